From an optimization exercise on the open Yosys and OpenROAD flow, aimed at small area and a short achievable clock period; shortcuts taken in it are not production practice.
In this exercise RTL edits were held to simulation tests only and were not proved equivalent to the original.
Order is by start time. A run may have started before the one above it ended, and the first run may already hold edits.
Some runs may be left out. An edit can pass the tests and still lose a function that they never use.
No driver is modelled on the clock port, so clocking that relies on it looks cheaper here than on a real chip.

--- flow/run.sh ---
#!/bin/bash
# synth_recipe.tcl (not shown) runs the flow's synth.tcl, then flattens the netlist and writes it again
# the make line also repeats each setting of config.mk as NAME=value (left out here)
make -C /OpenROAD-flow-scripts/flow DESIGN_CONFIG=/design/flow/config.mk WORK_HOME=/design/flow/orfs CLKGATE_MAP_FILE= SYNTH_SCRIPT=/design/flow/synth_recipe.tcl finish
--- flow/config.mk ---
export PLATFORM = sky130hd
export DESIGN_NAME = FNTT_FINTT_8point
export DESIGN_NICKNAME = FNTT_FINTT_8point
export VERILOG_FILES = /design/flow/design.v
export SDC_FILE = /design/flow/constraint.sdc
export NUM_CORES = 4
export LEC_CHECK = 0
export CAP_MARGIN = 20
export CORE_MARGIN = 2
export CORE_UTILIZATION = 40
export SLEW_MARGIN = 20
--- flow/constraint.sdc ---
create_clock -name core_clock -period 36.0 [get_ports {clock}]
set_input_delay 7.2000 -clock core_clock [delete_from_list [all_inputs] [get_ports {clock}]]
set_output_delay 7.2000 -clock core_clock [all_outputs]
set_load 0.01 [all_outputs]
--- flow/design.v ---
module ntt_add(input [7:0] a, input [7:0] b, input [7:0] mn, output [7:0] r);
  wire n0;
  wire n1;
  wire n2;
  wire n3;
  wire n4;
  wire n5;
  wire n6;
  wire n7;
  wire n8;
  wire n9;
  wire n10;
  wire n11;
  wire n12;
  wire n13;
  wire n14;
  wire n15;
  wire n16;
  wire n17;
  wire n18;
  wire n19;
  wire n20;
  wire n21;
  wire n22;
  wire n23;
  wire n24;
  wire n25;
  wire n26;
  wire n27;
  wire n28;
  wire n29;
  wire n30;
  wire n31;
  wire n32;
  wire n33;
  wire n34;
  wire n35;
  wire n36;
  wire n37;
  wire n38;
  wire n39;
  wire n40;
  wire n41;
  wire n42;
  wire n43;
  wire n44;
  assign n0 = a[0] ^ b[0];
  assign n1 = a[0] & b[0];
  assign n2 = a[1] ^ b[1] ^ n1;
  assign n3 = (a[1] & b[1]) | (a[1] & n1) | (b[1] & n1);
  assign n4 = a[2] ^ b[2] ^ n3;
  assign n5 = (a[2] & b[2]) | (a[2] & n3) | (b[2] & n3);
  assign n6 = a[3] ^ b[3] ^ n5;
  assign n7 = (a[3] & b[3]) | (a[3] & n5) | (b[3] & n5);
  assign n8 = a[4] ^ b[4] ^ n7;
  assign n9 = (a[4] & b[4]) | (a[4] & n7) | (b[4] & n7);
  assign n10 = a[5] ^ b[5] ^ n9;
  assign n11 = (a[5] & b[5]) | (a[5] & n9) | (b[5] & n9);
  assign n12 = a[6] ^ b[6] ^ n11;
  assign n13 = (a[6] & b[6]) | (a[6] & n11) | (b[6] & n11);
  assign n14 = a[7] ^ b[7] ^ n13;
  assign n15 = (a[7] & b[7]) | (a[7] & n13) | (b[7] & n13);
  assign n16 = n0 ^ mn[0];
  assign n17 = ~n16;
  assign n18 = n0 | mn[0];
  assign n19 = n2 ^ mn[1] ^ n18;
  assign n20 = (n2 & mn[1]) | (n2 & n18) | (mn[1] & n18);
  assign n21 = n4 ^ mn[2] ^ n20;
  assign n22 = (n4 & mn[2]) | (n4 & n20) | (mn[2] & n20);
  assign n23 = n6 ^ mn[3] ^ n22;
  assign n24 = (n6 & mn[3]) | (n6 & n22) | (mn[3] & n22);
  assign n25 = n8 ^ mn[4] ^ n24;
  assign n26 = (n8 & mn[4]) | (n8 & n24) | (mn[4] & n24);
  assign n27 = n10 ^ mn[5] ^ n26;
  assign n28 = (n10 & mn[5]) | (n10 & n26) | (mn[5] & n26);
  assign n29 = n12 ^ mn[6] ^ n28;
  assign n30 = (n12 & mn[6]) | (n12 & n28) | (mn[6] & n28);
  assign n31 = n14 ^ mn[7] ^ n30;
  assign n32 = (n14 & mn[7]) | (n14 & n30) | (mn[7] & n30);
  assign n33 = n15 ^ n32;
  assign n34 = ~n33;
  assign n35 = n15 | n32;
  assign n36 = n35 ? n17 : n0;
  assign n37 = n35 ? n19 : n2;
  assign n38 = n35 ? n21 : n4;
  assign n39 = n35 ? n23 : n6;
  assign n40 = n35 ? n25 : n8;
  assign n41 = n35 ? n27 : n10;
  assign n42 = n35 ? n29 : n12;
  assign n43 = n35 ? n31 : n14;
  assign n44 = n35 ? n34 : n15;
  assign r = {n43, n42, n41, n40, n39, n38, n37, n36};
endmodule
module ntt_sub(input [7:0] a, input [7:0] b, input [7:0] m, output [7:0] r);
  wire n0;
  wire n1;
  wire n2;
  wire n3;
  wire n4;
  wire n5;
  wire n6;
  wire n7;
  wire n8;
  wire n9;
  wire n10;
  wire n11;
  wire n12;
  wire n13;
  wire n14;
  wire n15;
  wire n16;
  wire n17;
  wire n18;
  wire n19;
  wire n20;
  wire n21;
  wire n22;
  wire n23;
  wire n24;
  wire n25;
  wire n26;
  wire n27;
  wire n28;
  wire n29;
  wire n30;
  wire n31;
  wire n32;
  wire n33;
  wire n34;
  wire n35;
  wire n36;
  wire n37;
  wire n38;
  wire n39;
  wire n40;
  wire n41;
  wire n42;
  wire n43;
  wire n44;
  wire n45;
  wire n46;
  wire n47;
  wire n48;
  assign n0 = ~b[0];
  assign n1 = ~b[1];
  assign n2 = ~b[2];
  assign n3 = ~b[3];
  assign n4 = ~b[4];
  assign n5 = ~b[5];
  assign n6 = ~b[6];
  assign n7 = ~b[7];
  assign n8 = a[0] ^ n0;
  assign n9 = ~n8;
  assign n10 = a[0] | n0;
  assign n11 = a[1] ^ n1 ^ n10;
  assign n12 = (a[1] & n1) | (a[1] & n10) | (n1 & n10);
  assign n13 = a[2] ^ n2 ^ n12;
  assign n14 = (a[2] & n2) | (a[2] & n12) | (n2 & n12);
  assign n15 = a[3] ^ n3 ^ n14;
  assign n16 = (a[3] & n3) | (a[3] & n14) | (n3 & n14);
  assign n17 = a[4] ^ n4 ^ n16;
  assign n18 = (a[4] & n4) | (a[4] & n16) | (n4 & n16);
  assign n19 = a[5] ^ n5 ^ n18;
  assign n20 = (a[5] & n5) | (a[5] & n18) | (n5 & n18);
  assign n21 = a[6] ^ n6 ^ n20;
  assign n22 = (a[6] & n6) | (a[6] & n20) | (n6 & n20);
  assign n23 = a[7] ^ n7 ^ n22;
  assign n24 = (a[7] & n7) | (a[7] & n22) | (n7 & n22);
  assign n25 = n9 ^ m[0];
  assign n26 = n9 & m[0];
  assign n27 = n11 ^ m[1] ^ n26;
  assign n28 = (n11 & m[1]) | (n11 & n26) | (m[1] & n26);
  assign n29 = n13 ^ m[2] ^ n28;
  assign n30 = (n13 & m[2]) | (n13 & n28) | (m[2] & n28);
  assign n31 = n15 ^ m[3] ^ n30;
  assign n32 = (n15 & m[3]) | (n15 & n30) | (m[3] & n30);
  assign n33 = n17 ^ m[4] ^ n32;
  assign n34 = (n17 & m[4]) | (n17 & n32) | (m[4] & n32);
  assign n35 = n19 ^ m[5] ^ n34;
  assign n36 = (n19 & m[5]) | (n19 & n34) | (m[5] & n34);
  assign n37 = n21 ^ m[6] ^ n36;
  assign n38 = (n21 & m[6]) | (n21 & n36) | (m[6] & n36);
  assign n39 = n23 ^ m[7] ^ n38;
  assign n40 = (n23 & m[7]) | (n23 & n38) | (m[7] & n38);
  assign n41 = n24 ? n9 : n25;
  assign n42 = n24 ? n11 : n27;
  assign n43 = n24 ? n13 : n29;
  assign n44 = n24 ? n15 : n31;
  assign n45 = n24 ? n17 : n33;
  assign n46 = n24 ? n19 : n35;
  assign n47 = n24 ? n21 : n37;
  assign n48 = n24 ? n23 : n39;
  assign r = {n48, n47, n46, n45, n44, n43, n42, n41};
endmodule
module ntt_dbl(input [7:0] x, input [7:0] mn, output [7:0] r);
  wire n0;
  wire n1;
  wire n2;
  wire n3;
  wire n4;
  wire n5;
  wire n6;
  wire n7;
  wire n8;
  wire n9;
  wire n10;
  wire n11;
  wire n12;
  wire n13;
  wire n14;
  wire n15;
  wire n16;
  wire n17;
  wire n18;
  wire n19;
  wire n20;
  wire n21;
  wire n22;
  wire n23;
  wire n24;
  wire n25;
  wire n26;
  assign n0 = ~mn[0];
  assign n1 = x[0] ^ mn[1] ^ mn[0];
  assign n2 = (x[0] & mn[1]) | (x[0] & mn[0]) | (mn[1] & mn[0]);
  assign n3 = x[1] ^ mn[2] ^ n2;
  assign n4 = (x[1] & mn[2]) | (x[1] & n2) | (mn[2] & n2);
  assign n5 = x[2] ^ mn[3] ^ n4;
  assign n6 = (x[2] & mn[3]) | (x[2] & n4) | (mn[3] & n4);
  assign n7 = x[3] ^ mn[4] ^ n6;
  assign n8 = (x[3] & mn[4]) | (x[3] & n6) | (mn[4] & n6);
  assign n9 = x[4] ^ mn[5] ^ n8;
  assign n10 = (x[4] & mn[5]) | (x[4] & n8) | (mn[5] & n8);
  assign n11 = x[5] ^ mn[6] ^ n10;
  assign n12 = (x[5] & mn[6]) | (x[5] & n10) | (mn[6] & n10);
  assign n13 = x[6] ^ mn[7] ^ n12;
  assign n14 = (x[6] & mn[7]) | (x[6] & n12) | (mn[7] & n12);
  assign n15 = x[7] ^ n14;
  assign n16 = ~n15;
  assign n17 = x[7] | n14;
  assign n18 = n17 ? n0 : 1'b0;
  assign n19 = n17 ? n1 : x[0];
  assign n20 = n17 ? n3 : x[1];
  assign n21 = n17 ? n5 : x[2];
  assign n22 = n17 ? n7 : x[3];
  assign n23 = n17 ? n9 : x[4];
  assign n24 = n17 ? n11 : x[5];
  assign n25 = n17 ? n13 : x[6];
  assign n26 = n17 ? n16 : x[7];
  assign r = {n25, n24, n23, n22, n21, n20, n19, n18};
endmodule
module ntt_tmul1(input [7:0] f, input [63:0] w, input [7:0] mn, output [9:0] r);
  wire n0;
  wire n1;
  wire n2;
  wire n3;
  wire n4;
  wire n5;
  wire n6;
  wire n7;
  wire n8;
  wire n9;
  wire n10;
  wire n11;
  wire n12;
  wire n13;
  wire n14;
  wire n15;
  wire n16;
  wire n17;
  wire n18;
  wire n19;
  wire n20;
  wire n21;
  wire n22;
  wire n23;
  wire n24;
  wire n25;
  wire n26;
  wire n27;
  wire n28;
  wire n29;
  wire n30;
  wire n31;
  wire n32;
  wire n33;
  wire n34;
  wire n35;
  wire n36;
  wire n37;
  wire n38;
  wire n39;
  wire n40;
  wire n41;
  wire n42;
  wire n43;
  wire n44;
  wire n45;
  wire n46;
  wire n47;
  wire n48;
  wire n49;
  wire n50;
  wire n51;
  wire n52;
  wire n53;
  wire n54;
  wire n55;
  wire n56;
  wire n57;
  wire n58;
  wire n59;
  wire n60;
  wire n61;
  wire n62;
  wire n63;
  wire n64;
  wire n65;
  wire n66;
  wire n67;
  wire n68;
  wire n69;
  wire n70;
  wire n71;
  wire n72;
  wire n73;
  wire n74;
  wire n75;
  wire n76;
  wire n77;
  wire n78;
  wire n79;
  wire n80;
  wire n81;
  wire n82;
  wire n83;
  wire n84;
  wire n85;
  wire n86;
  wire n87;
  wire n88;
  wire n89;
  wire n90;
  wire n91;
  wire n92;
  wire n93;
  wire n94;
  wire n95;
  wire n96;
  wire n97;
  wire n98;
  wire n99;
  wire n100;
  wire n101;
  wire n102;
  wire n103;
  wire n104;
  wire n105;
  wire n106;
  wire n107;
  wire n108;
  wire n109;
  wire n110;
  wire n111;
  wire n112;
  wire n113;
  wire n114;
  wire n115;
  wire n116;
  wire n117;
  wire n118;
  wire n119;
  wire n120;
  wire n121;
  wire n122;
  wire n123;
  wire n124;
  wire n125;
  wire n126;
  wire n127;
  wire n128;
  wire n129;
  wire n130;
  wire n131;
  wire n132;
  wire n133;
  wire n134;
  wire n135;
  wire n136;
  wire n137;
  wire n138;
  wire n139;
  wire n140;
  wire n141;
  wire n142;
  wire n143;
  wire n144;
  wire n145;
  wire n146;
  wire n147;
  wire n148;
  wire n149;
  wire n150;
  wire n151;
  wire n152;
  wire n153;
  wire n154;
  wire n155;
  wire n156;
  wire n157;
  wire n158;
  wire n159;
  wire n160;
  wire n161;
  wire n162;
  wire n163;
  wire n164;
  wire n165;
  wire n166;
  wire n167;
  wire n168;
  wire n169;
  wire n170;
  wire n171;
  wire n172;
  wire n173;
  wire n174;
  wire n175;
  wire n176;
  wire n177;
  wire n178;
  wire n179;
  wire n180;
  wire n181;
  wire n182;
  wire n183;
  wire n184;
  wire n185;
  wire n186;
  wire n187;
  wire n188;
  wire n189;
  wire n190;
  wire n191;
  wire n192;
  wire n193;
  wire n194;
  wire n195;
  wire n196;
  wire n197;
  wire n198;
  wire n199;
  wire n200;
  wire n201;
  wire n202;
  wire n203;
  wire n204;
  assign n0 = f[0] & w[0];
  assign n1 = f[1] & w[8];
  assign n2 = f[2] & w[16];
  assign n3 = f[3] & w[24];
  assign n4 = f[4] & w[32];
  assign n5 = f[5] & w[40];
  assign n6 = f[6] & w[48];
  assign n7 = f[7] & w[56];
  assign n8 = f[0] & w[1];
  assign n9 = f[1] & w[9];
  assign n10 = f[2] & w[17];
  assign n11 = f[3] & w[25];
  assign n12 = f[4] & w[33];
  assign n13 = f[5] & w[41];
  assign n14 = f[6] & w[49];
  assign n15 = f[7] & w[57];
  assign n16 = f[0] & w[2];
  assign n17 = f[1] & w[10];
  assign n18 = f[2] & w[18];
  assign n19 = f[3] & w[26];
  assign n20 = f[4] & w[34];
  assign n21 = f[5] & w[42];
  assign n22 = f[6] & w[50];
  assign n23 = f[7] & w[58];
  assign n24 = f[0] & w[3];
  assign n25 = f[1] & w[11];
  assign n26 = f[2] & w[19];
  assign n27 = f[3] & w[27];
  assign n28 = f[4] & w[35];
  assign n29 = f[5] & w[43];
  assign n30 = f[6] & w[51];
  assign n31 = f[7] & w[59];
  assign n32 = f[0] & w[4];
  assign n33 = f[1] & w[12];
  assign n34 = f[2] & w[20];
  assign n35 = f[3] & w[28];
  assign n36 = f[4] & w[36];
  assign n37 = f[5] & w[44];
  assign n38 = f[6] & w[52];
  assign n39 = f[7] & w[60];
  assign n40 = f[0] & w[5];
  assign n41 = f[1] & w[13];
  assign n42 = f[2] & w[21];
  assign n43 = f[3] & w[29];
  assign n44 = f[4] & w[37];
  assign n45 = f[5] & w[45];
  assign n46 = f[6] & w[53];
  assign n47 = f[7] & w[61];
  assign n48 = f[0] & w[6];
  assign n49 = f[1] & w[14];
  assign n50 = f[2] & w[22];
  assign n51 = f[3] & w[30];
  assign n52 = f[4] & w[38];
  assign n53 = f[5] & w[46];
  assign n54 = f[6] & w[54];
  assign n55 = f[7] & w[62];
  assign n56 = f[0] & w[7];
  assign n57 = f[1] & w[15];
  assign n58 = f[2] & w[23];
  assign n59 = f[3] & w[31];
  assign n60 = f[4] & w[39];
  assign n61 = f[5] & w[47];
  assign n62 = f[6] & w[55];
  assign n63 = f[7] & w[63];
  assign n64 = n0 ^ n1 ^ n2;
  assign n65 = (n0 & n1) | (n0 & n2) | (n1 & n2);
  assign n66 = n3 ^ n4 ^ n5;
  assign n67 = (n3 & n4) | (n3 & n5) | (n4 & n5);
  assign n68 = n8 ^ n9 ^ n10;
  assign n69 = (n8 & n9) | (n8 & n10) | (n9 & n10);
  assign n70 = n11 ^ n12 ^ n13;
  assign n71 = (n11 & n12) | (n11 & n13) | (n12 & n13);
  assign n72 = n16 ^ n17 ^ n18;
  assign n73 = (n16 & n17) | (n16 & n18) | (n17 & n18);
  assign n74 = n19 ^ n20 ^ n21;
  assign n75 = (n19 & n20) | (n19 & n21) | (n20 & n21);
  assign n76 = n24 ^ n25 ^ n26;
  assign n77 = (n24 & n25) | (n24 & n26) | (n25 & n26);
  assign n78 = n27 ^ n28 ^ n29;
  assign n79 = (n27 & n28) | (n27 & n29) | (n28 & n29);
  assign n80 = n32 ^ n33 ^ n34;
  assign n81 = (n32 & n33) | (n32 & n34) | (n33 & n34);
  assign n82 = n35 ^ n36 ^ n37;
  assign n83 = (n35 & n36) | (n35 & n37) | (n36 & n37);
  assign n84 = n40 ^ n41 ^ n42;
  assign n85 = (n40 & n41) | (n40 & n42) | (n41 & n42);
  assign n86 = n43 ^ n44 ^ n45;
  assign n87 = (n43 & n44) | (n43 & n45) | (n44 & n45);
  assign n88 = n48 ^ n49 ^ n50;
  assign n89 = (n48 & n49) | (n48 & n50) | (n49 & n50);
  assign n90 = n51 ^ n52 ^ n53;
  assign n91 = (n51 & n52) | (n51 & n53) | (n52 & n53);
  assign n92 = n56 ^ n57 ^ n58;
  assign n93 = (n56 & n57) | (n56 & n58) | (n57 & n58);
  assign n94 = n59 ^ n60 ^ n61;
  assign n95 = (n59 & n60) | (n59 & n61) | (n60 & n61);
  assign n96 = n64 ^ n66 ^ n6;
  assign n97 = (n64 & n66) | (n64 & n6) | (n66 & n6);
  assign n98 = n65 ^ n67 ^ n68;
  assign n99 = (n65 & n67) | (n65 & n68) | (n67 & n68);
  assign n100 = n70 ^ n14 ^ n15;
  assign n101 = (n70 & n14) | (n70 & n15) | (n14 & n15);
  assign n102 = n69 ^ n71 ^ n72;
  assign n103 = (n69 & n71) | (n69 & n72) | (n71 & n72);
  assign n104 = n74 ^ n22 ^ n23;
  assign n105 = (n74 & n22) | (n74 & n23) | (n22 & n23);
  assign n106 = n73 ^ n75 ^ n76;
  assign n107 = (n73 & n75) | (n73 & n76) | (n75 & n76);
  assign n108 = n78 ^ n30 ^ n31;
  assign n109 = (n78 & n30) | (n78 & n31) | (n30 & n31);
  assign n110 = n77 ^ n79 ^ n80;
  assign n111 = (n77 & n79) | (n77 & n80) | (n79 & n80);
  assign n112 = n82 ^ n38 ^ n39;
  assign n113 = (n82 & n38) | (n82 & n39) | (n38 & n39);
  assign n114 = n81 ^ n83 ^ n84;
  assign n115 = (n81 & n83) | (n81 & n84) | (n83 & n84);
  assign n116 = n86 ^ n46 ^ n47;
  assign n117 = (n86 & n46) | (n86 & n47) | (n46 & n47);
  assign n118 = n85 ^ n87 ^ n88;
  assign n119 = (n85 & n87) | (n85 & n88) | (n87 & n88);
  assign n120 = n90 ^ n54 ^ n55;
  assign n121 = (n90 & n54) | (n90 & n55) | (n54 & n55);
  assign n122 = n89 ^ n91 ^ n92;
  assign n123 = (n89 & n91) | (n89 & n92) | (n91 & n92);
  assign n124 = n94 ^ n62 ^ n63;
  assign n125 = (n94 & n62) | (n94 & n63) | (n62 & n63);
  assign n126 = n97 ^ n98 ^ n100;
  assign n127 = (n97 & n98) | (n97 & n100) | (n98 & n100);
  assign n128 = n99 ^ n101 ^ n102;
  assign n129 = (n99 & n101) | (n99 & n102) | (n101 & n102);
  assign n130 = n103 ^ n105 ^ n106;
  assign n131 = (n103 & n105) | (n103 & n106) | (n105 & n106);
  assign n132 = n107 ^ n109 ^ n110;
  assign n133 = (n107 & n109) | (n107 & n110) | (n109 & n110);
  assign n134 = n111 ^ n113 ^ n114;
  assign n135 = (n111 & n113) | (n111 & n114) | (n113 & n114);
  assign n136 = n115 ^ n117 ^ n118;
  assign n137 = (n115 & n117) | (n115 & n118) | (n117 & n118);
  assign n138 = n119 ^ n121 ^ n122;
  assign n139 = (n119 & n121) | (n119 & n122) | (n121 & n122);
  assign n140 = n123 ^ n125 ^ n93;
  assign n141 = (n123 & n125) | (n123 & n93) | (n125 & n93);
  assign n142 = n127 ^ n128 ^ n104;
  assign n143 = (n127 & n128) | (n127 & n104) | (n128 & n104);
  assign n144 = n129 ^ n130 ^ n108;
  assign n145 = (n129 & n130) | (n129 & n108) | (n130 & n108);
  assign n146 = n131 ^ n132 ^ n112;
  assign n147 = (n131 & n132) | (n131 & n112) | (n132 & n112);
  assign n148 = n133 ^ n134 ^ n116;
  assign n149 = (n133 & n134) | (n133 & n116) | (n134 & n116);
  assign n150 = n135 ^ n136 ^ n120;
  assign n151 = (n135 & n136) | (n135 & n120) | (n136 & n120);
  assign n152 = n137 ^ n138 ^ n124;
  assign n153 = (n137 & n138) | (n137 & n124) | (n138 & n124);
  assign n154 = n139 ^ n140 ^ n95;
  assign n155 = (n139 & n140) | (n139 & n95) | (n140 & n95);
  assign n156 = n96 ^ n7;
  assign n157 = n96 & n7;
  assign n158 = n126 ^ n157;
  assign n159 = n126 & n157;
  assign n160 = n142 ^ n159;
  assign n161 = n142 & n159;
  assign n162 = n143 ^ n144 ^ n161;
  assign n163 = (n143 & n144) | (n143 & n161) | (n144 & n161);
  assign n164 = n145 ^ n146 ^ n163;
  assign n165 = (n145 & n146) | (n145 & n163) | (n146 & n163);
  assign n166 = n147 ^ n148 ^ n165;
  assign n167 = (n147 & n148) | (n147 & n165) | (n148 & n165);
  assign n168 = n149 ^ n150 ^ n167;
  assign n169 = (n149 & n150) | (n149 & n167) | (n150 & n167);
  assign n170 = n151 ^ n152 ^ n169;
  assign n171 = (n151 & n152) | (n151 & n169) | (n152 & n169);
  assign n172 = n153 ^ n154 ^ n171;
  assign n173 = (n153 & n154) | (n153 & n171) | (n154 & n171);
  assign n174 = n155 ^ n141 ^ n173;
  assign n175 = (n155 & n141) | (n155 & n173) | (n141 & n173);
  assign n176 = n160 ^ mn[0];
  assign n177 = ~n176;
  assign n178 = n160 | mn[0];
  assign n179 = n162 ^ mn[1] ^ n178;
  assign n180 = (n162 & mn[1]) | (n162 & n178) | (mn[1] & n178);
  assign n181 = n164 ^ mn[2] ^ n180;
  assign n182 = (n164 & mn[2]) | (n164 & n180) | (mn[2] & n180);
  assign n183 = n166 ^ mn[3] ^ n182;
  assign n184 = (n166 & mn[3]) | (n166 & n182) | (mn[3] & n182);
  assign n185 = n168 ^ mn[4] ^ n184;
  assign n186 = (n168 & mn[4]) | (n168 & n184) | (mn[4] & n184);
  assign n187 = n170 ^ mn[5] ^ n186;
  assign n188 = (n170 & mn[5]) | (n170 & n186) | (mn[5] & n186);
  assign n189 = n172 ^ mn[6] ^ n188;
  assign n190 = (n172 & mn[6]) | (n172 & n188) | (mn[6] & n188);
  assign n191 = n174 ^ mn[7] ^ n190;
  assign n192 = (n174 & mn[7]) | (n174 & n190) | (mn[7] & n190);
  assign n193 = n175 ^ n192;
  assign n194 = ~n193;
  assign n195 = n175 | n192;
  assign n196 = n195 ? n177 : n160;
  assign n197 = n195 ? n179 : n162;
  assign n198 = n195 ? n181 : n164;
  assign n199 = n195 ? n183 : n166;
  assign n200 = n195 ? n185 : n168;
  assign n201 = n195 ? n187 : n170;
  assign n202 = n195 ? n189 : n172;
  assign n203 = n195 ? n191 : n174;
  assign n204 = n195 ? n194 : n175;
  assign r = {n203, n202, n201, n200, n199, n198, n197, n196, n158, n156};
endmodule
module ntt_red21(input [9:0] v, input [7:0] mn, output [7:0] r);
  wire n0;
  wire n1;
  wire n2;
  wire n3;
  wire n4;
  wire n5;
  wire n6;
  wire n7;
  wire n8;
  wire n9;
  wire n10;
  wire n11;
  wire n12;
  wire n13;
  wire n14;
  wire n15;
  wire n16;
  wire n17;
  wire n18;
  wire n19;
  wire n20;
  wire n21;
  wire n22;
  wire n23;
  wire n24;
  wire n25;
  wire n26;
  wire n27;
  wire n28;
  wire n29;
  wire n30;
  wire n31;
  wire n32;
  wire n33;
  wire n34;
  wire n35;
  wire n36;
  wire n37;
  wire n38;
  wire n39;
  wire n40;
  wire n41;
  wire n42;
  wire n43;
  wire n44;
  wire n45;
  wire n46;
  wire n47;
  wire n48;
  wire n49;
  wire n50;
  wire n51;
  wire n52;
  wire n53;
  wire n54;
  wire n55;
  wire n56;
  wire n57;
  assign n0 = v[1] ^ mn[0];
  assign n1 = ~n0;
  assign n2 = v[1] | mn[0];
  assign n3 = v[2] ^ mn[1] ^ n2;
  assign n4 = (v[2] & mn[1]) | (v[2] & n2) | (mn[1] & n2);
  assign n5 = v[3] ^ mn[2] ^ n4;
  assign n6 = (v[3] & mn[2]) | (v[3] & n4) | (mn[2] & n4);
  assign n7 = v[4] ^ mn[3] ^ n6;
  assign n8 = (v[4] & mn[3]) | (v[4] & n6) | (mn[3] & n6);
  assign n9 = v[5] ^ mn[4] ^ n8;
  assign n10 = (v[5] & mn[4]) | (v[5] & n8) | (mn[4] & n8);
  assign n11 = v[6] ^ mn[5] ^ n10;
  assign n12 = (v[6] & mn[5]) | (v[6] & n10) | (mn[5] & n10);
  assign n13 = v[7] ^ mn[6] ^ n12;
  assign n14 = (v[7] & mn[6]) | (v[7] & n12) | (mn[6] & n12);
  assign n15 = v[8] ^ mn[7] ^ n14;
  assign n16 = (v[8] & mn[7]) | (v[8] & n14) | (mn[7] & n14);
  assign n17 = v[9] ^ n16;
  assign n18 = ~n17;
  assign n19 = v[9] | n16;
  assign n20 = n19 ? n1 : v[1];
  assign n21 = n19 ? n3 : v[2];
  assign n22 = n19 ? n5 : v[3];
  assign n23 = n19 ? n7 : v[4];
  assign n24 = n19 ? n9 : v[5];
  assign n25 = n19 ? n11 : v[6];
  assign n26 = n19 ? n13 : v[7];
  assign n27 = n19 ? n15 : v[8];
  assign n28 = n19 ? n18 : v[9];
  assign n29 = v[0] ^ mn[0];
  assign n30 = ~n29;
  assign n31 = v[0] | mn[0];
  assign n32 = n20 ^ mn[1] ^ n31;
  assign n33 = (n20 & mn[1]) | (n20 & n31) | (mn[1] & n31);
  assign n34 = n21 ^ mn[2] ^ n33;
  assign n35 = (n21 & mn[2]) | (n21 & n33) | (mn[2] & n33);
  assign n36 = n22 ^ mn[3] ^ n35;
  assign n37 = (n22 & mn[3]) | (n22 & n35) | (mn[3] & n35);
  assign n38 = n23 ^ mn[4] ^ n37;
  assign n39 = (n23 & mn[4]) | (n23 & n37) | (mn[4] & n37);
  assign n40 = n24 ^ mn[5] ^ n39;
  assign n41 = (n24 & mn[5]) | (n24 & n39) | (mn[5] & n39);
  assign n42 = n25 ^ mn[6] ^ n41;
  assign n43 = (n25 & mn[6]) | (n25 & n41) | (mn[6] & n41);
  assign n44 = n26 ^ mn[7] ^ n43;
  assign n45 = (n26 & mn[7]) | (n26 & n43) | (mn[7] & n43);
  assign n46 = n27 ^ n45;
  assign n47 = ~n46;
  assign n48 = n27 | n45;
  assign n49 = n48 ? n30 : v[0];
  assign n50 = n48 ? n32 : n20;
  assign n51 = n48 ? n34 : n21;
  assign n52 = n48 ? n36 : n22;
  assign n53 = n48 ? n38 : n23;
  assign n54 = n48 ? n40 : n24;
  assign n55 = n48 ? n42 : n25;
  assign n56 = n48 ? n44 : n26;
  assign n57 = n48 ? n47 : n27;
  assign r = {n56, n55, n54, n53, n52, n51, n50, n49};
endmodule
module ntt_tmul4(input [7:0] f, input [63:0] w, input [31:0] w3, input [7:0] mn, output [8:0] r);
  wire n0;
  wire n1;
  wire n2;
  wire n3;
  wire n4;
  wire n5;
  wire n6;
  wire n7;
  wire n8;
  wire n9;
  wire n10;
  wire n11;
  wire n12;
  wire n13;
  wire n14;
  wire n15;
  wire n16;
  wire n17;
  wire n18;
  wire n19;
  wire n20;
  wire n21;
  wire n22;
  wire n23;
  wire n24;
  wire n25;
  wire n26;
  wire n27;
  wire n28;
  wire n29;
  wire n30;
  wire n31;
  wire n32;
  wire n33;
  wire n34;
  wire n35;
  wire n36;
  wire n37;
  wire n38;
  wire n39;
  wire n40;
  wire n41;
  wire n42;
  wire n43;
  wire n44;
  wire n45;
  wire n46;
  wire n47;
  wire n48;
  wire n49;
  wire n50;
  wire n51;
  wire n52;
  wire n53;
  wire n54;
  wire n55;
  wire n56;
  wire n57;
  wire n58;
  wire n59;
  wire n60;
  wire n61;
  wire n62;
  wire n63;
  wire n64;
  wire n65;
  wire n66;
  wire n67;
  wire n68;
  wire n69;
  wire n70;
  wire n71;
  wire n72;
  wire n73;
  wire n74;
  wire n75;
  wire n76;
  wire n77;
  wire n78;
  wire n79;
  wire n80;
  wire n81;
  wire n82;
  wire n83;
  wire n84;
  wire n85;
  wire n86;
  wire n87;
  wire n88;
  wire n89;
  wire n90;
  wire n91;
  wire n92;
  wire n93;
  wire n94;
  wire n95;
  wire n96;
  wire n97;
  wire n98;
  wire n99;
  wire n100;
  wire n101;
  wire n102;
  wire n103;
  wire n104;
  wire n105;
  wire n106;
  wire n107;
  wire n108;
  assign n0 = f[1] ? (f[0] ? w3[0] : w[8]) : (f[0] & w[0]);
  assign n1 = f[1] ? (f[0] ? w3[1] : w[9]) : (f[0] & w[1]);
  assign n2 = f[1] ? (f[0] ? w3[2] : w[10]) : (f[0] & w[2]);
  assign n3 = f[1] ? (f[0] ? w3[3] : w[11]) : (f[0] & w[3]);
  assign n4 = f[1] ? (f[0] ? w3[4] : w[12]) : (f[0] & w[4]);
  assign n5 = f[1] ? (f[0] ? w3[5] : w[13]) : (f[0] & w[5]);
  assign n6 = f[1] ? (f[0] ? w3[6] : w[14]) : (f[0] & w[6]);
  assign n7 = f[1] ? (f[0] ? w3[7] : w[15]) : (f[0] & w[7]);
  assign n8 = f[3] ? (f[2] ? w3[8] : w[24]) : (f[2] & w[16]);
  assign n9 = f[3] ? (f[2] ? w3[9] : w[25]) : (f[2] & w[17]);
  assign n10 = f[3] ? (f[2] ? w3[10] : w[26]) : (f[2] & w[18]);
  assign n11 = f[3] ? (f[2] ? w3[11] : w[27]) : (f[2] & w[19]);
  assign n12 = f[3] ? (f[2] ? w3[12] : w[28]) : (f[2] & w[20]);
  assign n13 = f[3] ? (f[2] ? w3[13] : w[29]) : (f[2] & w[21]);
  assign n14 = f[3] ? (f[2] ? w3[14] : w[30]) : (f[2] & w[22]);
  assign n15 = f[3] ? (f[2] ? w3[15] : w[31]) : (f[2] & w[23]);
  assign n16 = f[5] ? (f[4] ? w3[16] : w[40]) : (f[4] & w[32]);
  assign n17 = f[5] ? (f[4] ? w3[17] : w[41]) : (f[4] & w[33]);
  assign n18 = f[5] ? (f[4] ? w3[18] : w[42]) : (f[4] & w[34]);
  assign n19 = f[5] ? (f[4] ? w3[19] : w[43]) : (f[4] & w[35]);
  assign n20 = f[5] ? (f[4] ? w3[20] : w[44]) : (f[4] & w[36]);
  assign n21 = f[5] ? (f[4] ? w3[21] : w[45]) : (f[4] & w[37]);
  assign n22 = f[5] ? (f[4] ? w3[22] : w[46]) : (f[4] & w[38]);
  assign n23 = f[5] ? (f[4] ? w3[23] : w[47]) : (f[4] & w[39]);
  assign n24 = f[7] ? (f[6] ? w3[24] : w[56]) : (f[6] & w[48]);
  assign n25 = f[7] ? (f[6] ? w3[25] : w[57]) : (f[6] & w[49]);
  assign n26 = f[7] ? (f[6] ? w3[26] : w[58]) : (f[6] & w[50]);
  assign n27 = f[7] ? (f[6] ? w3[27] : w[59]) : (f[6] & w[51]);
  assign n28 = f[7] ? (f[6] ? w3[28] : w[60]) : (f[6] & w[52]);
  assign n29 = f[7] ? (f[6] ? w3[29] : w[61]) : (f[6] & w[53]);
  assign n30 = f[7] ? (f[6] ? w3[30] : w[62]) : (f[6] & w[54]);
  assign n31 = f[7] ? (f[6] ? w3[31] : w[63]) : (f[6] & w[55]);
  assign n32 = n0 ^ n8 ^ n16;
  assign n33 = (n0 & n8) | (n0 & n16) | (n8 & n16);
  assign n34 = n1 ^ n9 ^ n17;
  assign n35 = (n1 & n9) | (n1 & n17) | (n9 & n17);
  assign n36 = n2 ^ n10 ^ n18;
  assign n37 = (n2 & n10) | (n2 & n18) | (n10 & n18);
  assign n38 = n3 ^ n11 ^ n19;
  assign n39 = (n3 & n11) | (n3 & n19) | (n11 & n19);
  assign n40 = n4 ^ n12 ^ n20;
  assign n41 = (n4 & n12) | (n4 & n20) | (n12 & n20);
  assign n42 = n5 ^ n13 ^ n21;
  assign n43 = (n5 & n13) | (n5 & n21) | (n13 & n21);
  assign n44 = n6 ^ n14 ^ n22;
  assign n45 = (n6 & n14) | (n6 & n22) | (n14 & n22);
  assign n46 = n7 ^ n15 ^ n23;
  assign n47 = (n7 & n15) | (n7 & n23) | (n15 & n23);
  assign n48 = n33 ^ n34 ^ n25;
  assign n49 = (n33 & n34) | (n33 & n25) | (n34 & n25);
  assign n50 = n35 ^ n36 ^ n26;
  assign n51 = (n35 & n36) | (n35 & n26) | (n36 & n26);
  assign n52 = n37 ^ n38 ^ n27;
  assign n53 = (n37 & n38) | (n37 & n27) | (n38 & n27);
  assign n54 = n39 ^ n40 ^ n28;
  assign n55 = (n39 & n40) | (n39 & n28) | (n40 & n28);
  assign n56 = n41 ^ n42 ^ n29;
  assign n57 = (n41 & n42) | (n41 & n29) | (n42 & n29);
  assign n58 = n43 ^ n44 ^ n30;
  assign n59 = (n43 & n44) | (n43 & n30) | (n44 & n30);
  assign n60 = n45 ^ n46 ^ n31;
  assign n61 = (n45 & n46) | (n45 & n31) | (n46 & n31);
  assign n62 = n32 ^ n24;
  assign n63 = n32 & n24;
  assign n64 = n48 ^ n63;
  assign n65 = n48 & n63;
  assign n66 = n49 ^ n50 ^ n65;
  assign n67 = (n49 & n50) | (n49 & n65) | (n50 & n65);
  assign n68 = n51 ^ n52 ^ n67;
  assign n69 = (n51 & n52) | (n51 & n67) | (n52 & n67);
  assign n70 = n53 ^ n54 ^ n69;
  assign n71 = (n53 & n54) | (n53 & n69) | (n54 & n69);
  assign n72 = n55 ^ n56 ^ n71;
  assign n73 = (n55 & n56) | (n55 & n71) | (n56 & n71);
  assign n74 = n57 ^ n58 ^ n73;
  assign n75 = (n57 & n58) | (n57 & n73) | (n58 & n73);
  assign n76 = n59 ^ n60 ^ n75;
  assign n77 = (n59 & n60) | (n59 & n75) | (n60 & n75);
  assign n78 = n61 ^ n47 ^ n77;
  assign n79 = (n61 & n47) | (n61 & n77) | (n47 & n77);
  assign n80 = n64 ^ mn[0];
  assign n81 = ~n80;
  assign n82 = n64 | mn[0];
  assign n83 = n66 ^ mn[1] ^ n82;
  assign n84 = (n66 & mn[1]) | (n66 & n82) | (mn[1] & n82);
  assign n85 = n68 ^ mn[2] ^ n84;
  assign n86 = (n68 & mn[2]) | (n68 & n84) | (mn[2] & n84);
  assign n87 = n70 ^ mn[3] ^ n86;
  assign n88 = (n70 & mn[3]) | (n70 & n86) | (mn[3] & n86);
  assign n89 = n72 ^ mn[4] ^ n88;
  assign n90 = (n72 & mn[4]) | (n72 & n88) | (mn[4] & n88);
  assign n91 = n74 ^ mn[5] ^ n90;
  assign n92 = (n74 & mn[5]) | (n74 & n90) | (mn[5] & n90);
  assign n93 = n76 ^ mn[6] ^ n92;
  assign n94 = (n76 & mn[6]) | (n76 & n92) | (mn[6] & n92);
  assign n95 = n78 ^ mn[7] ^ n94;
  assign n96 = (n78 & mn[7]) | (n78 & n94) | (mn[7] & n94);
  assign n97 = n79 ^ n96;
  assign n98 = ~n97;
  assign n99 = n79 | n96;
  assign n100 = n99 ? n81 : n64;
  assign n101 = n99 ? n83 : n66;
  assign n102 = n99 ? n85 : n68;
  assign n103 = n99 ? n87 : n70;
  assign n104 = n99 ? n89 : n72;
  assign n105 = n99 ? n91 : n74;
  assign n106 = n99 ? n93 : n76;
  assign n107 = n99 ? n95 : n78;
  assign n108 = n99 ? n98 : n79;
  assign r = {n107, n106, n105, n104, n103, n102, n101, n100, n62};
endmodule
module ntt_red1(input [8:0] v, input [7:0] mn, output [7:0] r);
  wire n0;
  wire n1;
  wire n2;
  wire n3;
  wire n4;
  wire n5;
  wire n6;
  wire n7;
  wire n8;
  wire n9;
  wire n10;
  wire n11;
  wire n12;
  wire n13;
  wire n14;
  wire n15;
  wire n16;
  wire n17;
  wire n18;
  wire n19;
  wire n20;
  wire n21;
  wire n22;
  wire n23;
  wire n24;
  wire n25;
  wire n26;
  wire n27;
  wire n28;
  assign n0 = v[0] ^ mn[0];
  assign n1 = ~n0;
  assign n2 = v[0] | mn[0];
  assign n3 = v[1] ^ mn[1] ^ n2;
  assign n4 = (v[1] & mn[1]) | (v[1] & n2) | (mn[1] & n2);
  assign n5 = v[2] ^ mn[2] ^ n4;
  assign n6 = (v[2] & mn[2]) | (v[2] & n4) | (mn[2] & n4);
  assign n7 = v[3] ^ mn[3] ^ n6;
  assign n8 = (v[3] & mn[3]) | (v[3] & n6) | (mn[3] & n6);
  assign n9 = v[4] ^ mn[4] ^ n8;
  assign n10 = (v[4] & mn[4]) | (v[4] & n8) | (mn[4] & n8);
  assign n11 = v[5] ^ mn[5] ^ n10;
  assign n12 = (v[5] & mn[5]) | (v[5] & n10) | (mn[5] & n10);
  assign n13 = v[6] ^ mn[6] ^ n12;
  assign n14 = (v[6] & mn[6]) | (v[6] & n12) | (mn[6] & n12);
  assign n15 = v[7] ^ mn[7] ^ n14;
  assign n16 = (v[7] & mn[7]) | (v[7] & n14) | (mn[7] & n14);
  assign n17 = v[8] ^ n16;
  assign n18 = ~n17;
  assign n19 = v[8] | n16;
  assign n20 = n19 ? n1 : v[0];
  assign n21 = n19 ? n3 : v[1];
  assign n22 = n19 ? n5 : v[2];
  assign n23 = n19 ? n7 : v[3];
  assign n24 = n19 ? n9 : v[4];
  assign n25 = n19 ? n11 : v[5];
  assign n26 = n19 ? n13 : v[6];
  assign n27 = n19 ? n15 : v[7];
  assign n28 = n19 ? n18 : v[8];
  assign r = {n27, n26, n25, n24, n23, n22, n21, n20};
endmodule
module ntt_gmul0(input [7:0] a, input [7:0] b, input [7:0] mn, output [14:0] r);
  wire n0;
  wire n1;
  wire n2;
  wire n3;
  wire n4;
  wire n5;
  wire n6;
  wire n7;
  wire n8;
  wire n9;
  wire n10;
  wire n11;
  wire n12;
  wire n13;
  wire n14;
  wire n15;
  wire n16;
  wire n17;
  wire n18;
  wire n19;
  wire n20;
  wire n21;
  wire n22;
  wire n23;
  wire n24;
  wire n25;
  wire n26;
  wire n27;
  wire n28;
  wire n29;
  wire n30;
  wire n31;
  wire n32;
  wire n33;
  wire n34;
  wire n35;
  wire n36;
  wire n37;
  wire n38;
  wire n39;
  wire n40;
  wire n41;
  wire n42;
  wire n43;
  wire n44;
  wire n45;
  wire n46;
  wire n47;
  wire n48;
  wire n49;
  wire n50;
  wire n51;
  wire n52;
  wire n53;
  wire n54;
  wire n55;
  wire n56;
  wire n57;
  wire n58;
  wire n59;
  wire n60;
  wire n61;
  wire n62;
  wire n63;
  wire n64;
  wire n65;
  wire n66;
  wire n67;
  wire n68;
  wire n69;
  wire n70;
  wire n71;
  wire n72;
  wire n73;
  wire n74;
  wire n75;
  wire n76;
  wire n77;
  wire n78;
  wire n79;
  wire n80;
  wire n81;
  wire n82;
  wire n83;
  wire n84;
  wire n85;
  wire n86;
  wire n87;
  wire n88;
  wire n89;
  wire n90;
  wire n91;
  wire n92;
  wire n93;
  wire n94;
  wire n95;
  wire n96;
  wire n97;
  wire n98;
  wire n99;
  wire n100;
  wire n101;
  wire n102;
  wire n103;
  wire n104;
  wire n105;
  wire n106;
  wire n107;
  wire n108;
  wire n109;
  wire n110;
  wire n111;
  wire n112;
  wire n113;
  wire n114;
  wire n115;
  wire n116;
  wire n117;
  wire n118;
  wire n119;
  wire n120;
  wire n121;
  wire n122;
  wire n123;
  wire n124;
  wire n125;
  wire n126;
  wire n127;
  wire n128;
  wire n129;
  wire n130;
  wire n131;
  wire n132;
  wire n133;
  wire n134;
  wire n135;
  wire n136;
  wire n137;
  wire n138;
  wire n139;
  wire n140;
  wire n141;
  wire n142;
  wire n143;
  wire n144;
  wire n145;
  wire n146;
  wire n147;
  wire n148;
  wire n149;
  wire n150;
  wire n151;
  wire n152;
  wire n153;
  wire n154;
  wire n155;
  wire n156;
  wire n157;
  wire n158;
  wire n159;
  wire n160;
  wire n161;
  wire n162;
  wire n163;
  wire n164;
  wire n165;
  wire n166;
  wire n167;
  wire n168;
  wire n169;
  wire n170;
  wire n171;
  wire n172;
  wire n173;
  wire n174;
  wire n175;
  wire n176;
  wire n177;
  wire n178;
  wire n179;
  wire n180;
  wire n181;
  wire n182;
  wire n183;
  wire n184;
  wire n185;
  wire n186;
  wire n187;
  wire n188;
  wire n189;
  wire n190;
  wire n191;
  wire n192;
  wire n193;
  wire n194;
  wire n195;
  wire n196;
  wire n197;
  wire n198;
  wire n199;
  wire n200;
  wire n201;
  wire n202;
  wire n203;
  wire n204;
  assign n0 = a[0] & b[0];
  assign n1 = a[0] & b[1];
  assign n2 = a[0] & b[2];
  assign n3 = a[0] & b[3];
  assign n4 = a[0] & b[4];
  assign n5 = a[0] & b[5];
  assign n6 = a[0] & b[6];
  assign n7 = a[0] & b[7];
  assign n8 = a[1] & b[0];
  assign n9 = a[1] & b[1];
  assign n10 = a[1] & b[2];
  assign n11 = a[1] & b[3];
  assign n12 = a[1] & b[4];
  assign n13 = a[1] & b[5];
  assign n14 = a[1] & b[6];
  assign n15 = a[1] & b[7];
  assign n16 = a[2] & b[0];
  assign n17 = a[2] & b[1];
  assign n18 = a[2] & b[2];
  assign n19 = a[2] & b[3];
  assign n20 = a[2] & b[4];
  assign n21 = a[2] & b[5];
  assign n22 = a[2] & b[6];
  assign n23 = a[2] & b[7];
  assign n24 = a[3] & b[0];
  assign n25 = a[3] & b[1];
  assign n26 = a[3] & b[2];
  assign n27 = a[3] & b[3];
  assign n28 = a[3] & b[4];
  assign n29 = a[3] & b[5];
  assign n30 = a[3] & b[6];
  assign n31 = a[3] & b[7];
  assign n32 = a[4] & b[0];
  assign n33 = a[4] & b[1];
  assign n34 = a[4] & b[2];
  assign n35 = a[4] & b[3];
  assign n36 = a[4] & b[4];
  assign n37 = a[4] & b[5];
  assign n38 = a[4] & b[6];
  assign n39 = a[4] & b[7];
  assign n40 = a[5] & b[0];
  assign n41 = a[5] & b[1];
  assign n42 = a[5] & b[2];
  assign n43 = a[5] & b[3];
  assign n44 = a[5] & b[4];
  assign n45 = a[5] & b[5];
  assign n46 = a[5] & b[6];
  assign n47 = a[5] & b[7];
  assign n48 = a[6] & b[0];
  assign n49 = a[6] & b[1];
  assign n50 = a[6] & b[2];
  assign n51 = a[6] & b[3];
  assign n52 = a[6] & b[4];
  assign n53 = a[6] & b[5];
  assign n54 = a[6] & b[6];
  assign n55 = a[6] & b[7];
  assign n56 = a[7] & b[0];
  assign n57 = a[7] & b[1];
  assign n58 = a[7] & b[2];
  assign n59 = a[7] & b[3];
  assign n60 = a[7] & b[4];
  assign n61 = a[7] & b[5];
  assign n62 = a[7] & b[6];
  assign n63 = a[7] & b[7];
  assign n64 = n2 ^ n9 ^ n16;
  assign n65 = (n2 & n9) | (n2 & n16) | (n9 & n16);
  assign n66 = n3 ^ n10 ^ n17;
  assign n67 = (n3 & n10) | (n3 & n17) | (n10 & n17);
  assign n68 = n4 ^ n11 ^ n18;
  assign n69 = (n4 & n11) | (n4 & n18) | (n11 & n18);
  assign n70 = n5 ^ n12 ^ n19;
  assign n71 = (n5 & n12) | (n5 & n19) | (n12 & n19);
  assign n72 = n26 ^ n33 ^ n40;
  assign n73 = (n26 & n33) | (n26 & n40) | (n33 & n40);
  assign n74 = n6 ^ n13 ^ n20;
  assign n75 = (n6 & n13) | (n6 & n20) | (n13 & n20);
  assign n76 = n27 ^ n34 ^ n41;
  assign n77 = (n27 & n34) | (n27 & n41) | (n34 & n41);
  assign n78 = n7 ^ n14 ^ n21;
  assign n79 = (n7 & n14) | (n7 & n21) | (n14 & n21);
  assign n80 = n28 ^ n35 ^ n42;
  assign n81 = (n28 & n35) | (n28 & n42) | (n35 & n42);
  assign n82 = n15 ^ n22 ^ n29;
  assign n83 = (n15 & n22) | (n15 & n29) | (n22 & n29);
  assign n84 = n36 ^ n43 ^ n50;
  assign n85 = (n36 & n43) | (n36 & n50) | (n43 & n50);
  assign n86 = n23 ^ n30 ^ n37;
  assign n87 = (n23 & n30) | (n23 & n37) | (n30 & n37);
  assign n88 = n44 ^ n51 ^ n58;
  assign n89 = (n44 & n51) | (n44 & n58) | (n51 & n58);
  assign n90 = n31 ^ n38 ^ n45;
  assign n91 = (n31 & n38) | (n31 & n45) | (n38 & n45);
  assign n92 = n39 ^ n46 ^ n53;
  assign n93 = (n39 & n46) | (n39 & n53) | (n46 & n53);
  assign n94 = n47 ^ n54 ^ n61;
  assign n95 = (n47 & n54) | (n47 & n61) | (n54 & n61);
  assign n96 = n65 ^ n66 ^ n24;
  assign n97 = (n65 & n66) | (n65 & n24) | (n66 & n24);
  assign n98 = n67 ^ n68 ^ n25;
  assign n99 = (n67 & n68) | (n67 & n25) | (n68 & n25);
  assign n100 = n69 ^ n70 ^ n72;
  assign n101 = (n69 & n70) | (n69 & n72) | (n70 & n72);
  assign n102 = n71 ^ n73 ^ n74;
  assign n103 = (n71 & n73) | (n71 & n74) | (n73 & n74);
  assign n104 = n75 ^ n77 ^ n78;
  assign n105 = (n75 & n77) | (n75 & n78) | (n77 & n78);
  assign n106 = n80 ^ n49 ^ n56;
  assign n107 = (n80 & n49) | (n80 & n56) | (n49 & n56);
  assign n108 = n79 ^ n81 ^ n82;
  assign n109 = (n79 & n81) | (n79 & n82) | (n81 & n82);
  assign n110 = n83 ^ n85 ^ n86;
  assign n111 = (n83 & n85) | (n83 & n86) | (n85 & n86);
  assign n112 = n87 ^ n89 ^ n90;
  assign n113 = (n87 & n89) | (n87 & n90) | (n89 & n90);
  assign n114 = n91 ^ n92 ^ n60;
  assign n115 = (n91 & n92) | (n91 & n60) | (n92 & n60);
  assign n116 = n95 ^ n55 ^ n62;
  assign n117 = (n95 & n55) | (n95 & n62) | (n55 & n62);
  assign n118 = n97 ^ n98 ^ n32;
  assign n119 = (n97 & n98) | (n97 & n32) | (n98 & n32);
  assign n120 = n101 ^ n102 ^ n76;
  assign n121 = (n101 & n102) | (n101 & n76) | (n102 & n76);
  assign n122 = n103 ^ n104 ^ n106;
  assign n123 = (n103 & n104) | (n103 & n106) | (n104 & n106);
  assign n124 = n105 ^ n107 ^ n108;
  assign n125 = (n105 & n107) | (n105 & n108) | (n107 & n108);
  assign n126 = n109 ^ n110 ^ n88;
  assign n127 = (n109 & n110) | (n109 & n88) | (n110 & n88);
  assign n128 = n111 ^ n112 ^ n52;
  assign n129 = (n111 & n112) | (n111 & n52) | (n112 & n52);
  assign n130 = n115 ^ n93 ^ n94;
  assign n131 = (n115 & n93) | (n115 & n94) | (n93 & n94);
  assign n132 = n119 ^ n99 ^ n100;
  assign n133 = (n119 & n99) | (n119 & n100) | (n99 & n100);
  assign n134 = n123 ^ n124 ^ n84;
  assign n135 = (n123 & n124) | (n123 & n84) | (n124 & n84);
  assign n136 = n127 ^ n128 ^ n59;
  assign n137 = (n127 & n128) | (n127 & n59) | (n128 & n59);
  assign n138 = n129 ^ n113 ^ n114;
  assign n139 = (n129 & n113) | (n129 & n114) | (n113 & n114);
  assign n140 = n133 ^ n120 ^ n48;
  assign n141 = (n133 & n120) | (n133 & n48) | (n120 & n48);
  assign n142 = n135 ^ n125 ^ n126;
  assign n143 = (n135 & n125) | (n135 & n126) | (n125 & n126);
  assign n144 = n141 ^ n121 ^ n122;
  assign n145 = (n141 & n121) | (n141 & n122) | (n121 & n122);
  assign n146 = n145 ^ n134 ^ n57;
  assign n147 = (n145 & n134) | (n145 & n57) | (n134 & n57);
  assign n148 = n1 ^ n8;
  assign n149 = n1 & n8;
  assign n150 = n64 ^ n149;
  assign n151 = n64 & n149;
  assign n152 = n96 ^ n151;
  assign n153 = n96 & n151;
  assign n154 = n118 ^ n153;
  assign n155 = n118 & n153;
  assign n156 = n132 ^ n155;
  assign n157 = n132 & n155;
  assign n158 = n140 ^ n157;
  assign n159 = n140 & n157;
  assign n160 = n144 ^ n159;
  assign n161 = n144 & n159;
  assign n162 = n146 ^ n161;
  assign n163 = n146 & n161;
  assign n164 = n147 ^ n142 ^ n163;
  assign n165 = (n147 & n142) | (n147 & n163) | (n142 & n163);
  assign n166 = n143 ^ n136 ^ n165;
  assign n167 = (n143 & n136) | (n143 & n165) | (n136 & n165);
  assign n168 = n137 ^ n138 ^ n167;
  assign n169 = (n137 & n138) | (n137 & n167) | (n138 & n167);
  assign n170 = n139 ^ n130 ^ n169;
  assign n171 = (n139 & n130) | (n139 & n169) | (n130 & n169);
  assign n172 = n131 ^ n116 ^ n171;
  assign n173 = (n131 & n116) | (n131 & n171) | (n116 & n171);
  assign n174 = n117 ^ n63 ^ n173;
  assign n175 = (n117 & n63) | (n117 & n173) | (n63 & n173);
  assign n176 = n160 ^ mn[0];
  assign n177 = ~n176;
  assign n178 = n160 | mn[0];
  assign n179 = n162 ^ mn[1] ^ n178;
  assign n180 = (n162 & mn[1]) | (n162 & n178) | (mn[1] & n178);
  assign n181 = n164 ^ mn[2] ^ n180;
  assign n182 = (n164 & mn[2]) | (n164 & n180) | (mn[2] & n180);
  assign n183 = n166 ^ mn[3] ^ n182;
  assign n184 = (n166 & mn[3]) | (n166 & n182) | (mn[3] & n182);
  assign n185 = n168 ^ mn[4] ^ n184;
  assign n186 = (n168 & mn[4]) | (n168 & n184) | (mn[4] & n184);
  assign n187 = n170 ^ mn[5] ^ n186;
  assign n188 = (n170 & mn[5]) | (n170 & n186) | (mn[5] & n186);
  assign n189 = n172 ^ mn[6] ^ n188;
  assign n190 = (n172 & mn[6]) | (n172 & n188) | (mn[6] & n188);
  assign n191 = n174 ^ mn[7] ^ n190;
  assign n192 = (n174 & mn[7]) | (n174 & n190) | (mn[7] & n190);
  assign n193 = n175 ^ n192;
  assign n194 = ~n193;
  assign n195 = n175 | n192;
  assign n196 = n195 ? n177 : n160;
  assign n197 = n195 ? n179 : n162;
  assign n198 = n195 ? n181 : n164;
  assign n199 = n195 ? n183 : n166;
  assign n200 = n195 ? n185 : n168;
  assign n201 = n195 ? n187 : n170;
  assign n202 = n195 ? n189 : n172;
  assign n203 = n195 ? n191 : n174;
  assign n204 = n195 ? n194 : n175;
  assign r = {n203, n202, n201, n200, n199, n198, n197, n196, n158, n156, n154, n152, n150, n148, n0};
endmodule
module ntt_gmul1(input [14:0] v, input [7:0] mn, output [11:0] r);
  wire n0;
  wire n1;
  wire n2;
  wire n3;
  wire n4;
  wire n5;
  wire n6;
  wire n7;
  wire n8;
  wire n9;
  wire n10;
  wire n11;
  wire n12;
  wire n13;
  wire n14;
  wire n15;
  wire n16;
  wire n17;
  wire n18;
  wire n19;
  wire n20;
  wire n21;
  wire n22;
  wire n23;
  wire n24;
  wire n25;
  wire n26;
  wire n27;
  wire n28;
  wire n29;
  wire n30;
  wire n31;
  wire n32;
  wire n33;
  wire n34;
  wire n35;
  wire n36;
  wire n37;
  wire n38;
  wire n39;
  wire n40;
  wire n41;
  wire n42;
  wire n43;
  wire n44;
  wire n45;
  wire n46;
  wire n47;
  wire n48;
  wire n49;
  wire n50;
  wire n51;
  wire n52;
  wire n53;
  wire n54;
  wire n55;
  wire n56;
  wire n57;
  wire n58;
  wire n59;
  wire n60;
  wire n61;
  wire n62;
  wire n63;
  wire n64;
  wire n65;
  wire n66;
  wire n67;
  wire n68;
  wire n69;
  wire n70;
  wire n71;
  wire n72;
  wire n73;
  wire n74;
  wire n75;
  wire n76;
  wire n77;
  wire n78;
  wire n79;
  wire n80;
  wire n81;
  wire n82;
  wire n83;
  wire n84;
  wire n85;
  wire n86;
  assign n0 = v[6] ^ mn[0];
  assign n1 = ~n0;
  assign n2 = v[6] | mn[0];
  assign n3 = v[7] ^ mn[1] ^ n2;
  assign n4 = (v[7] & mn[1]) | (v[7] & n2) | (mn[1] & n2);
  assign n5 = v[8] ^ mn[2] ^ n4;
  assign n6 = (v[8] & mn[2]) | (v[8] & n4) | (mn[2] & n4);
  assign n7 = v[9] ^ mn[3] ^ n6;
  assign n8 = (v[9] & mn[3]) | (v[9] & n6) | (mn[3] & n6);
  assign n9 = v[10] ^ mn[4] ^ n8;
  assign n10 = (v[10] & mn[4]) | (v[10] & n8) | (mn[4] & n8);
  assign n11 = v[11] ^ mn[5] ^ n10;
  assign n12 = (v[11] & mn[5]) | (v[11] & n10) | (mn[5] & n10);
  assign n13 = v[12] ^ mn[6] ^ n12;
  assign n14 = (v[12] & mn[6]) | (v[12] & n12) | (mn[6] & n12);
  assign n15 = v[13] ^ mn[7] ^ n14;
  assign n16 = (v[13] & mn[7]) | (v[13] & n14) | (mn[7] & n14);
  assign n17 = v[14] ^ n16;
  assign n18 = ~n17;
  assign n19 = v[14] | n16;
  assign n20 = n19 ? n1 : v[6];
  assign n21 = n19 ? n3 : v[7];
  assign n22 = n19 ? n5 : v[8];
  assign n23 = n19 ? n7 : v[9];
  assign n24 = n19 ? n9 : v[10];
  assign n25 = n19 ? n11 : v[11];
  assign n26 = n19 ? n13 : v[12];
  assign n27 = n19 ? n15 : v[13];
  assign n28 = n19 ? n18 : v[14];
  assign n29 = v[5] ^ mn[0];
  assign n30 = ~n29;
  assign n31 = v[5] | mn[0];
  assign n32 = n20 ^ mn[1] ^ n31;
  assign n33 = (n20 & mn[1]) | (n20 & n31) | (mn[1] & n31);
  assign n34 = n21 ^ mn[2] ^ n33;
  assign n35 = (n21 & mn[2]) | (n21 & n33) | (mn[2] & n33);
  assign n36 = n22 ^ mn[3] ^ n35;
  assign n37 = (n22 & mn[3]) | (n22 & n35) | (mn[3] & n35);
  assign n38 = n23 ^ mn[4] ^ n37;
  assign n39 = (n23 & mn[4]) | (n23 & n37) | (mn[4] & n37);
  assign n40 = n24 ^ mn[5] ^ n39;
  assign n41 = (n24 & mn[5]) | (n24 & n39) | (mn[5] & n39);
  assign n42 = n25 ^ mn[6] ^ n41;
  assign n43 = (n25 & mn[6]) | (n25 & n41) | (mn[6] & n41);
  assign n44 = n26 ^ mn[7] ^ n43;
  assign n45 = (n26 & mn[7]) | (n26 & n43) | (mn[7] & n43);
  assign n46 = n27 ^ n45;
  assign n47 = ~n46;
  assign n48 = n27 | n45;
  assign n49 = n48 ? n30 : v[5];
  assign n50 = n48 ? n32 : n20;
  assign n51 = n48 ? n34 : n21;
  assign n52 = n48 ? n36 : n22;
  assign n53 = n48 ? n38 : n23;
  assign n54 = n48 ? n40 : n24;
  assign n55 = n48 ? n42 : n25;
  assign n56 = n48 ? n44 : n26;
  assign n57 = n48 ? n47 : n27;
  assign n58 = v[4] ^ mn[0];
  assign n59 = ~n58;
  assign n60 = v[4] | mn[0];
  assign n61 = n49 ^ mn[1] ^ n60;
  assign n62 = (n49 & mn[1]) | (n49 & n60) | (mn[1] & n60);
  assign n63 = n50 ^ mn[2] ^ n62;
  assign n64 = (n50 & mn[2]) | (n50 & n62) | (mn[2] & n62);
  assign n65 = n51 ^ mn[3] ^ n64;
  assign n66 = (n51 & mn[3]) | (n51 & n64) | (mn[3] & n64);
  assign n67 = n52 ^ mn[4] ^ n66;
  assign n68 = (n52 & mn[4]) | (n52 & n66) | (mn[4] & n66);
  assign n69 = n53 ^ mn[5] ^ n68;
  assign n70 = (n53 & mn[5]) | (n53 & n68) | (mn[5] & n68);
  assign n71 = n54 ^ mn[6] ^ n70;
  assign n72 = (n54 & mn[6]) | (n54 & n70) | (mn[6] & n70);
  assign n73 = n55 ^ mn[7] ^ n72;
  assign n74 = (n55 & mn[7]) | (n55 & n72) | (mn[7] & n72);
  assign n75 = n56 ^ n74;
  assign n76 = ~n75;
  assign n77 = n56 | n74;
  assign n78 = n77 ? n59 : v[4];
  assign n79 = n77 ? n61 : n49;
  assign n80 = n77 ? n63 : n50;
  assign n81 = n77 ? n65 : n51;
  assign n82 = n77 ? n67 : n52;
  assign n83 = n77 ? n69 : n53;
  assign n84 = n77 ? n71 : n54;
  assign n85 = n77 ? n73 : n55;
  assign n86 = n77 ? n76 : n56;
  assign r = {n85, n84, n83, n82, n81, n80, n79, n78, v[3], v[2], v[1], v[0]};
endmodule
module ntt_gmul2(input [11:0] v, input [7:0] mn, output [8:0] r);
  wire n0;
  wire n1;
  wire n2;
  wire n3;
  wire n4;
  wire n5;
  wire n6;
  wire n7;
  wire n8;
  wire n9;
  wire n10;
  wire n11;
  wire n12;
  wire n13;
  wire n14;
  wire n15;
  wire n16;
  wire n17;
  wire n18;
  wire n19;
  wire n20;
  wire n21;
  wire n22;
  wire n23;
  wire n24;
  wire n25;
  wire n26;
  wire n27;
  wire n28;
  wire n29;
  wire n30;
  wire n31;
  wire n32;
  wire n33;
  wire n34;
  wire n35;
  wire n36;
  wire n37;
  wire n38;
  wire n39;
  wire n40;
  wire n41;
  wire n42;
  wire n43;
  wire n44;
  wire n45;
  wire n46;
  wire n47;
  wire n48;
  wire n49;
  wire n50;
  wire n51;
  wire n52;
  wire n53;
  wire n54;
  wire n55;
  wire n56;
  wire n57;
  wire n58;
  wire n59;
  wire n60;
  wire n61;
  wire n62;
  wire n63;
  wire n64;
  wire n65;
  wire n66;
  wire n67;
  wire n68;
  wire n69;
  wire n70;
  wire n71;
  wire n72;
  wire n73;
  wire n74;
  wire n75;
  wire n76;
  wire n77;
  wire n78;
  wire n79;
  wire n80;
  wire n81;
  wire n82;
  wire n83;
  wire n84;
  wire n85;
  wire n86;
  assign n0 = v[3] ^ mn[0];
  assign n1 = ~n0;
  assign n2 = v[3] | mn[0];
  assign n3 = v[4] ^ mn[1] ^ n2;
  assign n4 = (v[4] & mn[1]) | (v[4] & n2) | (mn[1] & n2);
  assign n5 = v[5] ^ mn[2] ^ n4;
  assign n6 = (v[5] & mn[2]) | (v[5] & n4) | (mn[2] & n4);
  assign n7 = v[6] ^ mn[3] ^ n6;
  assign n8 = (v[6] & mn[3]) | (v[6] & n6) | (mn[3] & n6);
  assign n9 = v[7] ^ mn[4] ^ n8;
  assign n10 = (v[7] & mn[4]) | (v[7] & n8) | (mn[4] & n8);
  assign n11 = v[8] ^ mn[5] ^ n10;
  assign n12 = (v[8] & mn[5]) | (v[8] & n10) | (mn[5] & n10);
  assign n13 = v[9] ^ mn[6] ^ n12;
  assign n14 = (v[9] & mn[6]) | (v[9] & n12) | (mn[6] & n12);
  assign n15 = v[10] ^ mn[7] ^ n14;
  assign n16 = (v[10] & mn[7]) | (v[10] & n14) | (mn[7] & n14);
  assign n17 = v[11] ^ n16;
  assign n18 = ~n17;
  assign n19 = v[11] | n16;
  assign n20 = n19 ? n1 : v[3];
  assign n21 = n19 ? n3 : v[4];
  assign n22 = n19 ? n5 : v[5];
  assign n23 = n19 ? n7 : v[6];
  assign n24 = n19 ? n9 : v[7];
  assign n25 = n19 ? n11 : v[8];
  assign n26 = n19 ? n13 : v[9];
  assign n27 = n19 ? n15 : v[10];
  assign n28 = n19 ? n18 : v[11];
  assign n29 = v[2] ^ mn[0];
  assign n30 = ~n29;
  assign n31 = v[2] | mn[0];
  assign n32 = n20 ^ mn[1] ^ n31;
  assign n33 = (n20 & mn[1]) | (n20 & n31) | (mn[1] & n31);
  assign n34 = n21 ^ mn[2] ^ n33;
  assign n35 = (n21 & mn[2]) | (n21 & n33) | (mn[2] & n33);
  assign n36 = n22 ^ mn[3] ^ n35;
  assign n37 = (n22 & mn[3]) | (n22 & n35) | (mn[3] & n35);
  assign n38 = n23 ^ mn[4] ^ n37;
  assign n39 = (n23 & mn[4]) | (n23 & n37) | (mn[4] & n37);
  assign n40 = n24 ^ mn[5] ^ n39;
  assign n41 = (n24 & mn[5]) | (n24 & n39) | (mn[5] & n39);
  assign n42 = n25 ^ mn[6] ^ n41;
  assign n43 = (n25 & mn[6]) | (n25 & n41) | (mn[6] & n41);
  assign n44 = n26 ^ mn[7] ^ n43;
  assign n45 = (n26 & mn[7]) | (n26 & n43) | (mn[7] & n43);
  assign n46 = n27 ^ n45;
  assign n47 = ~n46;
  assign n48 = n27 | n45;
  assign n49 = n48 ? n30 : v[2];
  assign n50 = n48 ? n32 : n20;
  assign n51 = n48 ? n34 : n21;
  assign n52 = n48 ? n36 : n22;
  assign n53 = n48 ? n38 : n23;
  assign n54 = n48 ? n40 : n24;
  assign n55 = n48 ? n42 : n25;
  assign n56 = n48 ? n44 : n26;
  assign n57 = n48 ? n47 : n27;
  assign n58 = v[1] ^ mn[0];
  assign n59 = ~n58;
  assign n60 = v[1] | mn[0];
  assign n61 = n49 ^ mn[1] ^ n60;
  assign n62 = (n49 & mn[1]) | (n49 & n60) | (mn[1] & n60);
  assign n63 = n50 ^ mn[2] ^ n62;
  assign n64 = (n50 & mn[2]) | (n50 & n62) | (mn[2] & n62);
  assign n65 = n51 ^ mn[3] ^ n64;
  assign n66 = (n51 & mn[3]) | (n51 & n64) | (mn[3] & n64);
  assign n67 = n52 ^ mn[4] ^ n66;
  assign n68 = (n52 & mn[4]) | (n52 & n66) | (mn[4] & n66);
  assign n69 = n53 ^ mn[5] ^ n68;
  assign n70 = (n53 & mn[5]) | (n53 & n68) | (mn[5] & n68);
  assign n71 = n54 ^ mn[6] ^ n70;
  assign n72 = (n54 & mn[6]) | (n54 & n70) | (mn[6] & n70);
  assign n73 = n55 ^ mn[7] ^ n72;
  assign n74 = (n55 & mn[7]) | (n55 & n72) | (mn[7] & n72);
  assign n75 = n56 ^ n74;
  assign n76 = ~n75;
  assign n77 = n56 | n74;
  assign n78 = n77 ? n59 : v[1];
  assign n79 = n77 ? n61 : n49;
  assign n80 = n77 ? n63 : n50;
  assign n81 = n77 ? n65 : n51;
  assign n82 = n77 ? n67 : n52;
  assign n83 = n77 ? n69 : n53;
  assign n84 = n77 ? n71 : n54;
  assign n85 = n77 ? n73 : n55;
  assign n86 = n77 ? n76 : n56;
  assign r = {n85, n84, n83, n82, n81, n80, n79, n78, v[0]};
endmodule
module ntt_table(input clock, input [7:0] u, input [7:0] mn_in, input [7:0] mn,
                 output [63:0] w);
  reg [7:0] t0, t1, t2, t3, t4, t5, t6, t7;
  wire [7:0] d1, d2, d3, d4, d5, d6, d7;
  ntt_dbl g1(.x(u),  .mn(mn_in), .r(d1));
  ntt_dbl g2(.x(d1), .mn(mn_in), .r(d2));
  ntt_dbl g3(.x(t2), .mn(mn), .r(d3));
  ntt_dbl g4(.x(d3), .mn(mn), .r(d4));
  ntt_dbl g5(.x(t4), .mn(mn), .r(d5));
  ntt_dbl g6(.x(d5), .mn(mn), .r(d6));
  ntt_dbl g7(.x(t6), .mn(mn), .r(d7));
  always @(posedge clock) begin
    t0 <= u; t1 <= d1; t2 <= d2; t3 <= d3; t4 <= d4; t5 <= d5; t6 <= d6; t7 <= d7;
  end
  assign w = {t7, t6, t5, t4, t3, t2, t1, t0};
endmodule
module FNTT_FINTT_8point(
  input        clock,
  input        reset,
  input  [7:0] io_inData_0,
  input  [7:0] io_inData_1,
  input  [7:0] io_inData_2,
  input  [7:0] io_inData_3,
  input  [7:0] io_inData_4,
  input  [7:0] io_inData_5,
  input  [7:0] io_inData_6,
  input  [7:0] io_inData_7,
  input  [7:0] io_omega_0,
  input  [7:0] io_omega_1,
  input  [7:0] io_omega_2,
  input  [7:0] io_omega_3,
  input  [7:0] io_mod,
  input  [7:0] io_invN,
  input        io_mode,
  output [7:0] io_outData_0,
  output [7:0] io_outData_1,
  output [7:0] io_outData_2,
  output [7:0] io_outData_3,
  output [7:0] io_outData_4,
  output [7:0] io_outData_5,
  output [7:0] io_outData_6,
  output [7:0] io_outData_7
);
  reg [7:0] m;
  always @(posedge clock) m <= io_mod;
  wire [7:0] mn = ~m;
  wire [7:0] mn_in = ~io_mod;
  wire [63:0] wo0, wo2, ws;
  ntt_table tb0(.clock(clock), .u(io_omega_0), .mn_in(mn_in), .mn(mn), .w(wo0));
  ntt_table tb2(.clock(clock), .u(io_omega_2), .mn_in(mn_in), .mn(mn), .w(wo2));
  ntt_table tbs(.clock(clock), .u(io_invN),    .mn_in(mn_in), .mn(mn), .w(ws));
  reg [7:0] o1, o3;
  always @(posedge clock) begin o1 <= io_omega_1; o3 <= io_omega_3; end
  wire [31:0] ws3w;
  reg  [31:0] ws3;
  ntt_add s30(.a(ws[7:0]),   .b(ws[15:8]),  .mn(mn), .r(ws3w[7:0]));
  ntt_add s31(.a(ws[23:16]), .b(ws[31:24]), .mn(mn), .r(ws3w[15:8]));
  ntt_add s32(.a(ws[39:32]), .b(ws[47:40]), .mn(mn), .r(ws3w[23:16]));
  ntt_add s33(.a(ws[55:48]), .b(ws[63:56]), .mn(mn), .r(ws3w[31:24]));
  always @(posedge clock) ws3 <= ws3w;
  wire [7:0] pe0a, pe1a, pf0a, pf1a, pe0b, pe1b, pf0b, pf1b;
  ntt_add p0(.a(io_inData_0), .b(io_inData_4), .mn(mn_in),  .r(pe0a));
  ntt_sub p1(.a(io_inData_0), .b(io_inData_4), .m(io_mod), .r(pe1a));
  ntt_add p2(.a(io_inData_2), .b(io_inData_6), .mn(mn_in),  .r(pf0a));
  ntt_sub p3(.a(io_inData_2), .b(io_inData_6), .m(io_mod), .r(pf1a));
  ntt_add p4(.a(io_inData_1), .b(io_inData_5), .mn(mn_in),  .r(pe0b));
  ntt_sub p5(.a(io_inData_1), .b(io_inData_5), .m(io_mod), .r(pe1b));
  ntt_add p6(.a(io_inData_3), .b(io_inData_7), .mn(mn_in),  .r(pf0b));
  ntt_sub p7(.a(io_inData_3), .b(io_inData_7), .m(io_mod), .r(pf1b));
  reg [63:0] d1, d2, d3, d4;
  always @(posedge clock) begin
    d1 <= {pf1b, pf0b, pe1b, pe0b, pf1a, pf0a, pe1a, pe0a};
    d2 <= d1; d3 <= d2; d4 <= d3;
  end
  wire [9:0] q2a, q3a, q2b, q3b;
  ntt_tmul1 qa2(.f(d4[23:16]), .w(wo0), .mn(mn), .r(q2a));
  ntt_tmul1 qa3(.f(d4[31:24]), .w(wo2), .mn(mn), .r(q3a));
  ntt_tmul1 qb2(.f(d4[55:48]), .w(wo0), .mn(mn), .r(q2b));
  ntt_tmul1 qb3(.f(d4[63:56]), .w(wo2), .mn(mn), .r(q3b));
  reg [7:0] qe0a, qe1a, qe0b, qe1b;
  reg [9:0] qt2a, qt3a, qt2b, qt3b;
  always @(posedge clock) begin
    qe0a <= d4[7:0];   qe1a <= d4[15:8];  qe0b <= d4[39:32]; qe1b <= d4[47:40];
    qt2a <= q2a; qt3a <= q3a; qt2b <= q2b; qt3b <= q3b;
  end
  wire [7:0] t2a, t3a, t2b, t3b;
  ntt_red21 ra2(.v(qt2a), .mn(mn), .r(t2a));
  ntt_red21 ra3(.v(qt3a), .mn(mn), .r(t3a));
  ntt_red21 rb2(.v(qt2b), .mn(mn), .r(t2b));
  ntt_red21 rb3(.v(qt3b), .mn(mn), .r(t3b));
  wire [7:0] a0, a1, a2, a3, b0, b1, b2, b3;
  ntt_add ua0(.a(qe0a), .b(t2a), .mn(mn), .r(a0));
  ntt_add ua1(.a(qe1a), .b(t3a), .mn(mn), .r(a1));
  ntt_sub ua2(.a(qe0a), .b(t2a), .m(m),   .r(a2));
  ntt_sub ua3(.a(qe1a), .b(t3a), .m(m),   .r(a3));
  ntt_add ub0(.a(qe0b), .b(t2b), .mn(mn), .r(b0));
  ntt_add ub1(.a(qe1b), .b(t3b), .mn(mn), .r(b1));
  ntt_sub ub2(.a(qe0b), .b(t2b), .m(m),   .r(b2));
  ntt_sub ub3(.a(qe1b), .b(t3b), .m(m),   .r(b3));
  reg [63:0] ab;
  always @(posedge clock) ab <= {b3, b2, b1, b0, a3, a2, a1, a0};
  reg [31:0] aa7, aa8, aa9;
  reg [15:0] bb7, bb8;
  always @(posedge clock) begin
    aa7 <= ab[31:0]; aa8 <= aa7; aa9 <= aa8;
    bb7 <= {ab[55:48], ab[39:32]}; bb8 <= bb7;
  end
  wire [9:0] f0w, f2w;
  ntt_tmul1 fm0(.f(bb8[7:0]),  .w(wo0), .mn(mn), .r(f0w));
  ntt_tmul1 fm2(.f(bb8[15:8]), .w(wo2), .mn(mn), .r(f2w));
  reg [9:0] fp0, fp2;
  always @(posedge clock) begin fp0 <= f0w; fp2 <= f2w; end
  wire [7:0] g0, g1, g2, g3;
  ntt_red21 rf0(.v(fp0), .mn(mn), .r(g0));
  ntt_red21 rf2(.v(fp2), .mn(mn), .r(g2));
  wire [14:0] h1a, h3a;
  wire [11:0] h1b, h3b;
  wire [8:0]  h1c, h3c;
  reg  [14:0] k1a, k3a;
  reg  [11:0] k1b, k3b;
  reg  [8:0]  k1c, k3c;
  ntt_gmul0 gm1(.a(ab[47:40]), .b(o1), .mn(mn), .r(h1a));
  ntt_gmul0 gm3(.a(ab[63:56]), .b(o3), .mn(mn), .r(h3a));
  ntt_gmul1 gn1(.v(k1a), .mn(mn), .r(h1b));
  ntt_gmul1 gn3(.v(k3a), .mn(mn), .r(h3b));
  ntt_gmul2 go1(.v(k1b), .mn(mn), .r(h1c));
  ntt_gmul2 go3(.v(k3b), .mn(mn), .r(h3c));
  always @(posedge clock) begin
    k1a <= h1a; k3a <= h3a; k1b <= h1b; k3b <= h3b; k1c <= h1c; k3c <= h3c;
  end
  ntt_red1 rf1(.v(k1c), .mn(mn), .r(g1));
  ntt_red1 rf3(.v(k3c), .mn(mn), .r(g3));
  wire [7:0] y0, y1, y2, y3, y4, y5, y6, y7;
  ntt_add v0(.a(aa9[7:0]),   .b(g0), .mn(mn), .r(y0));
  ntt_add v1(.a(aa9[15:8]),  .b(g1), .mn(mn), .r(y1));
  ntt_add v2(.a(aa9[23:16]), .b(g2), .mn(mn), .r(y2));
  ntt_add v3(.a(aa9[31:24]), .b(g3), .mn(mn), .r(y3));
  ntt_sub v4(.a(aa9[7:0]),   .b(g0), .m(m),   .r(y4));
  ntt_sub v5(.a(aa9[15:8]),  .b(g1), .m(m),   .r(y5));
  ntt_sub v6(.a(aa9[23:16]), .b(g2), .m(m),   .r(y6));
  ntt_sub v7(.a(aa9[31:24]), .b(g3), .m(m),   .r(y7));
  reg [63:0] tr;    
  always @(posedge clock) tr <= {y7, y6, y5, y4, y3, y2, y1, y0};
  genvar k;
  wire [71:0] sp;
  reg  [71:0] sr;
  generate for (k = 0; k < 8; k = k + 1) begin : sc
    ntt_tmul4 sm(.f(tr[8*k+7:8*k]), .w(ws), .w3(ws3), .mn(mn), .r(sp[9*k+8:9*k]));
  end endgenerate
  always @(posedge clock) sr <= sp;
  wire [63:0] sv;
  generate for (k = 0; k < 8; k = k + 1) begin : sd
    ntt_red1 sr1(.v(sr[9*k+8:9*k]), .mn(mn), .r(sv[8*k+7:8*k]));
  end endgenerate
  reg [63:0] so;    
  always @(posedge clock) so <= sv;
  wire [63:0] y = io_mode ? tr : so;
  assign io_outData_0 = y[7:0];
  assign io_outData_1 = y[15:8];
  assign io_outData_2 = y[23:16];
  assign io_outData_3 = y[31:24];
  assign io_outData_4 = y[39:32];
  assign io_outData_5 = y[47:40];
  assign io_outData_6 = y[55:48];
  assign io_outData_7 = y[63:56];
endmodule
==> results.txt, run 1 <==
core footprint -> 0.1902 mm2
DP Worst Slack -> 19.88 ns
num rows -> 160
initial antenna violation count -> 13
FF+latch area -> 0.02125 mm2
worst-margin pin slew -> 1.044 ns
H-tree levels -> 3
Ys Warns -> 2
Required @ worst endpoint -> 28.80 ns
Port-buffer cells -> 177
area of the mapped netlist -> 0.07655 mm2
via count -> 49,570
Seq/Total Area, Yosys -> 0.2772
nets@finish -> 8,967
per-cell routed wire length -> 22.24 um
commonest non-fill, non-tap cell in the layout -> fa_1
max-slew violations -> 0
total iterations of the first detailed-routing run -> 6
CTS tree -> done
Yosys top cell area share -> 0.3711
RSZ-0062 raised after global routing -> false
Area contributors post-synth -> fa_1, dfxtp_1, inv_1
Worst R2R Start -> m[1]$_DFF_P_
worst r2r dst -> ab[34]$_DFF_P_
Layout area overhead -> 10.71%
fraction of registers with async set/reset -> 0
syn_area_per_cell -> 10.68 um2
fillcell total -> 17,930
post-synthesis register bit count -> 1,060
CP peak stage delay -> 0.63 ns
Routed Antenna Nets -> 0
Yosys top cell by area -> fa_1
outcome -> complete, no violations
commonest cells after routing, fill and taps aside -> fa_1, inv_1, dfxtp_1
placed cell areas -> 0.08071 mm2
CP Class -> input pin to output port
Mapped Nets -> 8,910
clk slew on worst S/H paths -> 0.06 ns
final instance area -> 0.08476 mm2
worst-case reg-to-reg path depth -> 41
Setup crit start kind -> input pin
clk sink count -> 1,060
Die Span Y -> 441.5 um
Clock Tree Root -> clkbuf_16
post-detail-place hpwl -> 168,900 um
share of cells above drive strength 1 -> 0.07921
CP arrival -> 8.89 ns
crit-path cells -> buf_2 > buf_4 > mux2_2 > clkdlybuf4s50_1
Worst Hold Launch -> d1[1]$_DFF_P_
drt initial violations -> 3,608
library cells used by synthesis -> 59
Worst Hold Path EP -> d2[1]$_DFF_P_
r2r setup slk -> 22.53 ns
crit path max-delay cell type -> buf_4
Fin. Hold Viols -> 0
GRT Total Usage -> 0.2309
final worst path period share -> 0.4471
DRC Markers -> 0
CTS Buf Count -> 114
first-pass GRT wire length -> 331,300 um
f_max -> 62.13 MHz
multi-input logic area -> 0.04942 mm2
worst skew pair latency -> 0.77 ns
Rel. slew slack -> 0.3033
Routed WL -> 218,900 um
min-delay worst type -> flop to flop
CTS Buffer Depth -> 3
starting density of the core -> 0.4025
die area -> 0.1949 mm2
dominant synthesized flop cell -> dfxtp_1
post-cts resize count -> 0
crit path capture type -> output port
Vias/cell -> 5.036
Syn Inst Count -> 7,166
vias in the first global route -> 53,040
Setup Viol. Count Final -> 0
die width -> 441.5 um
gr ovfl total -> 0
CP Max Fanout -> 64
post-layout min period -> 16.09 ns
pin count of the biggest net entering global routing -> 65
hold depth -> 0
GPL Wtd Cong -> 0.9650
number of buffers added for setup after CTS -> 0
IO Count -> 179
EDFF count, synth -> 0
final setup TNS -> 0 ns
Max-cap violations -> 0
clock skew -> 0.04599 ns
Setup WS post-layout -> 19.91 ns
hold buffer count at CTS -> 0
==> per-stage QoR <==
stage	cells	hold slack (ns)	util
floorplan	7166	0.3096	-
finish	9843	0.2820	0.4457
global placement	9618	0.3102	0.4244
CTS	9833	0.2801	0.4455
detailed placement	9618	0.3121	0.4244
global route	9839	0.3097	0.4456
==> critical path, delay by kind of cell <==
family	cells	cell delay, ns
buf+inv	3	1.20
mux	1	0.42
==> synth_stat cells (29+ instances only) <==
library cell and count:
and2_1 272, nand2_1 846, a21oi_1 197, a21o_1 29, xor2_1 31, o21ai_0 337, inv_1 1250, xnor2_1 29
fa_1 1419, nor2b_1 54, a22o_1 188, clkbuf_1 234, nand2b_1 51, nor2_1 173, mux2_2 267, ha_1 210
dfxtp_1 1060, mux2i_1 248, a22oi_1 70
==> cells by family after synthesis <==
group	after synthesis	share of synthesized area
and+or+nand+nor	1439	0.08509
xor gates and xnor gates	60	0.006864
AOI/OAI and AO/OA	916	0.07564
adders and majority gates	1629	0.4054
DFF	1060	0.2772
buffers and inverters	1542	0.07719
muxes	520	0.07263
==> layer usage <==
metal	GRT usage	wire, um
met2	0.3861	105100
met3	0.03947	14390
met5	0	26
met4	0.1187	12690
met1	0.2871	86680
==> area by class of cell <==
class,count,area share
Timing Repair Buffer,228,0.02545
Inverter,1255,0.05593
Sequential cell,1060,0.2507
Clock inverter,69,0.01029
Antenna cell,10,0.0002952
Clock buffer,146,0.03711
Multi-Input combinational cell,4564,0.5831
Tap cell,2511,0.03707
==> flip-flops by register name, indices dropped and copies added, names as in the netlist, 16 cells and up <==
register	cells
d1	64
bb8	16
d4	64
ab	64
aa8	32
tr	64
sr	72
so	64
d3	64
bb7	16
aa7	32
aa9	32
d2	64
ws3	32
==> worst max-delay path by stage <==
stage,from,end,slack (ns),cells past startpoint
3_5_place_dp,io_mode,io_outData_7[5],19.88,4
4_1_cts,io_mode,io_outData_7[5],19.87,4
3_3_place_gp,io_mode,io_outData_7[7],19.90,4
5_1_grt,io_mode,io_outData_7[7],19.79,4
6_report,io_mode,io_outData_2[0],19.91,4
2_1_floorplan,io_mode,io_outData_0[3],20.56,3
Power of run 1 is left out: the tool's default activity adds up to more than one toggle a clock period on the data nets, which glitch-free logic cannot reach.
==> run 2, diff against run 1 <==
--- a/flow/config.mk
+++ b/flow/config.mk
@@ -8,4 +8,6 @@
 export CAP_MARGIN = 20
 export CORE_MARGIN = 2
-export CORE_UTILIZATION = 40
+export CORE_UTILIZATION = 65
+export CTS_CLUSTER_SIZE = 30
+export PLACE_DENSITY = 0.75
 export SLEW_MARGIN = 20
==> run 2 against run 1 <==
Against the previous run:
- still clean on timing, DRC and antenna
- register-to-register slack worse by 0.13 ns
- final area is 1.6% lower
- core utilization is 27 points higher
- non-clock buffer count is 8 lower
- critical endpoint is now io_outData_2[7]
==> results.txt, run 2 <==
CP arrival -> 9.38 ns
library cells used by synthesis -> 59
adder-cell share of the synthesized area -> 0.4054
die area -> 0.1205 mm2
dominant synthesized flop cell -> dfxtp_1
area of the mapped netlist -> 0.07655 mm2
Setup crit start kind -> input pin
worst skew pair latency -> 0.75 ns
syn_area_per_cell -> 10.68 um2
Worst Hold Path EP -> aa8[5]$_DFF_P_
buffers plus inverters on the worst setup path -> 3
worst-case reg-to-reg path depth -> 42
Vias/cell -> 5.788
Compound-Gate Fraction of Synth Area -> 0.07564
clock skew -> 0.02125 ns
crit-path cells -> buf_2 > buf_4 > mux2_2 > clkdlybuf4s50_1
num rows -> 125
final worst path period share -> 0.4604
XOR/XNOR Fraction of Synth Area -> 0.006864
count leader, synth -> fa_1
via count -> 51,120
register with the most flip-flops -> sr
Max-cap violations -> 0
GPL Wtd Cong -> 1.032
vias in the first global route -> 54,820
commonest cells after routing, fill and taps aside -> fa_1, inv_1, dfxtp_1
RSZ-0062 raised after global routing -> false
worst r2r dst -> ab[13]$_DFF_P_
drt initial violations -> 4,665
max reg flops -> 72
core footprint -> 0.1165 mm2
Worst Hold Launch -> aa7[5]$_DFF_P_
Die Span Y -> 347.2 um
final instance area -> 0.08337 mm2
multiplexer area fraction after synthesis -> 0.07263
Clock Tree Root -> clkbuf_16
commonest non-fill, non-tap cell in the layout -> fa_1
Area contributors post-synth -> fa_1, dfxtp_1, inv_1
crit path max-delay cell type -> buf_4
Layout area overhead -> 8.903%
clk sink count -> 1,060
CP Class -> input pin to output port
starting density of the core -> 0.6570
largest family of logic cells by synthesized area -> adder cells
CTS Buf Count -> 110
Yosys top cell area share -> 0.3711
min-delay worst type -> flop to flop
Seq/Total Area, Yosys -> 0.2772
post-cts resize count -> 0
delay-heaviest family, CP -> buffers and inverters
die width -> 347.2 um
max-slew violations -> 0
DRC Markers -> 0
fraction of registers with async set/reset -> 0
first-pass GRT wire length -> 328,200 um
Setup Viol. Count Final -> 0
CP Max Fanout -> 35
synth cell count leaders -> fa_1, inv_1, dfxtp_1, nand2_1, o21ai_0
Layout Utilization -> 0.7155
Required @ worst endpoint -> 28.80 ns
Worst R2R Start -> m[1]$_DFF_P_
placed cell areas -> 0.07942 mm2
Mapped Nets -> 8,910
post-synthesis register bit count -> 1,060
hold depth -> 0
post-detail-place hpwl -> 161,200 um
hold buffer count at CTS -> 0
gr ovfl total -> 0
CP peak stage delay -> 0.57 ns
post-layout min period -> 16.58 ns
CP Depth -> 4
CTS tree -> done
crit path capture type -> output port
Routed Antenna Nets -> 0
CTS Buffer Depth -> 3
r2r setup slk -> 22.40 ns
Ys Warns -> 2
nets@finish -> 8,955
clk slew on worst S/H paths -> 0.06 ns
pin count of the biggest net entering global routing -> 49
IO Count -> 179
Post-Synth Simple-Gate Area -> 0.08509
Port-buffer cells -> 177
Syn Inst Count -> 7,166
Routed WL -> 214,900 um
Fin. Hold Viols -> 0
number of buffers added for setup after CTS -> 0
EDFF count, synth -> 0
total iterations of the first detailed-routing run -> 9
worst-margin pin slew -> 1.142 ns
GRT Total Usage -> 0.3696
final setup TNS -> 0 ns
outcome -> complete, no violations
per-cell routed wire length -> 24.33 um
Rel. slew slack -> 0.2378
initial antenna violation count -> 8
f_max -> 60.33 MHz
share of cells above drive strength 1 -> 0.07749
H-tree levels -> 3
Yosys top cell by area -> fa_1
## run 2: cell counts after synthesis
No cell type changed its count.
## run 2: metal layers
layer,up-vias,wire [um],GRT usage
met2,2401,99800,0.5939
met4,10,15190,0.2089
li1,22300,-,-
met3,743,19320,0.08754
met1,25670,80520,0.4621
met5,-,69,0
## run 2: area by class of cell
| class | count | area, um2 |
|---|---|---|
| fill | 8439 | 33150 |
| antenna | 5 | 12.51 |
| clock buffer | 136 | 3023 |
| timing repair buffer | 220 | 2097 |
| inverter | 1255 | 4741 |
| multi-input combinational | 4564 | 49420 |
| sequential | 1060 | 21250 |
| tap | 1524 | 1907 |
| clock inverter | 69 | 914.6 |
## run 2: cell families after synthesis
kind of cell	after synthesis
AND/OR/NAND/NOR	1439
multiplexers	520
flip-flops	1060
buffers and inverters	1542
XOR/XNOR	60
AO/OA/AOI/OAI	916
adder cells (fa/ha/maj)	1629
## run 2: how the worst max path moves through the flow
stage,slack (ns),endpoint,start
global placement,19.49,io_outData_2[7],io_mode
global route,19.35,io_outData_2[7],io_mode
detailed placement,19.42,io_outData_2[7],io_mode
finish,19.42,io_outData_2[7],io_mode
CTS,19.42,io_outData_2[7],io_mode
floorplan,20.56,io_outData_0[3],io_mode
## run 2: stage by stage
| step | std cells | setup WS [ns] | hold slack (ns) |
|---|---|---|---|
| 2_1_floorplan | 7166 | 20.56 | 0.3096 |
| 3_3_place_gp | 8623 | 19.49 | 0.3100 |
| 3_5_place_dp | 8623 | 19.42 | 0.3121 |
| 4_1_cts | 8828 | 19.42 | 0.3190 |
| 5_1_grt | 8828 | 19.35 | 0.3193 |
| 6_report | 8833 | 19.42 | 0.3169 |
Power of run 2 is left out for the same reason.
==> run 3, diff against run 2 <==
--- a/flow/design.v
+++ b/flow/design.v
@@ -520,116 +520,116 @@
   assign n62 = f[6] & w[55];
   assign n63 = f[7] & w[63];
-  assign n64 = n0 ^ n1 ^ n2;
-  assign n65 = (n0 & n1) | (n0 & n2) | (n1 & n2);
-  assign n66 = n3 ^ n4 ^ n5;
-  assign n67 = (n3 & n4) | (n3 & n5) | (n4 & n5);
-  assign n68 = n8 ^ n9 ^ n10;
-  assign n69 = (n8 & n9) | (n8 & n10) | (n9 & n10);
-  assign n70 = n11 ^ n12 ^ n13;
-  assign n71 = (n11 & n12) | (n11 & n13) | (n12 & n13);
-  assign n72 = n16 ^ n17 ^ n18;
-  assign n73 = (n16 & n17) | (n16 & n18) | (n17 & n18);
-  assign n74 = n19 ^ n20 ^ n21;
-  assign n75 = (n19 & n20) | (n19 & n21) | (n20 & n21);
-  assign n76 = n24 ^ n25 ^ n26;
-  assign n77 = (n24 & n25) | (n24 & n26) | (n25 & n26);
-  assign n78 = n27 ^ n28 ^ n29;
-  assign n79 = (n27 & n28) | (n27 & n29) | (n28 & n29);
-  assign n80 = n32 ^ n33 ^ n34;
-  assign n81 = (n32 & n33) | (n32 & n34) | (n33 & n34);
-  assign n82 = n35 ^ n36 ^ n37;
-  assign n83 = (n35 & n36) | (n35 & n37) | (n36 & n37);
-  assign n84 = n40 ^ n41 ^ n42;
-  assign n85 = (n40 & n41) | (n40 & n42) | (n41 & n42);
-  assign n86 = n43 ^ n44 ^ n45;
-  assign n87 = (n43 & n44) | (n43 & n45) | (n44 & n45);
-  assign n88 = n48 ^ n49 ^ n50;
-  assign n89 = (n48 & n49) | (n48 & n50) | (n49 & n50);
-  assign n90 = n51 ^ n52 ^ n53;
-  assign n91 = (n51 & n52) | (n51 & n53) | (n52 & n53);
-  assign n92 = n56 ^ n57 ^ n58;
-  assign n93 = (n56 & n57) | (n56 & n58) | (n57 & n58);
-  assign n94 = n59 ^ n60 ^ n61;
-  assign n95 = (n59 & n60) | (n59 & n61) | (n60 & n61);
-  assign n96 = n64 ^ n66 ^ n6;
-  assign n97 = (n64 & n66) | (n64 & n6) | (n66 & n6);
-  assign n98 = n65 ^ n67 ^ n68;
-  assign n99 = (n65 & n67) | (n65 & n68) | (n67 & n68);
-  assign n100 = n70 ^ n14 ^ n15;
-  assign n101 = (n70 & n14) | (n70 & n15) | (n14 & n15);
-  assign n102 = n69 ^ n71 ^ n72;
-  assign n103 = (n69 & n71) | (n69 & n72) | (n71 & n72);
-  assign n104 = n74 ^ n22 ^ n23;
-  assign n105 = (n74 & n22) | (n74 & n23) | (n22 & n23);
-  assign n106 = n73 ^ n75 ^ n76;
-  assign n107 = (n73 & n75) | (n73 & n76) | (n75 & n76);
-  assign n108 = n78 ^ n30 ^ n31;
-  assign n109 = (n78 & n30) | (n78 & n31) | (n30 & n31);
-  assign n110 = n77 ^ n79 ^ n80;
-  assign n111 = (n77 & n79) | (n77 & n80) | (n79 & n80);
-  assign n112 = n82 ^ n38 ^ n39;
-  assign n113 = (n82 & n38) | (n82 & n39) | (n38 & n39);
-  assign n114 = n81 ^ n83 ^ n84;
-  assign n115 = (n81 & n83) | (n81 & n84) | (n83 & n84);
-  assign n116 = n86 ^ n46 ^ n47;
-  assign n117 = (n86 & n46) | (n86 & n47) | (n46 & n47);
-  assign n118 = n85 ^ n87 ^ n88;
-  assign n119 = (n85 & n87) | (n85 & n88) | (n87 & n88);
-  assign n120 = n90 ^ n54 ^ n55;
-  assign n121 = (n90 & n54) | (n90 & n55) | (n54 & n55);
-  assign n122 = n89 ^ n91 ^ n92;
-  assign n123 = (n89 & n91) | (n89 & n92) | (n91 & n92);
-  assign n124 = n94 ^ n62 ^ n63;
-  assign n125 = (n94 & n62) | (n94 & n63) | (n62 & n63);
-  assign n126 = n97 ^ n98 ^ n100;
-  assign n127 = (n97 & n98) | (n97 & n100) | (n98 & n100);
-  assign n128 = n99 ^ n101 ^ n102;
-  assign n129 = (n99 & n101) | (n99 & n102) | (n101 & n102);
-  assign n130 = n103 ^ n105 ^ n106;
-  assign n131 = (n103 & n105) | (n103 & n106) | (n105 & n106);
-  assign n132 = n107 ^ n109 ^ n110;
-  assign n133 = (n107 & n109) | (n107 & n110) | (n109 & n110);
-  assign n134 = n111 ^ n113 ^ n114;
-  assign n135 = (n111 & n113) | (n111 & n114) | (n113 & n114);
-  assign n136 = n115 ^ n117 ^ n118;
-  assign n137 = (n115 & n117) | (n115 & n118) | (n117 & n118);
-  assign n138 = n119 ^ n121 ^ n122;
-  assign n139 = (n119 & n121) | (n119 & n122) | (n121 & n122);
-  assign n140 = n123 ^ n125 ^ n93;
-  assign n141 = (n123 & n125) | (n123 & n93) | (n125 & n93);
-  assign n142 = n127 ^ n128 ^ n104;
-  assign n143 = (n127 & n128) | (n127 & n104) | (n128 & n104);
-  assign n144 = n129 ^ n130 ^ n108;
-  assign n145 = (n129 & n130) | (n129 & n108) | (n130 & n108);
-  assign n146 = n131 ^ n132 ^ n112;
-  assign n147 = (n131 & n132) | (n131 & n112) | (n132 & n112);
-  assign n148 = n133 ^ n134 ^ n116;
-  assign n149 = (n133 & n134) | (n133 & n116) | (n134 & n116);
-  assign n150 = n135 ^ n136 ^ n120;
-  assign n151 = (n135 & n136) | (n135 & n120) | (n136 & n120);
-  assign n152 = n137 ^ n138 ^ n124;
-  assign n153 = (n137 & n138) | (n137 & n124) | (n138 & n124);
-  assign n154 = n139 ^ n140 ^ n95;
-  assign n155 = (n139 & n140) | (n139 & n95) | (n140 & n95);
-  assign n156 = n96 ^ n7;
-  assign n157 = n96 & n7;
-  assign n158 = n126 ^ n157;
-  assign n159 = n126 & n157;
-  assign n160 = n142 ^ n159;
-  assign n161 = n142 & n159;
-  assign n162 = n143 ^ n144 ^ n161;
-  assign n163 = (n143 & n144) | (n143 & n161) | (n144 & n161);
-  assign n164 = n145 ^ n146 ^ n163;
-  assign n165 = (n145 & n146) | (n145 & n163) | (n146 & n163);
-  assign n166 = n147 ^ n148 ^ n165;
-  assign n167 = (n147 & n148) | (n147 & n165) | (n148 & n165);
-  assign n168 = n149 ^ n150 ^ n167;
-  assign n169 = (n149 & n150) | (n149 & n167) | (n150 & n167);
-  assign n170 = n151 ^ n152 ^ n169;
-  assign n171 = (n151 & n152) | (n151 & n169) | (n152 & n169);
-  assign n172 = n153 ^ n154 ^ n171;
-  assign n173 = (n153 & n154) | (n153 & n171) | (n154 & n171);
-  assign n174 = n155 ^ n141 ^ n173;
-  assign n175 = (n155 & n141) | (n155 & n173) | (n141 & n173);
+  assign n64 = n0 ^ n2 ^ n4;
+  assign n65 = (n0 & n2) | (n0 & n4) | (n2 & n4);
+  assign n66 = n6 ^ n64 ^ n1;
+  assign n67 = (n6 & n64) | (n6 & n1) | (n64 & n1);
+  assign n68 = n3 ^ n5 ^ n7;
+  assign n69 = (n3 & n5) | (n3 & n7) | (n5 & n7);
+  assign n70 = n8 ^ n10 ^ n12;
+  assign n71 = (n8 & n10) | (n8 & n12) | (n10 & n12);
+  assign n72 = n14 ^ n65 ^ n70;
+  assign n73 = (n14 & n65) | (n14 & n70) | (n65 & n70);
+  assign n74 = n72 ^ n9 ^ n11;
+  assign n75 = (n72 & n9) | (n72 & n11) | (n9 & n11);
+  assign n76 = n13 ^ n15 ^ n67;
+  assign n77 = (n13 & n15) | (n13 & n67) | (n15 & n67);
+  assign n78 = n69 ^ n74 ^ n76;
+  assign n79 = (n69 & n74) | (n69 & n76) | (n74 & n76);
+  assign n80 = n16 ^ n18 ^ n20;
+  assign n81 = (n16 & n18) | (n16 & n20) | (n18 & n20);
+  assign n82 = n22 ^ n71 ^ n80;
+  assign n83 = (n22 & n71) | (n22 & n80) | (n71 & n80);
+  assign n84 = n73 ^ n82 ^ n17;
+  assign n85 = (n73 & n82) | (n73 & n17) | (n82 & n17);
+  assign n86 = n19 ^ n21 ^ n23;
+  assign n87 = (n19 & n21) | (n19 & n23) | (n21 & n23);
+  assign n88 = n75 ^ n84 ^ n86;
+  assign n89 = (n75 & n84) | (n75 & n86) | (n84 & n86);
+  assign n90 = n77 ^ n88 ^ n79;
+  assign n91 = (n77 & n88) | (n77 & n79) | (n88 & n79);
+  assign n92 = n24 ^ n26 ^ n28;
+  assign n93 = (n24 & n26) | (n24 & n28) | (n26 & n28);
+  assign n94 = n30 ^ n81 ^ n92;
+  assign n95 = (n30 & n81) | (n30 & n92) | (n81 & n92);
+  assign n96 = n83 ^ n94 ^ n25;
+  assign n97 = (n83 & n94) | (n83 & n25) | (n94 & n25);
+  assign n98 = n27 ^ n29 ^ n31;
+  assign n99 = (n27 & n29) | (n27 & n31) | (n29 & n31);
+  assign n100 = n85 ^ n87 ^ n96;
+  assign n101 = (n85 & n87) | (n85 & n96) | (n87 & n96);
+  assign n102 = n98 ^ n89 ^ n100;
+  assign n103 = (n98 & n89) | (n98 & n100) | (n89 & n100);
+  assign n104 = n32 ^ n34 ^ n36;
+  assign n105 = (n32 & n34) | (n32 & n36) | (n34 & n36);
+  assign n106 = n38 ^ n93 ^ n104;
+  assign n107 = (n38 & n93) | (n38 & n104) | (n93 & n104);
+  assign n108 = n95 ^ n106 ^ n33;
+  assign n109 = (n95 & n106) | (n95 & n33) | (n106 & n33);
+  assign n110 = n35 ^ n37 ^ n39;
+  assign n111 = (n35 & n37) | (n35 & n39) | (n37 & n39);
+  assign n112 = n97 ^ n99 ^ n108;
+  assign n113 = (n97 & n99) | (n97 & n108) | (n99 & n108);
+  assign n114 = n110 ^ n101 ^ n112;
+  assign n115 = (n110 & n101) | (n110 & n112) | (n101 & n112);
+  assign n116 = n40 ^ n42 ^ n44;
+  assign n117 = (n40 & n42) | (n40 & n44) | (n42 & n44);
+  assign n118 = n46 ^ n105 ^ n116;
+  assign n119 = (n46 & n105) | (n46 & n116) | (n105 & n116);
+  assign n120 = n107 ^ n118 ^ n41;
+  assign n121 = (n107 & n118) | (n107 & n41) | (n118 & n41);
+  assign n122 = n43 ^ n45 ^ n47;
+  assign n123 = (n43 & n45) | (n43 & n47) | (n45 & n47);
+  assign n124 = n109 ^ n111 ^ n120;
+  assign n125 = (n109 & n111) | (n109 & n120) | (n111 & n120);
+  assign n126 = n122 ^ n113 ^ n124;
+  assign n127 = (n122 & n113) | (n122 & n124) | (n113 & n124);
+  assign n128 = n48 ^ n50 ^ n52;
+  assign n129 = (n48 & n50) | (n48 & n52) | (n50 & n52);
+  assign n130 = n54 ^ n117 ^ n128;
+  assign n131 = (n54 & n117) | (n54 & n128) | (n117 & n128);
+  assign n132 = n119 ^ n130 ^ n49;
+  assign n133 = (n119 & n130) | (n119 & n49) | (n130 & n49);
+  assign n134 = n51 ^ n53 ^ n55;
+  assign n135 = (n51 & n53) | (n51 & n55) | (n53 & n55);
+  assign n136 = n121 ^ n123 ^ n132;
+  assign n137 = (n121 & n123) | (n121 & n132) | (n123 & n132);
+  assign n138 = n134 ^ n125 ^ n136;
+  assign n139 = (n134 & n125) | (n134 & n136) | (n125 & n136);
+  assign n140 = n56 ^ n58 ^ n60;
+  assign n141 = (n56 & n58) | (n56 & n60) | (n58 & n60);
+  assign n142 = n62 ^ n129 ^ n140;
+  assign n143 = (n62 & n129) | (n62 & n140) | (n129 & n140);
+  assign n144 = n131 ^ n142 ^ n57;
+  assign n145 = (n131 & n142) | (n131 & n57) | (n142 & n57);
+  assign n146 = n59 ^ n61 ^ n63;
+  assign n147 = (n59 & n61) | (n59 & n63) | (n61 & n63);
+  assign n148 = n133 ^ n135 ^ n144;
+  assign n149 = (n133 & n135) | (n133 & n144) | (n135 & n144);
+  assign n150 = n146 ^ n137 ^ n148;
+  assign n151 = (n146 & n137) | (n146 & n148) | (n137 & n148);
+  assign n152 = n141 ^ n143 ^ n145;
+  assign n153 = (n141 & n143) | (n141 & n145) | (n143 & n145);
+  assign n154 = n147 ^ n149 ^ n152;
+  assign n155 = (n147 & n149) | (n147 & n152) | (n149 & n152);
+  assign n156 = n66 ^ n68;
+  assign n157 = n66 & n68;
+  assign n158 = n78 ^ n157;
+  assign n159 = n78 & n157;
+  assign n160 = n90 ^ n159;
+  assign n161 = n90 & n159;
+  assign n162 = n91 ^ n102 ^ n161;
+  assign n163 = (n91 & n102) | (n91 & n161) | (n102 & n161);
+  assign n164 = n103 ^ n114 ^ n163;
+  assign n165 = (n103 & n114) | (n103 & n163) | (n114 & n163);
+  assign n166 = n115 ^ n126 ^ n165;
+  assign n167 = (n115 & n126) | (n115 & n165) | (n126 & n165);
+  assign n168 = n127 ^ n138 ^ n167;
+  assign n169 = (n127 & n138) | (n127 & n167) | (n138 & n167);
+  assign n170 = n139 ^ n150 ^ n169;
+  assign n171 = (n139 & n150) | (n139 & n169) | (n150 & n169);
+  assign n172 = n151 ^ n154 ^ n171;
+  assign n173 = (n151 & n154) | (n151 & n171) | (n154 & n171);
+  assign n174 = n153 ^ n155 ^ n173;
+  assign n175 = (n153 & n155) | (n153 & n173) | (n155 & n173);
   assign n176 = n160 ^ mn[0];
   assign n177 = ~n176;
@@ -928,48 +928,48 @@
   assign n34 = n1 ^ n9 ^ n17;
   assign n35 = (n1 & n9) | (n1 & n17) | (n9 & n17);
-  assign n36 = n2 ^ n10 ^ n18;
-  assign n37 = (n2 & n10) | (n2 & n18) | (n10 & n18);
-  assign n38 = n3 ^ n11 ^ n19;
-  assign n39 = (n3 & n11) | (n3 & n19) | (n11 & n19);
-  assign n40 = n4 ^ n12 ^ n20;
-  assign n41 = (n4 & n12) | (n4 & n20) | (n12 & n20);
-  assign n42 = n5 ^ n13 ^ n21;
-  assign n43 = (n5 & n13) | (n5 & n21) | (n13 & n21);
-  assign n44 = n6 ^ n14 ^ n22;
-  assign n45 = (n6 & n14) | (n6 & n22) | (n14 & n22);
-  assign n46 = n7 ^ n15 ^ n23;
-  assign n47 = (n7 & n15) | (n7 & n23) | (n15 & n23);
-  assign n48 = n33 ^ n34 ^ n25;
-  assign n49 = (n33 & n34) | (n33 & n25) | (n34 & n25);
-  assign n50 = n35 ^ n36 ^ n26;
-  assign n51 = (n35 & n36) | (n35 & n26) | (n36 & n26);
-  assign n52 = n37 ^ n38 ^ n27;
-  assign n53 = (n37 & n38) | (n37 & n27) | (n38 & n27);
-  assign n54 = n39 ^ n40 ^ n28;
-  assign n55 = (n39 & n40) | (n39 & n28) | (n40 & n28);
-  assign n56 = n41 ^ n42 ^ n29;
-  assign n57 = (n41 & n42) | (n41 & n29) | (n42 & n29);
-  assign n58 = n43 ^ n44 ^ n30;
-  assign n59 = (n43 & n44) | (n43 & n30) | (n44 & n30);
-  assign n60 = n45 ^ n46 ^ n31;
-  assign n61 = (n45 & n46) | (n45 & n31) | (n46 & n31);
-  assign n62 = n32 ^ n24;
-  assign n63 = n32 & n24;
-  assign n64 = n48 ^ n63;
-  assign n65 = n48 & n63;
-  assign n66 = n49 ^ n50 ^ n65;
-  assign n67 = (n49 & n50) | (n49 & n65) | (n50 & n65);
-  assign n68 = n51 ^ n52 ^ n67;
-  assign n69 = (n51 & n52) | (n51 & n67) | (n52 & n67);
-  assign n70 = n53 ^ n54 ^ n69;
-  assign n71 = (n53 & n54) | (n53 & n69) | (n54 & n69);
-  assign n72 = n55 ^ n56 ^ n71;
-  assign n73 = (n55 & n56) | (n55 & n71) | (n56 & n71);
-  assign n74 = n57 ^ n58 ^ n73;
-  assign n75 = (n57 & n58) | (n57 & n73) | (n58 & n73);
-  assign n76 = n59 ^ n60 ^ n75;
-  assign n77 = (n59 & n60) | (n59 & n75) | (n60 & n75);
-  assign n78 = n61 ^ n47 ^ n77;
-  assign n79 = (n61 & n47) | (n61 & n77) | (n47 & n77);
+  assign n36 = n25 ^ n33 ^ n34;
+  assign n37 = (n25 & n33) | (n25 & n34) | (n33 & n34);
+  assign n38 = n2 ^ n10 ^ n18;
+  assign n39 = (n2 & n10) | (n2 & n18) | (n10 & n18);
+  assign n40 = n26 ^ n35 ^ n38;
+  assign n41 = (n26 & n35) | (n26 & n38) | (n35 & n38);
+  assign n42 = n3 ^ n11 ^ n19;
+  assign n43 = (n3 & n11) | (n3 & n19) | (n11 & n19);
+  assign n44 = n27 ^ n39 ^ n42;
+  assign n45 = (n27 & n39) | (n27 & n42) | (n39 & n42);
+  assign n46 = n4 ^ n12 ^ n20;
+  assign n47 = (n4 & n12) | (n4 & n20) | (n12 & n20);
+  assign n48 = n28 ^ n43 ^ n46;
+  assign n49 = (n28 & n43) | (n28 & n46) | (n43 & n46);
+  assign n50 = n5 ^ n13 ^ n21;
+  assign n51 = (n5 & n13) | (n5 & n21) | (n13 & n21);
+  assign n52 = n29 ^ n47 ^ n50;
+  assign n53 = (n29 & n47) | (n29 & n50) | (n47 & n50);
+  assign n54 = n6 ^ n14 ^ n22;
+  assign n55 = (n6 & n14) | (n6 & n22) | (n14 & n22);
+  assign n56 = n30 ^ n51 ^ n54;
+  assign n57 = (n30 & n51) | (n30 & n54) | (n51 & n54);
+  assign n58 = n7 ^ n15 ^ n23;
+  assign n59 = (n7 & n15) | (n7 & n23) | (n15 & n23);
+  assign n60 = n31 ^ n55 ^ n58;
+  assign n61 = (n31 & n55) | (n31 & n58) | (n55 & n58);
+  assign n62 = n24 ^ n32;
+  assign n63 = n24 & n32;
+  assign n64 = n36 ^ n63;
+  assign n65 = n36 & n63;
+  assign n66 = n37 ^ n40 ^ n65;
+  assign n67 = (n37 & n40) | (n37 & n65) | (n40 & n65);
+  assign n68 = n41 ^ n44 ^ n67;
+  assign n69 = (n41 & n44) | (n41 & n67) | (n44 & n67);
+  assign n70 = n45 ^ n48 ^ n69;
+  assign n71 = (n45 & n48) | (n45 & n69) | (n48 & n69);
+  assign n72 = n49 ^ n52 ^ n71;
+  assign n73 = (n49 & n52) | (n49 & n71) | (n52 & n71);
+  assign n74 = n53 ^ n56 ^ n73;
+  assign n75 = (n53 & n56) | (n53 & n73) | (n56 & n73);
+  assign n76 = n57 ^ n60 ^ n75;
+  assign n77 = (n57 & n60) | (n57 & n75) | (n60 & n75);
+  assign n78 = n59 ^ n61 ^ n77;
+  assign n79 = (n59 & n61) | (n59 & n77) | (n61 & n77);
   assign n80 = n64 ^ mn[0];
   assign n81 = ~n80;
@@ -1064,5 +1064,5 @@
   assign r = {n27, n26, n25, n24, n23, n22, n21, n20};
 endmodule
-module ntt_gmul0(input [7:0] a, input [7:0] b, input [7:0] mn, output [14:0] r);
+module ntt_gmul0(input [7:0] a, input [7:0] b, input [7:0] mn, output [12:0] r);
   wire n0;
   wire n1;
@@ -1270,4 +1270,62 @@
   wire n203;
   wire n204;
+  wire n205;
+  wire n206;
+  wire n207;
+  wire n208;
+  wire n209;
+  wire n210;
+  wire n211;
+  wire n212;
+  wire n213;
+  wire n214;
+  wire n215;
+  wire n216;
+  wire n217;
+  wire n218;
+  wire n219;
+  wire n220;
+  wire n221;
+  wire n222;
+  wire n223;
+  wire n224;
+  wire n225;
+  wire n226;
+  wire n227;
+  wire n228;
+  wire n229;
+  wire n230;
+  wire n231;
+  wire n232;
+  wire n233;
+  wire n234;
+  wire n235;
+  wire n236;
+  wire n237;
+  wire n238;
+  wire n239;
+  wire n240;
+  wire n241;
+  wire n242;
+  wire n243;
+  wire n244;
+  wire n245;
+  wire n246;
+  wire n247;
+  wire n248;
+  wire n249;
+  wire n250;
+  wire n251;
+  wire n252;
+  wire n253;
+  wire n254;
+  wire n255;
+  wire n256;
+  wire n257;
+  wire n258;
+  wire n259;
+  wire n260;
+  wire n261;
+  wire n262;
   assign n0 = a[0] & b[0];
   assign n1 = a[0] & b[1];
@@ -1338,112 +1396,112 @@
   assign n66 = n3 ^ n10 ^ n17;
   assign n67 = (n3 & n10) | (n3 & n17) | (n10 & n17);
-  assign n68 = n4 ^ n11 ^ n18;
-  assign n69 = (n4 & n11) | (n4 & n18) | (n11 & n18);
-  assign n70 = n5 ^ n12 ^ n19;
-  assign n71 = (n5 & n12) | (n5 & n19) | (n12 & n19);
-  assign n72 = n26 ^ n33 ^ n40;
-  assign n73 = (n26 & n33) | (n26 & n40) | (n33 & n40);
-  assign n74 = n6 ^ n13 ^ n20;
-  assign n75 = (n6 & n13) | (n6 & n20) | (n13 & n20);
-  assign n76 = n27 ^ n34 ^ n41;
-  assign n77 = (n27 & n34) | (n27 & n41) | (n34 & n41);
-  assign n78 = n7 ^ n14 ^ n21;
-  assign n79 = (n7 & n14) | (n7 & n21) | (n14 & n21);
-  assign n80 = n28 ^ n35 ^ n42;
-  assign n81 = (n28 & n35) | (n28 & n42) | (n35 & n42);
-  assign n82 = n15 ^ n22 ^ n29;
-  assign n83 = (n15 & n22) | (n15 & n29) | (n22 & n29);
-  assign n84 = n36 ^ n43 ^ n50;
-  assign n85 = (n36 & n43) | (n36 & n50) | (n43 & n50);
-  assign n86 = n23 ^ n30 ^ n37;
-  assign n87 = (n23 & n30) | (n23 & n37) | (n30 & n37);
-  assign n88 = n44 ^ n51 ^ n58;
-  assign n89 = (n44 & n51) | (n44 & n58) | (n51 & n58);
-  assign n90 = n31 ^ n38 ^ n45;
-  assign n91 = (n31 & n38) | (n31 & n45) | (n38 & n45);
-  assign n92 = n39 ^ n46 ^ n53;
-  assign n93 = (n39 & n46) | (n39 & n53) | (n46 & n53);
-  assign n94 = n47 ^ n54 ^ n61;
-  assign n95 = (n47 & n54) | (n47 & n61) | (n54 & n61);
-  assign n96 = n65 ^ n66 ^ n24;
-  assign n97 = (n65 & n66) | (n65 & n24) | (n66 & n24);
-  assign n98 = n67 ^ n68 ^ n25;
-  assign n99 = (n67 & n68) | (n67 & n25) | (n68 & n25);
-  assign n100 = n69 ^ n70 ^ n72;
-  assign n101 = (n69 & n70) | (n69 & n72) | (n70 & n72);
-  assign n102 = n71 ^ n73 ^ n74;
-  assign n103 = (n71 & n73) | (n71 & n74) | (n73 & n74);
-  assign n104 = n75 ^ n77 ^ n78;
-  assign n105 = (n75 & n77) | (n75 & n78) | (n77 & n78);
-  assign n106 = n80 ^ n49 ^ n56;
-  assign n107 = (n80 & n49) | (n80 & n56) | (n49 & n56);
-  assign n108 = n79 ^ n81 ^ n82;
-  assign n109 = (n79 & n81) | (n79 & n82) | (n81 & n82);
-  assign n110 = n83 ^ n85 ^ n86;
-  assign n111 = (n83 & n85) | (n83 & n86) | (n85 & n86);
-  assign n112 = n87 ^ n89 ^ n90;
-  assign n113 = (n87 & n89) | (n87 & n90) | (n89 & n90);
-  assign n114 = n91 ^ n92 ^ n60;
-  assign n115 = (n91 & n92) | (n91 & n60) | (n92 & n60);
-  assign n116 = n95 ^ n55 ^ n62;
-  assign n117 = (n95 & n55) | (n95 & n62) | (n55 & n62);
-  assign n118 = n97 ^ n98 ^ n32;
-  assign n119 = (n97 & n98) | (n97 & n32) | (n98 & n32);
-  assign n120 = n101 ^ n102 ^ n76;
-  assign n121 = (n101 & n102) | (n101 & n76) | (n102 & n76);
-  assign n122 = n103 ^ n104 ^ n106;
-  assign n123 = (n103 & n104) | (n103 & n106) | (n104 & n106);
-  assign n124 = n105 ^ n107 ^ n108;
-  assign n125 = (n105 & n107) | (n105 & n108) | (n107 & n108);
-  assign n126 = n109 ^ n110 ^ n88;
-  assign n127 = (n109 & n110) | (n109 & n88) | (n110 & n88);
-  assign n128 = n111 ^ n112 ^ n52;
-  assign n129 = (n111 & n112) | (n111 & n52) | (n112 & n52);
-  assign n130 = n115 ^ n93 ^ n94;
-  assign n131 = (n115 & n93) | (n115 & n94) | (n93 & n94);
-  assign n132 = n119 ^ n99 ^ n100;
-  assign n133 = (n119 & n99) | (n119 & n100) | (n99 & n100);
-  assign n134 = n123 ^ n124 ^ n84;
-  assign n135 = (n123 & n124) | (n123 & n84) | (n124 & n84);
-  assign n136 = n127 ^ n128 ^ n59;
-  assign n137 = (n127 & n128) | (n127 & n59) | (n128 & n59);
-  assign n138 = n129 ^ n113 ^ n114;
-  assign n139 = (n129 & n113) | (n129 & n114) | (n113 & n114);
-  assign n140 = n133 ^ n120 ^ n48;
-  assign n141 = (n133 & n120) | (n133 & n48) | (n120 & n48);
-  assign n142 = n135 ^ n125 ^ n126;
-  assign n143 = (n135 & n125) | (n135 & n126) | (n125 & n126);
-  assign n144 = n141 ^ n121 ^ n122;
-  assign n145 = (n141 & n121) | (n141 & n122) | (n121 & n122);
-  assign n146 = n145 ^ n134 ^ n57;
-  assign n147 = (n145 & n134) | (n145 & n57) | (n134 & n57);
+  assign n68 = n24 ^ n65 ^ n66;
+  assign n69 = (n24 & n65) | (n24 & n66) | (n65 & n66);
+  assign n70 = n4 ^ n11 ^ n18;
+  assign n71 = (n4 & n11) | (n4 & n18) | (n11 & n18);
+  assign n72 = n25 ^ n32 ^ n67;
+  assign n73 = (n25 & n32) | (n25 & n67) | (n32 & n67);
+  assign n74 = n70 ^ n69 ^ n72;
+  assign n75 = (n70 & n69) | (n70 & n72) | (n69 & n72);
+  assign n76 = n5 ^ n12 ^ n19;
+  assign n77 = (n5 & n12) | (n5 & n19) | (n12 & n19);
+  assign n78 = n26 ^ n33 ^ n40;
+  assign n79 = (n26 & n33) | (n26 & n40) | (n33 & n40);
+  assign n80 = n71 ^ n76 ^ n78;
+  assign n81 = (n71 & n76) | (n71 & n78) | (n76 & n78);
+  assign n82 = n73 ^ n80 ^ n75;
+  assign n83 = (n73 & n80) | (n73 & n75) | (n80 & n75);
+  assign n84 = n6 ^ n13 ^ n20;
+  assign n85 = (n6 & n13) | (n6 & n20) | (n13 & n20);
+  assign n86 = n27 ^ n34 ^ n41;
+  assign n87 = (n27 & n34) | (n27 & n41) | (n34 & n41);
+  assign n88 = n48 ^ n77 ^ n79;
+  assign n89 = (n48 & n77) | (n48 & n79) | (n77 & n79);
+  assign n90 = n84 ^ n86 ^ n81;
+  assign n91 = (n84 & n86) | (n84 & n81) | (n86 & n81);
+  assign n92 = n88 ^ n90 ^ n83;
+  assign n93 = (n88 & n90) | (n88 & n83) | (n90 & n83);
+  assign n94 = n7 ^ n14 ^ n21;
+  assign n95 = (n7 & n14) | (n7 & n21) | (n14 & n21);
+  assign n96 = n28 ^ n35 ^ n42;
+  assign n97 = (n28 & n35) | (n28 & n42) | (n35 & n42);
+  assign n98 = n49 ^ n56 ^ n85;
+  assign n99 = (n49 & n56) | (n49 & n85) | (n56 & n85);
+  assign n100 = n87 ^ n94 ^ n96;
+  assign n101 = (n87 & n94) | (n87 & n96) | (n94 & n96);
+  assign n102 = n89 ^ n98 ^ n100;
+  assign n103 = (n89 & n98) | (n89 & n100) | (n98 & n100);
+  assign n104 = n91 ^ n102 ^ n93;
+  assign n105 = (n91 & n102) | (n91 & n93) | (n102 & n93);
+  assign n106 = n15 ^ n22 ^ n29;
+  assign n107 = (n15 & n22) | (n15 & n29) | (n22 & n29);
+  assign n108 = n36 ^ n43 ^ n50;
+  assign n109 = (n36 & n43) | (n36 & n50) | (n43 & n50);
+  assign n110 = n57 ^ n95 ^ n97;
+  assign n111 = (n57 & n95) | (n57 & n97) | (n95 & n97);
+  assign n112 = n106 ^ n108 ^ n99;
+  assign n113 = (n106 & n108) | (n106 & n99) | (n108 & n99);
+  assign n114 = n101 ^ n110 ^ n103;
+  assign n115 = (n101 & n110) | (n101 & n103) | (n110 & n103);
+  assign n116 = n112 ^ n114 ^ n105;
+  assign n117 = (n112 & n114) | (n112 & n105) | (n114 & n105);
+  assign n118 = n23 ^ n30 ^ n37;
+  assign n119 = (n23 & n30) | (n23 & n37) | (n30 & n37);
+  assign n120 = n44 ^ n51 ^ n58;
+  assign n121 = (n44 & n51) | (n44 & n58) | (n51 & n58);
+  assign n122 = n107 ^ n109 ^ n118;
+  assign n123 = (n107 & n109) | (n107 & n118) | (n109 & n118);
+  assign n124 = n120 ^ n111 ^ n122;
+  assign n125 = (n120 & n111) | (n120 & n122) | (n111 & n122);
+  assign n126 = n113 ^ n124 ^ n115;
+  assign n127 = (n113 & n124) | (n113 & n115) | (n124 & n115);
+  assign n128 = n31 ^ n38 ^ n45;
+  assign n129 = (n31 & n38) | (n31 & n45) | (n38 & n45);
+  assign n130 = n52 ^ n59 ^ n119;
+  assign n131 = (n52 & n59) | (n52 & n119) | (n59 & n119);
+  assign n132 = n121 ^ n128 ^ n123;
+  assign n133 = (n121 & n128) | (n121 & n123) | (n128 & n123);
+  assign n134 = n130 ^ n125 ^ n132;
+  assign n135 = (n130 & n125) | (n130 & n132) | (n125 & n132);
+  assign n136 = n39 ^ n46 ^ n53;
+  assign n137 = (n39 & n46) | (n39 & n53) | (n46 & n53);
+  assign n138 = n60 ^ n129 ^ n136;
+  assign n139 = (n60 & n129) | (n60 & n136) | (n129 & n136);
+  assign n140 = n131 ^ n138 ^ n133;
+  assign n141 = (n131 & n138) | (n131 & n133) | (n138 & n133);
+  assign n142 = n47 ^ n54 ^ n61;
+  assign n143 = (n47 & n54) | (n47 & n61) | (n54 & n61);
+  assign n144 = n137 ^ n142 ^ n139;
+  assign n145 = (n137 & n142) | (n137 & n139) | (n142 & n139);
+  assign n146 = n55 ^ n62 ^ n143;
+  assign n147 = (n55 & n62) | (n55 & n143) | (n62 & n143);
   assign n148 = n1 ^ n8;
   assign n149 = n1 & n8;
   assign n150 = n64 ^ n149;
   assign n151 = n64 & n149;
-  assign n152 = n96 ^ n151;
-  assign n153 = n96 & n151;
-  assign n154 = n118 ^ n153;
-  assign n155 = n118 & n153;
-  assign n156 = n132 ^ n155;
-  assign n157 = n132 & n155;
-  assign n158 = n140 ^ n157;
-  assign n159 = n140 & n157;
-  assign n160 = n144 ^ n159;
-  assign n161 = n144 & n159;
-  assign n162 = n146 ^ n161;
-  assign n163 = n146 & n161;
-  assign n164 = n147 ^ n142 ^ n163;
-  assign n165 = (n147 & n142) | (n147 & n163) | (n142 & n163);
-  assign n166 = n143 ^ n136 ^ n165;
-  assign n167 = (n143 & n136) | (n143 & n165) | (n136 & n165);
-  assign n168 = n137 ^ n138 ^ n167;
-  assign n169 = (n137 & n138) | (n137 & n167) | (n138 & n167);
-  assign n170 = n139 ^ n130 ^ n169;
-  assign n171 = (n139 & n130) | (n139 & n169) | (n130 & n169);
-  assign n172 = n131 ^ n116 ^ n171;
-  assign n173 = (n131 & n116) | (n131 & n171) | (n116 & n171);
-  assign n174 = n117 ^ n63 ^ n173;
-  assign n175 = (n117 & n63) | (n117 & n173) | (n63 & n173);
+  assign n152 = n68 ^ n151;
+  assign n153 = n68 & n151;
+  assign n154 = n74 ^ n153;
+  assign n155 = n74 & n153;
+  assign n156 = n82 ^ n155;
+  assign n157 = n82 & n155;
+  assign n158 = n92 ^ n157;
+  assign n159 = n92 & n157;
+  assign n160 = n104 ^ n159;
+  assign n161 = n104 & n159;
+  assign n162 = n116 ^ n161;
+  assign n163 = n116 & n161;
+  assign n164 = n117 ^ n126 ^ n163;
+  assign n165 = (n117 & n126) | (n117 & n163) | (n126 & n163);
+  assign n166 = n127 ^ n134 ^ n165;
+  assign n167 = (n127 & n134) | (n127 & n165) | (n134 & n165);
+  assign n168 = n135 ^ n140 ^ n167;
+  assign n169 = (n135 & n140) | (n135 & n167) | (n140 & n167);
+  assign n170 = n141 ^ n144 ^ n169;
+  assign n171 = (n141 & n144) | (n141 & n169) | (n144 & n169);
+  assign n172 = n145 ^ n146 ^ n171;
+  assign n173 = (n145 & n146) | (n145 & n171) | (n146 & n171);
+  assign n174 = n63 ^ n147 ^ n173;
+  assign n175 = (n63 & n147) | (n63 & n173) | (n147 & n173);
   assign n176 = n160 ^ mn[0];
   assign n177 = ~n176;
@@ -1475,7 +1533,65 @@
   assign n203 = n195 ? n191 : n174;
   assign n204 = n195 ? n194 : n175;
-  assign r = {n203, n202, n201, n200, n199, n198, n197, n196, n158, n156, n154, n152, n150, n148, n0};
+  assign n205 = n158 ^ mn[0];
+  assign n206 = ~n205;
+  assign n207 = n158 | mn[0];
+  assign n208 = n196 ^ mn[1] ^ n207;
+  assign n209 = (n196 & mn[1]) | (n196 & n207) | (mn[1] & n207);
+  assign n210 = n197 ^ mn[2] ^ n209;
+  assign n211 = (n197 & mn[2]) | (n197 & n209) | (mn[2] & n209);
+  assign n212 = n198 ^ mn[3] ^ n211;
+  assign n213 = (n198 & mn[3]) | (n198 & n211) | (mn[3] & n211);
+  assign n214 = n199 ^ mn[4] ^ n213;
+  assign n215 = (n199 & mn[4]) | (n199 & n213) | (mn[4] & n213);
+  assign n216 = n200 ^ mn[5] ^ n215;
+  assign n217 = (n200 & mn[5]) | (n200 & n215) | (mn[5] & n215);
+  assign n218 = n201 ^ mn[6] ^ n217;
+  assign n219 = (n201 & mn[6]) | (n201 & n217) | (mn[6] & n217);
+  assign n220 = n202 ^ mn[7] ^ n219;
+  assign n221 = (n202 & mn[7]) | (n202 & n219) | (mn[7] & n219);
+  assign n222 = n203 ^ n221;
+  assign n223 = ~n222;
+  assign n224 = n203 | n221;
+  assign n225 = n224 ? n206 : n158;
+  assign n226 = n224 ? n208 : n196;
+  assign n227 = n224 ? n210 : n197;
+  assign n228 = n224 ? n212 : n198;
+  assign n229 = n224 ? n214 : n199;
+  assign n230 = n224 ? n216 : n200;
+  assign n231 = n224 ? n218 : n201;
+  assign n232 = n224 ? n220 : n202;
+  assign n233 = n224 ? n223 : n203;
+  assign n234 = n156 ^ mn[0];
+  assign n235 = ~n234;
+  assign n236 = n156 | mn[0];
+  assign n237 = n225 ^ mn[1] ^ n236;
+  assign n238 = (n225 & mn[1]) | (n225 & n236) | (mn[1] & n236);
+  assign n239 = n226 ^ mn[2] ^ n238;
+  assign n240 = (n226 & mn[2]) | (n226 & n238) | (mn[2] & n238);
+  assign n241 = n227 ^ mn[3] ^ n240;
+  assign n242 = (n227 & mn[3]) | (n227 & n240) | (mn[3] & n240);
+  assign n243 = n228 ^ mn[4] ^ n242;
+  assign n244 = (n228 & mn[4]) | (n228 & n242) | (mn[4] & n242);
+  assign n245 = n229 ^ mn[5] ^ n244;
+  assign n246 = (n229 & mn[5]) | (n229 & n244) | (mn[5] & n244);
+  assign n247 = n230 ^ mn[6] ^ n246;
+  assign n248 = (n230 & mn[6]) | (n230 & n246) | (mn[6] & n246);
+  assign n249 = n231 ^ mn[7] ^ n248;
+  assign n250 = (n231 & mn[7]) | (n231 & n248) | (mn[7] & n248);
+  assign n251 = n232 ^ n250;
+  assign n252 = ~n251;
+  assign n253 = n232 | n250;
+  assign n254 = n253 ? n235 : n156;
+  assign n255 = n253 ? n237 : n225;
+  assign n256 = n253 ? n239 : n226;
+  assign n257 = n253 ? n241 : n227;
+  assign n258 = n253 ? n243 : n228;
+  assign n259 = n253 ? n245 : n229;
+  assign n260 = n253 ? n247 : n230;
+  assign n261 = n253 ? n249 : n231;
+  assign n262 = n253 ? n252 : n232;
+  assign r = {n261, n260, n259, n258, n257, n256, n255, n254, n154, n152, n150, n148, n0};
 endmodule
-module ntt_gmul1(input [14:0] v, input [7:0] mn, output [11:0] r);
+module ntt_gmul1(input [12:0] v, input [7:0] mn, output [9:0] r);
   wire n0;
   wire n1;
@@ -1565,36 +1681,36 @@
   wire n85;
   wire n86;
-  assign n0 = v[6] ^ mn[0];
+  assign n0 = v[4] ^ mn[0];
   assign n1 = ~n0;
-  assign n2 = v[6] | mn[0];
-  assign n3 = v[7] ^ mn[1] ^ n2;
-  assign n4 = (v[7] & mn[1]) | (v[7] & n2) | (mn[1] & n2);
-  assign n5 = v[8] ^ mn[2] ^ n4;
-  assign n6 = (v[8] & mn[2]) | (v[8] & n4) | (mn[2] & n4);
-  assign n7 = v[9] ^ mn[3] ^ n6;
-  assign n8 = (v[9] & mn[3]) | (v[9] & n6) | (mn[3] & n6);
-  assign n9 = v[10] ^ mn[4] ^ n8;
-  assign n10 = (v[10] & mn[4]) | (v[10] & n8) | (mn[4] & n8);
-  assign n11 = v[11] ^ mn[5] ^ n10;
-  assign n12 = (v[11] & mn[5]) | (v[11] & n10) | (mn[5] & n10);
-  assign n13 = v[12] ^ mn[6] ^ n12;
-  assign n14 = (v[12] & mn[6]) | (v[12] & n12) | (mn[6] & n12);
-  assign n15 = v[13] ^ mn[7] ^ n14;
-  assign n16 = (v[13] & mn[7]) | (v[13] & n14) | (mn[7] & n14);
-  assign n17 = v[14] ^ n16;
+  assign n2 = v[4] | mn[0];
+  assign n3 = v[5] ^ mn[1] ^ n2;
+  assign n4 = (v[5] & mn[1]) | (v[5] & n2) | (mn[1] & n2);
+  assign n5 = v[6] ^ mn[2] ^ n4;
+  assign n6 = (v[6] & mn[2]) | (v[6] & n4) | (mn[2] & n4);
+  assign n7 = v[7] ^ mn[3] ^ n6;
+  assign n8 = (v[7] & mn[3]) | (v[7] & n6) | (mn[3] & n6);
+  assign n9 = v[8] ^ mn[4] ^ n8;
+  assign n10 = (v[8] & mn[4]) | (v[8] & n8) | (mn[4] & n8);
+  assign n11 = v[9] ^ mn[5] ^ n10;
+  assign n12 = (v[9] & mn[5]) | (v[9] & n10) | (mn[5] & n10);
+  assign n13 = v[10] ^ mn[6] ^ n12;
+  assign n14 = (v[10] & mn[6]) | (v[10] & n12) | (mn[6] & n12);
+  assign n15 = v[11] ^ mn[7] ^ n14;
+  assign n16 = (v[11] & mn[7]) | (v[11] & n14) | (mn[7] & n14);
+  assign n17 = v[12] ^ n16;
   assign n18 = ~n17;
-  assign n19 = v[14] | n16;
-  assign n20 = n19 ? n1 : v[6];
-  assign n21 = n19 ? n3 : v[7];
-  assign n22 = n19 ? n5 : v[8];
-  assign n23 = n19 ? n7 : v[9];
-  assign n24 = n19 ? n9 : v[10];
-  assign n25 = n19 ? n11 : v[11];
-  assign n26 = n19 ? n13 : v[12];
-  assign n27 = n19 ? n15 : v[13];
-  assign n28 = n19 ? n18 : v[14];
-  assign n29 = v[5] ^ mn[0];
+  assign n19 = v[12] | n16;
+  assign n20 = n19 ? n1 : v[4];
+  assign n21 = n19 ? n3 : v[5];
+  assign n22 = n19 ? n5 : v[6];
+  assign n23 = n19 ? n7 : v[7];
+  assign n24 = n19 ? n9 : v[8];
+  assign n25 = n19 ? n11 : v[9];
+  assign n26 = n19 ? n13 : v[10];
+  assign n27 = n19 ? n15 : v[11];
+  assign n28 = n19 ? n18 : v[12];
+  assign n29 = v[3] ^ mn[0];
   assign n30 = ~n29;
-  assign n31 = v[5] | mn[0];
+  assign n31 = v[3] | mn[0];
   assign n32 = n20 ^ mn[1] ^ n31;
   assign n33 = (n20 & mn[1]) | (n20 & n31) | (mn[1] & n31);
@@ -1614,5 +1730,5 @@
   assign n47 = ~n46;
   assign n48 = n27 | n45;
-  assign n49 = n48 ? n30 : v[5];
+  assign n49 = n48 ? n30 : v[3];
   assign n50 = n48 ? n32 : n20;
   assign n51 = n48 ? n34 : n21;
@@ -1623,7 +1739,7 @@
   assign n56 = n48 ? n44 : n26;
   assign n57 = n48 ? n47 : n27;
-  assign n58 = v[4] ^ mn[0];
+  assign n58 = v[2] ^ mn[0];
   assign n59 = ~n58;
-  assign n60 = v[4] | mn[0];
+  assign n60 = v[2] | mn[0];
   assign n61 = n49 ^ mn[1] ^ n60;
   assign n62 = (n49 & mn[1]) | (n49 & n60) | (mn[1] & n60);
@@ -1643,5 +1759,5 @@
   assign n76 = ~n75;
   assign n77 = n56 | n74;
-  assign n78 = n77 ? n59 : v[4];
+  assign n78 = n77 ? n59 : v[2];
   assign n79 = n77 ? n61 : n49;
   assign n80 = n77 ? n63 : n50;
@@ -1652,7 +1768,7 @@
   assign n85 = n77 ? n73 : n55;
   assign n86 = n77 ? n76 : n56;
-  assign r = {n85, n84, n83, n82, n81, n80, n79, n78, v[3], v[2], v[1], v[0]};
+  assign r = {n85, n84, n83, n82, n81, n80, n79, n78, v[1], v[0]};
 endmodule
-module ntt_gmul2(input [11:0] v, input [7:0] mn, output [8:0] r);
+module ntt_gmul2(input [9:0] v, input [7:0] mn, output [7:0] r);
   wire n0;
   wire n1;
@@ -1713,65 +1829,36 @@
   wire n56;
   wire n57;
-  wire n58;
-  wire n59;
-  wire n60;
-  wire n61;
-  wire n62;
-  wire n63;
-  wire n64;
-  wire n65;
-  wire n66;
-  wire n67;
-  wire n68;
-  wire n69;
-  wire n70;
-  wire n71;
-  wire n72;
-  wire n73;
-  wire n74;
-  wire n75;
-  wire n76;
-  wire n77;
-  wire n78;
-  wire n79;
-  wire n80;
-  wire n81;
-  wire n82;
-  wire n83;
-  wire n84;
-  wire n85;
-  wire n86;
-  assign n0 = v[3] ^ mn[0];
+  assign n0 = v[1] ^ mn[0];
   assign n1 = ~n0;
-  assign n2 = v[3] | mn[0];
-  assign n3 = v[4] ^ mn[1] ^ n2;
-  assign n4 = (v[4] & mn[1]) | (v[4] & n2) | (mn[1] & n2);
-  assign n5 = v[5] ^ mn[2] ^ n4;
-  assign n6 = (v[5] & mn[2]) | (v[5] & n4) | (mn[2] & n4);
-  assign n7 = v[6] ^ mn[3] ^ n6;
-  assign n8 = (v[6] & mn[3]) | (v[6] & n6) | (mn[3] & n6);
-  assign n9 = v[7] ^ mn[4] ^ n8;
-  assign n10 = (v[7] & mn[4]) | (v[7] & n8) | (mn[4] & n8);
-  assign n11 = v[8] ^ mn[5] ^ n10;
-  assign n12 = (v[8] & mn[5]) | (v[8] & n10) | (mn[5] & n10);
-  assign n13 = v[9] ^ mn[6] ^ n12;
-  assign n14 = (v[9] & mn[6]) | (v[9] & n12) | (mn[6] & n12);
-  assign n15 = v[10] ^ mn[7] ^ n14;
-  assign n16 = (v[10] & mn[7]) | (v[10] & n14) | (mn[7] & n14);
-  assign n17 = v[11] ^ n16;
+  assign n2 = v[1] | mn[0];
+  assign n3 = v[2] ^ mn[1] ^ n2;
+  assign n4 = (v[2] & mn[1]) | (v[2] & n2) | (mn[1] & n2);
+  assign n5 = v[3] ^ mn[2] ^ n4;
+  assign n6 = (v[3] & mn[2]) | (v[3] & n4) | (mn[2] & n4);
+  assign n7 = v[4] ^ mn[3] ^ n6;
+  assign n8 = (v[4] & mn[3]) | (v[4] & n6) | (mn[3] & n6);
+  assign n9 = v[5] ^ mn[4] ^ n8;
+  assign n10 = (v[5] & mn[4]) | (v[5] & n8) | (mn[4] & n8);
+  assign n11 = v[6] ^ mn[5] ^ n10;
+  assign n12 = (v[6] & mn[5]) | (v[6] & n10) | (mn[5] & n10);
+  assign n13 = v[7] ^ mn[6] ^ n12;
+  assign n14 = (v[7] & mn[6]) | (v[7] & n12) | (mn[6] & n12);
+  assign n15 = v[8] ^ mn[7] ^ n14;
+  assign n16 = (v[8] & mn[7]) | (v[8] & n14) | (mn[7] & n14);
+  assign n17 = v[9] ^ n16;
   assign n18 = ~n17;
-  assign n19 = v[11] | n16;
-  assign n20 = n19 ? n1 : v[3];
-  assign n21 = n19 ? n3 : v[4];
-  assign n22 = n19 ? n5 : v[5];
-  assign n23 = n19 ? n7 : v[6];
-  assign n24 = n19 ? n9 : v[7];
-  assign n25 = n19 ? n11 : v[8];
-  assign n26 = n19 ? n13 : v[9];
-  assign n27 = n19 ? n15 : v[10];
-  assign n28 = n19 ? n18 : v[11];
-  assign n29 = v[2] ^ mn[0];
+  assign n19 = v[9] | n16;
+  assign n20 = n19 ? n1 : v[1];
+  assign n21 = n19 ? n3 : v[2];
+  assign n22 = n19 ? n5 : v[3];
+  assign n23 = n19 ? n7 : v[4];
+  assign n24 = n19 ? n9 : v[5];
+  assign n25 = n19 ? n11 : v[6];
+  assign n26 = n19 ? n13 : v[7];
+  assign n27 = n19 ? n15 : v[8];
+  assign n28 = n19 ? n18 : v[9];
+  assign n29 = v[0] ^ mn[0];
   assign n30 = ~n29;
-  assign n31 = v[2] | mn[0];
+  assign n31 = v[0] | mn[0];
   assign n32 = n20 ^ mn[1] ^ n31;
   assign n33 = (n20 & mn[1]) | (n20 & n31) | (mn[1] & n31);
@@ -1791,5 +1878,5 @@
   assign n47 = ~n46;
   assign n48 = n27 | n45;
-  assign n49 = n48 ? n30 : v[2];
+  assign n49 = n48 ? n30 : v[0];
   assign n50 = n48 ? n32 : n20;
   assign n51 = n48 ? n34 : n21;
@@ -1800,41 +1887,11 @@
   assign n56 = n48 ? n44 : n26;
   assign n57 = n48 ? n47 : n27;
-  assign n58 = v[1] ^ mn[0];
-  assign n59 = ~n58;
-  assign n60 = v[1] | mn[0];
-  assign n61 = n49 ^ mn[1] ^ n60;
-  assign n62 = (n49 & mn[1]) | (n49 & n60) | (mn[1] & n60);
-  assign n63 = n50 ^ mn[2] ^ n62;
-  assign n64 = (n50 & mn[2]) | (n50 & n62) | (mn[2] & n62);
-  assign n65 = n51 ^ mn[3] ^ n64;
-  assign n66 = (n51 & mn[3]) | (n51 & n64) | (mn[3] & n64);
-  assign n67 = n52 ^ mn[4] ^ n66;
-  assign n68 = (n52 & mn[4]) | (n52 & n66) | (mn[4] & n66);
-  assign n69 = n53 ^ mn[5] ^ n68;
-  assign n70 = (n53 & mn[5]) | (n53 & n68) | (mn[5] & n68);
-  assign n71 = n54 ^ mn[6] ^ n70;
-  assign n72 = (n54 & mn[6]) | (n54 & n70) | (mn[6] & n70);
-  assign n73 = n55 ^ mn[7] ^ n72;
-  assign n74 = (n55 & mn[7]) | (n55 & n72) | (mn[7] & n72);
-  assign n75 = n56 ^ n74;
-  assign n76 = ~n75;
-  assign n77 = n56 | n74;
-  assign n78 = n77 ? n59 : v[1];
-  assign n79 = n77 ? n61 : n49;
-  assign n80 = n77 ? n63 : n50;
-  assign n81 = n77 ? n65 : n51;
-  assign n82 = n77 ? n67 : n52;
-  assign n83 = n77 ? n69 : n53;
-  assign n84 = n77 ? n71 : n54;
-  assign n85 = n77 ? n73 : n55;
-  assign n86 = n77 ? n76 : n56;
-  assign r = {n85, n84, n83, n82, n81, n80, n79, n78, v[0]};
+  assign r = {n56, n55, n54, n53, n52, n51, n50, n49};
 endmodule
-module ntt_table(input clock, input [7:0] u, input [7:0] mn_in, input [7:0] mn,
-                 output [63:0] w);
-  reg [7:0] t0, t1, t2, t3, t4, t5, t6, t7;
+module ntt_table(input clock, input [7:0] u, input [7:0] mn, output [63:0] w);
+  reg [7:0] t0, t2, t4, t6;
   wire [7:0] d1, d2, d3, d4, d5, d6, d7;
-  ntt_dbl g1(.x(u),  .mn(mn_in), .r(d1));
-  ntt_dbl g2(.x(d1), .mn(mn_in), .r(d2));
+  ntt_dbl g1(.x(t0), .mn(mn), .r(d1));
+  ntt_dbl g2(.x(d1), .mn(mn), .r(d2));
   ntt_dbl g3(.x(t2), .mn(mn), .r(d3));
   ntt_dbl g4(.x(d3), .mn(mn), .r(d4));
@@ -1843,7 +1900,7 @@
   ntt_dbl g7(.x(t6), .mn(mn), .r(d7));
   always @(posedge clock) begin
-    t0 <= u; t1 <= d1; t2 <= d2; t3 <= d3; t4 <= d4; t5 <= d5; t6 <= d6; t7 <= d7;
+    t0 <= u; t2 <= d2; t4 <= d4; t6 <= d6;
   end
-  assign w = {t7, t6, t5, t4, t3, t2, t1, t0};
+  assign w = {d7, t6, d5, t4, d3, t2, d1, t0};
 endmodule
 module FNTT_FINTT_8point(
@@ -1879,7 +1936,7 @@
   wire [7:0] mn_in = ~io_mod;
   wire [63:0] wo0, wo2, ws;
-  ntt_table tb0(.clock(clock), .u(io_omega_0), .mn_in(mn_in), .mn(mn), .w(wo0));
-  ntt_table tb2(.clock(clock), .u(io_omega_2), .mn_in(mn_in), .mn(mn), .w(wo2));
-  ntt_table tbs(.clock(clock), .u(io_invN),    .mn_in(mn_in), .mn(mn), .w(ws));
+  ntt_table tb0(.clock(clock), .u(io_omega_0), .mn(mn), .w(wo0));
+  ntt_table tb2(.clock(clock), .u(io_omega_2), .mn(mn), .w(wo2));
+  ntt_table tbs(.clock(clock), .u(io_invN),    .mn(mn), .w(ws));
   reg [7:0] o1, o3;
   always @(posedge clock) begin o1 <= io_omega_1; o3 <= io_omega_3; end
@@ -1943,13 +2000,13 @@
   reg [9:0] fp0, fp2;
   always @(posedge clock) begin fp0 <= f0w; fp2 <= f2w; end
-  wire [7:0] g0, g1, g2, g3;
+  wire [7:0] g0, g2;
   ntt_red21 rf0(.v(fp0), .mn(mn), .r(g0));
   ntt_red21 rf2(.v(fp2), .mn(mn), .r(g2));
-  wire [14:0] h1a, h3a;
-  wire [11:0] h1b, h3b;
-  wire [8:0]  h1c, h3c;
-  reg  [14:0] k1a, k3a;
-  reg  [11:0] k1b, k3b;
-  reg  [8:0]  k1c, k3c;
+  wire [12:0] h1a, h3a;
+  wire [9:0]  h1b, h3b;
+  wire [7:0]  h1c, h3c;
+  reg  [12:0] k1a, k3a;
+  reg  [9:0]  k1b, k3b;
+  reg  [7:0]  g1, g3;
   ntt_gmul0 gm1(.a(ab[47:40]), .b(o1), .mn(mn), .r(h1a));
   ntt_gmul0 gm3(.a(ab[63:56]), .b(o3), .mn(mn), .r(h3a));
@@ -1959,8 +2016,6 @@
   ntt_gmul2 go3(.v(k3b), .mn(mn), .r(h3c));
   always @(posedge clock) begin
-    k1a <= h1a; k3a <= h3a; k1b <= h1b; k3b <= h3b; k1c <= h1c; k3c <= h3c;
+    k1a <= h1a; k3a <= h3a; k1b <= h1b; k3b <= h3b; g1 <= h1c; g3 <= h3c;
   end
-  ntt_red1 rf1(.v(k1c), .mn(mn), .r(g1));
-  ntt_red1 rf3(.v(k3c), .mn(mn), .r(g3));
   wire [7:0] y0, y1, y2, y3, y4, y5, y6, y7;
   ntt_add v0(.a(aa9[7:0]),   .b(g0), .mn(mn), .r(y0));
--- a/flow/config.mk
+++ b/flow/config.mk
@@ -8,6 +8,4 @@
 export CAP_MARGIN = 20
 export CORE_MARGIN = 2
-export CORE_UTILIZATION = 65
-export CTS_CLUSTER_SIZE = 30
-export PLACE_DENSITY = 0.75
+export CORE_UTILIZATION = 40
 export SLEW_MARGIN = 20
==> run 3 against run 2 <==
Against the previous run:
- die area rose by 56%
- count of clock-buffer cells in the layout fell by 3
- cell count rose by 5.0%
- non-clock buffer count rose by 6
- register-to-register slack got worse by 1.8 ns
- clock skew rose by 0.046 ns
- synthesized area fell by 3.6%
- critical endpoint is now io_outData_6[2]
- highest routed layer unchanged
==> results.txt, run 3 <==
outcome -> complete, no violations
Yosys top cell area share -> 0.3969
clk sink count -> 954
final setup TNS -> 0 ns
commonest non-fill, non-tap cell in the layout -> fa_1
Routed Antenna Nets -> 0
Setup Viol. Count Final -> 0
placed cell areas -> 0.07820 mm2
Setup crit start kind -> input pin
Setup WS post-layout -> 19.83 ns
Mapped Nets -> 8,346
delay-heaviest family, CP -> buffers and inverters
num rows -> 157
Port-buffer cells -> 177
Seq/Total Area, Yosys -> 0.2588
CP Class -> input pin to output port
CP arrival -> 8.97 ns
crit path capture type -> output port
Die Span Y -> 433.5 um
CTS Buffer Depth -> 3
Rel. slew slack -> 0.2888
worst-margin pin slew -> 1.063 ns
Area contributors post-synth -> fa_1, dfxtp_1, mux2_2
GPL Wtd Cong -> 0.9438
nets@finish -> 8,460
Ys Warns -> 2
crit path max-delay cell type -> buf_4
crit-path cells -> buf_2 > buf_4 > mux2_2 > clkdlybuf4s50_1
share of cells above drive strength 1 -> 0.1132
f_max -> 61.84 MHz
Syn Inst Count -> 6,608
post-detail-place hpwl -> 156,900 um
Layout area overhead -> 11.00%
DP Worst Slack -> 19.78 ns
GRT Total Usage -> 0.2240
H-tree levels -> 3
fraction of registers with async set/reset -> 0
initial antenna violation count -> 3
RSZ-0062 raised after global routing -> false
final instance area -> 0.08191 mm2
post-synthesis register bit count -> 954
syn_area_per_cell -> 11.17 um2
Max-cap violations -> 0
library cells used by synthesis -> 59
count leader, synth -> fa_1
starting density of the core -> 0.4027
commonest cells after routing, fill and taps aside -> fa_1, inv_1, dfxtp_1
EDFF count, synth -> 0
Fin. Hold Viols -> 0
Clock Tree Root -> clkbuf_16
IO Count -> 179
r2r setup slk -> 20.59 ns
Yosys top cell by area -> fa_1
vias in the first global route -> 50,200
clk slew on worst S/H paths -> 0.06 ns
max reg flops -> 72
gr ovfl total -> 0
hold buffer count at CTS -> 0
total iterations of the first detailed-routing run -> 6
CTS tree -> done
die area -> 0.1879 mm2
Required @ worst endpoint -> 28.80 ns
post-cts resize count -> 0
drt initial violations -> 3,182
via count -> 46,160
synth cell count leaders -> fa_1, inv_1, dfxtp_1, nand2_1, mux2_2
final worst path period share -> 0.4492
area of the mapped netlist -> 0.07380 mm2
CTS Buf Count -> 105
core footprint -> 0.1833 mm2
worst skew pair latency -> 0.76 ns
dominant synthesized flop cell -> dfxtp_1
Routed WL -> 203,300 um
post-layout min period -> 16.17 ns
DRC Markers -> 0
buffers plus inverters on the worst setup path -> 3
per-cell routed wire length -> 21.91 um
clock skew -> 0.06704 ns
pin count of the biggest net entering global routing -> 65
CP peak stage delay -> 0.66 ns
max-slew violations -> 0
Vias/cell -> 4.975
first-pass GRT wire length -> 310,800 um
min-delay worst type -> flop to flop
fillcell total -> 17,010
die width -> 433.5 um
CP Max Fanout -> 64
register with the most flip-flops -> sr
number of buffers added for setup after CTS -> 0
run 3: layer usage:
layer	vias up	GRT usage	wire, um
met5	-	0	20
met4	2	0.08739	9036
met3	392	0.03806	11580
met2	1358	0.3839	100500
met1	23750	0.2814	82100
li1	20660	-	-
run 3: final cells by class:
cell class,instances,area [um2],area share
diodes,2,5.005,0.00006110
multi-input cells,4172,49070,0.5991
repair buffers,226,2160,0.02636
flip-flops and latches,954,19120,0.2334
clock buffers,133,2935,0.03583
well taps,2464,3083,0.03764
inverters,1263,4771,0.05824
clock inverters,65,768.2,0.009379
run 3: kinds of logic (layout without fill, tap and decap cells):
family / after synthesis / in the layout / synth area share
adder cells (fa/ha/maj): 1623 / 1623 / 0.4240
buffers and inverters: 1482 / 1687 / 0.07667
AND/OR/NAND/NOR: 1193 / 1193 / 0.07831
flip-flops: 954 / 954 / 0.2588
multiplexers: 712 / 712 / 0.1061
AO/OA/AOI/OAI: 616 / 616 / 0.05285
XOR/XNOR: 28 / 28 / 0.003323
other: 0 / 2 / 0
run 3: worst paths after layout:
| check | start | cells past startpoint | to |
|---|---|---|---|
| max | io_mode | 4 | io_outData_6[2] |
| min | d1[37]$_DFF_P_ | 0 | d2[37]$_DFF_P_ |
| max reg2reg | ab[58]$_DFF_P_ | 49 | k3a[6]$_DFF_P_ |
| min reg2reg | d1[37]$_DFF_P_ | 0 | d2[37]$_DFF_P_ |
run 3: per-stage QoR:
step                        util  instances  hold slack (ns)
final                     0.4469       9279           0.2986
after global routing      0.4469       9277           0.3118
after CTS                 0.4469       9277           0.2944
after detailed placement  0.4266       9079           0.3121
after global placement    0.4266       9079           0.3095
after floorplan                -       6608           0.3096
Power of run 3 is left out for the same reason.
==> run 4, diff against run 3 <==
==> flow/flow/run.sh (new file) <==
#!/bin/bash
# Layout flow: the standard synthesis; then the inverters that Yosys left
# around full-adder cells are folded into the adders' polarity (flow/invopt.py,
# a full adder is self-dual); then the standard ORFS steps, with buf_2 port
# buffers.  Each tool's output goes to its own log file in this folder.
set -euo pipefail
R=orfs/results/${FLOW_PLATFORM}/FNTT_FINTT_8point/base
bash standard.sh synth > synth.log 2>&1
cp "$R/1_2_yosys.v" 1_2_yosys_standard.v
if ! python3 flow/invopt.py 1_2_yosys_standard.v 1_2_yosys_invopt.v > invopt.log 2>&1; then
  cp 1_2_yosys_standard.v 1_2_yosys_invopt.v
fi
cp 1_2_yosys_invopt.v "$R/1_2_yosys.v"
touch "$R/1_2_yosys.v"
bash standard.sh 'BUFFER_PORTS_ARGS=-buffer_cell sky130_fd_sc_hd__buf_2' finish > layout.log 2>&1
==> flow/flow/invopt.py (new file) <==
#!/usr/bin/env python3
"""Remove inverters around full-adder cells by flipping the adders' polarity.

A full adder is self-dual: FA(~a, ~b, ~c) = (~s, ~co).  The script collapses the
inverters of a flat gate-level netlist into (root net, polarity) requirements,
picks for each sky130 fa cell whether it computes on complemented values so that
as few roots as possible are needed in both polarities, and writes the netlist
back with one inverter per root that still needs its complement.
usage: invopt.py in.v out.v
"""
import re, sys, random

src = open(sys.argv[1]).read()
m = re.search(r'\bmodule\s+(\w+)', src)
head_end = src.index(';', m.end()) + 1
body = src[head_end:src.rindex('endmodule')]

inst_re = re.compile(r'(sky130_fd_sc_hd__\w+)\s+(\\?\S+)\s*\((.*?)\);', re.S)
pin_re = re.compile(r'\.(\w+)\(\s*(.*?)\s*\)\s*(?:,|$)', re.S)
decls, insts, assigns = [], [], []
pos = 0
for stmt in re.split(r';', body):
    s = stmt.strip()
    if not s:
        continue
    if s.startswith(('wire', 'input', 'output', 'reg')):
        decls.append(s + ' ;')
    elif s.startswith('assign'):
        assigns.append(s + ' ;')
    else:
        mm = re.match(r'(sky130_fd_sc_hd__\w+)\s+(\\?\S+)\s*\((.*)\)\s*$', s, re.S)
        if not mm:
            raise SystemExit('cannot parse: ' + s[:200])
        pins = dict((p, n.strip()) for p, n in re.findall(r'\.(\w+)\(\s*([^()]*?)\s*\)', mm.group(3)))
        insts.append([mm.group(1), mm.group(2), pins])

OUTPINS = {'X', 'Y', 'Q', 'Q_N', 'SUM', 'COUT', 'HI', 'LO'}
isinv = lambda t: re.match(r'sky130_fd_sc_hd__(inv|clkinv)_\d+$', t) is not None
isfa = lambda t: re.match(r'sky130_fd_sc_hd__fa_\d+$', t) is not None

inv_of = {}          # inverter output net -> input net
for t, n, p in insts:
    if isinv(t):
        inv_of[p['Y']] = p['A']
keep = set()
for a in assigns:
    keep.update(re.findall(r'[\\\w\[\]\.$]+', a.split('=', 1)[1]))
    keep.update(re.findall(r'[\\\w\[\]\.$]+', a.split('=', 1)[0].replace('assign', '')))
ports = set()
for d in decls:
    if d.startswith(('input', 'output')):
        mm = re.match(r'(input|output)\s*(\[(\d+):(\d+)\])?\s*(\S+)\s*;', d)
        nm = mm.group(5)
        if mm.group(2):
            hi, lo = int(mm.group(3)), int(mm.group(4))
            for i in range(min(hi, lo), max(hi, lo) + 1):
                ports.add('%s[%d]' % (nm, i))
        else:
            ports.add(nm)

def root(net):
    pol = 0
    while net in inv_of and net not in ports:
        net = inv_of[net]; pol ^= 1
    return net, pol

# consumers: (root, pol, fa_index or None)
fa_idx = [i for i, (t, n, p) in enumerate(insts) if isfa(t)]
fa_pos = {i: k for k, i in enumerate(fa_idx)}
uses = {}            # root -> list of (pol, fa k or -1)
drv_fa = {}          # root net -> fa k
for i, (t, n, p) in enumerate(insts):
    if isinv(t):
        continue
    for pin, net in p.items():
        if pin in OUTPINS:
            if isfa(t):
                drv_fa[net] = fa_pos[i]
            continue
        r, pol = root(net)
        uses.setdefault(r, []).append((pol, fa_pos[i] if isfa(t) else -1))
# ports and assign reads that are inverter outputs need their polarity too
for net in set(ports) | set(keep):
    r, pol = root(net)
    uses.setdefault(r, []).append((pol, -1))

flip = [0] * len(fa_idx)
fa_roots = [[] for _ in fa_idx]
for r, lst in uses.items():
    for pol, k in lst:
        if k >= 0 and r not in fa_roots[k]:
            fa_roots[k].append(r)
for r, k in drv_fa.items():
    if r not in fa_roots[k]:
        fa_roots[k].append(r)

def cost(r):
    have = flip[drv_fa[r]] if r in drv_fa else 0
    need = set((pol ^ (flip[k] if k >= 0 else 0)) for pol, k in uses.get(r, []))
    return 1 if (1 - have) in need else 0

total = sum(cost(r) for r in uses)
print('inverters before: %d, needed with no flips: %d' % (len(inv_of), total))
random.seed(1)
improved = True
it = 0
while improved and it < 50:
    improved = False; it += 1
    order = list(range(len(fa_idx))); random.shuffle(order)
    for k in order:
        rs = fa_roots[k]
        before = sum(cost(r) for r in rs)
        flip[k] ^= 1
        after = sum(cost(r) for r in rs)
        if after < before:
            improved = True
        elif after == before and random.random() < 0.3:
            pass
        else:
            flip[k] ^= 1
total = sum(cost(r) for r in uses)
print('needed after flips: %d (%d flipped)' % (total, sum(flip)))

# rebuild
comp = {}
newinsts = []
cnt = [0]
def complement(r):
    if r not in comp:
        cnt[0] += 1
        comp[r] = 'ipo_n%d' % cnt[0]
        newinsts.append(('sky130_fd_sc_hd__inv_1', 'ipo_i%d' % cnt[0], {'A': r, 'Y': comp[r]}))
    return comp[r]

def source(r, want):
    """net carrying root r's true value xor want"""
    have = flip[drv_fa[r]] if r in drv_fa else 0
    return r if have == want else complement(r)

def esc(x):
    return x + ' ' if x.startswith('\\') else x

out = []
for i, (t, n, p) in enumerate(insts):
    if isinv(t):
        y = p['Y']
        if y in ports or y in keep:
            r, pol = root(y)
            # drive the kept net from the right polarity with a buffer-free inverter
            have = flip[drv_fa[r]] if r in drv_fa else 0
            if have == pol:
                raise SystemExit('kept inverter output would need a buffer: %s' % y)
            out.append((t, n, {'A': r, 'Y': y}))
        continue
    q = dict(p)
    f = flip[fa_pos[i]] if isfa(t) else 0
    for pin, net in p.items():
        if pin in OUTPINS:
            continue
        r, pol = root(net)
        q[pin] = source(r, pol ^ f)
    out.append((t, n, q))
out += newinsts
used = set()
for t, n, p in out:
    used.update(p.values())
L = [src[:head_end]]
for d in decls:
    L.append('  ' + d)
for nm in sorted(comp.values()):
    L.append('  wire %s;' % nm)
for t, n, p in out:
    L.append('  %s %s (%s);' % (t, esc(n), ', '.join('.%s(%s)' % (a, esc(b)) for a, b in p.items())))
for a in assigns:
    L.append('  ' + a)
L.append('endmodule')
open(sys.argv[2], 'w').write('\n'.join(L) + '\n')
print('inverters after: %d' % sum(1 for t, n, p in out if isinv(t)))
==> flow/standard.sh (new file) <==
#!/bin/bash
# synth_recipe.tcl (not shown) runs the flow's synth.tcl, then flattens the netlist and writes it again
# the make line also repeats each setting of config.mk as NAME=value (left out here)
make -C /OpenROAD-flow-scripts/flow DESIGN_CONFIG=/design/flow/config.mk WORK_HOME=/design/flow/orfs CLKGATE_MAP_FILE= SYNTH_SCRIPT=/design/flow/synth_recipe.tcl "${@:-finish}"
--- a/flow/config.mk
+++ b/flow/config.mk
@@ -9,3 +9,5 @@
 export CORE_MARGIN = 2
 export CORE_UTILIZATION = 40
+export CTS_CLUSTER_DIAMETER = 120
+export CTS_CLUSTER_SIZE = 20
 export SLEW_MARGIN = 20
removed: flow/run.sh
==> run 4 against run 3 <==
Against the previous run:
- non-clock buffer count is 12 lower
- first-iteration DRC count is 9.0% higher
- count of clock-buffer cells in the layout is 72 lower
- die area is 2.4% lower
- flip-flop and latch count stayed put
- global-route usage is 0.19 points lower
- cell count is 7.8% lower
- critical path depth is 1 lower
- worst setup slack better by 0.30 ns
- hold slack better by 0.0047 ns
- critical endpoint is now io_outData_2[6]
- synthesized area is 2.5% lower
==> results.txt, run 4 <==
max-slew violations -> 0
pin count of the biggest net entering global routing -> 65
FF+latch area -> 0.01912 mm2
post-detail-place hpwl -> 153,500 um
final worst path period share -> 0.4407
clk slew on worst S/H paths -> 0.09 ns
initial antenna violation count -> 10
multi-input logic area -> 0.04907 mm2
Post-Place Cells -> 8,475
clock skew -> 0.04366 ns
r2r setup slk -> 20.49 ns
CP Class -> input pin to output port
Layout area overhead -> 6.918%
Clock Tree Root -> clkbuf_16
final instance area -> 0.07696 mm2
share of cells above drive strength 1 -> 0.1322
delay-heaviest family, CP -> buffers and inverters
worst-case reg-to-reg path depth -> 43
die width -> 428.2 um
outcome -> complete, no violations
crit-path cells -> buf_4 > mux2_2 > buf_2
CP Max Fanout -> 64
RSZ-0062 raised after global routing -> false
drt initial violations -> 3,469
Rel. slew slack -> 0.1827
fillcell total -> 16,670
num rows -> 155
nets@finish -> 7,917
starting density of the core -> 0.4030
worst setup path start -> io_mode
worst skew pair latency -> 0.73 ns
DRC Markers -> 0
Mapped Nets -> 7,863
gr ovfl total -> 0
crit path capture type -> output port
Routed WL -> 200,400 um
worst r2r dst -> k3a[12]$_DFF_P_
register with the most flip-flops -> sr
Port-buffer cells -> 177
area of the mapped netlist -> 0.07198 mm2
total iterations of the first detailed-routing run -> 6
post-cts resize count -> 0
crit path max-delay cell type -> buf_4
clk sink count -> 954
CTS tree -> done
placed cell areas -> 0.07532 mm2
hold buffer count at CTS -> 0
die area -> 0.1834 mm2
first-pass GRT wire length -> 302,500 um
min-delay worst type -> flop to flop
GPL Wtd Cong -> 0.9380
DP Worst Slack -> 20.11 ns
Worst R2R Start -> ab[58]$_DFF_P_
worst-margin pin slew -> 1.226 ns
final setup TNS -> 0 ns
via count -> 44,410
IO Count -> 179
commonest non-fill, non-tap cell in the layout -> fa_1
H-tree levels -> 2
Routed Antenna Nets -> 0
Setup WS post-layout -> 20.13 ns
Post-Layout Cell Count -> 8,553
core footprint -> 0.1786 mm2
max reg flops -> 72
CP peak stage delay -> 0.72 ns
CTS Buf Count -> 57
Ys Warns -> 2
CP Depth -> 3
Max-cap violations -> 0
number of buffers added for setup after CTS -> 0
Vias/cell -> 5.193
Fin. Hold Viols -> 0
syn_area_per_cell -> 11.75 um2
post-layout min period -> 15.87 ns
crit path capture -> io_outData_2[6]
commonest cells after routing, fill and taps aside -> fa_1, dfxtp_1, inv_1
vias in the first global route -> 47,860
Syn Inst Count -> 6,125
Setup crit start kind -> input pin
GRT Total Usage -> 0.2221
CP arrival -> 8.67 ns
Die Span Y -> 428.2 um
per-cell routed wire length -> 23.43 um
Required @ worst endpoint -> 28.80 ns
CTS Buffer Depth -> 3
f_max -> 63.03 MHz
Setup Viol. Count Final -> 0
buffers plus inverters on the worst setup path -> 2
==> run 4: through the flow <==
stage	util	hold slack, ns
6_report	0.4309	0.3033
5_1_grt	0.4309	0.3019
4_1_cts	0.4308	0.2999
3_5_place_dp	0.4217	0.3121
3_3_place_gp	0.4216	0.3104
2_1_floorplan	-	0.3096
==> run 4: area by class of cell <==
cell class	instances	area share
Clock inverter	14	0.002146
Clock buffer	61	0.01900
Antenna cell	3	0.00009754
Timing Repair Buffer	214	0.01596
Multi-Input combinational cell	4172	0.6376
Tap cell	2355	0.03829
Sequential cell	954	0.2484
Inverter	780	0.03843
==> run 4: routing by layer <==
layer  global-route usage  vias up  routed length [um]
met5                    0        -                  76
met4              0.07842       12                7977
met3              0.03781      345               12970
met2               0.3727     1433               97450
met1               0.2896    23150               81890
li1                     -    19480                   -
==> run 4: worst min-delay path by stage <==
| stage | start | end | slack (ns) | depth (start not counted) |
|---|---|---|---|---|
| finish | d3[1]$_DFF_P_ | d4[1]$_DFF_P_ | 0.30 | 0 |
| global route | d4[0]$_DFF_P_ | qe0a[0]$_DFF_P_ | 0.30 | 0 |
| global placement | aa8[23]$_DFF_P_ | aa9[23]$_DFF_P_ | 0.31 | 0 |
| floorplan | ab[0]$_DFF_P_ | aa7[0]$_DFF_P_ | 0.31 | 0 |
| CTS | d3[1]$_DFF_P_ | d4[1]$_DFF_P_ | 0.30 | 0 |
| detailed placement | aa7[25]$_DFF_P_ | aa8[25]$_DFF_P_ | 0.31 | 0 |
==> run 4: worst reg2reg max path: cells and delay by family (launching register included) <==
family,cells,cell delay (ns)
muxes,1,0.17
buffers and inverters,3,0.30
adders and majority gates,29,11.76
DFF,1,0.41
and+or+nand+nor,5,1.45
AOI/OAI and AO/OA,5,1.27
Power of run 4 is left out for the same reason.
==> run 5, diff against run 4 <==
--- a/flow/design.v
+++ b/flow/design.v
@@ -1064,5 +1064,5 @@
   assign r = {n27, n26, n25, n24, n23, n22, n21, n20};
 endmodule
-module ntt_gmul0(input [7:0] a, input [7:0] b, input [7:0] mn, output [12:0] r);
+module ntt_gmul0(input [7:0] a, input [7:0] b, input [7:0] mn, output [13:0] r);
   wire n0;
   wire n1;
@@ -1299,33 +1299,4 @@
   wire n232;
   wire n233;
-  wire n234;
-  wire n235;
-  wire n236;
-  wire n237;
-  wire n238;
-  wire n239;
-  wire n240;
-  wire n241;
-  wire n242;
-  wire n243;
-  wire n244;
-  wire n245;
-  wire n246;
-  wire n247;
-  wire n248;
-  wire n249;
-  wire n250;
-  wire n251;
-  wire n252;
-  wire n253;
-  wire n254;
-  wire n255;
-  wire n256;
-  wire n257;
-  wire n258;
-  wire n259;
-  wire n260;
-  wire n261;
-  wire n262;
   assign n0 = a[0] & b[0];
   assign n1 = a[0] & b[1];
@@ -1562,36 +1533,7 @@
   assign n232 = n224 ? n220 : n202;
   assign n233 = n224 ? n223 : n203;
-  assign n234 = n156 ^ mn[0];
-  assign n235 = ~n234;
-  assign n236 = n156 | mn[0];
-  assign n237 = n225 ^ mn[1] ^ n236;
-  assign n238 = (n225 & mn[1]) | (n225 & n236) | (mn[1] & n236);
-  assign n239 = n226 ^ mn[2] ^ n238;
-  assign n240 = (n226 & mn[2]) | (n226 & n238) | (mn[2] & n238);
-  assign n241 = n227 ^ mn[3] ^ n240;
-  assign n242 = (n227 & mn[3]) | (n227 & n240) | (mn[3] & n240);
-  assign n243 = n228 ^ mn[4] ^ n242;
-  assign n244 = (n228 & mn[4]) | (n228 & n242) | (mn[4] & n242);
-  assign n245 = n229 ^ mn[5] ^ n244;
-  assign n246 = (n229 & mn[5]) | (n229 & n244) | (mn[5] & n244);
-  assign n247 = n230 ^ mn[6] ^ n246;
-  assign n248 = (n230 & mn[6]) | (n230 & n246) | (mn[6] & n246);
-  assign n249 = n231 ^ mn[7] ^ n248;
-  assign n250 = (n231 & mn[7]) | (n231 & n248) | (mn[7] & n248);
-  assign n251 = n232 ^ n250;
-  assign n252 = ~n251;
-  assign n253 = n232 | n250;
-  assign n254 = n253 ? n235 : n156;
-  assign n255 = n253 ? n237 : n225;
-  assign n256 = n253 ? n239 : n226;
-  assign n257 = n253 ? n241 : n227;
-  assign n258 = n253 ? n243 : n228;
-  assign n259 = n253 ? n245 : n229;
-  assign n260 = n253 ? n247 : n230;
-  assign n261 = n253 ? n249 : n231;
-  assign n262 = n253 ? n252 : n232;
-  assign r = {n261, n260, n259, n258, n257, n256, n255, n254, n154, n152, n150, n148, n0};
+  assign r = {n232, n231, n230, n229, n228, n227, n226, n225, n156, n154, n152, n150, n148, n0};
 endmodule
-module ntt_gmul1(input [12:0] v, input [7:0] mn, output [9:0] r);
+module ntt_gmul1(input [13:0] v, input [7:0] mn, output [10:0] r);
   wire n0;
   wire n1;
@@ -1681,36 +1623,36 @@
   wire n85;
   wire n86;
-  assign n0 = v[4] ^ mn[0];
+  assign n0 = v[5] ^ mn[0];
   assign n1 = ~n0;
-  assign n2 = v[4] | mn[0];
-  assign n3 = v[5] ^ mn[1] ^ n2;
-  assign n4 = (v[5] & mn[1]) | (v[5] & n2) | (mn[1] & n2);
-  assign n5 = v[6] ^ mn[2] ^ n4;
-  assign n6 = (v[6] & mn[2]) | (v[6] & n4) | (mn[2] & n4);
-  assign n7 = v[7] ^ mn[3] ^ n6;
-  assign n8 = (v[7] & mn[3]) | (v[7] & n6) | (mn[3] & n6);
-  assign n9 = v[8] ^ mn[4] ^ n8;
-  assign n10 = (v[8] & mn[4]) | (v[8] & n8) | (mn[4] & n8);
-  assign n11 = v[9] ^ mn[5] ^ n10;
-  assign n12 = (v[9] & mn[5]) | (v[9] & n10) | (mn[5] & n10);
-  assign n13 = v[10] ^ mn[6] ^ n12;
-  assign n14 = (v[10] & mn[6]) | (v[10] & n12) | (mn[6] & n12);
-  assign n15 = v[11] ^ mn[7] ^ n14;
-  assign n16 = (v[11] & mn[7]) | (v[11] & n14) | (mn[7] & n14);
-  assign n17 = v[12] ^ n16;
+  assign n2 = v[5] | mn[0];
+  assign n3 = v[6] ^ mn[1] ^ n2;
+  assign n4 = (v[6] & mn[1]) | (v[6] & n2) | (mn[1] & n2);
+  assign n5 = v[7] ^ mn[2] ^ n4;
+  assign n6 = (v[7] & mn[2]) | (v[7] & n4) | (mn[2] & n4);
+  assign n7 = v[8] ^ mn[3] ^ n6;
+  assign n8 = (v[8] & mn[3]) | (v[8] & n6) | (mn[3] & n6);
+  assign n9 = v[9] ^ mn[4] ^ n8;
+  assign n10 = (v[9] & mn[4]) | (v[9] & n8) | (mn[4] & n8);
+  assign n11 = v[10] ^ mn[5] ^ n10;
+  assign n12 = (v[10] & mn[5]) | (v[10] & n10) | (mn[5] & n10);
+  assign n13 = v[11] ^ mn[6] ^ n12;
+  assign n14 = (v[11] & mn[6]) | (v[11] & n12) | (mn[6] & n12);
+  assign n15 = v[12] ^ mn[7] ^ n14;
+  assign n16 = (v[12] & mn[7]) | (v[12] & n14) | (mn[7] & n14);
+  assign n17 = v[13] ^ n16;
   assign n18 = ~n17;
-  assign n19 = v[12] | n16;
-  assign n20 = n19 ? n1 : v[4];
-  assign n21 = n19 ? n3 : v[5];
-  assign n22 = n19 ? n5 : v[6];
-  assign n23 = n19 ? n7 : v[7];
-  assign n24 = n19 ? n9 : v[8];
-  assign n25 = n19 ? n11 : v[9];
-  assign n26 = n19 ? n13 : v[10];
-  assign n27 = n19 ? n15 : v[11];
-  assign n28 = n19 ? n18 : v[12];
-  assign n29 = v[3] ^ mn[0];
+  assign n19 = v[13] | n16;
+  assign n20 = n19 ? n1 : v[5];
+  assign n21 = n19 ? n3 : v[6];
+  assign n22 = n19 ? n5 : v[7];
+  assign n23 = n19 ? n7 : v[8];
+  assign n24 = n19 ? n9 : v[9];
+  assign n25 = n19 ? n11 : v[10];
+  assign n26 = n19 ? n13 : v[11];
+  assign n27 = n19 ? n15 : v[12];
+  assign n28 = n19 ? n18 : v[13];
+  assign n29 = v[4] ^ mn[0];
   assign n30 = ~n29;
-  assign n31 = v[3] | mn[0];
+  assign n31 = v[4] | mn[0];
   assign n32 = n20 ^ mn[1] ^ n31;
   assign n33 = (n20 & mn[1]) | (n20 & n31) | (mn[1] & n31);
@@ -1730,5 +1672,5 @@
   assign n47 = ~n46;
   assign n48 = n27 | n45;
-  assign n49 = n48 ? n30 : v[3];
+  assign n49 = n48 ? n30 : v[4];
   assign n50 = n48 ? n32 : n20;
   assign n51 = n48 ? n34 : n21;
@@ -1739,7 +1681,7 @@
   assign n56 = n48 ? n44 : n26;
   assign n57 = n48 ? n47 : n27;
-  assign n58 = v[2] ^ mn[0];
+  assign n58 = v[3] ^ mn[0];
   assign n59 = ~n58;
-  assign n60 = v[2] | mn[0];
+  assign n60 = v[3] | mn[0];
   assign n61 = n49 ^ mn[1] ^ n60;
   assign n62 = (n49 & mn[1]) | (n49 & n60) | (mn[1] & n60);
@@ -1759,5 +1701,5 @@
   assign n76 = ~n75;
   assign n77 = n56 | n74;
-  assign n78 = n77 ? n59 : v[2];
+  assign n78 = n77 ? n59 : v[3];
   assign n79 = n77 ? n61 : n49;
   assign n80 = n77 ? n63 : n50;
@@ -1768,7 +1710,7 @@
   assign n85 = n77 ? n73 : n55;
   assign n86 = n77 ? n76 : n56;
-  assign r = {n85, n84, n83, n82, n81, n80, n79, n78, v[1], v[0]};
+  assign r = {n85, n84, n83, n82, n81, n80, n79, n78, v[2], v[1], v[0]};
 endmodule
-module ntt_gmul2(input [9:0] v, input [7:0] mn, output [7:0] r);
+module ntt_gmul2(input [10:0] v, input [7:0] mn, output [7:0] r);
   wire n0;
   wire n1;
@@ -1829,36 +1771,65 @@
   wire n56;
   wire n57;
-  assign n0 = v[1] ^ mn[0];
+  wire n58;
+  wire n59;
+  wire n60;
+  wire n61;
+  wire n62;
+  wire n63;
+  wire n64;
+  wire n65;
+  wire n66;
+  wire n67;
+  wire n68;
+  wire n69;
+  wire n70;
+  wire n71;
+  wire n72;
+  wire n73;
+  wire n74;
+  wire n75;
+  wire n76;
+  wire n77;
+  wire n78;
+  wire n79;
+  wire n80;
+  wire n81;
+  wire n82;
+  wire n83;
+  wire n84;
+  wire n85;
+  wire n86;
+  assign n0 = v[2] ^ mn[0];
   assign n1 = ~n0;
-  assign n2 = v[1] | mn[0];
-  assign n3 = v[2] ^ mn[1] ^ n2;
-  assign n4 = (v[2] & mn[1]) | (v[2] & n2) | (mn[1] & n2);
-  assign n5 = v[3] ^ mn[2] ^ n4;
-  assign n6 = (v[3] & mn[2]) | (v[3] & n4) | (mn[2] & n4);
-  assign n7 = v[4] ^ mn[3] ^ n6;
-  assign n8 = (v[4] & mn[3]) | (v[4] & n6) | (mn[3] & n6);
-  assign n9 = v[5] ^ mn[4] ^ n8;
-  assign n10 = (v[5] & mn[4]) | (v[5] & n8) | (mn[4] & n8);
-  assign n11 = v[6] ^ mn[5] ^ n10;
-  assign n12 = (v[6] & mn[5]) | (v[6] & n10) | (mn[5] & n10);
-  assign n13 = v[7] ^ mn[6] ^ n12;
-  assign n14 = (v[7] & mn[6]) | (v[7] & n12) | (mn[6] & n12);
-  assign n15 = v[8] ^ mn[7] ^ n14;
-  assign n16 = (v[8] & mn[7]) | (v[8] & n14) | (mn[7] & n14);
-  assign n17 = v[9] ^ n16;
+  assign n2 = v[2] | mn[0];
+  assign n3 = v[3] ^ mn[1] ^ n2;
+  assign n4 = (v[3] & mn[1]) | (v[3] & n2) | (mn[1] & n2);
+  assign n5 = v[4] ^ mn[2] ^ n4;
+  assign n6 = (v[4] & mn[2]) | (v[4] & n4) | (mn[2] & n4);
+  assign n7 = v[5] ^ mn[3] ^ n6;
+  assign n8 = (v[5] & mn[3]) | (v[5] & n6) | (mn[3] & n6);
+  assign n9 = v[6] ^ mn[4] ^ n8;
+  assign n10 = (v[6] & mn[4]) | (v[6] & n8) | (mn[4] & n8);
+  assign n11 = v[7] ^ mn[5] ^ n10;
+  assign n12 = (v[7] & mn[5]) | (v[7] & n10) | (mn[5] & n10);
+  assign n13 = v[8] ^ mn[6] ^ n12;
+  assign n14 = (v[8] & mn[6]) | (v[8] & n12) | (mn[6] & n12);
+  assign n15 = v[9] ^ mn[7] ^ n14;
+  assign n16 = (v[9] & mn[7]) | (v[9] & n14) | (mn[7] & n14);
+  assign n17 = v[10] ^ n16;
   assign n18 = ~n17;
-  assign n19 = v[9] | n16;
-  assign n20 = n19 ? n1 : v[1];
-  assign n21 = n19 ? n3 : v[2];
-  assign n22 = n19 ? n5 : v[3];
-  assign n23 = n19 ? n7 : v[4];
-  assign n24 = n19 ? n9 : v[5];
-  assign n25 = n19 ? n11 : v[6];
-  assign n26 = n19 ? n13 : v[7];
-  assign n27 = n19 ? n15 : v[8];
-  assign n28 = n19 ? n18 : v[9];
-  assign n29 = v[0] ^ mn[0];
+  assign n19 = v[10] | n16;
+  assign n20 = n19 ? n1 : v[2];
+  assign n21 = n19 ? n3 : v[3];
+  assign n22 = n19 ? n5 : v[4];
+  assign n23 = n19 ? n7 : v[5];
+  assign n24 = n19 ? n9 : v[6];
+  assign n25 = n19 ? n11 : v[7];
+  assign n26 = n19 ? n13 : v[8];
+  assign n27 = n19 ? n15 : v[9];
+  assign n28 = n19 ? n18 : v[10];
+  assign n29 = v[1] ^ mn[0];
   assign n30 = ~n29;
-  assign n31 = v[0] | mn[0];
+  assign n31 = v[1] | mn[0];
   assign n32 = n20 ^ mn[1] ^ n31;
   assign n33 = (n20 & mn[1]) | (n20 & n31) | (mn[1] & n31);
@@ -1878,5 +1849,5 @@
   assign n47 = ~n46;
   assign n48 = n27 | n45;
-  assign n49 = n48 ? n30 : v[0];
+  assign n49 = n48 ? n30 : v[1];
   assign n50 = n48 ? n32 : n20;
   assign n51 = n48 ? n34 : n21;
@@ -1887,5 +1858,34 @@
   assign n56 = n48 ? n44 : n26;
   assign n57 = n48 ? n47 : n27;
-  assign r = {n56, n55, n54, n53, n52, n51, n50, n49};
+  assign n58 = v[0] ^ mn[0];
+  assign n59 = ~n58;
+  assign n60 = v[0] | mn[0];
+  assign n61 = n49 ^ mn[1] ^ n60;
+  assign n62 = (n49 & mn[1]) | (n49 & n60) | (mn[1] & n60);
+  assign n63 = n50 ^ mn[2] ^ n62;
+  assign n64 = (n50 & mn[2]) | (n50 & n62) | (mn[2] & n62);
+  assign n65 = n51 ^ mn[3] ^ n64;
+  assign n66 = (n51 & mn[3]) | (n51 & n64) | (mn[3] & n64);
+  assign n67 = n52 ^ mn[4] ^ n66;
+  assign n68 = (n52 & mn[4]) | (n52 & n66) | (mn[4] & n66);
+  assign n69 = n53 ^ mn[5] ^ n68;
+  assign n70 = (n53 & mn[5]) | (n53 & n68) | (mn[5] & n68);
+  assign n71 = n54 ^ mn[6] ^ n70;
+  assign n72 = (n54 & mn[6]) | (n54 & n70) | (mn[6] & n70);
+  assign n73 = n55 ^ mn[7] ^ n72;
+  assign n74 = (n55 & mn[7]) | (n55 & n72) | (mn[7] & n72);
+  assign n75 = n56 ^ n74;
+  assign n76 = ~n75;
+  assign n77 = n56 | n74;
+  assign n78 = n77 ? n59 : v[0];
+  assign n79 = n77 ? n61 : n49;
+  assign n80 = n77 ? n63 : n50;
+  assign n81 = n77 ? n65 : n51;
+  assign n82 = n77 ? n67 : n52;
+  assign n83 = n77 ? n69 : n53;
+  assign n84 = n77 ? n71 : n54;
+  assign n85 = n77 ? n73 : n55;
+  assign n86 = n77 ? n76 : n56;
+  assign r = {n85, n84, n83, n82, n81, n80, n79, n78};
 endmodule
 module ntt_table(input clock, input [7:0] u, input [7:0] mn, output [63:0] w);
@@ -2003,9 +2003,9 @@
   ntt_red21 rf0(.v(fp0), .mn(mn), .r(g0));
   ntt_red21 rf2(.v(fp2), .mn(mn), .r(g2));
-  wire [12:0] h1a, h3a;
-  wire [9:0]  h1b, h3b;
+  wire [13:0] h1a, h3a;
+  wire [10:0] h1b, h3b;
   wire [7:0]  h1c, h3c;
-  reg  [12:0] k1a, k3a;
-  reg  [9:0]  k1b, k3b;
+  reg  [13:0] k1a, k3a;
+  reg  [10:0] k1b, k3b;
   reg  [7:0]  g1, g3;
   ntt_gmul0 gm1(.a(ab[47:40]), .b(o1), .mn(mn), .r(h1a));
--- a/flow/flow/run.sh
+++ b/flow/flow/run.sh
@@ -3,5 +3,6 @@
 # around full-adder cells are folded into the adders' polarity (flow/invopt.py,
 # a full adder is self-dual); then the standard ORFS steps, with buf_2 port
-# buffers.  Each tool's output goes to its own log file in this folder.
+# buffers and a buf_16 on the io_mode port (flow/mode_buf.tcl, before CTS).
+# Each tool's output goes to its own log file in this folder.
 set -euo pipefail
 R=orfs/results/${FLOW_PLATFORM}/FNTT_FINTT_8point/base
@@ -13,3 +14,3 @@
 cp 1_2_yosys_invopt.v "$R/1_2_yosys.v"
 touch "$R/1_2_yosys.v"
-bash standard.sh 'BUFFER_PORTS_ARGS=-buffer_cell sky130_fd_sc_hd__buf_2' finish > layout.log 2>&1
+bash standard.sh 'BUFFER_PORTS_ARGS=-buffer_cell sky130_fd_sc_hd__buf_2' "PRE_CTS_TCL=$PWD/flow/mode_buf.tcl" finish > layout.log 2>&1
==> flow/flow/mode_buf.tcl (new file) <==
# io_mode selects all 64 output multiplexers in the same cycle; drive that net
# from a strong port buffer instead of the small one buffer_ports put there.
set block [ord::get_db_block]
set net [[$block findBTerm io_mode] getNet]
foreach it [$net getITerms] {
  set inst [$it getInst]
  if {[string match sky130_fd_sc_hd__buf_* [[$inst getMaster] getName]]} {
    puts "mode_buf.tcl: [$inst getName] -> sky130_fd_sc_hd__buf_16"
    replace_cell [$inst getName] sky130_fd_sc_hd__buf_16
  }
}
==> run 5 against run 4 <==
Against the previous run:
- highest routed layer unchanged
- via count increased by 4.5%
- global-route usage grew 0.32 points
- register-to-register slack improved by 2.5 ns
- critical path depth increased by 1
- critical endpoint is now io_outData_6[2]
- routed wire length rose by 2.6%
- first-iteration DRC count is 2.1% higher
- hold slack improved by 0.0051 ns
- count of clock-buffer cells in the layout is 3 higher
==> results.txt, run 5 <==
outcome -> complete, no violations
CTS tree -> done
per-cell routed wire length -> 23.13 um
IO Count -> 179
post-layout min period -> 15.94 ns
hold buffer count at CTS -> 0
clk slew on worst S/H paths -> 0.09 ns
min-delay worst type -> flop to flop
CTS Buf Count -> 58
core footprint -> 0.1813 mm2
hold depth -> 0
Setup crit start kind -> input pin
Port-buffer cells -> 177
post-cts resize count -> 0
starting density of the core -> 0.4035
via count -> 46,390
gr ovfl total -> 0
share of cells above drive strength 1 -> 0.1133
Setup Viol. Count Final -> 0
area of the mapped netlist -> 0.07316 mm2
crit path capture type -> output port
final setup TNS -> 0 ns
Setup WS post-layout -> 20.06 ns
worst skew pair latency -> 0.73 ns
r2r setup slk -> 23.01 ns
CP Class -> input pin to output port
max-slew violations -> 0
commonest cells after routing, fill and taps aside -> fa_1, dfxtp_1, inv_1
final worst path period share -> 0.4427
initial antenna violation count -> 9
drt initial violations -> 3,543
syn_area_per_cell -> 11.36 um2
clk sink count -> 958
GPL Wtd Cong -> 0.9351
DRC Markers -> 0
fillcell total -> 17,010
die width -> 431.7 um
CP peak stage delay -> 0.68 ns
crit-path cells -> buf_16 > buf_4 > mux2_2 > buf_2
Routed WL -> 205,600 um
Layout Utilization -> 0.4312
pin count of the biggest net entering global routing -> 66
multi-input logic area -> 0.04984 mm2
clock skew -> 0.03752 ns
die area -> 0.1863 mm2
Vias/cell -> 5.220
buffers plus inverters on the worst setup path -> 3
CP Depth -> 4
first-pass GRT wire length -> 310,700 um
total iterations of the first detailed-routing run -> 8
GRT Total Usage -> 0.2253
RSZ-0062 raised after global routing -> false
delay-heaviest family, CP -> buffers and inverters
DP Worst Slack -> 20.03 ns
Required @ worst endpoint -> 28.80 ns
num rows -> 156
CP Max Fanout -> 64
register with the most flip-flops -> sr
Rel. slew slack -> 0.2870
Die Span Y -> 431.7 um
Max-cap violations -> 0
Ys Warns -> 2
Syn Inst Count -> 6,439
max reg flops -> 72
crit path max-delay cell type -> buf_4
Mapped Nets -> 8,183
worst-margin pin slew -> 1.040 ns
Layout area overhead -> 6.880%
commonest non-fill, non-tap cell in the layout -> fa_1
vias in the first global route -> 49,300
worst-case reg-to-reg path depth -> 42
FF+latch area -> 0.01921 mm2
number of buffers added for setup after CTS -> 0
post-detail-place hpwl -> 155,100 um
CP arrival -> 8.74 ns
Fin. Hold Viols -> 0
Routed Antenna Nets -> 0
nets@finish -> 8,237
f_max -> 62.74 MHz
run 5: worst paths after layout:
path            startpoint               to
min          d4[1]$_DFF_P_  qe0a[1]$_DFF_P_
max                io_mode  io_outData_6[2]
max reg2reg   m[1]$_DFF_P_   ab[40]$_DFF_P_
min reg2reg  d4[1]$_DFF_P_  qe0a[1]$_DFF_P_
run 5: per-layer routing:
layer / global-route usage / vias up / wire, um
met3: 0.03411 / 411 / 13050
met2: 0.3734 / 1519 / 98140
met4: 0.08827 / 4 / 9211
li1: - / 20540 / -
met1: 0.2971 / 23920 / 85150
met5: 0 / - / 25
run 5: area by class of cell:
| class | instances | share of cell area |
|---|---|---|
| Timing Repair Buffer | 222 | 0.01630 |
| Multi-Input combinational cell | 4405 | 0.6373 |
| Tap cell | 2370 | 0.03792 |
| Sequential cell | 958 | 0.2456 |
| Antenna cell | 6 | 0.0001920 |
| Inverter | 848 | 0.04109 |
| Clock inverter | 14 | 0.002384 |
| Clock buffer | 64 | 0.01912 |
run 5: metrics by stage:
| stage | cells | hold WS, ns | cell area, um2 |
|---|---|---|---|
| CTS | 8880 | 0.3188 | 78170 |
| detailed placement | 8802 | 0.3121 | 76470 |
| finish | 8887 | 0.3084 | 78200 |
| floorplan | 6439 | 0.3096 | 73160 |
| global placement | 8802 | 0.3097 | 76470 |
| global route | 8883 | 0.3232 | 78190 |
run 5: worst register-to-register path, delay by kind of cell, from the launching register on:
family | cells | cell delay [ns]
adders and majority gates | 23 | 8.38
buffers and inverters | 8 | 1.62
AOI/OAI and AO/OA | 5 | 1.13
and+or+nand+nor | 5 | 0.71
DFF | 1 | 0.60
muxes | 1 | 0.43
Power of run 5 is left out for the same reason.
==> run 6, diff against run 5 <==
==> flow/design.v: back to that of run 3 <==
==> run 6 against run 5 <==
Against the previous run:
- register-to-register slack worse by 2.5 ns
- highest routed layer unchanged
- core utilization is essentially flat
- still clean on timing, DRC and antenna
- critical path depth up 39
- synthesized area fell by 1.6%
- sequential share of layout area rose by 0.27 points
==> results.txt, run 6 <==
max reg flops -> 72
Ys Warns -> 2
final instance area -> 0.07698 mm2
worst-margin pin slew -> 1.213 ns
Required @ worst endpoint -> 36.58 ns
grt met3 use -> 0.03781
post-detail-place hpwl -> 153,500 um
RSZ-0062 raised after global routing -> false
Port-buffer cells -> 177
worst skew pair latency -> 0.73 ns
final setup TNS -> 0 ns
GPL Wtd Cong -> 0.9380
starting density of the core -> 0.4030
post-cts resize count -> 0
Setup Viol. Count Final -> 0
DRC Markers -> 0
gr ovfl total -> 0
drt initial violations -> 3,423
first-pass GRT wire length -> 302,500 um
per-cell routed wire length -> 23.42 um
met2 global-route usage -> 0.3727
IO Count -> 179
CP peak stage delay -> 0.59 ns
commonest non-fill, non-tap cell in the layout -> fa_1
Routed Antenna Nets -> 0
GRT Total Usage -> 0.2221
die width -> 428.2 um
CP arrival -> 16.10 ns
Max-cap violations -> 0
Rel. slew slack -> 0.1913
Layout area overhead -> 6.939%
Vias/cell -> 5.188
core footprint -> 0.1786 mm2
clock skew -> 0.04328 ns
busiest grt layer -> met2
CP Class -> flop to flop
CP Max Fanout -> 16
Routed WL -> 200,300 um
clk slew on worst S/H paths -> 0.09 ns
pin count of the biggest net entering global routing -> 65
Min Hold Slack -> 0.3010 ns
hold buffer count at CTS -> 0
vias in the first global route -> 47,860
Syn Inst Count -> 6,125
max-slew violations -> 0
post-layout min period -> 15.52 ns
final worst path period share -> 0.4310
number of buffers added for setup after CTS -> 0
Fin. Hold Viols -> 0
syn_area_per_cell -> 11.75 um2
crit path capture type -> flop
Die Span Y -> 428.2 um
total iterations of the first detailed-routing run -> 7
CTS Buf Count -> 57
nets@finish -> 7,917
Critical Path Most Common Cell -> fa_1
CTS tree -> done
initial antenna violation count -> 10
commonest cells after routing, fill and taps aside -> fa_1, dfxtp_1, inv_1
min-delay worst type -> flop to flop
num rows -> 155
clk sink count -> 954
f_max -> 64.44 MHz
die area -> 0.1834 mm2
placed cell areas -> 0.07532 mm2
via count -> 44,360
register with the most flip-flops -> sr
Setup crit start kind -> flop
M1 GR Usage -> 0.2896
crit path max-delay cell type -> fa_1
share of cells above drive strength 1 -> 0.1322
Mapped Nets -> 7,863
outcome -> complete, no violations
area of the mapped netlist -> 0.07198 mm2
==> run 6: per-layer routing <==
metal	vias to the layer above	routed length [um]
li1	19480	-
met1	23150	81530
met2	1392	97520
met3	324	13330
met4	12	7813
met5	-	77
==> run 6: area by class of cell <==
class | instances | area, um2
Multi-Input combinational cell | 4172 | 49070
Fill cell | 16670 | 101600
Antenna cell | 1 | 2.502
Clock buffer | 61 | 1463
Timing Repair Buffer | 214 | 1249
Inverter | 780 | 2958
Sequential cell | 954 | 19120
Clock inverter | 14 | 165.2
Tap cell | 2355 | 2947
==> run 6: final timing paths <==
check	from	end	slack (ns)	cells past startpoint
worst max-delay path	ab[58]$_DFF_P_	k3a[12]$_DFF_P_	20.48	43
worst min-delay path	aa7[20]$_DFF_P_	aa8[20]$_DFF_P_	0.30	0
worst max register to register	ab[58]$_DFF_P_	k3a[12]$_DFF_P_	20.48	43
worst min register to register	aa7[20]$_DFF_P_	aa8[20]$_DFF_P_	0.30	0
==> run 6: stage by stage <==
step	cells	utilization	worst slack (ns)
6_report	8551	0.4310	20.48
3_3_place_gp	8475	0.4216	20.12
5_1_grt	8550	0.4310	19.61
3_5_place_dp	8475	0.4217	20.11
4_1_cts	8550	0.4309	20.43
2_1_floorplan	6125	-	20.47
==> run 6: worst max-delay path: cells and delay by family, from the launching register on <==
kind,cells,cell delay (ns)
fa+ha+maj,29,11.77
simple gates,5,1.45
compound gates,5,1.27
flops,1,0.41
buf+inv,3,0.30
mux,1,0.17
Power of run 6 is left out for the same reason.
==> run 7, diff against run 6 <==
--- a/flow/design.v
+++ b/flow/design.v
@@ -1064,5 +1064,5 @@
   assign r = {n27, n26, n25, n24, n23, n22, n21, n20};
 endmodule
-module ntt_gmul0(input [7:0] a, input [7:0] b, input [7:0] mn, output [12:0] r);
+module ntt_gmul0(input [7:0] a, input [7:0] b, input [7:0] mn, output [13:0] r);
   wire n0;
   wire n1;
@@ -1318,14 +1318,4 @@
   wire n251;
   wire n252;
-  wire n253;
-  wire n254;
-  wire n255;
-  wire n256;
-  wire n257;
-  wire n258;
-  wire n259;
-  wire n260;
-  wire n261;
-  wire n262;
   assign n0 = a[0] & b[0];
   assign n1 = a[0] & b[1];
@@ -1490,108 +1480,98 @@
   assign n160 = n104 ^ n159;
   assign n161 = n104 & n159;
-  assign n162 = n116 ^ n161;
-  assign n163 = n116 & n161;
-  assign n164 = n117 ^ n126 ^ n163;
-  assign n165 = (n117 & n126) | (n117 & n163) | (n126 & n163);
-  assign n166 = n127 ^ n134 ^ n165;
-  assign n167 = (n127 & n134) | (n127 & n165) | (n134 & n165);
-  assign n168 = n135 ^ n140 ^ n167;
-  assign n169 = (n135 & n140) | (n135 & n167) | (n140 & n167);
-  assign n170 = n141 ^ n144 ^ n169;
-  assign n171 = (n141 & n144) | (n141 & n169) | (n144 & n169);
-  assign n172 = n145 ^ n146 ^ n171;
-  assign n173 = (n145 & n146) | (n145 & n171) | (n146 & n171);
-  assign n174 = n63 ^ n147 ^ n173;
-  assign n175 = (n63 & n147) | (n63 & n173) | (n147 & n173);
-  assign n176 = n160 ^ mn[0];
-  assign n177 = ~n176;
-  assign n178 = n160 | mn[0];
-  assign n179 = n162 ^ mn[1] ^ n178;
-  assign n180 = (n162 & mn[1]) | (n162 & n178) | (mn[1] & n178);
-  assign n181 = n164 ^ mn[2] ^ n180;
-  assign n182 = (n164 & mn[2]) | (n164 & n180) | (mn[2] & n180);
-  assign n183 = n166 ^ mn[3] ^ n182;
-  assign n184 = (n166 & mn[3]) | (n166 & n182) | (mn[3] & n182);
-  assign n185 = n168 ^ mn[4] ^ n184;
-  assign n186 = (n168 & mn[4]) | (n168 & n184) | (mn[4] & n184);
-  assign n187 = n170 ^ mn[5] ^ n186;
-  assign n188 = (n170 & mn[5]) | (n170 & n186) | (mn[5] & n186);
-  assign n189 = n172 ^ mn[6] ^ n188;
-  assign n190 = (n172 & mn[6]) | (n172 & n188) | (mn[6] & n188);
-  assign n191 = n174 ^ mn[7] ^ n190;
-  assign n192 = (n174 & mn[7]) | (n174 & n190) | (mn[7] & n190);
-  assign n193 = n175 ^ n192;
-  assign n194 = ~n193;
-  assign n195 = n175 | n192;
-  assign n196 = n195 ? n177 : n160;
-  assign n197 = n195 ? n179 : n162;
-  assign n198 = n195 ? n181 : n164;
-  assign n199 = n195 ? n183 : n166;
-  assign n200 = n195 ? n185 : n168;
-  assign n201 = n195 ? n187 : n170;
-  assign n202 = n195 ? n189 : n172;
-  assign n203 = n195 ? n191 : n174;
-  assign n204 = n195 ? n194 : n175;
-  assign n205 = n158 ^ mn[0];
-  assign n206 = ~n205;
-  assign n207 = n158 | mn[0];
-  assign n208 = n196 ^ mn[1] ^ n207;
-  assign n209 = (n196 & mn[1]) | (n196 & n207) | (mn[1] & n207);
-  assign n210 = n197 ^ mn[2] ^ n209;
-  assign n211 = (n197 & mn[2]) | (n197 & n209) | (mn[2] & n209);
-  assign n212 = n198 ^ mn[3] ^ n211;
-  assign n213 = (n198 & mn[3]) | (n198 & n211) | (mn[3] & n211);
-  assign n214 = n199 ^ mn[4] ^ n213;
-  assign n215 = (n199 & mn[4]) | (n199 & n213) | (mn[4] & n213);
-  assign n216 = n200 ^ mn[5] ^ n215;
-  assign n217 = (n200 & mn[5]) | (n200 & n215) | (mn[5] & n215);
-  assign n218 = n201 ^ mn[6] ^ n217;
-  assign n219 = (n201 & mn[6]) | (n201 & n217) | (mn[6] & n217);
-  assign n220 = n202 ^ mn[7] ^ n219;
-  assign n221 = (n202 & mn[7]) | (n202 & n219) | (mn[7] & n219);
-  assign n222 = n203 ^ n221;
-  assign n223 = ~n222;
-  assign n224 = n203 | n221;
-  assign n225 = n224 ? n206 : n158;
-  assign n226 = n224 ? n208 : n196;
-  assign n227 = n224 ? n210 : n197;
-  assign n228 = n224 ? n212 : n198;
-  assign n229 = n224 ? n214 : n199;
-  assign n230 = n224 ? n216 : n200;
-  assign n231 = n224 ? n218 : n201;
-  assign n232 = n224 ? n220 : n202;
-  assign n233 = n224 ? n223 : n203;
-  assign n234 = n156 ^ mn[0];
-  assign n235 = ~n234;
-  assign n236 = n156 | mn[0];
-  assign n237 = n225 ^ mn[1] ^ n236;
-  assign n238 = (n225 & mn[1]) | (n225 & n236) | (mn[1] & n236);
-  assign n239 = n226 ^ mn[2] ^ n238;
-  assign n240 = (n226 & mn[2]) | (n226 & n238) | (mn[2] & n238);
-  assign n241 = n227 ^ mn[3] ^ n240;
-  assign n242 = (n227 & mn[3]) | (n227 & n240) | (mn[3] & n240);
-  assign n243 = n228 ^ mn[4] ^ n242;
-  assign n244 = (n228 & mn[4]) | (n228 & n242) | (mn[4] & n242);
-  assign n245 = n229 ^ mn[5] ^ n244;
-  assign n246 = (n229 & mn[5]) | (n229 & n244) | (mn[5] & n244);
-  assign n247 = n230 ^ mn[6] ^ n246;
-  assign n248 = (n230 & mn[6]) | (n230 & n246) | (mn[6] & n246);
-  assign n249 = n231 ^ mn[7] ^ n248;
-  assign n250 = (n231 & mn[7]) | (n231 & n248) | (mn[7] & n248);
-  assign n251 = n232 ^ n250;
-  assign n252 = ~n251;
-  assign n253 = n232 | n250;
-  assign n254 = n253 ? n235 : n156;
-  assign n255 = n253 ? n237 : n225;
-  assign n256 = n253 ? n239 : n226;
-  assign n257 = n253 ? n241 : n227;
-  assign n258 = n253 ? n243 : n228;
-  assign n259 = n253 ? n245 : n229;
-  assign n260 = n253 ? n247 : n230;
-  assign n261 = n253 ? n249 : n231;
-  assign n262 = n253 ? n252 : n232;
-  assign r = {n261, n260, n259, n258, n257, n256, n255, n254, n154, n152, n150, n148, n0};
+  assign n162 = n117 ^ n126;
+  assign n163 = n117 & n126;
+  assign n164 = n127 ^ n134 ^ n163;
+  assign n165 = (n127 & n134) | (n127 & n163) | (n134 & n163);
+  assign n166 = n135 ^ n140 ^ n165;
+  assign n167 = (n135 & n140) | (n135 & n165) | (n140 & n165);
+  assign n168 = n141 ^ n144 ^ n167;
+  assign n169 = (n141 & n144) | (n141 & n167) | (n144 & n167);
+  assign n170 = n145 ^ n146 ^ n169;
+  assign n171 = (n145 & n146) | (n145 & n169) | (n146 & n169);
+  assign n172 = n63 ^ n147 ^ n171;
+  assign n173 = (n63 & n147) | (n63 & n171) | (n147 & n171);
+  assign n174 = ~n116;
+  assign n175 = n117 ^ n126 ^ n116;
+  assign n176 = (n117 & n126) | (n117 & n116) | (n126 & n116);
+  assign n177 = n127 ^ n134 ^ n176;
+  assign n178 = (n127 & n134) | (n127 & n176) | (n134 & n176);
+  assign n179 = n135 ^ n140 ^ n178;
+  assign n180 = (n135 & n140) | (n135 & n178) | (n140 & n178);
+  assign n181 = n141 ^ n144 ^ n180;
+  assign n182 = (n141 & n144) | (n141 & n180) | (n144 & n180);
+  assign n183 = n145 ^ n146 ^ n182;
+  assign n184 = (n145 & n146) | (n145 & n182) | (n146 & n182);
+  assign n185 = n63 ^ n147 ^ n184;
+  assign n186 = (n63 & n147) | (n63 & n184) | (n147 & n184);
+  assign n187 = n161 ? n174 : n116;
+  assign n188 = n161 ? n175 : n162;
+  assign n189 = n161 ? n177 : n164;
+  assign n190 = n161 ? n179 : n166;
+  assign n191 = n161 ? n181 : n168;
+  assign n192 = n161 ? n183 : n170;
+  assign n193 = n161 ? n185 : n172;
+  assign n194 = n161 ? n186 : n173;
+  assign n195 = n160 ^ mn[0];
+  assign n196 = ~n195;
+  assign n197 = n160 | mn[0];
+  assign n198 = n187 ^ mn[1] ^ n197;
+  assign n199 = (n187 & mn[1]) | (n187 & n197) | (mn[1] & n197);
+  assign n200 = n188 ^ mn[2] ^ n199;
+  assign n201 = (n188 & mn[2]) | (n188 & n199) | (mn[2] & n199);
+  assign n202 = n189 ^ mn[3] ^ n201;
+  assign n203 = (n189 & mn[3]) | (n189 & n201) | (mn[3] & n201);
+  assign n204 = n190 ^ mn[4] ^ n203;
+  assign n205 = (n190 & mn[4]) | (n190 & n203) | (mn[4] & n203);
+  assign n206 = n191 ^ mn[5] ^ n205;
+  assign n207 = (n191 & mn[5]) | (n191 & n205) | (mn[5] & n205);
+  assign n208 = n192 ^ mn[6] ^ n207;
+  assign n209 = (n192 & mn[6]) | (n192 & n207) | (mn[6] & n207);
+  assign n210 = n193 ^ mn[7] ^ n209;
+  assign n211 = (n193 & mn[7]) | (n193 & n209) | (mn[7] & n209);
+  assign n212 = n194 ^ n211;
+  assign n213 = ~n212;
+  assign n214 = n194 | n211;
+  assign n215 = n214 ? n196 : n160;
+  assign n216 = n214 ? n198 : n187;
+  assign n217 = n214 ? n200 : n188;
+  assign n218 = n214 ? n202 : n189;
+  assign n219 = n214 ? n204 : n190;
+  assign n220 = n214 ? n206 : n191;
+  assign n221 = n214 ? n208 : n192;
+  assign n222 = n214 ? n210 : n193;
+  assign n223 = n214 ? n213 : n194;
+  assign n224 = n158 ^ mn[0];
+  assign n225 = ~n224;
+  assign n226 = n158 | mn[0];
+  assign n227 = n215 ^ mn[1] ^ n226;
+  assign n228 = (n215 & mn[1]) | (n215 & n226) | (mn[1] & n226);
+  assign n229 = n216 ^ mn[2] ^ n228;
+  assign n230 = (n216 & mn[2]) | (n216 & n228) | (mn[2] & n228);
+  assign n231 = n217 ^ mn[3] ^ n230;
+  assign n232 = (n217 & mn[3]) | (n217 & n230) | (mn[3] & n230);
+  assign n233 = n218 ^ mn[4] ^ n232;
+  assign n234 = (n218 & mn[4]) | (n218 & n232) | (mn[4] & n232);
+  assign n235 = n219 ^ mn[5] ^ n234;
+  assign n236 = (n219 & mn[5]) | (n219 & n234) | (mn[5] & n234);
+  assign n237 = n220 ^ mn[6] ^ n236;
+  assign n238 = (n220 & mn[6]) | (n220 & n236) | (mn[6] & n236);
+  assign n239 = n221 ^ mn[7] ^ n238;
+  assign n240 = (n221 & mn[7]) | (n221 & n238) | (mn[7] & n238);
+  assign n241 = n222 ^ n240;
+  assign n242 = ~n241;
+  assign n243 = n222 | n240;
+  assign n244 = n243 ? n225 : n158;
+  assign n245 = n243 ? n227 : n215;
+  assign n246 = n243 ? n229 : n216;
+  assign n247 = n243 ? n231 : n217;
+  assign n248 = n243 ? n233 : n218;
+  assign n249 = n243 ? n235 : n219;
+  assign n250 = n243 ? n237 : n220;
+  assign n251 = n243 ? n239 : n221;
+  assign n252 = n243 ? n242 : n222;
+  assign r = {n251, n250, n249, n248, n247, n246, n245, n244, n156, n154, n152, n150, n148, n0};
 endmodule
-module ntt_gmul1(input [12:0] v, input [7:0] mn, output [9:0] r);
+module ntt_gmul1(input [13:0] v, input [7:0] mn, output [10:0] r);
   wire n0;
   wire n1;
@@ -1681,36 +1661,36 @@
   wire n85;
   wire n86;
-  assign n0 = v[4] ^ mn[0];
+  assign n0 = v[5] ^ mn[0];
   assign n1 = ~n0;
-  assign n2 = v[4] | mn[0];
-  assign n3 = v[5] ^ mn[1] ^ n2;
-  assign n4 = (v[5] & mn[1]) | (v[5] & n2) | (mn[1] & n2);
-  assign n5 = v[6] ^ mn[2] ^ n4;
-  assign n6 = (v[6] & mn[2]) | (v[6] & n4) | (mn[2] & n4);
-  assign n7 = v[7] ^ mn[3] ^ n6;
-  assign n8 = (v[7] & mn[3]) | (v[7] & n6) | (mn[3] & n6);
-  assign n9 = v[8] ^ mn[4] ^ n8;
-  assign n10 = (v[8] & mn[4]) | (v[8] & n8) | (mn[4] & n8);
-  assign n11 = v[9] ^ mn[5] ^ n10;
-  assign n12 = (v[9] & mn[5]) | (v[9] & n10) | (mn[5] & n10);
-  assign n13 = v[10] ^ mn[6] ^ n12;
-  assign n14 = (v[10] & mn[6]) | (v[10] & n12) | (mn[6] & n12);
-  assign n15 = v[11] ^ mn[7] ^ n14;
-  assign n16 = (v[11] & mn[7]) | (v[11] & n14) | (mn[7] & n14);
-  assign n17 = v[12] ^ n16;
+  assign n2 = v[5] | mn[0];
+  assign n3 = v[6] ^ mn[1] ^ n2;
+  assign n4 = (v[6] & mn[1]) | (v[6] & n2) | (mn[1] & n2);
+  assign n5 = v[7] ^ mn[2] ^ n4;
+  assign n6 = (v[7] & mn[2]) | (v[7] & n4) | (mn[2] & n4);
+  assign n7 = v[8] ^ mn[3] ^ n6;
+  assign n8 = (v[8] & mn[3]) | (v[8] & n6) | (mn[3] & n6);
+  assign n9 = v[9] ^ mn[4] ^ n8;
+  assign n10 = (v[9] & mn[4]) | (v[9] & n8) | (mn[4] & n8);
+  assign n11 = v[10] ^ mn[5] ^ n10;
+  assign n12 = (v[10] & mn[5]) | (v[10] & n10) | (mn[5] & n10);
+  assign n13 = v[11] ^ mn[6] ^ n12;
+  assign n14 = (v[11] & mn[6]) | (v[11] & n12) | (mn[6] & n12);
+  assign n15 = v[12] ^ mn[7] ^ n14;
+  assign n16 = (v[12] & mn[7]) | (v[12] & n14) | (mn[7] & n14);
+  assign n17 = v[13] ^ n16;
   assign n18 = ~n17;
-  assign n19 = v[12] | n16;
-  assign n20 = n19 ? n1 : v[4];
-  assign n21 = n19 ? n3 : v[5];
-  assign n22 = n19 ? n5 : v[6];
-  assign n23 = n19 ? n7 : v[7];
-  assign n24 = n19 ? n9 : v[8];
-  assign n25 = n19 ? n11 : v[9];
-  assign n26 = n19 ? n13 : v[10];
-  assign n27 = n19 ? n15 : v[11];
-  assign n28 = n19 ? n18 : v[12];
-  assign n29 = v[3] ^ mn[0];
+  assign n19 = v[13] | n16;
+  assign n20 = n19 ? n1 : v[5];
+  assign n21 = n19 ? n3 : v[6];
+  assign n22 = n19 ? n5 : v[7];
+  assign n23 = n19 ? n7 : v[8];
+  assign n24 = n19 ? n9 : v[9];
+  assign n25 = n19 ? n11 : v[10];
+  assign n26 = n19 ? n13 : v[11];
+  assign n27 = n19 ? n15 : v[12];
+  assign n28 = n19 ? n18 : v[13];
+  assign n29 = v[4] ^ mn[0];
   assign n30 = ~n29;
-  assign n31 = v[3] | mn[0];
+  assign n31 = v[4] | mn[0];
   assign n32 = n20 ^ mn[1] ^ n31;
   assign n33 = (n20 & mn[1]) | (n20 & n31) | (mn[1] & n31);
@@ -1730,5 +1710,5 @@
   assign n47 = ~n46;
   assign n48 = n27 | n45;
-  assign n49 = n48 ? n30 : v[3];
+  assign n49 = n48 ? n30 : v[4];
   assign n50 = n48 ? n32 : n20;
   assign n51 = n48 ? n34 : n21;
@@ -1739,7 +1719,7 @@
   assign n56 = n48 ? n44 : n26;
   assign n57 = n48 ? n47 : n27;
-  assign n58 = v[2] ^ mn[0];
+  assign n58 = v[3] ^ mn[0];
   assign n59 = ~n58;
-  assign n60 = v[2] | mn[0];
+  assign n60 = v[3] | mn[0];
   assign n61 = n49 ^ mn[1] ^ n60;
   assign n62 = (n49 & mn[1]) | (n49 & n60) | (mn[1] & n60);
@@ -1759,5 +1739,5 @@
   assign n76 = ~n75;
   assign n77 = n56 | n74;
-  assign n78 = n77 ? n59 : v[2];
+  assign n78 = n77 ? n59 : v[3];
   assign n79 = n77 ? n61 : n49;
   assign n80 = n77 ? n63 : n50;
@@ -1768,7 +1748,7 @@
   assign n85 = n77 ? n73 : n55;
   assign n86 = n77 ? n76 : n56;
-  assign r = {n85, n84, n83, n82, n81, n80, n79, n78, v[1], v[0]};
+  assign r = {n85, n84, n83, n82, n81, n80, n79, n78, v[2], v[1], v[0]};
 endmodule
-module ntt_gmul2(input [9:0] v, input [7:0] mn, output [7:0] r);
+module ntt_gmul2(input [10:0] v, input [7:0] mn, output [7:0] r);
   wire n0;
   wire n1;
@@ -1829,36 +1809,65 @@
   wire n56;
   wire n57;
-  assign n0 = v[1] ^ mn[0];
+  wire n58;
+  wire n59;
+  wire n60;
+  wire n61;
+  wire n62;
+  wire n63;
+  wire n64;
+  wire n65;
+  wire n66;
+  wire n67;
+  wire n68;
+  wire n69;
+  wire n70;
+  wire n71;
+  wire n72;
+  wire n73;
+  wire n74;
+  wire n75;
+  wire n76;
+  wire n77;
+  wire n78;
+  wire n79;
+  wire n80;
+  wire n81;
+  wire n82;
+  wire n83;
+  wire n84;
+  wire n85;
+  wire n86;
+  assign n0 = v[2] ^ mn[0];
   assign n1 = ~n0;
-  assign n2 = v[1] | mn[0];
-  assign n3 = v[2] ^ mn[1] ^ n2;
-  assign n4 = (v[2] & mn[1]) | (v[2] & n2) | (mn[1] & n2);
-  assign n5 = v[3] ^ mn[2] ^ n4;
-  assign n6 = (v[3] & mn[2]) | (v[3] & n4) | (mn[2] & n4);
-  assign n7 = v[4] ^ mn[3] ^ n6;
-  assign n8 = (v[4] & mn[3]) | (v[4] & n6) | (mn[3] & n6);
-  assign n9 = v[5] ^ mn[4] ^ n8;
-  assign n10 = (v[5] & mn[4]) | (v[5] & n8) | (mn[4] & n8);
-  assign n11 = v[6] ^ mn[5] ^ n10;
-  assign n12 = (v[6] & mn[5]) | (v[6] & n10) | (mn[5] & n10);
-  assign n13 = v[7] ^ mn[6] ^ n12;
-  assign n14 = (v[7] & mn[6]) | (v[7] & n12) | (mn[6] & n12);
-  assign n15 = v[8] ^ mn[7] ^ n14;
-  assign n16 = (v[8] & mn[7]) | (v[8] & n14) | (mn[7] & n14);
-  assign n17 = v[9] ^ n16;
+  assign n2 = v[2] | mn[0];
+  assign n3 = v[3] ^ mn[1] ^ n2;
+  assign n4 = (v[3] & mn[1]) | (v[3] & n2) | (mn[1] & n2);
+  assign n5 = v[4] ^ mn[2] ^ n4;
+  assign n6 = (v[4] & mn[2]) | (v[4] & n4) | (mn[2] & n4);
+  assign n7 = v[5] ^ mn[3] ^ n6;
+  assign n8 = (v[5] & mn[3]) | (v[5] & n6) | (mn[3] & n6);
+  assign n9 = v[6] ^ mn[4] ^ n8;
+  assign n10 = (v[6] & mn[4]) | (v[6] & n8) | (mn[4] & n8);
+  assign n11 = v[7] ^ mn[5] ^ n10;
+  assign n12 = (v[7] & mn[5]) | (v[7] & n10) | (mn[5] & n10);
+  assign n13 = v[8] ^ mn[6] ^ n12;
+  assign n14 = (v[8] & mn[6]) | (v[8] & n12) | (mn[6] & n12);
+  assign n15 = v[9] ^ mn[7] ^ n14;
+  assign n16 = (v[9] & mn[7]) | (v[9] & n14) | (mn[7] & n14);
+  assign n17 = v[10] ^ n16;
   assign n18 = ~n17;
-  assign n19 = v[9] | n16;
-  assign n20 = n19 ? n1 : v[1];
-  assign n21 = n19 ? n3 : v[2];
-  assign n22 = n19 ? n5 : v[3];
-  assign n23 = n19 ? n7 : v[4];
-  assign n24 = n19 ? n9 : v[5];
-  assign n25 = n19 ? n11 : v[6];
-  assign n26 = n19 ? n13 : v[7];
-  assign n27 = n19 ? n15 : v[8];
-  assign n28 = n19 ? n18 : v[9];
-  assign n29 = v[0] ^ mn[0];
+  assign n19 = v[10] | n16;
+  assign n20 = n19 ? n1 : v[2];
+  assign n21 = n19 ? n3 : v[3];
+  assign n22 = n19 ? n5 : v[4];
+  assign n23 = n19 ? n7 : v[5];
+  assign n24 = n19 ? n9 : v[6];
+  assign n25 = n19 ? n11 : v[7];
+  assign n26 = n19 ? n13 : v[8];
+  assign n27 = n19 ? n15 : v[9];
+  assign n28 = n19 ? n18 : v[10];
+  assign n29 = v[1] ^ mn[0];
   assign n30 = ~n29;
-  assign n31 = v[0] | mn[0];
+  assign n31 = v[1] | mn[0];
   assign n32 = n20 ^ mn[1] ^ n31;
   assign n33 = (n20 & mn[1]) | (n20 & n31) | (mn[1] & n31);
@@ -1878,5 +1887,5 @@
   assign n47 = ~n46;
   assign n48 = n27 | n45;
-  assign n49 = n48 ? n30 : v[0];
+  assign n49 = n48 ? n30 : v[1];
   assign n50 = n48 ? n32 : n20;
   assign n51 = n48 ? n34 : n21;
@@ -1887,5 +1896,34 @@
   assign n56 = n48 ? n44 : n26;
   assign n57 = n48 ? n47 : n27;
-  assign r = {n56, n55, n54, n53, n52, n51, n50, n49};
+  assign n58 = v[0] ^ mn[0];
+  assign n59 = ~n58;
+  assign n60 = v[0] | mn[0];
+  assign n61 = n49 ^ mn[1] ^ n60;
+  assign n62 = (n49 & mn[1]) | (n49 & n60) | (mn[1] & n60);
+  assign n63 = n50 ^ mn[2] ^ n62;
+  assign n64 = (n50 & mn[2]) | (n50 & n62) | (mn[2] & n62);
+  assign n65 = n51 ^ mn[3] ^ n64;
+  assign n66 = (n51 & mn[3]) | (n51 & n64) | (mn[3] & n64);
+  assign n67 = n52 ^ mn[4] ^ n66;
+  assign n68 = (n52 & mn[4]) | (n52 & n66) | (mn[4] & n66);
+  assign n69 = n53 ^ mn[5] ^ n68;
+  assign n70 = (n53 & mn[5]) | (n53 & n68) | (mn[5] & n68);
+  assign n71 = n54 ^ mn[6] ^ n70;
+  assign n72 = (n54 & mn[6]) | (n54 & n70) | (mn[6] & n70);
+  assign n73 = n55 ^ mn[7] ^ n72;
+  assign n74 = (n55 & mn[7]) | (n55 & n72) | (mn[7] & n72);
+  assign n75 = n56 ^ n74;
+  assign n76 = ~n75;
+  assign n77 = n56 | n74;
+  assign n78 = n77 ? n59 : v[0];
+  assign n79 = n77 ? n61 : n49;
+  assign n80 = n77 ? n63 : n50;
+  assign n81 = n77 ? n65 : n51;
+  assign n82 = n77 ? n67 : n52;
+  assign n83 = n77 ? n69 : n53;
+  assign n84 = n77 ? n71 : n54;
+  assign n85 = n77 ? n73 : n55;
+  assign n86 = n77 ? n76 : n56;
+  assign r = {n85, n84, n83, n82, n81, n80, n79, n78};
 endmodule
 module ntt_table(input clock, input [7:0] u, input [7:0] mn, output [63:0] w);
@@ -1904,4 +1942,28 @@
   assign w = {d7, t6, d5, t4, d3, t2, d1, t0};
 endmodule
+module ntt_table4(input clock, input [7:0] u, input [7:0] mn_in, input [7:0] mn,
+                  output [63:0] w, output [31:0] w3);
+  reg [7:0] t0, t2, t4, t6;
+  reg [31:0] r3;
+  wire [7:0] e1, e2, d1, d3, d4, d5, d6, d7;
+  wire [31:0] s3;
+  ntt_dbl g0(.x(u),  .mn(mn_in), .r(e1));
+  ntt_dbl g1(.x(e1), .mn(mn_in), .r(e2));
+  ntt_dbl g2(.x(t0), .mn(mn), .r(d1));
+  ntt_dbl g3(.x(t2), .mn(mn), .r(d3));
+  ntt_dbl g4(.x(d3), .mn(mn), .r(d4));
+  ntt_dbl g5(.x(t4), .mn(mn), .r(d5));
+  ntt_dbl g6(.x(d5), .mn(mn), .r(d6));
+  ntt_dbl g7(.x(t6), .mn(mn), .r(d7));
+  ntt_add a0(.a(t0), .b(d1), .mn(mn), .r(s3[7:0]));
+  ntt_add a1(.a(t2), .b(d3), .mn(mn), .r(s3[15:8]));
+  ntt_add a2(.a(t4), .b(d5), .mn(mn), .r(s3[23:16]));
+  ntt_add a3(.a(t6), .b(d7), .mn(mn), .r(s3[31:24]));
+  always @(posedge clock) begin
+    t0 <= u; t2 <= e2; t4 <= d4; t6 <= d6; r3 <= s3;
+  end
+  assign w = {d7, t6, d5, t4, d3, t2, d1, t0};
+  assign w3 = r3;
+endmodule
 module FNTT_FINTT_8point(
   input        clock,
@@ -1967,6 +2029,6 @@
   ntt_tmul1 qb2(.f(d4[55:48]), .w(wo0), .mn(mn), .r(q2b));
   ntt_tmul1 qb3(.f(d4[63:56]), .w(wo2), .mn(mn), .r(q3b));
-  reg [7:0] qe0a, qe1a, qe0b, qe1b;
   reg [9:0] qt2a, qt3a, qt2b, qt3b;
+  reg [7:0] qe0a, qe1a, qe0b, qe1b;
   always @(posedge clock) begin
     qe0a <= d4[7:0];   qe1a <= d4[15:8];  qe0b <= d4[39:32]; qe1b <= d4[47:40];
@@ -2003,9 +2065,9 @@
   ntt_red21 rf0(.v(fp0), .mn(mn), .r(g0));
   ntt_red21 rf2(.v(fp2), .mn(mn), .r(g2));
-  wire [12:0] h1a, h3a;
-  wire [9:0]  h1b, h3b;
+  wire [13:0] h1a, h3a;
+  wire [10:0] h1b, h3b;
   wire [7:0]  h1c, h3c;
-  reg  [12:0] k1a, k3a;
-  reg  [9:0]  k1b, k3b;
+  reg  [13:0] k1a, k3a;
+  reg  [10:0] k1b, k3b;
   reg  [7:0]  g1, g3;
   ntt_gmul0 gm1(.a(ab[47:40]), .b(o1), .mn(mn), .r(h1a));
--- a/flow/flow/run.sh
+++ b/flow/flow/run.sh
@@ -3,5 +3,5 @@
 # around full-adder cells are folded into the adders' polarity (flow/invopt.py,
 # a full adder is self-dual); then the standard ORFS steps, with buf_2 port
-# buffers and a buf_16 on the io_mode port (flow/mode_buf.tcl, before CTS).
+# buffers and buf_16 buffers on the io_mode net (flow/mode_buf.tcl, before CTS).
 # Each tool's output goes to its own log file in this folder.
 set -euo pipefail
==> flow/flow/mode_buf.tcl (replaced) <==
# io_mode selects all 64 output multiplexers in the same cycle; drive that net
# from strong buffers: every buffer between the io_mode port and the
# multiplexers becomes a buf_16.
set block [ord::get_db_block]
set nets [list [[$block findBTerm io_mode] getNet]]
set seen {}
while {[llength $nets]} {
  set net [lindex $nets 0]
  set nets [lrange $nets 1 end]
  foreach it [$net getITerms] {
    if {![$it isInputSignal]} continue
    set inst [$it getInst]
    set name [$inst getName]
    set m [[$inst getMaster] getName]
    if {![regexp {^sky130_fd_sc_hd__(clk)?buf_[0-9]+$} $m] || [lsearch $seen $name] >= 0} continue
    lappend seen $name
    if {$m ne "sky130_fd_sc_hd__buf_16"} {
      puts "mode_buf.tcl: $name $m -> sky130_fd_sc_hd__buf_16"
      replace_cell $name sky130_fd_sc_hd__buf_16
    }
    foreach ot [$inst getITerms] {
      if {[$ot isOutputSignal] && [$ot getNet] ne "NULL"} { lappend nets [$ot getNet] }
    }
  }
}
==> run 7 against run 6 <==
Against the previous run:
- die area rose by 1.2%
- worst setup slack improved by 0.056 ns
- largest cell class unchanged
- final area rose by 1.4%
==> results.txt, run 7 <==
via count -> 45,970
clk slew on worst S/H paths -> 0.09 ns
clk sink count -> 958
grt met3 use -> 0.04790
CP Class -> input pin to output port
Worst R2R Start -> m[1]$_DFF_P_
starting density of the core -> 0.4027
CTS Buf Count -> 58
share of cells above drive strength 1 -> 0.1163
total iterations of the first detailed-routing run -> 6
core footprint -> 0.1809 mm2
Setup Viol. Count Final -> 0
worst r2r dst -> ab[42]$_DFF_P_
syn_area_per_cell -> 11.35 um2
Routed Antenna Nets -> 0
post-layout min period -> 15.46 ns
number of buffers added for setup after CTS -> 0
M1 GR Usage -> 0.2981
Worst Hold Path EP -> d4[58]$_DFF_P_
busiest grt layer -> met2
Syn Inst Count -> 6,423
CP Max Fanout -> 64
Max-cap violations -> 0
Mapped Nets -> 8,167
first-pass GRT wire length -> 311,700 um
crit path capture type -> output port
die width -> 430.8 um
IO Count -> 179
CTS tree -> done
gr ovfl total -> 0
Post-Place Cells -> 8,785
final worst path period share -> 0.4295
Port-buffer cells -> 177
hold depth -> 0
min-delay worst type -> flop to flop
Rel. slew slack -> 0.1670
f_max -> 64.68 MHz
Post-Layout Cell Count -> 8,869
num rows -> 156
met2 global-route usage -> 0.3738
clock skew -> 0.02462 ns
post-cts resize count -> 0
commonest non-fill, non-tap cell in the layout -> fa_1
pin count of the biggest net entering global routing -> 65
Setup crit start kind -> input pin
Ys Warns -> 2
worst skew pair latency -> 0.74 ns
Layout area overhead -> 7.076%
GPL Wtd Cong -> 0.9335
max reg flops -> 72
nets@finish -> 8,219
Die Span Y -> 430.8 um
commonest cells after routing, fill and taps aside -> fa_1, dfxtp_1, inv_1
r2r setup slk -> 23.01 ns
Fin. Hold Viols -> 0
Required @ worst endpoint -> 28.80 ns
register with the most flip-flops -> sr
outcome -> complete, no violations
Routed WL -> 206,700 um
worst-case reg-to-reg path depth -> 41
CP arrival -> 8.26 ns
final setup TNS -> 0 ns
hold buffer count at CTS -> 0
per-cell routed wire length -> 23.31 um
post-detail-place hpwl -> 157,200 um
drt initial violations -> 3,532
area of the mapped netlist -> 0.07287 mm2
Vias/cell -> 5.183
Worst Hold Launch -> d3[58]$_DFF_P_
vias in the first global route -> 48,750
max-slew violations -> 0
worst-margin pin slew -> 1.250 ns
RSZ-0062 raised after global routing -> false
die area -> 0.1856 mm2
initial antenna violation count -> 16
GRT Total Usage -> 0.2274
DRC Markers -> 0
## run 7: worst max path at each step
| stage | cells after the start | startpoint | end | slack, ns |
|---|---|---|---|---|
| after detailed placement | 4 | io_mode | io_outData_7[1] | 20.11 |
| after global placement | 4 | io_mode | io_outData_7[1] | 20.13 |
| after CTS | 4 | io_mode | io_outData_7[1] | 20.55 |
| after global routing | 4 | io_mode | io_outData_7[1] | 20.52 |
| final | 4 | io_mode | io_outData_7[1] | 20.54 |
| after floorplan | 3 | io_mode | io_outData_0[0] | 20.56 |
## run 7: layout make-up
| class | instances | area (um2) |
|---|---|---|
| well taps | 2370 | 2965 |
| inverters | 841 | 3188 |
| repair buffers | 213 | 1236 |
| clock inverters | 13 | 234.0 |
| diodes | 5 | 12.51 |
| fillers | 16850 | 102900 |
| multi-input cells | 4403 | 49660 |
| clock buffers | 66 | 1523 |
| flip-flops and latches | 958 | 19210 |
## run 7: stage by stage
step,hold WS [ns],util,setup WS [ns],cell area [um2]
global placement,0.3101,0.4212,20.13,76210
finish,0.3091,0.4312,20.54,78030
global route,0.3155,0.4312,20.52,78020
CTS,0.3096,0.4312,20.55,78010
floorplan,0.3096,-,20.56,72870
detailed placement,0.3121,0.4212,20.11,76210
## run 7: worst max-delay path: stages
cell    delay [ns]
buf_16        0.08
buf_16        0.28
mux2_2        0.46
buf_2         0.17
## run 7: routing by layer
metal,vias up,part of all wire
li1,20430,-
met1,23580,0.41
met2,1577,0.47
met3,360,0.074
met4,20,0.038
met5,-,0.00080
Power of run 7 is left out for the same reason.
==> run 8, diff against run 7 <==
==> flow/design.v: back to that of run 3 <==
--- a/flow/config.mk
+++ b/flow/config.mk
@@ -9,5 +9,6 @@
 export CORE_MARGIN = 2
 export CORE_UTILIZATION = 40
-export CTS_CLUSTER_DIAMETER = 120
-export CTS_CLUSTER_SIZE = 20
+export CTS_BUF_LIST = sky130_fd_sc_hd__clkbuf_8
+export CTS_CLUSTER_DIAMETER = 100
+export CTS_CLUSTER_SIZE = 16
 export SLEW_MARGIN = 20
==> run 8 against run 7 <==
Against the previous run:
- register-to-register slack got worse by 2.5 ns
- final area decreased by 1.8%
- die area decreased by 1.2%
- worst setup slack worse by 0.034 ns
- critical path type is now flop to flop
- critical endpoint is now k3a[12]$_DFF_P_
==> results.txt, run 8 <==
outcome -> complete, no violations
per-cell routed wire length -> 23.41 um
Routed WL -> 200,800 um
nets@finish -> 7,934
hold buffer count at CTS -> 0
Worst R2R Start -> ab[58]$_DFF_P_
r2r setup slk -> 20.50 ns
DRC Markers -> 0
worst setup path start -> ab[58]$_DFF_P_
clk sink count -> 954
first-pass GRT wire length -> 303,400 um
met2 global-route usage -> 0.3748
M1 GR Usage -> 0.2910
CP Class -> flop to flop
Fin. Hold Viols -> 0
Setup crit start kind -> flop
CP arrival -> 16.19 ns
num rows -> 155
CP Max Fanout -> 16
Ys Warns -> 2
starting density of the core -> 0.4030
fillcell total -> 16,700
initial antenna violation count -> 13
CTS tree -> done
Required @ worst endpoint -> 36.69 ns
GPL Wtd Cong -> 0.9380
via count -> 44,460
Mapped Nets -> 7,863
final worst path period share -> 0.4304
RSZ-0062 raised after global routing -> false
core footprint -> 0.1786 mm2
Setup Viol. Count Final -> 0
worst r2r dst -> k3a[12]$_DFF_P_
crit path max-delay cell type -> fa_1
Routed Antenna Nets -> 0
area of the mapped netlist -> 0.07198 mm2
f_max -> 64.53 MHz
worst-case reg-to-reg path depth -> 43
Rel. slew slack -> 0.2657
vias in the first global route -> 47,980
worst-margin pin slew -> 1.101 ns
Layout area overhead -> 6.485%
max-slew violations -> 0
Post-Layout Cell Count -> 8,578
clock skew -> 0.07982 ns
grt met3 use -> 0.04039
IO Count -> 179
register with the most flip-flops -> sr
CTS Buf Count -> 74
share of cells above drive strength 1 -> 0.1348
clk slew on worst S/H paths -> 0.12 ns
post-detail-place hpwl -> 153,500 um
gr ovfl total -> 0
die area -> 0.1834 mm2
number of buffers added for setup after CTS -> 0
Syn Inst Count -> 6,125
commonest cells after routing, fill and taps aside -> fa_1, dfxtp_1, inv_1
post-layout min period -> 15.50 ns
syn_area_per_cell -> 11.75 um2
pin count of the biggest net entering global routing -> 65
busiest grt layer -> met2
final setup TNS -> 0 ns
Post-Place Cells -> 8,475
Max-cap violations -> 0
Critical Path Most Common Cell -> fa_1
worst skew pair latency -> 0.85 ns
drt initial violations -> 3,531
GRT Total Usage -> 0.2234
crit path capture -> k3a[12]$_DFF_P_
CP peak stage delay -> 0.59 ns
min-delay worst type -> flop to flop
Port-buffer cells -> 177
Die Span Y -> 428.2 um
die width -> 428.2 um
crit path capture type -> flop
Vias/cell -> 5.183
max reg flops -> 72
post-cts resize count -> 0
total iterations of the first detailed-routing run -> 9
commonest non-fill, non-tap cell in the layout -> fa_1
==> run 8: final cells by class <==
| class | count | area [um2] | area share |
|---|---|---|---|
| multi-input cells | 4172 | 49070 | 0.6402 |
| flip-flops and latches | 954 | 19120 | 0.2494 |
| inverters | 780 | 2958 | 0.03859 |
| well taps | 2355 | 2947 | 0.03844 |
| repair buffers | 214 | 1249 | 0.01629 |
| clock buffers | 75 | 1032 | 0.01347 |
| clock inverters | 20 | 251.5 | 0.003281 |
| diodes | 8 | 20.02 | 0.0002612 |
==> run 8: how the worst min path moves through the flow <==
stage | start | end | slack [ns] | cells after the start
6_report | bb7[9]$_DFF_P_ | bb8[9]$_DFF_P_ | 0.29 | 0
5_1_grt | d4[0]$_DFF_P_ | qe0a[0]$_DFF_P_ | 0.31 | 0
4_1_cts | bb7[9]$_DFF_P_ | bb8[9]$_DFF_P_ | 0.29 | 0
3_5_place_dp | aa7[25]$_DFF_P_ | aa8[25]$_DFF_P_ | 0.31 | 0
3_3_place_gp | aa8[23]$_DFF_P_ | aa9[23]$_DFF_P_ | 0.31 | 0
2_1_floorplan | ab[0]$_DFF_P_ | aa7[0]$_DFF_P_ | 0.31 | 0
==> run 8: per-stage QoR <==
step / worst slack (ns) / utilization / area (um2) / hold slack, ns
after global placement: 20.12 / 0.4216 / 75310 / 0.3104
after CTS: 20.45 / 0.4290 / 76620 / 0.2917
after detailed placement: 20.11 / 0.4217 / 75320 / 0.3121
after floorplan: 20.47 / - / 71980 / 0.3096
after global routing: 19.61 / 0.4291 / 76640 / 0.3117
final: 20.50 / 0.4291 / 76650 / 0.2868
==> run 8: metal layers <==
metal / vias to the layer above / wire [um] / share of wire
li1: 19490 / - / -
met1: 23170 / 81000 / 0.40
met2: 1442 / 97980 / 0.49
met3: 347 / 13960 / 0.070
met4: 12 / 7784 / 0.039
met5: - / 68 / 0.00034
==> run 8: worst max-delay path: cells and delay by family (launching register included) <==
family / cells / cell delay [ns]
fa+ha+maj: 29 / 11.76
simple gates: 5 / 1.42
compound gates: 5 / 1.28
flops: 1 / 0.41
buf+inv: 3 / 0.30
mux: 1 / 0.16
Power of run 8 is left out for the same reason.
==> run 9, diff against run 8 <==
==> flow/design.v: back to that of run 7 <==
--- a/flow/flow/run.sh
+++ b/flow/flow/run.sh
@@ -2,5 +2,6 @@
 # Layout flow: the standard synthesis; then the inverters that Yosys left
 # around full-adder cells are folded into the adders' polarity (flow/invopt.py,
-# a full adder is self-dual); then the standard ORFS steps, with buf_2 port
+# a full adder is self-dual), and the io_mode output multiplexers are rebuilt
+# as NAND-NAND logic (flow/outmux.py); then the standard ORFS steps, with buf_2 port
 # buffers and buf_16 buffers on the io_mode net (flow/mode_buf.tcl, before CTS).
 # Each tool's output goes to its own log file in this folder.
@@ -12,5 +13,8 @@
   cp 1_2_yosys_standard.v 1_2_yosys_invopt.v
 fi
-cp 1_2_yosys_invopt.v "$R/1_2_yosys.v"
+if ! python3 flow/outmux.py 1_2_yosys_invopt.v 1_2_yosys_outmux.v > outmux.log 2>&1; then
+  cp 1_2_yosys_invopt.v 1_2_yosys_outmux.v
+fi
+cp 1_2_yosys_outmux.v "$R/1_2_yosys.v"
 touch "$R/1_2_yosys.v"
 bash standard.sh 'BUFFER_PORTS_ARGS=-buffer_cell sky130_fd_sc_hd__buf_2' "PRE_CTS_TCL=$PWD/flow/mode_buf.tcl" finish > layout.log 2>&1
==> flow/flow/mode_buf.tcl (replaced) <==
# io_mode selects all 64 output multiplexers in the same cycle; drive that net
# from strong cells: every buffer between the io_mode port and the output
# logic becomes a buf_16, every inverter an inv_8.
set block [ord::get_db_block]
set nets [list [[$block findBTerm io_mode] getNet]]
set seen {}
while {[llength $nets]} {
  set net [lindex $nets 0]
  set nets [lrange $nets 1 end]
  foreach it [$net getITerms] {
    if {![$it isInputSignal]} continue
    set inst [$it getInst]
    set name [$inst getName]
    set m [[$inst getMaster] getName]
    if {[lsearch $seen $name] >= 0} continue
    if {[regexp {^sky130_fd_sc_hd__(clk)?buf_[0-9]+$} $m]} {
      set to sky130_fd_sc_hd__buf_16
    } elseif {[regexp {^sky130_fd_sc_hd__(clk)?inv_[0-9]+$} $m]} {
      set to sky130_fd_sc_hd__inv_8
    } else {
      continue
    }
    lappend seen $name
    if {$m ne $to} {
      puts "mode_buf.tcl: $name $m -> $to"
      replace_cell $name $to
    }
    foreach ot [$inst getITerms] {
      if {[$ot isOutputSignal] && [$ot getNet] ne "NULL"} { lappend nets [$ot getNet] }
    }
  }
}
==> flow/flow/outmux.py (new file) <==
#!/usr/bin/env python3
"""Rebuild the output multiplexers that io_mode selects as NAND-NAND logic.

io_mode acts on the outputs in the same cycle, so io_mode -> output is the
longest path; a mux2's select-to-output delay is much larger than a NAND2's.
Each mux2 cell driving an output port, whose select comes (through buffers)
from io_mode, becomes  X = ~(~(A1 & m) & ~(A0 & ~m))  with m = io_mode and one
shared inverter for ~m.  Buffers left without loads are dropped.
usage: outmux.py in.v out.v
"""
import re, sys

src = open(sys.argv[1]).read()
head_end = src.index(';', re.search(r'\bmodule\s+\w+', src).end()) + 1
body = src[head_end:src.rindex('endmodule')]
decls, insts, assigns = [], [], []
for stmt in body.split(';'):
    s = stmt.strip()
    if not s:
        continue
    if s.startswith(('wire', 'input', 'output', 'reg')):
        decls.append(s + ' ;')
    elif s.startswith('assign'):
        assigns.append(s + ' ;')
    else:
        mm = re.match(r'(sky130_fd_sc_hd__\w+)\s+(\\?\S+)\s*\((.*)\)\s*$', s, re.S)
        if not mm:
            raise SystemExit('cannot parse: ' + s[:200])
        pins = dict((p, n.strip()) for p, n in re.findall(r'\.(\w+)\(\s*([^()]*?)\s*\)', mm.group(3)))
        insts.append([mm.group(1), mm.group(2), pins])

P = 'sky130_fd_sc_hd__'
outs = set()
for d in decls:
    mm = re.match(r'output\s*\[(\d+):(\d+)\]\s*(\S+)\s*;', d)
    if mm:
        for i in range(int(mm.group(2)), int(mm.group(1)) + 1):
            outs.add('%s[%d]' % (mm.group(3), i))
buf_of = {}
for t, n, p in insts:
    if re.match(P + r'(clk)?buf_\d+$', t):
        buf_of[p['X']] = p['A']

def root(net):
    while net in buf_of:
        net = buf_of[net]
    return net

new = []
done = 0
for t, n, p in insts:
    if re.match(P + r'mux2_\d+$', t) and p.get('X') in outs and root(p['S']) == 'io_mode':
        k = done
        done += 1
        new.append((P + 'nand2_1', 'omx_a%d' % k, {'A': p['A1'], 'B': 'io_mode', 'Y': 'omx_n1_%d' % k}))
        new.append((P + 'nand2_1', 'omx_b%d' % k, {'A': p['A0'], 'B': 'omx_modeb', 'Y': 'omx_n0_%d' % k}))
        new.append((P + 'nand2_1', 'omx_c%d' % k, {'A': 'omx_n1_%d' % k, 'B': 'omx_n0_%d' % k, 'Y': p['X']}))
    else:
        new.append((t, n, p))
if done:
    new.append((P + 'inv_1', 'omx_inv', {'A': 'io_mode', 'Y': 'omx_modeb'}))
# drop buffers without loads (repeat until none)
while True:
    used = set()
    for t, n, p in new:
        for pin, net in p.items():
            if pin not in ('X', 'Y', 'Q', 'SUM', 'COUT'):
                used.add(net)
    keep = [(t, n, p) for t, n, p in new
            if not (re.match(P + r'(clk)?buf_\d+$', t) and p['X'] not in used and p['X'] not in outs)]
    if len(keep) == len(new):
        break
    new = keep
print('output multiplexers rebuilt: %d' % done)

def esc(x):
    return x + ' ' if x.startswith('\\') else x

L = [src[:head_end]] + ['  ' + d for d in decls]
if done:
    L.append('  wire omx_modeb;')
    L += ['  wire omx_n1_%d;\n  wire omx_n0_%d;' % (k, k) for k in range(done)]
for t, n, p in new:
    L.append('  %s %s (%s);' % (t, esc(n), ', '.join('.%s(%s)' % (a, esc(b)) for a, b in p.items())))
L += ['  ' + a for a in assigns]
L.append('endmodule')
open(sys.argv[2], 'w').write('\n'.join(L) + '\n')
--- a/flow/config.mk
+++ b/flow/config.mk
@@ -9,6 +9,5 @@
 export CORE_MARGIN = 2
 export CORE_UTILIZATION = 40
-export CTS_BUF_LIST = sky130_fd_sc_hd__clkbuf_8
-export CTS_CLUSTER_DIAMETER = 100
-export CTS_CLUSTER_SIZE = 16
+export CTS_CLUSTER_DIAMETER = 120
+export CTS_CLUSTER_SIZE = 20
 export SLEW_MARGIN = 20
==> run 9 against run 8 <==
Against the previous run:
- critical path depth decreased by 36
- maximum frequency hardly changed
- first-iteration DRC count increased by 13%
- largest cell class unchanged
- core utilization rose by 0.22 points
- routed wire length increased by 2.4%
- global-route usage grew 0.21 points
- flip-flop and latch count increased by 4
- cell count up 4.9%
- clock skew shrank 0.032 ns
- die area grew 1.2%
==> results.txt, run 9 <==
outcome -> complete, no violations
Die Span Y -> 430.8 um
total iterations of the first detailed-routing run -> 7
die area -> 0.1856 mm2
pin count of the biggest net entering global routing -> 65
nets@finish -> 8,349
CP arrival -> 8.29 ns
f_max -> 64.55 MHz
Setup crit start kind -> input pin
final instance area -> 0.07805 mm2
area of the mapped netlist -> 0.07285 mm2
Mapped Nets -> 8,289
starting density of the core -> 0.4026
worst-margin pin slew -> 1.309 ns
Min Hold Slack -> 0.2935 ns
min-delay worst type -> flop to flop
IO Count -> 179
Worst Hold Launch -> d4[35]$_DFF_P_
crit path capture type -> output port
die width -> 430.8 um
syn_area_per_cell -> 11.13 um2
r2r setup slk -> 22.75 ns
clk slew on worst S/H paths -> 0.08 ns
fillcell total -> 16,990
register with the most flip-flops -> sr
Worst R2R Start -> m[2]$_DFF_P_
Layout area overhead -> 7.147%
clock skew -> 0.04768 ns
Rel. slew slack -> 0.1269
GRT Total Usage -> 0.2255
placed cell areas -> 0.07621 mm2
DP Worst Slack -> 20.06 ns
DRC Markers -> 0
RSZ-0062 raised after global routing -> false
post-detail-place hpwl -> 155,200 um
Routed WL -> 205,700 um
Required @ worst endpoint -> 28.80 ns
Max-cap violations -> 0
Fin. Hold Viols -> 0
core footprint -> 0.1809 mm2
post-layout min period -> 15.49 ns
final worst path period share -> 0.4304
gr ovfl total -> 0
commonest cells after routing, fill and taps aside -> fa_1, dfxtp_1, inv_1
per-cell routed wire length -> 22.86 um
share of cells above drive strength 1 -> 0.1045
Setup WS post-layout -> 20.51 ns
CP Max Fanout -> 64
worst setup path start -> io_mode
Port-buffer cells -> 177
max-slew violations -> 0
commonest non-fill, non-tap cell in the layout -> fa_1
drt initial violations -> 4,004
CP Class -> input pin to output port
via count -> 46,760
max reg flops -> 72
first-pass GRT wire length -> 310,200 um
worst skew pair latency -> 0.75 ns
Setup Viol. Count Final -> 0
GPL Wtd Cong -> 0.9298
initial antenna violation count -> 7
post-cts resize count -> 0
Ys Warns -> 2
vias in the first global route -> 50,130
Vias/cell -> 5.196
CTS tree -> done
CTS Buf Count -> 59
hold buffer count at CTS -> 0
number of buffers added for setup after CTS -> 0
num rows -> 156
Syn Inst Count -> 6,545
clk sink count -> 958
final setup TNS -> 0 ns
Routed Antenna Nets -> 0
## run 9: metrics by stage
stage,std cells,utilization
after floorplan,6545,-
after global placement,8914,0.4212
after detailed placement,8914,0.4212
after CTS,8994,0.4313
after global routing,8995,0.4313
final,8998,0.4314
## run 9: cell type report
| type | count | area (um2) | share of cell area |
|---|---|---|---|
| Clock inverter | 14 | 224.0 | 0.002869 |
| Sequential cell | 958 | 19210 | 0.2461 |
| Tap cell | 2370 | 2965 | 0.03799 |
| Antenna cell | 4 | 10.01 | 0.0001282 |
| Multi-Input combinational cell | 4531 | 49660 | 0.6362 |
| Clock buffer | 66 | 1524 | 0.01952 |
| Timing Repair Buffer | 213 | 1264 | 0.01619 |
| Inverter | 842 | 3199 | 0.04099 |
## run 9: layer usage
metal / vias to the layer above / GRT usage / routed length, um
met4: 8 / 0.09123 / 10080
met5: - / 0.003383 / 77
met2: 1748 / 0.3685 / 95500
met3: 486 / 0.04981 / 16580
li1: 20780 / - / -
met1: 23740 / 0.2899 / 83450
## run 9: worst paths after layout
path | endpoint | cells past startpoint
worst min register to register | qe0b[3]$_DFF_P_ | 0
worst max register to register | tr[16]$_DFF_P_ | 35
worst min-delay path | qe0b[3]$_DFF_P_ | 0
worst max-delay path | io_outData_0[5] | 7
## run 9: worst max-delay path, stage by stage
cell	delay, ns
buf_16	0.11
buf_16	0.16
inv_8	0.09
buf_16	0.24
nand2_1	0.10
nand2_1	0.13
buf_2	0.15
Power of run 9 is left out for the same reason.
==> run 10, diff against run 9 <==
--- a/flow/flow/run.sh
+++ b/flow/flow/run.sh
@@ -4,5 +4,5 @@
 # a full adder is self-dual), and the io_mode output multiplexers are rebuilt
 # as NAND-NAND logic (flow/outmux.py); then the standard ORFS steps, with buf_2 port
-# buffers and buf_16 buffers on the io_mode net (flow/mode_buf.tcl, before CTS).
+# buffers and strong buffers on the io_mode net (flow/mode_buf.tcl, before CTS).
 # Each tool's output goes to its own log file in this folder.
 set -euo pipefail
==> flow/flow/mode_buf.tcl (replaced) <==
# io_mode selects the 64 output NAND-NAND multiplexers (flow/outmux.py) in the
# same cycle, so io_mode -> outputs is the longest path.  Drive it from strong
# cells: every buffer between the io_mode port and the output logic becomes a
# buf_16; the inverter for ~io_mode becomes an inv_16 fed by the port buffer
# and driving its 64 loads itself, without the buffer repair_design put after it.
set block [ord::get_db_block]
set pnet [[$block findBTerm io_mode] getNet]
set nets [list $pnet]
set seen {}
while {[llength $nets]} {
  set net [lindex $nets 0]
  set nets [lrange $nets 1 end]
  foreach it [$net getITerms] {
    if {![$it isInputSignal]} continue
    set inst [$it getInst]
    set name [$inst getName]
    set m [[$inst getMaster] getName]
    if {[lsearch $seen $name] >= 0} continue
    if {![regexp {^sky130_fd_sc_hd__(clk)?(buf|inv)_[0-9]+$} $m]} continue
    lappend seen $name
    foreach ot [$inst getITerms] {
      if {[$ot isOutputSignal] && [$ot getNet] ne "NULL"} { lappend nets [$ot getNet] }
    }
  }
}
set inv [$block findInst omx_inv]
if {$inv ne "NULL"} {
  set iout [[$inv findITerm Y] getNet]
  # fold the buffers after the inverter into it
  set again 1
  while {$again} {
    set again 0
    foreach it [$iout getITerms] {
      if {![$it isInputSignal]} continue
      set b [$it getInst]
      if {![regexp {^sky130_fd_sc_hd__(clk)?buf_[0-9]+$} [[$b getMaster] getName]]} continue
      set bout [[$b findITerm X] getNet]
      foreach lt [$bout getITerms] {
        if {[$lt isInputSignal]} { $lt disconnect; $lt connect $iout }
      }
      puts "mode_buf.tcl: removed [$b getName] after omx_inv"
      set i [lsearch $seen [$b getName]]
      if {$i >= 0} { set seen [lreplace $seen $i $i] }
      $it disconnect
      odb::dbInst_destroy $b
      odb::dbNet_destroy $bout
      set again 1
      break
    }
  }
  # fold chained buffers on the io_mode side into the first one after the
  # port buffer
  set pbi ""
  foreach it [$pnet getITerms] { if {[$it isInputSignal]} { set pbi [$it getInst] } }
  set again 1
  while {$again && $pbi ne ""} {
    set again 0
    foreach name $seen {
      set b [$block findInst $name]
      if {$b eq "NULL" || $b eq $pbi || $b eq $inv} continue
      if {![regexp {^sky130_fd_sc_hd__(clk)?buf_[0-9]+$} [[$b getMaster] getName]]} continue
      set bin [[$b findITerm A] getNet]
      set drv [$bin getFirstOutput]
      if {$drv eq "NULL"} continue
      set d [$drv getInst]
      if {$d eq $pbi || $d eq $inv} continue
      if {![regexp {^sky130_fd_sc_hd__(clk)?buf_[0-9]+$} [[$d getMaster] getName]]} continue
      set bout [[$b findITerm X] getNet]
      foreach lt [$bout getITerms] {
        if {[$lt isInputSignal]} { $lt disconnect; $lt connect $bin }
      }
      puts "mode_buf.tcl: folded $name into [$d getName]"
      [$b findITerm A] disconnect
      set i [lsearch $seen $name]
      set seen [lreplace $seen $i $i]
      odb::dbInst_destroy $b
      odb::dbNet_destroy $bout
      set again 1
      break
    }
  }
  # feed the inverter from the port buffer
  set pb ""
  foreach it [$pnet getITerms] { if {[$it isInputSignal]} { set pb [$it getInst] } }
  if {$pb ne ""} {
    set pbout [[$pb findITerm X] getNet]
    set ia [$inv findITerm A]
    if {[$ia getNet] ne $pbout} { $ia disconnect; $ia connect $pbout; puts "mode_buf.tcl: omx_inv fed from [$pb getName]" }
  }
}
foreach name $seen {
  set inst [$block findInst $name]
  if {$inst eq "NULL"} continue
  set m [[$inst getMaster] getName]
  set to [expr {[string match *inv* $m] ? "sky130_fd_sc_hd__inv_16" : "sky130_fd_sc_hd__buf_16"}]
  if {$m ne $to} {
    puts "mode_buf.tcl: $name $m -> $to"
    replace_cell $name $to
  }
}
==> run 10 against run 9 <==
Against the previous run:
- maximum frequency increased by 1.8%
- critical path depth decreased by 2
- die area unchanged
- critical endpoint is now io_outData_0[4]
- hold slack improved by 0.0040 ns
- clock skew decreased by 0.0029 ns
- via count increased by 0.15%
- cell count about the same
- count of clock-buffer cells in the layout unchanged
- sequential share of layout area about the same
- synthesized area unchanged
- global-route usage about the same
- final area about the same
==> results.txt, run 10 <==
outcome -> complete, no violations
core footprint -> 0.1809 mm2
max reg flops -> 72
worst-case reg-to-reg path depth -> 35
post-cts resize count -> 0
die width -> 430.8 um
f_max -> 65.69 MHz
M1 GR Usage -> 0.2899
delay-heaviest family, CP -> buffers and inverters
final worst path period share -> 0.4229
CTS tree -> done
FF+latch area -> 0.01921 mm2
initial antenna violation count -> 7
Mapped Nets -> 8,289
first-pass GRT wire length -> 310,300 um
commonest non-fill, non-tap cell in the layout -> fa_1
worst skew pair latency -> 0.75 ns
drt initial violations -> 4,209
worst-margin pin slew -> 1.283 ns
hold buffer count at CTS -> 0
Rel. slew slack -> 0.1432
Setup crit start kind -> input pin
vias in the first global route -> 50,110
Fin. Hold Viols -> 0
register with the most flip-flops -> sr
Die Span Y -> 430.8 um
Required @ worst endpoint -> 28.80 ns
CP Depth -> 5
CP arrival -> 8.02 ns
gr ovfl total -> 0
Vias/cell -> 5.204
Layout area overhead -> 7.087%
Routed Antenna Nets -> 0
max-slew violations -> 0
number of buffers added for setup after CTS -> 0
crit-path cells -> buf_16 > buf_16 > nand2_1 > nand2_1 > buf_2
multi-input logic area -> 0.04966 mm2
CP Max Fanout -> 64
per-cell routed wire length -> 22.85 um
starting density of the core -> 0.4026
CP peak stage delay -> 0.27 ns
total iterations of the first detailed-routing run -> 8
Max-cap violations -> 0
met2 global-route usage -> 0.3689
via count -> 46,820
RSZ-0062 raised after global routing -> false
crit path max-delay cell type -> buf_16
Port-buffer cells -> 177
DRC Markers -> 0
CP Class -> input pin to output port
GRT Total Usage -> 0.2256
area of the mapped netlist -> 0.07285 mm2
clk slew on worst S/H paths -> 0.08 ns
pin count of the biggest net entering global routing -> 65
clock skew -> 0.04483 ns
Routed WL -> 205,600 um
clk sink count -> 958
share of cells above drive strength 1 -> 0.1042
syn_area_per_cell -> 11.13 um2
GPL Wtd Cong -> 0.9298
fillcell total -> 17,000
buffers plus inverters on the worst setup path -> 3
grt met3 use -> 0.04981
final setup TNS -> 0 ns
Ys Warns -> 2
min-delay worst type -> flop to flop
die area -> 0.1856 mm2
post-layout min period -> 15.22 ns
busiest grt layer -> met2
IO Count -> 179
post-detail-place hpwl -> 155,200 um
crit path capture type -> output port
num rows -> 156
CTS Buf Count -> 59
Syn Inst Count -> 6,545
hold depth -> 0
commonest cells after routing, fill and taps aside -> fa_1, dfxtp_1, inv_1
Setup Viol. Count Final -> 0
nets@finish -> 8,347
-- run 10: metal layers --
metal / vias up / wire (um)
li1: 20790 / -
met1: 23810 / 83100
met2: 1755 / 96230
met3: 462 / 16700
met4: 10 / 9493
met5: - / 76
-- run 10: final cells by class --
cell class	count	share of cell area
antenna	5	0.0001604
timing repair buffer	211	0.01549
tap	2370	0.03801
clock inverter	14	0.002871
multi-input combinational	4531	0.6366
inverter	842	0.04112
clock buffer	66	0.01954
sequential	958	0.2462
-- run 10: final timing paths --
| path | start | to | slack (ns) |
|---|---|---|---|
| worst min-delay path | d4[35]$_DFF_P_ | qe0b[3]$_DFF_P_ | 0.30 |
| worst max register to register | m[2]$_DFF_P_ | tr[22]$_DFF_P_ | 22.73 |
| worst max-delay path | io_mode | io_outData_0[4] | 20.78 |
| worst min register to register | d4[35]$_DFF_P_ | qe0b[3]$_DFF_P_ | 0.30 |
-- run 10: stage by stage --
step / hold slack, ns / utilization / cell area [um2] / std cells / setup slack [ns]
after floorplan: 0.3096 / - / 72850 / 6545 / 20.45
after global placement: 0.3096 / 0.4212 / 76210 / 8914 / 20.09
after detailed placement: 0.3121 / 0.4212 / 76210 / 8914 / 20.06
after CTS: 0.2911 / 0.4311 / 78000 / 8992 / 20.76
after global routing: 0.2946 / 0.4311 / 78000 / 8993 / 20.71
final: 0.2975 / 0.4311 / 78010 / 8997 / 20.78
Power of run 10 is left out for the same reason.
==> run 11, diff against run 10 <==
--- a/flow/design.v
+++ b/flow/design.v
@@ -1064,5 +1064,5 @@
   assign r = {n27, n26, n25, n24, n23, n22, n21, n20};
 endmodule
-module ntt_gmul0(input [7:0] a, input [7:0] b, input [7:0] mn, output [13:0] r);
+module ntt_gmul0(input [7:0] a, input [7:0] b, input [7:0] mn, output [12:0] r);
   wire n0;
   wire n1;
@@ -1318,4 +1318,33 @@
   wire n251;
   wire n252;
+  wire n253;
+  wire n254;
+  wire n255;
+  wire n256;
+  wire n257;
+  wire n258;
+  wire n259;
+  wire n260;
+  wire n261;
+  wire n262;
+  wire n263;
+  wire n264;
+  wire n265;
+  wire n266;
+  wire n267;
+  wire n268;
+  wire n269;
+  wire n270;
+  wire n271;
+  wire n272;
+  wire n273;
+  wire n274;
+  wire n275;
+  wire n276;
+  wire n277;
+  wire n278;
+  wire n279;
+  wire n280;
+  wire n281;
   assign n0 = a[0] & b[0];
   assign n1 = a[0] & b[1];
@@ -1571,7 +1600,36 @@
   assign n251 = n243 ? n239 : n221;
   assign n252 = n243 ? n242 : n222;
-  assign r = {n251, n250, n249, n248, n247, n246, n245, n244, n156, n154, n152, n150, n148, n0};
+  assign n253 = n156 ^ mn[0];
+  assign n254 = ~n253;
+  assign n255 = n156 | mn[0];
+  assign n256 = n244 ^ mn[1] ^ n255;
+  assign n257 = (n244 & mn[1]) | (n244 & n255) | (mn[1] & n255);
+  assign n258 = n245 ^ mn[2] ^ n257;
+  assign n259 = (n245 & mn[2]) | (n245 & n257) | (mn[2] & n257);
+  assign n260 = n246 ^ mn[3] ^ n259;
+  assign n261 = (n246 & mn[3]) | (n246 & n259) | (mn[3] & n259);
+  assign n262 = n247 ^ mn[4] ^ n261;
+  assign n263 = (n247 & mn[4]) | (n247 & n261) | (mn[4] & n261);
+  assign n264 = n248 ^ mn[5] ^ n263;
+  assign n265 = (n248 & mn[5]) | (n248 & n263) | (mn[5] & n263);
+  assign n266 = n249 ^ mn[6] ^ n265;
+  assign n267 = (n249 & mn[6]) | (n249 & n265) | (mn[6] & n265);
+  assign n268 = n250 ^ mn[7] ^ n267;
+  assign n269 = (n250 & mn[7]) | (n250 & n267) | (mn[7] & n267);
+  assign n270 = n251 ^ n269;
+  assign n271 = ~n270;
+  assign n272 = n251 | n269;
+  assign n273 = n272 ? n254 : n156;
+  assign n274 = n272 ? n256 : n244;
+  assign n275 = n272 ? n258 : n245;
+  assign n276 = n272 ? n260 : n246;
+  assign n277 = n272 ? n262 : n247;
+  assign n278 = n272 ? n264 : n248;
+  assign n279 = n272 ? n266 : n249;
+  assign n280 = n272 ? n268 : n250;
+  assign n281 = n272 ? n271 : n251;
+  assign r = {n280, n279, n278, n277, n276, n275, n274, n273, n154, n152, n150, n148, n0};
 endmodule
-module ntt_gmul1(input [13:0] v, input [7:0] mn, output [10:0] r);
+module ntt_gmul1(input [12:0] v, input [7:0] mn, output [9:0] r);
   wire n0;
   wire n1;
@@ -1661,36 +1719,36 @@
   wire n85;
   wire n86;
-  assign n0 = v[5] ^ mn[0];
+  assign n0 = v[4] ^ mn[0];
   assign n1 = ~n0;
-  assign n2 = v[5] | mn[0];
-  assign n3 = v[6] ^ mn[1] ^ n2;
-  assign n4 = (v[6] & mn[1]) | (v[6] & n2) | (mn[1] & n2);
-  assign n5 = v[7] ^ mn[2] ^ n4;
-  assign n6 = (v[7] & mn[2]) | (v[7] & n4) | (mn[2] & n4);
-  assign n7 = v[8] ^ mn[3] ^ n6;
-  assign n8 = (v[8] & mn[3]) | (v[8] & n6) | (mn[3] & n6);
-  assign n9 = v[9] ^ mn[4] ^ n8;
-  assign n10 = (v[9] & mn[4]) | (v[9] & n8) | (mn[4] & n8);
-  assign n11 = v[10] ^ mn[5] ^ n10;
-  assign n12 = (v[10] & mn[5]) | (v[10] & n10) | (mn[5] & n10);
-  assign n13 = v[11] ^ mn[6] ^ n12;
-  assign n14 = (v[11] & mn[6]) | (v[11] & n12) | (mn[6] & n12);
-  assign n15 = v[12] ^ mn[7] ^ n14;
-  assign n16 = (v[12] & mn[7]) | (v[12] & n14) | (mn[7] & n14);
-  assign n17 = v[13] ^ n16;
+  assign n2 = v[4] | mn[0];
+  assign n3 = v[5] ^ mn[1] ^ n2;
+  assign n4 = (v[5] & mn[1]) | (v[5] & n2) | (mn[1] & n2);
+  assign n5 = v[6] ^ mn[2] ^ n4;
+  assign n6 = (v[6] & mn[2]) | (v[6] & n4) | (mn[2] & n4);
+  assign n7 = v[7] ^ mn[3] ^ n6;
+  assign n8 = (v[7] & mn[3]) | (v[7] & n6) | (mn[3] & n6);
+  assign n9 = v[8] ^ mn[4] ^ n8;
+  assign n10 = (v[8] & mn[4]) | (v[8] & n8) | (mn[4] & n8);
+  assign n11 = v[9] ^ mn[5] ^ n10;
+  assign n12 = (v[9] & mn[5]) | (v[9] & n10) | (mn[5] & n10);
+  assign n13 = v[10] ^ mn[6] ^ n12;
+  assign n14 = (v[10] & mn[6]) | (v[10] & n12) | (mn[6] & n12);
+  assign n15 = v[11] ^ mn[7] ^ n14;
+  assign n16 = (v[11] & mn[7]) | (v[11] & n14) | (mn[7] & n14);
+  assign n17 = v[12] ^ n16;
   assign n18 = ~n17;
-  assign n19 = v[13] | n16;
-  assign n20 = n19 ? n1 : v[5];
-  assign n21 = n19 ? n3 : v[6];
-  assign n22 = n19 ? n5 : v[7];
-  assign n23 = n19 ? n7 : v[8];
-  assign n24 = n19 ? n9 : v[9];
-  assign n25 = n19 ? n11 : v[10];
-  assign n26 = n19 ? n13 : v[11];
-  assign n27 = n19 ? n15 : v[12];
-  assign n28 = n19 ? n18 : v[13];
-  assign n29 = v[4] ^ mn[0];
+  assign n19 = v[12] | n16;
+  assign n20 = n19 ? n1 : v[4];
+  assign n21 = n19 ? n3 : v[5];
+  assign n22 = n19 ? n5 : v[6];
+  assign n23 = n19 ? n7 : v[7];
+  assign n24 = n19 ? n9 : v[8];
+  assign n25 = n19 ? n11 : v[9];
+  assign n26 = n19 ? n13 : v[10];
+  assign n27 = n19 ? n15 : v[11];
+  assign n28 = n19 ? n18 : v[12];
+  assign n29 = v[3] ^ mn[0];
   assign n30 = ~n29;
-  assign n31 = v[4] | mn[0];
+  assign n31 = v[3] | mn[0];
   assign n32 = n20 ^ mn[1] ^ n31;
   assign n33 = (n20 & mn[1]) | (n20 & n31) | (mn[1] & n31);
@@ -1710,5 +1768,5 @@
   assign n47 = ~n46;
   assign n48 = n27 | n45;
-  assign n49 = n48 ? n30 : v[4];
+  assign n49 = n48 ? n30 : v[3];
   assign n50 = n48 ? n32 : n20;
   assign n51 = n48 ? n34 : n21;
@@ -1719,7 +1777,7 @@
   assign n56 = n48 ? n44 : n26;
   assign n57 = n48 ? n47 : n27;
-  assign n58 = v[3] ^ mn[0];
+  assign n58 = v[2] ^ mn[0];
   assign n59 = ~n58;
-  assign n60 = v[3] | mn[0];
+  assign n60 = v[2] | mn[0];
   assign n61 = n49 ^ mn[1] ^ n60;
   assign n62 = (n49 & mn[1]) | (n49 & n60) | (mn[1] & n60);
@@ -1739,5 +1797,5 @@
   assign n76 = ~n75;
   assign n77 = n56 | n74;
-  assign n78 = n77 ? n59 : v[3];
+  assign n78 = n77 ? n59 : v[2];
   assign n79 = n77 ? n61 : n49;
   assign n80 = n77 ? n63 : n50;
@@ -1748,7 +1806,7 @@
   assign n85 = n77 ? n73 : n55;
   assign n86 = n77 ? n76 : n56;
-  assign r = {n85, n84, n83, n82, n81, n80, n79, n78, v[2], v[1], v[0]};
+  assign r = {n85, n84, n83, n82, n81, n80, n79, n78, v[1], v[0]};
 endmodule
-module ntt_gmul2(input [10:0] v, input [7:0] mn, output [7:0] r);
+module ntt_gmul2(input [9:0] v, input [7:0] mn, output [7:0] r);
   wire n0;
   wire n1;
@@ -1809,65 +1867,36 @@
   wire n56;
   wire n57;
-  wire n58;
-  wire n59;
-  wire n60;
-  wire n61;
-  wire n62;
-  wire n63;
-  wire n64;
-  wire n65;
-  wire n66;
-  wire n67;
-  wire n68;
-  wire n69;
-  wire n70;
-  wire n71;
-  wire n72;
-  wire n73;
-  wire n74;
-  wire n75;
-  wire n76;
-  wire n77;
-  wire n78;
-  wire n79;
-  wire n80;
-  wire n81;
-  wire n82;
-  wire n83;
-  wire n84;
-  wire n85;
-  wire n86;
-  assign n0 = v[2] ^ mn[0];
+  assign n0 = v[1] ^ mn[0];
   assign n1 = ~n0;
-  assign n2 = v[2] | mn[0];
-  assign n3 = v[3] ^ mn[1] ^ n2;
-  assign n4 = (v[3] & mn[1]) | (v[3] & n2) | (mn[1] & n2);
-  assign n5 = v[4] ^ mn[2] ^ n4;
-  assign n6 = (v[4] & mn[2]) | (v[4] & n4) | (mn[2] & n4);
-  assign n7 = v[5] ^ mn[3] ^ n6;
-  assign n8 = (v[5] & mn[3]) | (v[5] & n6) | (mn[3] & n6);
-  assign n9 = v[6] ^ mn[4] ^ n8;
-  assign n10 = (v[6] & mn[4]) | (v[6] & n8) | (mn[4] & n8);
-  assign n11 = v[7] ^ mn[5] ^ n10;
-  assign n12 = (v[7] & mn[5]) | (v[7] & n10) | (mn[5] & n10);
-  assign n13 = v[8] ^ mn[6] ^ n12;
-  assign n14 = (v[8] & mn[6]) | (v[8] & n12) | (mn[6] & n12);
-  assign n15 = v[9] ^ mn[7] ^ n14;
-  assign n16 = (v[9] & mn[7]) | (v[9] & n14) | (mn[7] & n14);
-  assign n17 = v[10] ^ n16;
+  assign n2 = v[1] | mn[0];
+  assign n3 = v[2] ^ mn[1] ^ n2;
+  assign n4 = (v[2] & mn[1]) | (v[2] & n2) | (mn[1] & n2);
+  assign n5 = v[3] ^ mn[2] ^ n4;
+  assign n6 = (v[3] & mn[2]) | (v[3] & n4) | (mn[2] & n4);
+  assign n7 = v[4] ^ mn[3] ^ n6;
+  assign n8 = (v[4] & mn[3]) | (v[4] & n6) | (mn[3] & n6);
+  assign n9 = v[5] ^ mn[4] ^ n8;
+  assign n10 = (v[5] & mn[4]) | (v[5] & n8) | (mn[4] & n8);
+  assign n11 = v[6] ^ mn[5] ^ n10;
+  assign n12 = (v[6] & mn[5]) | (v[6] & n10) | (mn[5] & n10);
+  assign n13 = v[7] ^ mn[6] ^ n12;
+  assign n14 = (v[7] & mn[6]) | (v[7] & n12) | (mn[6] & n12);
+  assign n15 = v[8] ^ mn[7] ^ n14;
+  assign n16 = (v[8] & mn[7]) | (v[8] & n14) | (mn[7] & n14);
+  assign n17 = v[9] ^ n16;
   assign n18 = ~n17;
-  assign n19 = v[10] | n16;
-  assign n20 = n19 ? n1 : v[2];
-  assign n21 = n19 ? n3 : v[3];
-  assign n22 = n19 ? n5 : v[4];
-  assign n23 = n19 ? n7 : v[5];
-  assign n24 = n19 ? n9 : v[6];
-  assign n25 = n19 ? n11 : v[7];
-  assign n26 = n19 ? n13 : v[8];
-  assign n27 = n19 ? n15 : v[9];
-  assign n28 = n19 ? n18 : v[10];
-  assign n29 = v[1] ^ mn[0];
+  assign n19 = v[9] | n16;
+  assign n20 = n19 ? n1 : v[1];
+  assign n21 = n19 ? n3 : v[2];
+  assign n22 = n19 ? n5 : v[3];
+  assign n23 = n19 ? n7 : v[4];
+  assign n24 = n19 ? n9 : v[5];
+  assign n25 = n19 ? n11 : v[6];
+  assign n26 = n19 ? n13 : v[7];
+  assign n27 = n19 ? n15 : v[8];
+  assign n28 = n19 ? n18 : v[9];
+  assign n29 = v[0] ^ mn[0];
   assign n30 = ~n29;
-  assign n31 = v[1] | mn[0];
+  assign n31 = v[0] | mn[0];
   assign n32 = n20 ^ mn[1] ^ n31;
   assign n33 = (n20 & mn[1]) | (n20 & n31) | (mn[1] & n31);
@@ -1887,5 +1916,5 @@
   assign n47 = ~n46;
   assign n48 = n27 | n45;
-  assign n49 = n48 ? n30 : v[1];
+  assign n49 = n48 ? n30 : v[0];
   assign n50 = n48 ? n32 : n20;
   assign n51 = n48 ? n34 : n21;
@@ -1896,34 +1925,5 @@
   assign n56 = n48 ? n44 : n26;
   assign n57 = n48 ? n47 : n27;
-  assign n58 = v[0] ^ mn[0];
-  assign n59 = ~n58;
-  assign n60 = v[0] | mn[0];
-  assign n61 = n49 ^ mn[1] ^ n60;
-  assign n62 = (n49 & mn[1]) | (n49 & n60) | (mn[1] & n60);
-  assign n63 = n50 ^ mn[2] ^ n62;
-  assign n64 = (n50 & mn[2]) | (n50 & n62) | (mn[2] & n62);
-  assign n65 = n51 ^ mn[3] ^ n64;
-  assign n66 = (n51 & mn[3]) | (n51 & n64) | (mn[3] & n64);
-  assign n67 = n52 ^ mn[4] ^ n66;
-  assign n68 = (n52 & mn[4]) | (n52 & n66) | (mn[4] & n66);
-  assign n69 = n53 ^ mn[5] ^ n68;
-  assign n70 = (n53 & mn[5]) | (n53 & n68) | (mn[5] & n68);
-  assign n71 = n54 ^ mn[6] ^ n70;
-  assign n72 = (n54 & mn[6]) | (n54 & n70) | (mn[6] & n70);
-  assign n73 = n55 ^ mn[7] ^ n72;
-  assign n74 = (n55 & mn[7]) | (n55 & n72) | (mn[7] & n72);
-  assign n75 = n56 ^ n74;
-  assign n76 = ~n75;
-  assign n77 = n56 | n74;
-  assign n78 = n77 ? n59 : v[0];
-  assign n79 = n77 ? n61 : n49;
-  assign n80 = n77 ? n63 : n50;
-  assign n81 = n77 ? n65 : n51;
-  assign n82 = n77 ? n67 : n52;
-  assign n83 = n77 ? n69 : n53;
-  assign n84 = n77 ? n71 : n54;
-  assign n85 = n77 ? n73 : n55;
-  assign n86 = n77 ? n76 : n56;
-  assign r = {n85, n84, n83, n82, n81, n80, n79, n78};
+  assign r = {n56, n55, n54, n53, n52, n51, n50, n49};
 endmodule
 module ntt_table(input clock, input [7:0] u, input [7:0] mn, output [63:0] w);
@@ -2065,9 +2065,9 @@
   ntt_red21 rf0(.v(fp0), .mn(mn), .r(g0));
   ntt_red21 rf2(.v(fp2), .mn(mn), .r(g2));
-  wire [13:0] h1a, h3a;
-  wire [10:0] h1b, h3b;
+  wire [12:0] h1a, h3a;
+  wire [9:0] h1b, h3b;
   wire [7:0]  h1c, h3c;
-  reg  [13:0] k1a, k3a;
-  reg  [10:0] k1b, k3b;
+  reg  [12:0] k1a, k3a;
+  reg  [9:0] k1b, k3b;
   reg  [7:0]  g1, g3;
   ntt_gmul0 gm1(.a(ab[47:40]), .b(o1), .mn(mn), .r(h1a));
==> run 11 against run 10 <==
Against the previous run:
- hold slack improved by 0.0059 ns
- sequential share of layout area is 0.22 points higher
- still clean on timing, DRC and antenna
- worst setup slack worse by 0.86 ns
- global-route usage increased by 0.26 points
- non-clock buffer count grew 1
- count of clock-buffer cells in the layout down 1
- final area is 1.3% lower
- cell count decreased by 2.5%
- core utilization hardly changed
- register-to-register slack got worse by 2.8 ns
- via count down 2.8%
- synthesized cell count is 3.2% lower
==> results.txt, run 11 <==
outcome -> complete, no violations
commonest non-fill, non-tap cell in the layout -> fa_1
post-layout min period -> 16.08 ns
crit path capture type -> flop
GRT Total Usage -> 0.2281
Mapped Nets -> 8,072
die width -> 428.0 um
Routed WL -> 205,700 um
core footprint -> 0.1786 mm2
Layout area overhead -> 7.091%
clock skew -> 0.04853 ns
Worst R2R Start -> o3[2]$_DFF_P_
via count -> 45,500
worst-margin pin slew -> 1.230 ns
final setup TNS -> 0 ns
GPL Wtd Cong -> 0.9450
Fin. Hold Viols -> 0
RSZ-0062 raised after global routing -> false
starting density of the core -> 0.4025
initial antenna violation count -> 7
clk sink count -> 954
grt met3 use -> 0.04319
total iterations of the first detailed-routing run -> 7
number of buffers added for setup after CTS -> 0
fillcell total -> 16,810
M1 GR Usage -> 0.2888
final worst path period share -> 0.4466
nets@finish -> 8,134
worst setup path start -> o3[2]$_DFF_P_
Max-cap violations -> 0
Ys Warns -> 2
Die Span Y -> 428.0 um
Routed Antenna Nets -> 0
Critical Path Most Common Cell -> fa_1
crit path max-delay cell type -> fa_1
max-slew violations -> 0
CP arrival -> 16.68 ns
clk slew on worst S/H paths -> 0.09 ns
register with the most flip-flops -> sr
busiest grt layer -> met2
area of the mapped netlist -> 0.07190 mm2
Required @ worst endpoint -> 36.60 ns
pin count of the biggest net entering global routing -> 65
share of cells above drive strength 1 -> 0.1130
hold depth -> 0
CTS tree -> done
post-detail-place hpwl -> 155,800 um
num rows -> 155
Vias/cell -> 5.184
Worst Hold Launch -> aa8[23]$_DFF_P_
post-cts resize count -> 0
r2r setup slk -> 19.92 ns
delay-heaviest family, CP -> adder cells
hold buffer count at CTS -> 0
CTS Buf Count -> 57
vias in the first global route -> 48,980
worst skew pair latency -> 0.74 ns
Setup crit start kind -> flop
buffers plus inverters on the worst setup path -> 3
Worst Hold Path EP -> aa9[23]$_DFF_P_
CP Class -> flop to flop
CP peak stage delay -> 0.55 ns
Setup Viol. Count Final -> 0
max reg flops -> 72
per-cell routed wire length -> 23.44 um
commonest cells after routing, fill and taps aside -> fa_1, dfxtp_1, inv_1
min-delay worst type -> flop to flop
met2 global-route usage -> 0.3807
first-pass GRT wire length -> 309,100 um
Rel. slew slack -> 0.1799
Syn Inst Count -> 6,334
gr ovfl total -> 0
CP Max Fanout -> 8
IO Count -> 179
worst-case reg-to-reg path depth -> 47
Port-buffer cells -> 177
Layout Utilization -> 0.4311
die area -> 0.1832 mm2
syn_area_per_cell -> 11.35 um2
worst r2r dst -> k3a[11]$_DFF_P_
DRC Markers -> 0
drt initial violations -> 3,544
f_max -> 62.19 MHz
-- run 11: area by class of cell --
cell class                 instances  area (um2)  share of cell area
clock inverter                    12       165.2            0.002145
sequential                       954       19130              0.2484
inverter                         811        3090             0.04014
clock buffer                      65        1476             0.01917
multi-input combinational       4360       48970              0.6359
timing repair buffer             212        1207             0.01568
antenna                            7       17.52           0.0002275
tap                             2355        2947             0.03827
-- run 11: worst max-delay path by stage --
stage | endpoint | slack [ns] | cells after the start
floorplan | io_outData_0[0] | 20.45 | 3
detailed placement | k3a[11]$_DFF_P_ | 19.82 | 47
CTS | k3a[11]$_DFF_P_ | 19.79 | 47
global placement | k3a[11]$_DFF_P_ | 19.98 | 47
global route | k3a[7]$_DFF_P_ | 18.99 | 47
finish | k3a[11]$_DFF_P_ | 19.92 | 47
-- run 11: worst register-to-register path, delay by kind of cell, from the launching register on --
| family | cells | cell delay, ns |
|---|---|---|
| adders and majority gates | 28 | 11.30 |
| AOI/OAI and AO/OA | 7 | 2.48 |
| and+or+nand+nor | 7 | 0.94 |
| muxes | 2 | 0.53 |
| DFF | 1 | 0.49 |
| buffers and inverters | 3 | 0.24 |
-- run 11: routing by layer --
| metal | part of all wire | routed length (um) |
|---|---|---|
| met4 | 0.051 | 10480 |
| met3 | 0.073 | 14980 |
| met2 | 0.48 | 98340 |
| met5 | 0.0015 | 314 |
| met1 | 0.40 | 81570 |
-- run 11: stage by stage --
stage,hold WS (ns),std cells,worst slack (ns),cell area [um2]
2_1_floorplan,0.3096,6334,20.45,71900
3_3_place_gp,0.3097,8693,19.98,75290
3_5_place_dp,0.3121,8694,19.82,75300
4_1_cts,0.3132,8769,19.79,76980
5_1_grt,0.3226,8769,18.99,76980
6_report,0.3034,8776,19.92,77000
Power of run 11 is left out for the same reason.

port drivers added, routing unchanged:
In the flow no input, the clock included, has a driving cell. The finished layouts below were timed again as built, in two steps.
Step 1: set_driving_cell puts a clkbuf_16 on clock and a buf_2 on each other input, an assumption about the parent block.
Step 2, shift: input delay + t, output delay - t, t = (earliest + latest rising clock arrival at the registers) / 2. This alone moves slack from input paths to output paths.
Three values: no drivers, after step 1, after step 2; two values: the first two.
run | t (ns) | slack for setup (ns) | worst setup path at the end | clock arrival spread, ns
run 1 | 0.833 | 19.905 / 19.884 / 19.884 | input to output | 0.051 / 0.051
run 2 | 0.814 | 19.425 / 19.403 / 19.403 | input to output | 0.023 / 0.023
run 3 | 0.813 | 19.830 / 19.804 / 19.804 | input to output | 0.075 / 0.074
run 4 | 0.792 | 20.133 / 20.017 / 20.017 | input to output | 0.048 / 0.048
run 5 | 0.793 | 20.062 / 19.974 / 19.974 | input to output | 0.039 / 0.040
run 6 | 0.791 | 20.483 / 20.447 / 20.447 | input to output | 0.047 / 0.046
run 7 | 0.812 | 20.539 / 20.450 / 20.450 | input to output | 0.030 / 0.030
run 8 | 0.887 | 20.504 / 20.439 / 20.439 | input to output | 0.080 / 0.080
run 9 | 0.811 | 20.507 / 20.437 / 20.437 | input to output | 0.049 / 0.049
run 10 | 0.810 | 20.777 / 20.676 / 20.676 | input to output | 0.046 / 0.046
run 11 | 0.791 | 19.921 / 19.921 / 19.921 | register to register | 0.052 / 0.051
After both steps every run listed still meets setup and hold. The setup slack of run 4, which loses most, moves by -0.116 ns with the drivers and by -0.116 ns with both steps.
